Background: an optimization exercise with open tools, aiming at small area. Do not read the settings as production practice. Where RTL was checked, it was by simulation tests only, not by an equivalence proof against the original. Runs are listed by start time; runs that overlapped did not see each other's results, and the first one shown may already differ from the original design. The series may have gaps, and a smaller design here may also do less where the tests do not look. No functional check of the RTL was part of runs 3, 4 and 17. The clock port is modelled as an ideal driver; clocking choices that lean on that would not hold on a real chip. No activity file was given, so power comes from the tool's default toggle rates.

==> flow/design.v <==
module module_top (
    input  logic        clk,
    input  logic [3:0]  fil,
    input  logic        rst_in,
    input  logic        rst,
    output logic        rst_1,
    output logic [3:0]  col,
    output logic [6:0]  seg,
    output logic        seg_dot,
    output logic [3:0]  cats
);
    assign rst_1   = 1'b1;
    assign seg_dot = 1'b0;
    logic [14:0] cnt;
    logic [1:0]  idx;        
    logic [1:0]  idx_prev;   
    wire term = cnt[14] & cnt[13] & cnt[11] & cnt[8] & cnt[6] & cnt[5] & cnt[4] & cnt[3];
    always_ff @(posedge clk) begin
        if (rst) begin
            cnt <= '0;
            idx <= 2'd0;
        end else if (term) begin
            cnt <= '0;
            idx <= idx + 2'd1;
        end else begin
            cnt <= cnt + 15'd1;
        end
        idx_prev <= idx;     
    end
    assign col = 4'b0001 << idx;
    logic [3:0] fil_reg;
    logic       rst_in_reg;
    always_ff @(posedge clk) begin
        if (rst) begin
            fil_reg    <= '0;
            rst_in_reg <= 1'b0;
        end else begin
            fil_reg    <= fil;
            rst_in_reg <= rst_in;
        end
    end
    logic press, reset;
    module_DeBounce DB     (.clk(clk), .rst(rst), .button_in(|fil_reg),  .DB_out(press));
    module_DeBounce DB_rst (.clk(clk), .rst(rst), .button_in(rst_in_reg), .DB_out(reset));
    logic [3:0] key;
    always_comb begin
        key = 4'h0;
        case (fil_reg)
            4'b0001: case (idx_prev) 2'd0: key = 4'h1; 2'd1: key = 4'h2; 2'd2: key = 4'h3; 2'd3: key = 4'hA; endcase
            4'b0010: case (idx_prev) 2'd0: key = 4'h4; 2'd1: key = 4'h5; 2'd2: key = 4'h6; 2'd3: key = 4'hB; endcase
            4'b0100: case (idx_prev) 2'd0: key = 4'h7; 2'd1: key = 4'h8; 2'd2: key = 4'h9; 2'd3: key = 4'hC; endcase
            4'b1000: case (idx_prev) 2'd0: key = 4'hE; 2'd1: key = 4'h0; 2'd2: key = 4'hF; 2'd3: key = 4'hD; endcase
            default: key = 4'h0;
        endcase
    end
    logic [3:0] numero;
    always_ff @(posedge clk)
        if (rst || reset) numero <= '0;
        else              numero <= key;
    localparam logic [2:0] INICIO = 3'b000, PRIMERO = 3'b001, SEGUNDO = 3'b010,
                           DIVIDIR = 3'b100, RESET = 3'b111;
    logic [2:0] state;
    always_ff @(posedge clk) begin
        if (rst || reset) state <= INICIO;
        else case (state)
            INICIO:  if (press) state <= PRIMERO;
            PRIMERO: if (press) state <= SEGUNDO;
            SEGUNDO: if (press) state <= DIVIDIR;
            DIVIDIR: if (press) state <= RESET;
            default: state <= INICIO;
        endcase
    end
    wire sel_disp = (state == DIVIDIR);
    wire clr_ab   = rst | reset | (state == RESET);
    logic [3:0] A, B;
    always_ff @(posedge clk) begin
        if (clr_ab) begin
            A <= '0;
            B <= '0;
        end else begin
            if (press && state == INICIO)  A <= numero;
            if (press && state == PRIMERO) B <= numero;
        end
    end
    logic       B_prev, start;
    logic [3:0] Rr, Q;
    logic [1:0] ind;
    logic       done;
    wire        bnz   = |B;
    wire  [4:0] Rn    = {Rr, A[~ind]};
    wire  [4:0] D     = Rn - {1'b0, B};
    wire        signo = D[4];
    always_ff @(posedge clk) begin
        if (rst) begin
            B_prev <= 1'b0;
            start  <= 1'b0;
            Rr     <= '0;
            ind    <= 2'd0;
            done   <= 1'b1;
            Q      <= '0;
        end else begin
            B_prev <= bnz;
            start  <= bnz & ~B_prev;
            if (!done) Q[~ind] <= ~signo;
            if (start) begin
                Rr   <= '0;
                ind  <= 2'd0;
                done <= 1'b0;
            end else if (!done) begin
                Rr <= signo ? Rn[3:0] : D[3:0];
                if (ind == 2'd3) done <= 1'b1;
                else             ind  <= ind + 2'd1;
            end
        end
    end
    wire       q_ten = Q[3] & (Q[2] | Q[1]);
    wire       r_ten = Rr[3] & (Rr[2] | Rr[1]);
    wire [3:0] q_one = q_ten ? Q - 4'd10 : Q;
    wire [3:0] r_one = r_ten ? Rr - 4'd10 : Rr;
    logic [3:0] num;
    always_comb begin
        if (sel_disp)
            case (idx)
                2'd0: num = r_one;
                2'd1: num = {3'b000, r_ten};
                2'd2: num = q_one;
                default: num = {3'b000, q_ten};
            endcase
        else
            case (idx)
                2'd1: num = B;
                2'd2: num = A;
                default: num = 4'h8;
            endcase
    end
    always_comb begin
        case (num)
            4'h0: seg = 7'b0111111;
            4'h1: seg = 7'b0000110;
            4'h2: seg = 7'b1011011;
            4'h3: seg = 7'b1001111;
            4'h4: seg = 7'b1100110;
            4'h5: seg = 7'b1101101;
            4'h6: seg = 7'b1111101;
            4'h7: seg = 7'b0000111;
            4'h8: seg = 7'b1111111;
            4'h9: seg = 7'b1101111;
            4'hA: seg = 7'b1110111;
            4'hB: seg = 7'b1111100;
            4'hC: seg = 7'b0111001;
            4'hD: seg = 7'b1011110;
            4'hE: seg = 7'b1111001;
            default: seg = 7'b1110001;
        endcase
    end
    assign cats = ~(sel_disp ? col : {1'b0, idx == 2'd2, idx == 2'd1, 1'b0});
endmodule
module module_DeBounce (
    input  logic clk,
    input  logic rst,
    input  logic button_in,
    output logic DB_out
);
    localparam logic [1:0] IDLE = 2'd0, PULSE = 2'd1, WAIT_LOW = 2'd2, INHIBITED = 2'd3;
    logic        DFF1, DFF2;
    logic [19:0] cnt;
    logic [1:0]  state;
    always_ff @(posedge clk) begin
        if (rst) begin
            DFF1   <= 1'b0;
            DFF2   <= 1'b0;
            cnt    <= '0;
            state  <= IDLE;
            DB_out <= 1'b0;
        end else begin
            DFF1   <= button_in;
            DFF2   <= DFF1;
            cnt    <= (DFF1 ^ DFF2) ? 20'd0 : cnt + 20'd1;
            DB_out <= (state == PULSE);
            case (state)
                IDLE:      if (cnt[9] && DFF2) state <= PULSE;
                PULSE:     state <= WAIT_LOW;
                WAIT_LOW:  if (!DFF2) state <= INHIBITED;
                INHIBITED: if (cnt[19] && !DFF2) state <= IDLE;
            endcase
        end
    end
endmodule
==> flow/run.sh <==
#!/bin/bash
# synth_recipe.tcl (not shown) runs the flow's synth.tcl, then flattens the netlist and writes it again
# the make line also repeats each setting of config.mk as NAME=value (left out here)
make -C /OpenROAD-flow-scripts/flow DESIGN_CONFIG=/design/flow/config.mk WORK_HOME=/design/flow/orfs CLKGATE_MAP_FILE= SYNTH_SCRIPT=/design/flow/synth_recipe.tcl finish
==> flow/config.mk <==
export PLATFORM = sky130hd
export DESIGN_NAME = module_top
export DESIGN_NICKNAME = module_top
export VERILOG_FILES = /design/flow/design.v
export SDC_FILE = /design/flow/constraint.sdc
export NUM_CORES = 4
export LEC_CHECK = 0
export CAP_MARGIN = 20
export CORE_MARGIN = 2
export CORE_UTILIZATION = 40
export SLEW_MARGIN = 20
==> flow/constraint.sdc <==
create_clock -name core_clock -period 10.0 [get_ports {clk}]
set_input_delay 2.0000 -clock core_clock [delete_from_list [all_inputs] [get_ports {clk}]]
set_output_delay 2.0000 -clock core_clock [all_outputs]
set_load 0.01 [all_outputs]
==> results of run 1 <==
-- metrics by stage --
stage                     area, um2  setup slack (ns)  total power [W]  hold slack (ns)  instances
after floorplan                5230              5.83         0.000512            0.373        597
after global placement         5550              5.20         0.000525            0.385        769
after detailed placement       5550              5.12         0.000530            0.387        769
after CTS                      5840              4.72         0.000874            0.397        785
after global routing           5840              4.45         0.000907            0.413        785
final                          5840              4.73         0.000862            0.393        785
-- metal layers --
metal  share of wire  global-route usage  vias to the layer above
met5               0                   0                        -
met4           0.016              0.0551                        0
met3           0.035              0.0410                       15
met2            0.44               0.225                       49
met1            0.51               0.199                     1847
li1                -                   -                     2047
-- how the worst max path moves through the flow --
stage               startpoint     end  slack (ns)  cells past startpoint
detailed placement       Rr[1]  seg[4]        5.12                     11
global route             Rr[1]  seg[4]        4.45                     11
finish                   Rr[1]  seg[4]        4.73                     11
floorplan                Rr[1]  seg[4]        5.83                     12
CTS                      Rr[1]  seg[4]        4.72                     11
global placement         Rr[1]  seg[4]        5.20                     11
-- power breakdown --
| part | switching, W | internal, W |
|---|---|---|
| Clock | 0.000147 | 0.000193 |
| Sequential | 0.0000143 | 0.000420 |
| Combinational | 0.0000505 | 0.0000368 |
| Total | 0.000212 | 0.000650 |
-- cells in the mapped netlist, drive strengths merged, types with 5 or more instances --
cell	instances
nand3	21
o21ai	18
dfxtp	102
a21oi	37
xnor2	16
inv	35
clkbuf	15
mux2i	12
buf	7
nand2b	5
nor3	9
nor2b	14
a211oi	6
ha	42
xor2	36
nand4	11
and3	10
nor2	97
nand2	29
or3	10
and4	8
-- layout make-up --
class,instances,area share
Inverter,35,0.0225
Clock buffer,12,0.0405
Tap cell,172,0.0369
Multi-Input combinational cell,438,0.505
Timing Repair Buffer,22,0.0373
Clock inverter,4,0.00815
Sequential cell,102,0.350
-- worst reg2reg max path, stage by stage, from the launching register on --
cell and delay [ns]:
dfxtp_1 0.45, mux4_2 0.58, inv_1 0.09, ha_1 0.13, inv_1 0.06, fa_1 0.40
a21o_1 0.19, a21oi_1 0.25, xor2_1 0.43, nor2_1 0.08, a211oi_1 0.24, nor3_1 0.07
-- logic make-up after synthesis --
family,after synthesis,synth area share
and+or+nand+nor,230,0.219
other,2,0.00143
DFF,102,0.390
adders and majority gates,43,0.104
buffers and inverters,57,0.0471
AOI/OAI and AO/OA,94,0.115
xor gates and xnor gates,52,0.0870
muxes,17,0.0359
==> flow_metrics.env, run 1 <==
export IMPL_status="no timing/DRC/antenna violations"
export IMPL_finClkSkew_ns=0.00656
export IMPL_nets=658
export IMPL_die_area_um2=14000
export IMPL_clk_latency_ns=0.35
export IMPL_most_common_layout_cells="dfxtp_1 (102), nor2_1 (97), ha_1 (42)"
export IMPL_ir_drop_mv=0.105
export IMPL_grt_overflow_total=0
export IMPL_postCtsHoldBufs=0
export IMPL_synth_area_leaders="dfxtp_1 (39%), ha_1 (10%), nor2_1 (7.0%), xor2_1 (6.0%), a21oi_1 (3.4%)"
export IMPL_wl_um=9710
export IMPL_slew_headroom=0.358
export IMPL_vias=3958
export IMPL_min_path_type="flop to flop"
export IMPL_cts_tree="done"
export IMPL_grt_use_total=0.148
export IMPL_power_leakage_nw=2.17
export IMPL_rr_endpoint="Rr[0]"
export IMPL_clkTransAtPathRegs_ns=0.07
export IMPL_synth_seq_cells=102
export IMPL_synth_edf_count=0
export IMPL_gp_congestion=0.827
export IMPL_core_area_um2=12700
export IMPL_min_to="start"
export IMPL_drt_pass1_iterations=4
export IMPL_grt_pass1_wl_um=17200
export IMPL_synth_top_flop_cell="dfxtp_1"
export IMPL_crit_reg2reg_launch="ind[1]"
export IMPL_syn2layout_area_growth_pct=11.5
export IMPL_syn_inst=597
export IMPL_postSynth_asyncResetShare=0
export IMPL_rr_worst_depth=11
export IMPL_drc=0
export IMPL_period_share=0.527
export IMPL_final_util=0.459
export IMPL_syn_nets=647
export IMPL_io_pins=24
export IMPL_reg2reg_setup_slack_ns=6.93
export IMPL_drt_vias_per_instance=5.04
export IMPL_drv_slew=0
export IMPL_max_freq_mhz=190
export IMPL_syn_avg_cell_area_um2=8.77
export IMPL_tightest_slew_ns=0.963
export IMPL_powerDensity_nw_per_um2=148
export IMPL_die_x_um=118
export IMPL_avgRoutedWirePerCell_um=12.4
export IMPL_maxCapViolations=0
export IMPL_cts_sinks=102
export IMPL_crit_path_max_incr_delay_ns=0.74
export IMPL_hold_violations=0
export IMPL_crit_buf_inv=3
export IMPL_hold_path_startpoint="B_prev"
export IMPL_numCtsBuffers=9
export IMPL_slowest_stage="a32oi_1"
export IMPL_layout_drive_gt1_share=0.0457
export IMPL_critPathMaxFanout=12
export IMPL_rsz0062_at_grt="no"
export IMPL_layout_commonest_cell="dfxtp_1"
export IMPL_dp_hpwl_um=6880
export IMPL_arrival_ns=3.27
export IMPL_grt_antenna_before_repair=0
export IMPL_reg_top3="DB.cnt (20), DB_rst.cnt (20), cnt (15)"
export IMPL_seq_area_um2=2040
export IMPL_ctsResizeCount=0
export IMPL_rows=41
export IMPL_grt_pass1_vias=3734
export IMPL_ys_warnings_count=2
export IMPL_synth_area_um2=5230
export IMPL_cp_required_ns=8.00
export IMPL_grt_max_degree=31
export IMPL_path_class="flop to output pin"
export IMPL_start_kind="flop"
export IMPL_drt_initial_drc_count=193
export IMPL_finalSetupViolCount=0
export IMPL_diodes=0
export IMPL_min_period_ns=5.27
export IMPL_start_util=0.411
export IMPL_cp_top_family="compound AO/OA/AOI/OAI gates"
export IMPL_multi_input_area_um2=2950
export IMPL_hold_depth=1
export IMPL_fillers=1258
export IMPL_port_buffers=21
export IMPL_cts_buffer_depth=2
export IMPL_crit_path_end_kind="output pin"
export IMPL_crit_chain="inv_1, ha_1, inv_1, ha_1, nand2_1, o211ai_1, o21ai_0, a32oi_1, nand2b_1, a2bb2oi_1, clkdlybuf4s50_1"
export IMPL_ctsHtreeMaxLevel=3
export IMPL_yosys_area_top_type="dfxtp_1"
export IMPL_ant_nets=0
export IMPL_cts_setup_buffers=0
export IMPL_ctsRootBufferMaster="clkbuf_16"
export IMPL_yosysSeqAreaShare=0.390
export IMPL_ys_types=55
export IMPL_die_h_um=118
export IMPL_synth_top_area_share=0.390
export IMPL_tns_ns=0
==> run 2, diff against run 1 <==
--- a/flow/config.mk
+++ b/flow/config.mk
@@ -7,2 +7,3 @@
 export LEC_CHECK = 0
+export ABC_AREA = 1
 export CAP_MARGIN = 20
==> flow_metrics.env, run 2 <==
export IMPL_power_leakage_nw=2.53
export IMPL_maxCapViolations=0
export IMPL_grt_max_degree=27
export IMPL_vias=4716
export IMPL_tns_ns=0
export IMPL_grt_use_total=0.155
export IMPL_layout_commonest_cell="nand2_1"
export IMPL_syn2layout_area_growth_pct=12.3
export IMPL_yosysMostFrequentCell="nand2_1"
export IMPL_synth_area_leaders="dfxtp_1 (37%), nand2_1 (11%), ha_1 (9.5%), inv_1 (8.2%), nor2_1 (7.3%)"
export IMPL_syn_nets=833
export IMPL_synth_area_um2=5530
export IMPL_ctsResizeCount=0
export IMPL_cp_required_ns=8.00
export IMPL_min_path_type="flop to flop"
export IMPL_synth_seq_cells=102
export IMPL_gp_congestion=0.818
export IMPL_reg2reg_setup_slack_ns=7.28
export IMPL_critPathMaxFanout=5
export IMPL_arrival_ns=2.90
export IMPL_whs_ns=0.393
export IMPL_drt_initial_drc_count=192
export IMPL_slew_headroom=0.651
export IMPL_dp_cells=972
export IMPL_grt_antenna_before_repair=0
export IMPL_final_cells=987
export IMPL_clk_latency_ns=0.35
export IMPL_rr_endpoint="Rr[3]"
export IMPL_hold_depth=1
export IMPL_cts_buffer_depth=2
export IMPL_wl_um=11000
export IMPL_ctsRootBufferMaster="clkbuf_16"
export IMPL_drt_vias_per_instance=4.78
export IMPL_rsz0062_at_grt="no"
export IMPL_layout_drive_gt1_share=0.0654
export IMPL_grt_overflow_total=0
export IMPL_cts_setup_buffers=0
export IMPL_die_area_um2=14800
export IMPL_synth_edf_count=0
export IMPL_yosysSeqAreaShare=0.369
export IMPL_synth_top_area_share=0.369
export IMPL_period_share=0.490
export IMPL_yosys_area_top_type="dfxtp_1"
export IMPL_synth_top_cells_by_count="nand2_1 (167), inv_1 (120), nor2_1 (107), dfxtp_1 (102), a21oi_1 (60)"
export IMPL_diodes=0
export IMPL_drt_pass1_iterations=6
export IMPL_drv_slew=0
export IMPL_crit_path_end_kind="output pin"
export IMPL_clkTransAtPathRegs_ns=0.07
export IMPL_cts_sinks=102
export IMPL_syn_inst=783
export IMPL_path_class="flop to output pin"
export IMPL_nets=857
export IMPL_placed_area_um2=5910
export IMPL_start_util=0.414
export IMPL_dp_hpwl_um=8330
export IMPL_final_area_um2=6200
export IMPL_synth_top_flop_cell="dfxtp_1"
export IMPL_port_buffers=21
export IMPL_core_area_um2=13300
export IMPL_syn_avg_cell_area_um2=7.06
export IMPL_postCtsHoldBufs=0
export IMPL_finalSetupViolCount=0
export IMPL_ant_nets=0
export IMPL_crit_reg2reg_launch="ind[0]"
export IMPL_cts_tree="done"
export IMPL_ys_warnings_count=2
export IMPL_reg_top3="DB.cnt (20), DB_rst.cnt (20), cnt (15)"
export IMPL_hold_violations=0
export IMPL_rows=42
export IMPL_drc=0
export IMPL_grt_pass1_vias=4327
export IMPL_max_freq_mhz=204
export IMPL_numCtsBuffers=9
export IMPL_most_common_layout_cells="nand2_1 (167), inv_1 (120), nor2_1 (107)"
export IMPL_hold_path_startpoint="B_prev"
export IMPL_postSynth_asyncResetShare=0
export IMPL_startpoint="Rr[1]"
export IMPL_die_x_um=122
export IMPL_finClkSkew_ns=0.00735
export IMPL_ys_types=42
export IMPL_min_period_ns=4.90
export IMPL_rr_worst_depth=15
export IMPL_status="no timing/DRC/antenna violations"
export IMPL_min_to="start"
export IMPL_grt_pass1_wl_um=18500
export IMPL_powerDensity_nw_per_um2=149
export IMPL_io_pins=24
export IMPL_tightest_slew_ns=0.522
export IMPL_start_kind="flop"
export IMPL_ctsHtreeMaxLevel=3
export IMPL_avgRoutedWirePerCell_um=11.1
export IMPL_die_h_um=122
export IMPL_ir_drop_mv=0.0931
[run 2: worst max-delay path by stage]
stage                     endpoint  slack [ns]
final                       seg[3]        5.10
after global routing        seg[3]        4.83
after CTS                   seg[3]        5.09
after detailed placement    seg[3]        5.48
after global placement      seg[1]        5.60
after floorplan             seg[3]        6.17
[run 2: cell families (layout without fill, tap and decap cells)]
logic type	Yosys count	in the layout	share of synthesized area
AO/OA/AOI/OAI	123	123	0.122
XOR/XNOR	7	7	0.0111
adder cells (fa/ha/maj)	43	43	0.0987
buffers and inverters	136	164	0.0969
flip-flops	102	102	0.369
other	2	2	0.00136
AND/OR/NAND/NOR	370	370	0.300
[run 2: metal layers]
metal	track usage	share of wire	vias up
met5	0	0	-
met4	0.0632	0.015	0
met3	0.0332	0.031	12
met2	0.256	0.46	66
met1	0.196	0.49	2113
li1	-	-	2525
[run 2: final cells by class]
| type | count | area (um2) |
|---|---|---|
| clock inverter | 3 | 45.0 |
| inverter | 127 | 484 |
| clock buffer | 12 | 246 |
| sequential | 102 | 2040 |
| multi-input combinational | 545 | 2950 |
| timing repair buffer | 22 | 218 |
| fill | 1360 | 7140 |
| tap | 176 | 220 |
[run 2: critical path, cell delays in order (launching register included)]
cell             delay [ns]
dfxtp_1                0.38
inv_1                  0.09
ha_1                   0.22
inv_1                  0.06
ha_1                   0.19
nand2_1                0.07
nand3_1                0.09
nand2_1                0.08
a21oi_1                0.35
ha_1                   0.28
nand3b_1               0.12
nand2_1                0.06
nand2_1                0.06
nand2_1                0.05
clkdlybuf4s50_1        0.46
[run 2: stage by stage]
step / setup slack [ns] / util / power, W
final: 5.10 / 0.465 / 0.000927
after global routing: 4.83 / 0.465 / 0.000978
after CTS: 5.09 / 0.465 / 0.000943
after detailed placement: 5.48 / 0.443 / 0.000589
after global placement: 5.60 / 0.443 / 0.000584
after floorplan: 6.17 / - / 0.000549
[run 2: power breakdown]
part / switching, W / internal, W
sequential: 0.0000158 / 0.000425
combinational: 0.0000843 / 0.0000554
clock: 0.000148 / 0.000200
==> run 3, diff against run 2 <==
==> flow/design.v (replaced) <==
module module_top (
    input  logic        clk,
    input  logic [3:0]  fil,
    input  logic        rst_in,
    input  logic        rst,
    output logic        rst_1,
    output logic [3:0]  col,
    output logic [6:0]  seg,
    output logic        seg_dot,
    output logic [3:0]  cats
);
    assign rst_1   = 1'b1;
    assign seg_dot = 1'b0;
    logic [14:0] sc;
    logic [1:0]  idx;        
    wire term = ~sc[14] & sc[13] & ~sc[12] & sc[11] & sc[9] & sc[7] & sc[6] & sc[5]
              & ~sc[4] & sc[3] & sc[1] & ~sc[0];
    always_ff @(posedge clk) begin
        if (rst || term) sc <= 15'd28769;
        else             sc <= {~sc[13:0], sc[14] ^ sc[0]};
        if (rst)       idx <= 2'd0;
        else if (term) idx <= idx + 2'd1;
    end
    assign col = 4'b0001 << idx;
    logic any_row, rst_in_reg;     
    always_ff @(posedge clk) begin
        if (rst) begin
            any_row    <= 1'b0;
            rst_in_reg <= 1'b0;
        end else begin
            any_row    <= |fil;
            rst_in_reg <= rst_in;
        end
    end
    logic press, reset, pulse, pulse_rst;
    module_DeBounce DB     (.clk(clk), .rst(rst), .button_in(any_row),    .DB_out(press), .pulse(pulse));
    module_DeBounce DB_rst (.clk(clk), .rst(rst), .button_in(rst_in_reg), .DB_out(reset), .pulse(pulse_rst));
    logic [3:0] key;
    always_comb begin
        key = 4'h0;
        case (fil)
            4'b0001: case (idx) 2'd0: key = 4'h1; 2'd1: key = 4'h2; 2'd2: key = 4'h3; 2'd3: key = 4'hA; endcase
            4'b0010: case (idx) 2'd0: key = 4'h4; 2'd1: key = 4'h5; 2'd2: key = 4'h6; 2'd3: key = 4'hB; endcase
            4'b0100: case (idx) 2'd0: key = 4'h7; 2'd1: key = 4'h8; 2'd2: key = 4'h9; 2'd3: key = 4'hC; endcase
            4'b1000: case (idx) 2'd0: key = 4'hE; 2'd1: key = 4'h0; 2'd2: key = 4'hF; 2'd3: key = 4'hD; endcase
            default: key = 4'h0;
        endcase
    end
    logic [3:0] numero;
    always_ff @(posedge clk)
        if (pulse) numero <= reset ? 4'h0 : numero;
        else       numero <= key;
    localparam logic [2:0] INICIO = 3'b000, PRIMERO = 3'b001, SEG1 = 3'b011, SEGUNDO = 3'b010,
                           DIVIDIR = 3'b110, RESET = 3'b100;
    logic [2:0] state;
    always_ff @(posedge clk) begin
        if (rst || reset) state <= INICIO;
        else case (state)
            INICIO:  if (press) state <= PRIMERO;
            PRIMERO: if (press) state <= SEG1;
            SEG1:    state <= press ? DIVIDIR : SEGUNDO;
            SEGUNDO: if (press) state <= DIVIDIR;
            DIVIDIR: if (press) state <= RESET;
            default: state <= INICIO;
        endcase
    end
    wire sel_disp = (state == DIVIDIR);
    wire clr_ab   = rst | reset | (state == RESET);
    logic [3:0] A, B;
    always_ff @(posedge clk) begin
        if (clr_ab) begin
            A <= '0;
            B <= '0;
        end else begin
            if (press && state == INICIO)  A <= numero;
            if (press && state == PRIMERO) B <= numero;
        end
    end
    localparam logic [2:0] D_IDLE = 3'b000, D_START = 3'b001;
    logic [2:0] dst;
    logic [3:0] Rr, Q;
    wire  [1:0] ind   = dst[1:0];
    wire        busy  = dst[2];
    wire  [4:0] Rn    = {Rr, A[~ind]};
    wire  [4:0] D     = Rn - {1'b0, B};
    wire        signo = D[4];
    always_ff @(posedge clk) begin
        if (rst) begin
            dst <= D_IDLE;
            Rr  <= '0;
            Q   <= '0;
        end else if (busy) begin
            Q[~ind] <= ~signo;
            Rr      <= signo ? Rn[3:0] : D[3:0];
            dst     <= (ind == 2'd3) ? D_IDLE : dst + 3'd1;
        end else if (dst == D_START) begin
            Rr  <= '0;
            dst <= 3'b100;
        end else if (state == SEG1 && B != 4'd0) begin
            dst <= D_START;
        end
    end
    wire       q_ten = Q[3] & (Q[2] | Q[1]);
    wire       r_ten = Rr[3] & (Rr[2] | Rr[1]);
    wire [3:0] q_one = q_ten ? Q - 4'd10 : Q;
    wire [3:0] r_one = r_ten ? Rr - 4'd10 : Rr;
    logic [3:0] num;
    always_comb begin
        if (sel_disp)
            case (idx)
                2'd0: num = r_one;
                2'd1: num = {3'b000, r_ten};
                2'd2: num = q_one;
                default: num = {3'b000, q_ten};
            endcase
        else
            case (idx)
                2'd1: num = B;
                2'd2: num = A;
                default: num = 4'h8;
            endcase
    end
    always_comb begin
        case (num)
            4'h0: seg = 7'b0111111;
            4'h1: seg = 7'b0000110;
            4'h2: seg = 7'b1011011;
            4'h3: seg = 7'b1001111;
            4'h4: seg = 7'b1100110;
            4'h5: seg = 7'b1101101;
            4'h6: seg = 7'b1111101;
            4'h7: seg = 7'b0000111;
            4'h8: seg = 7'b1111111;
            4'h9: seg = 7'b1101111;
            4'hA: seg = 7'b1110111;
            4'hB: seg = 7'b1111100;
            4'hC: seg = 7'b0111001;
            4'hD: seg = 7'b1011110;
            4'hE: seg = 7'b1111001;
            default: seg = 7'b1110001;
        endcase
    end
    assign cats = ~(sel_disp ? col : {1'b0, idx == 2'd2, idx == 2'd1, 1'b0});
endmodule
module module_DeBounce (
    input  logic clk,
    input  logic rst,
    input  logic button_in,
    output logic DB_out,
    output logic pulse        
);
    localparam logic [1:0] IDLE = 2'd0, PULSE = 2'd1, WAIT_LOW = 2'd2, INHIBITED = 2'd3;
    logic        DFF1, DFF2;
    logic [19:0] lf;
    logic [1:0]  state;
    wire t512  = ~lf[13] & ~lf[9] & lf[5] & ~lf[4] & lf[2] & ~lf[1];
    wire t2p19 = ~lf[18] & lf[17] & ~lf[16] & lf[15] & ~lf[14] & lf[13] & ~lf[12] & ~lf[10]
               & lf[9] & ~lf[8] & ~lf[7] & ~lf[6] & ~lf[5] & ~lf[3] & ~lf[2] & ~lf[1] & ~lf[0];
    assign pulse = (state == PULSE);
    always_ff @(posedge clk)
        if (DFF1 ^ DFF2) lf <= '0;
        else             lf <= {~lf[18:0], ~(lf[19] ^ lf[16])};
    always_ff @(posedge clk) begin
        if (rst) begin
            DFF1   <= 1'b0;
            DFF2   <= 1'b0;
            state  <= IDLE;
            DB_out <= 1'b0;
        end else begin
            DFF1   <= button_in;
            DFF2   <= DFF1;
            DB_out <= pulse;
            case (state)
                IDLE:      if (t512 && DFF2) state <= PULSE;
                PULSE:     state <= WAIT_LOW;
                WAIT_LOW:  if (!DFF2) state <= INHIBITED;
                INHIBITED: if (t2p19 && !DFF2) state <= IDLE;
            endcase
        end
    end
endmodule
--- a/flow/config.mk
+++ b/flow/config.mk
@@ -7,3 +7,2 @@
 export LEC_CHECK = 0
-export ABC_AREA = 1
 export CAP_MARGIN = 20
==> flow_metrics.env, run 3 <==
export IMPL_status="no timing/DRC/antenna violations"
export IMPL_ctsHtreeMaxLevel=3
export IMPL_layout_commonest_cell="dfxtp_1"
export IMPL_place_ws_ns=5.04
export IMPL_crit_path_end_kind="output pin"
export IMPL_switching_share=0.292
export IMPL_grt_use_total=0.156
export IMPL_gp_congestion=0.868
export IMPL_diodes=0
export IMPL_cp_top_family="compound AO/OA/AOI/OAI gates"
export IMPL_die_x_um=108
export IMPL_clkTransAtPathRegs_ns=0.11
export IMPL_crit_path_max_incr_delay_ns=0.55
export IMPL_grt_pass1_wl_um=14700
export IMPL_die_h_um=108
export IMPL_hold_violations=0
export IMPL_min_path_type="flop to flop"
export IMPL_cp_required_ns=8.00
export IMPL_tns_ns=0
export IMPL_drc=0
export IMPL_yosys_area_top_type="dfxtp_1"
export IMPL_start_util=0.415
export IMPL_syn_avg_cell_area_um2=9.18
export IMPL_slew_headroom=0.463
export IMPL_ctsResizeCount=0
export IMPL_drt_vias_per_instance=5.13
export IMPL_max_freq_mhz=186
export IMPL_dp_hpwl_um=6190
export IMPL_p_comb_frac=0.110
export IMPL_crit_buf_inv=2
export IMPL_nets=527
export IMPL_min_period_ns=5.39
export IMPL_synth_compound_area_frac=0.122
export IMPL_synth_seq_cells=95
export IMPL_syn_nets=514
export IMPL_clk_latency_ns=0.36
export IMPL_die_area_um2=11700
export IMPL_synth_area_um2=4320
export IMPL_ys_warnings_count=2
export IMPL_layout_drive_gt1_share=0.0593
export IMPL_synthSimpleGateAreaFrac=0.198
export IMPL_finalSetupViolCount=0
export IMPL_period_share=0.539
export IMPL_wl_um=8440
export IMPL_synth_edf_count=4
export IMPL_drt_pass1_iterations=4
export IMPL_synth_mux_area_frac=0.0475
export IMPL_reg_top3="DB.lf (20), DB_rst.lf (20), sc (15)"
export IMPL_reg2reg_setup_slack_ns=7.05
export IMPL_maxCapViolations=0
export IMPL_tightest_slew_ns=0.799
export IMPL_vias=3208
export IMPL_most_common_layout_cells="dfxtp_1 (91), nor2_1 (87), ha_1 (35)"
export IMPL_worst_slack_ns=4.61
export IMPL_finClkSkew_ns=0.0116
export IMPL_cts_buffer_depth=2
export IMPL_synth_top_family_by_area="simple AND/OR/NAND/NOR gates"
export IMPL_core_area_um2=10400
export IMPL_grt_overflow_total=0
export IMPL_postSynth_asyncResetShare=0
export IMPL_syn2layout_area_growth_pct=11.9
export IMPL_rsz0062_at_grt="no"
export IMPL_synth_top_area_share=0.422
export IMPL_synth_xor_area_share=0.0287
export IMPL_ys_types=59
export IMPL_io_pins=24
export IMPL_ctsRootBufferMaster="clkbuf_8"
export IMPL_synth_area_leaders="dfxtp_1 (42%), ha_1 (10%), nor2_1 (7.6%), mux2i_1 (3.7%), a21oi_1 (3.0%)"
export IMPL_p_int_w=0.000581
export IMPL_yosysMostFrequentCell="dfxtp_1"
export IMPL_numCtsBuffers=9
export IMPL_syn_inst=471
export IMPL_rows=37
export IMPL_arrival_ns=3.39
export IMPL_critPathMaxFanout=11
export IMPL_port_buffers=21
export IMPL_grt_pass1_vias=3108
export IMPL_grt_max_degree=37
export IMPL_clkPwrFrac=0.307
export IMPL_seq_power_share=0.583
export IMPL_cts_sinks=95
export IMPL_start_kind="flop"
export IMPL_synth_top_cells_by_count="dfxtp_1 (91), nor2_1 (87), ha_1 (35), nand2_1 (29), inv_1 (28)"
export IMPL_cts_setup_buffers=0
export IMPL_cts_tree="done"
export IMPL_power_leakage_nw=1.85
export IMPL_avgRoutedWirePerCell_um=13.5
export IMPL_drv_slew=0
export IMPL_path_class="flop to output pin"
export IMPL_slowest_stage="clkdlybuf4s50_1"
export IMPL_synth_fa_ha_area_frac=0.106
export IMPL_yosysSeqAreaShare=0.449
export IMPL_synth_top_flop_cell="dfxtp_1"
export IMPL_p_switching_w=0.000239
export IMPL_ant_nets=0
export IMPL_postCtsHoldBufs=0
export IMPL_crit_top_cell="a21oi_1"
export IMPL_fillers=1044
export IMPL_crit_chain="inv_1, ha_1, a222oi_1, nor2_1, a21oi_1, nor2_1, a31o_2, ha_1, a21oi_1, nor3_1, a21oi_1, clkdlybuf4s50_1"
export IMPL_ir_drop_mv=0.0804
export IMPL_drt_initial_drc_count=190
export IMPL_powerDensity_nw_per_um2=170
export IMPL_grt_antenna_before_repair=0
[run 3: cell count changes after synthesis, moves of 8 or more]
cell / previous run / this run
dfxtp_1: 102 / 91
mux2i_1: 0 / 16
a21oi_1: 60 / 26
nand4_1: 15 / 1
clkbuf_1: 3 / 16
nand3_1: 36 / 4
inv_1: 120 / 28
nor2b_1: 0 / 8
o21ai_0: 43 / 11
nor2_1: 107 / 87
nand2_1: 167 / 29
[run 3: path summary, 6_finish.rpt]
kind | cells past startpoint | endpoint | from
setup reg to reg | 10 | Q[0] | dst[1]
hold reg to reg | 1 | sc[9] | sc[8]
hold / removal | 1 | sc[9] | sc[8]
setup / recovery | 12 | seg[3] | idx[0]
[run 3: power by group through the flow]
stage	Clock (W)	Combinational [W]	Sequential, W
floorplan	0	0.0000765	0.000472
finish	0.000252	0.0000904	0.000478
CTS	0.000262	0.0000916	0.000478
detailed placement	0	0.0000912	0.000487
global placement	0	0.0000879	0.000485
global route	0.000281	0.000106	0.000485
[run 3: cells by family (layout without fill, tap and decap cells)]
family	Yosys count	in the layout
mux	19	19
simple gates	178	178
other cells	2	2
buf+inv	50	68
fa+ha+maj	36	36
flops	95	95
compound gates	79	79
xor+xnor	12	12
[run 3: through the flow]
| stage | power, W | instance area [um2] | cells | hold slack, ns | util |
|---|---|---|---|---|---|
| global route | 0.000872 | 4830 | 625 | 0.396 | 0.464 |
| CTS | 0.000832 | 4830 | 625 | 0.381 | 0.464 |
| detailed placement | 0.000578 | 4630 | 609 | 0.367 | 0.444 |
| global placement | 0.000573 | 4630 | 609 | 0.365 | 0.444 |
| finish | 0.000820 | 4830 | 625 | 0.381 | 0.464 |
| floorplan | 0.000549 | 4320 | 471 | 0.358 | - |
[run 3: area by class of cell]
type / instances / area (um2) / share of cell area
Sequential cell: 95 / 1940 / 0.402
Clock buffer: 9 / 124 / 0.0256
Inverter: 28 / 105 / 0.0217
Timing Repair Buffer: 24 / 233 / 0.0481
Clock inverter: 7 / 83.8 / 0.0173
Multi-Input combinational cell: 326 / 2180 / 0.450
Tap cell: 136 / 170 / 0.0352
[run 3: routing by layer]
layer  share of wire  vias to the layer above  GRT usage  wire, um
li1                -                     1643          -         -
met1            0.50                     1524      0.205      4190
met2            0.47                       39      0.257      3930
met3           0.033                        2     0.0392       278
met4          0.0043                        0     0.0385        36
met5               0                        -          0         0
[run 3: worst register-to-register path, cell delays in order, from the launching register on]
cell and delay (ns):
dfxtp_1 0.49, mux4_2 0.54, inv_1 0.09, ha_1 0.21, fa_1 0.22, and2b_1 0.19, o21ai_2 0.15, nand2b_4 0.10
xor2_4 0.27, or4b_1 0.47, a21oi_1 0.14
==> run 4, diff against run 3 <==
==> flow/flow/run.sh (new file) <==
#!/bin/bash
# Own layout flow: the standard flow (standard.sh) with
#  - synthesis through flow/own_synth.tcl: the standard synthesis script with
#    area-oriented ABC mapping and no half/full-adder cell extraction
#    (registers are mapped exactly as in the standard synthesis),
#  - port buffers of the smallest buffer cell,
#  - a small clock tree without dummy loads.
set -euo pipefail
W=$(pwd)
sed -e "s|SYNTH_SCRIPT=[^ ]*|SYNTH_SCRIPT=$W/flow/own_synth.tcl|" standard.sh > own_standard.sh
export BUFFER_PORTS_ARGS="-buffer_cell sky130_fd_sc_hd__buf_1"
export CTS_ARGS="-sink_clustering_enable -repair_clock_nets -dont_use_dummy_load -buf_list sky130_fd_sc_hd__clkbuf_4 -root_buf sky130_fd_sc_hd__clkbuf_8 -sink_clustering_size 25"
bash own_standard.sh finish > own_flow.log 2>&1
==> flow/flow/own_synth.tcl (new file) <==
proc synth {args} { yosys synth -nofsm -noshare {*}$args }
# area-oriented mapping: no half/full adder cells, plain ABC liberty mapping
proc extract_fa {args} { puts "own flow: extract_fa skipped" }
proc abc {args} {
  global lib_args lib_dont_use_args
  yosys abc {*}$lib_args {*}$lib_dont_use_args
}
source $::env(SCRIPTS_DIR)/synth.tcl
# left out here: clear keep_hierarchy, flatten, clean up, hide names made inside functions, write 1_2_yosys.v
==> flow/standard.sh (new file) <==
#!/bin/bash
# synth_recipe.tcl (not shown) runs the flow's synth.tcl, then flattens the netlist and writes it again
# the make line also repeats each setting of config.mk as NAME=value (left out here)
make -C /OpenROAD-flow-scripts/flow DESIGN_CONFIG=/design/flow/config.mk WORK_HOME=/design/flow/orfs CLKGATE_MAP_FILE= SYNTH_SCRIPT=/design/flow/synth_recipe.tcl "${@:-finish}"
--- a/flow/config.mk
+++ b/flow/config.mk
@@ -9,3 +9,3 @@
 export CORE_MARGIN = 2
-export CORE_UTILIZATION = 40
+export CORE_UTILIZATION = 55
 export SLEW_MARGIN = 20
removed: flow/run.sh
==> flow_metrics.env, run 4 <==
export IMPL_maxCapViolations=0
export IMPL_hold_violations=0
export IMPL_most_common_layout_cells="nor2_1 (93), dfxtp_1 (91), nand2_1 (31)"
export IMPL_die_x_um=85.0
export IMPL_yosysSeqAreaShare=0.538
export IMPL_reg_top3="DB.lf (20), DB_rst.lf (20), sc (15)"
export IMPL_cts_buffer_depth=2
export IMPL_grt_antenna_before_repair=0
export IMPL_grt_pass1_wl_um=12100
export IMPL_min_path_type="flop to flop"
export IMPL_finalSetupViolCount=0
export IMPL_crit_path_end_kind="output pin"
export IMPL_p_total_w=0.000698
export IMPL_ys_warnings_count=2
export IMPL_io_pins=24
export IMPL_ir_drop_mv=0.120
export IMPL_grt_overflow_total=0
export IMPL_syn_avg_cell_area_um2=8.93
export IMPL_status="no timing/DRC/antenna violations"
export IMPL_synth_top_area_share=0.505
export IMPL_numCtsBuffers=9
export IMPL_power_leakage_nw=1.43
export IMPL_drt_initial_drc_count=228
export IMPL_vias=2908
export IMPL_start_kind="flop"
export IMPL_tns_ns=0
export IMPL_slowest_stage="a21oi_1"
export IMPL_yosysMostFrequentCell="nor2_1"
export IMPL_period_share=0.508
export IMPL_start_util=0.568
export IMPL_syn_inst=404
export IMPL_dp_hpwl_um=5110
export IMPL_path_class="flop to output pin"
export IMPL_die_h_um=85.0
export IMPL_drt_vias_per_instance=5.68
export IMPL_placed_area_um2=3790
export IMPL_syn_nets=411
export IMPL_arrival_ns=3.08
export IMPL_wl_um=7130
export IMPL_ctsHtreeMaxLevel=3
export IMPL_ctsRootBufferMaster="clkbuf_8"
export IMPL_drv_slew=0
export IMPL_final_area_um2=3910
export IMPL_syn2layout_area_growth_pct=8.50
export IMPL_finClkSkew_ns=0.0214
export IMPL_cts_setup_buffers=0
export IMPL_clkPwrFrac=0.276
export IMPL_switching_share=0.239
export IMPL_slew_headroom=0.405
export IMPL_final_util=0.616
export IMPL_nets=444
export IMPL_die_area_um2=7220
export IMPL_max_freq_mhz=197
export IMPL_crit_path_max_incr_delay_ns=0.56
export IMPL_tightest_slew_ns=0.883
export IMPL_layout_drive_gt1_share=0.0299
export IMPL_clkTransAtPathRegs_ns=0.07
export IMPL_yosys_area_top_type="dfxtp_1"
export IMPL_synth_top_flop_cell="dfxtp_1"
export IMPL_reg2reg_setup_slack_ns=7.32
export IMPL_min_period_ns=5.08
export IMPL_grt_use_total=0.210
export IMPL_cts_sinks=95
export IMPL_core_area_um2=6350
export IMPL_postCtsHoldBufs=0
export IMPL_layout_commonest_cell="nor2_1"
export IMPL_diodes=0
export IMPL_grt_max_degree=33
export IMPL_postSynth_asyncResetShare=0
export IMPL_crit_chain="nor2b_1, clkinv_1, o22ai_1, o32ai_1, a21oi_1, nand2_1, nor2_1, a22oi_1, buf_1"
export IMPL_p_comb_frac=0.068
export IMPL_p_switching_w=0.000167
export IMPL_cp_required_ns=8.00
export IMPL_synth_area_um2=3610
export IMPL_drc=0
export IMPL_p_int_w=0.000531
export IMPL_ant_nets=0
export IMPL_clk_latency_ns=0.36
export IMPL_cts_tree="done"
export IMPL_avgRoutedWirePerCell_um=13.9
export IMPL_synth_edf_count=4
export IMPL_synth_area_leaders="dfxtp_1 (51%), nor2_1 (9.7%), edfxtp_1 (3.3%), nand2_1 (3.2%), a21oi_1 (3.1%)"
export IMPL_rows=29
export IMPL_drt_pass1_iterations=4
export IMPL_synth_seq_cells=95
export IMPL_rsz0062_at_grt="no"
export IMPL_gp_congestion=0.877
export IMPL_seq_power_share=0.656
export IMPL_port_buffers=21
export IMPL_ys_types=46
export IMPL_powerDensity_nw_per_um2=178
export IMPL_synth_top_cells_by_count="nor2_1 (93), dfxtp_1 (91), nand2_1 (31), a21oi_1 (22), nor3_1 (17)"
export IMPL_critPathMaxFanout=11
export IMPL_ctsResizeCount=0
export IMPL_grt_pass1_vias=2618
-- run 4: area by class of cell --
cell class / count / area, um2
timing repair buffer: 24 / 101
clock buffer: 9 / 124
multi-input combinational: 299 / 1620
sequential: 95 / 1940
tap: 77 / 96.3
inverter: 8 / 30.0
fill: 582 / 2440
-- run 4: power by group through the flow --
stage | sequential (W) | combinational (W) | clock (W)
floorplan | 0.000458 | 0.0000369 | 0
global placement | 0.000466 | 0.0000463 | 0
detailed placement | 0.000466 | 0.0000481 | 0
CTS | 0.000458 | 0.0000483 | 0.000198
global route | 0.000464 | 0.0000557 | 0.000214
finish | 0.000458 | 0.0000476 | 0.000192
-- run 4: kinds of logic after synthesis --
family / count (synthesis) / synth area share
other cells: 2 / 0.00208
xor+xnor: 11 / 0.0267
simple gates: 209 / 0.278
compound gates: 76 / 0.136
buf+inv: 10 / 0.0125
flops: 95 / 0.538
mux: 1 / 0.00624
-- run 4: layer usage --
layer,wire [um],GRT usage
met1,3520,0.294
met2,3140,0.315
met3,346,0.0545
met4,118,0.0750
met5,0,0
-- run 4: stage by stage --
step	hold slack, ns	worst slack (ns)	std cells
floorplan	0.353	5.67	404
global placement	0.360	5.52	503
detailed placement	0.366	5.36	503
CTS	0.384	4.97	512
global route	0.400	4.60	512
finish	0.383	4.92	512
-- run 4: worst paths after layout --
kind	startpoint	cells after the start	endpoint
setup / recovery	idx[1]	9	seg[0]
hold reg to reg	sc[2]	1	sc[3]
setup reg to reg	dst[1]	7	Rr[1]
hold / removal	sc[2]	1	sc[3]
-- run 4: worst max-delay path: cells and delay by family (launching register included) --
family | cells | cell delay, ns
buf+inv | 2 | 0.41
simple gates | 3 | 0.85
flops | 1 | 0.51
compound gates | 4 | 0.98
==> run 5, diff against run 4 <==
--- a/flow/design.v
+++ b/flow/design.v
@@ -50,4 +50,3 @@
     always_ff @(posedge clk)
-        if (pulse) numero <= reset ? 4'h0 : numero;
-        else       numero <= key;
+        numero <= pulse ? (numero & {4{~reset}}) : key;
     localparam logic [2:0] INICIO = 3'b000, PRIMERO = 3'b001, SEG1 = 3'b011, SEGUNDO = 3'b010,
@@ -60,3 +59,3 @@
             PRIMERO: if (press) state <= SEG1;
-            SEG1:    state <= press ? DIVIDIR : SEGUNDO;
+            SEG1:    state <= SEGUNDO;    
             SEGUNDO: if (press) state <= DIVIDIR;
@@ -78,24 +77,34 @@
     end
-    localparam logic [2:0] D_IDLE = 3'b000, D_START = 3'b001;
     logic [2:0] dst;
     logic [3:0] Rr, Q;
-    wire  [1:0] ind   = dst[1:0];
-    wire        busy  = dst[2];
-    wire  [4:0] Rn    = {Rr, A[~ind]};
-    wire  [4:0] D     = Rn - {1'b0, B};
-    wire        signo = D[4];
+    wire        busy = dst[1];
+    wire        a = dst[2] ? (dst[0] ? A[0] : A[1]) : (dst[0] ? A[3] : A[2]);
+    wire  [3:0] x = {Rr[2:0], a};
+    wire  [4:0] bw;
+    wire  [3:0] d;
+    assign bw[0] = 1'b0;
+    for (genvar i = 0; i < 4; i++) begin : fsub
+        assign d[i]    = x[i] ^ B[i] ^ bw[i];
+        assign bw[i+1] = (~x[i] & B[i]) | (~x[i] & bw[i]) | (B[i] & bw[i]);
+    end
+    wire signo = Rr[3] ^ bw[4];      
     always_ff @(posedge clk) begin
         if (rst) begin
-            dst <= D_IDLE;
+            dst <= 3'b000;
             Rr  <= '0;
             Q   <= '0;
-        end else if (busy) begin
-            Q[~ind] <= ~signo;
-            Rr      <= signo ? Rn[3:0] : D[3:0];
-            dst     <= (ind == 2'd3) ? D_IDLE : dst + 3'd1;
-        end else if (dst == D_START) begin
-            Rr  <= '0;
-            dst <= 3'b100;
-        end else if (state == SEG1 && B != 4'd0) begin
-            dst <= D_START;
+        end else begin
+            if (dst == 3'b001) Rr <= '0;
+            if (busy) begin
+                Q  <= {Q[2:0], ~signo};
+                Rr <= signo ? x : d;
+            end
+            case (dst)
+                3'b000:  if (state == SEG1 && B != 4'd0) dst <= 3'b001;
+                3'b001:  dst <= 3'b011;
+                3'b011:  dst <= 3'b010;
+                3'b010:  dst <= 3'b110;
+                3'b110:  dst <= 3'b111;
+                default: dst <= 3'b000;
+            endcase
         end
@@ -147,10 +156,11 @@
     input  logic rst,
-    input  logic button_in,
-    output logic DB_out,
+    input  logic button_in,   
+    output logic DB_out,      
     output logic pulse        
 );
-    localparam logic [1:0] IDLE = 2'd0, PULSE = 2'd1, WAIT_LOW = 2'd2, INHIBITED = 2'd3;
-    logic        DFF1, DFF2;
+    localparam logic [2:0] IDLE = 3'b000, PULSE = 3'b001, WL1 = 3'b011, WLF = 3'b111,
+                           INHF = 3'b110, WAIT_LOW = 3'b010, INHIBITED = 3'b100;
+    logic        DFF1;
     logic [19:0] lf;
-    logic [1:0]  state;
+    logic [2:0]  state;
     wire t512  = ~lf[13] & ~lf[9] & lf[5] & ~lf[4] & lf[2] & ~lf[1];
@@ -158,21 +168,22 @@
                & lf[9] & ~lf[8] & ~lf[7] & ~lf[6] & ~lf[5] & ~lf[3] & ~lf[2] & ~lf[1] & ~lf[0];
-    assign pulse = (state == PULSE);
+    assign DB_out = state[2] & state[1];
+    assign pulse  = (state == WL1);
     always_ff @(posedge clk)
-        if (DFF1 ^ DFF2) lf <= '0;
-        else             lf <= {~lf[18:0], ~(lf[19] ^ lf[16])};
+        if (button_in ^ DFF1) lf <= '0;
+        else                  lf <= {~lf[18:0], ~(lf[19] ^ lf[16])};
     always_ff @(posedge clk) begin
         if (rst) begin
-            DFF1   <= 1'b0;
-            DFF2   <= 1'b0;
-            state  <= IDLE;
-            DB_out <= 1'b0;
+            DFF1  <= 1'b0;
+            state <= IDLE;
         end else begin
-            DFF1   <= button_in;
-            DFF2   <= DFF1;
-            DB_out <= pulse;
+            DFF1 <= button_in;
             case (state)
-                IDLE:      if (t512 && DFF2) state <= PULSE;
-                PULSE:     state <= WAIT_LOW;
-                WAIT_LOW:  if (!DFF2) state <= INHIBITED;
-                INHIBITED: if (t2p19 && !DFF2) state <= IDLE;
+                IDLE:      if (t512 && DFF1) state <= PULSE;
+                PULSE:     state <= WL1;
+                WL1:       state <= DFF1 ? WLF : INHF;
+                WLF:       state <= DFF1 ? WAIT_LOW : INHIBITED;
+                INHF:      state <= INHIBITED;    
+                WAIT_LOW:  if (!DFF1) state <= INHIBITED;
+                INHIBITED: if (t2p19 && !DFF1) state <= IDLE;
+                default:   state <= INHIBITED;
             endcase
--- a/flow/flow/run.sh
+++ b/flow/flow/run.sh
@@ -11,3 +11,3 @@
 export BUFFER_PORTS_ARGS="-buffer_cell sky130_fd_sc_hd__buf_1"
-export CTS_ARGS="-sink_clustering_enable -repair_clock_nets -dont_use_dummy_load -buf_list sky130_fd_sc_hd__clkbuf_4 -root_buf sky130_fd_sc_hd__clkbuf_8 -sink_clustering_size 25"
+export CTS_ARGS="-sink_clustering_enable -repair_clock_nets -dont_use_dummy_load -buf_list sky130_fd_sc_hd__clkbuf_2 -root_buf sky130_fd_sc_hd__clkbuf_16 -tree_buf sky130_fd_sc_hd__clkbuf_2"
 bash own_standard.sh finish > own_flow.log 2>&1
--- a/flow/flow/own_synth.tcl
+++ b/flow/flow/own_synth.tcl
@@ -2,3 +2,3 @@
 # area-oriented mapping: no half/full adder cells, plain ABC liberty mapping
-proc extract_fa {args} { puts "own flow: extract_fa skipped" }
+proc extract_fa {args} { yosys extract_fa -fa }
 proc abc {args} {
--- a/flow/config.mk
+++ b/flow/config.mk
@@ -10,2 +10,3 @@
 export CORE_UTILIZATION = 55
+export GPL_TIMING_DRIVEN = 0
 export SLEW_MARGIN = 20
==> flow_metrics.env, run 5 <==
export IMPL_rr_endpoint="Rr[0]"
export IMPL_placed_area_um2=3730
export IMPL_yosys_area_top_type="dfxtp_1"
export IMPL_synth_seq_cells=93
export IMPL_ir_drop_mv=0.128
export IMPL_port_buffers=21
export IMPL_arrival_ns=2.87
export IMPL_fillers=559
export IMPL_grt_pass1_vias=2739
export IMPL_crit_buf_inv=2
export IMPL_crit_chain="nand2b_1, clkinv_1, a221oi_1, a31o_1, nand2_1, a21boi_0, o21bai_1, buf_1"
export IMPL_worst_slack_ns=5.13
export IMPL_path_class="flop to output pin"
export IMPL_power_leakage_nw=1.43
export IMPL_syn_avg_cell_area_um2=9.12
export IMPL_gp_congestion=0.842
export IMPL_tns_ns=0
export IMPL_dp_hpwl_um=5040
export IMPL_seq_area_um2=1860
export IMPL_powerDensity_nw_per_um2=189
export IMPL_synth_top_cells_by_count="nor2_1 (94), dfxtp_1 (93), a21oi_1 (24), nand2_1 (22), clkinv_1 (12)"
export IMPL_crit_reg2reg_launch="dst[2]"
export IMPL_grt_overflow_total=0
export IMPL_ctsHtreeMaxLevel=3
export IMPL_synth_top_area_share=0.526
export IMPL_start_kind="flop"
export IMPL_rsz0062_at_grt="no"
export IMPL_final_area_um2=3950
export IMPL_ant_nets=0
export IMPL_grt_use_total=0.212
export IMPL_status="no timing/DRC/antenna violations"
export IMPL_drt_pass1_iterations=4
export IMPL_maxCapViolations=0
export IMPL_ys_warnings_count=2
export IMPL_die_h_um=84.2
export IMPL_multi_input_area_um2=1630
export IMPL_yosysSeqAreaShare=0.526
export IMPL_rows=29
export IMPL_reg_top3="DB.lf (20), DB_rst.lf (20), sc (15)"
export IMPL_core_area_um2=6280
export IMPL_ctsResizeCount=0
export IMPL_reg2reg_setup_slack_ns=6.85
export IMPL_clk_latency_ns=0.33
export IMPL_p_total_w=0.000747
export IMPL_p_comb_frac=0.051
export IMPL_p_switching_w=0.000164
export IMPL_critPathMaxFanout=14
export IMPL_crit_path_max_incr_delay_ns=0.56
export IMPL_postSynth_asyncResetShare=0
export IMPL_place_ws_ns=5.50
export IMPL_tightest_slew_ns=0.829
export IMPL_wl_um=7100
export IMPL_grt_antenna_before_repair=0
export IMPL_drc=0
export IMPL_drv_slew=0
export IMPL_whs_ns=0.374
export IMPL_synth_edf_count=0
export IMPL_synth_area_um2=3540
export IMPL_drt_vias_per_instance=5.71
export IMPL_syn2layout_area_growth_pct=11.8
export IMPL_clkTransAtPathRegs_ns=0.05
export IMPL_max_freq_mhz=206
export IMPL_hold_path_startpoint="sc[11]"
export IMPL_die_x_um=84.2
export IMPL_syn_inst=388
export IMPL_vias=2826
export IMPL_period_share=0.487
export IMPL_p_int_w=0.000583
export IMPL_postCtsHoldBufs=0
export IMPL_cts_sinks=93
export IMPL_grt_pass1_wl_um=12300
export IMPL_slowest_stage="dfxtp_1"
export IMPL_min_to="sc[12]"
export IMPL_ys_types=50
export IMPL_syn_nets=398
export IMPL_clkPwrFrac=0.374
export IMPL_crit_path_end_kind="output pin"
export IMPL_most_common_layout_cells="nor2_1 (94), dfxtp_1 (93), a21oi_1 (24)"
export IMPL_min_period_ns=4.87
export IMPL_finClkSkew_ns=0.0146
export IMPL_switching_share=0.220
export IMPL_die_area_um2=7090
export IMPL_hold_violations=0
export IMPL_rr_worst_depth=10
export IMPL_cts_buffer_depth=2
export IMPL_yosysMostFrequentCell="nor2_1"
export IMPL_layout_drive_gt1_share=0.0359
export IMPL_numCtsBuffers=9
export IMPL_cts_tree="done"
export IMPL_hold_depth=1
export IMPL_io_pins=24
export IMPL_cts_setup_buffers=0
export IMPL_layout_commonest_cell="nor2_1"
export IMPL_grt_max_degree=31
export IMPL_ctsRootBufferMaster="clkbuf_16"
export IMPL_synth_area_leaders="dfxtp_1 (53%), nor2_1 (10%), a21oi_1 (3.4%), nand2_1 (2.3%), mux2i_1 (2.0%)"
export IMPL_slew_headroom=0.444
export IMPL_finalSetupViolCount=0
export IMPL_nets=430
export IMPL_min_path_type="flop to flop"
export IMPL_start_util=0.563
export IMPL_cp_required_ns=8.00
export IMPL_synth_top_flop_cell="dfxtp_1"
export IMPL_seq_power_share=0.575
export IMPL_drt_initial_drc_count=165
export IMPL_cp_top_family="compound AO/OA/AOI/OAI gates"
export IMPL_diodes=0
export IMPL_avgRoutedWirePerCell_um=14.4
==> run 5: cell count changes in the layout (fill, tap and decap cells not counted), moves of 6 or more <==
cell	before	now
a311oi_1	6	0
nor3_1	17	5
nand2b_1	16	8
clkbuf_16	0	9
a31oi_1	11	4
clkbuf_8	9	0
nand3_1	5	11
nor2b_1	14	5
nand2_1	31	22
mux2i_1	0	7
==> run 5: kinds of logic (layout without fill, tap and decap cells) <==
family          Yosys count  count (layout)  share of synthesized area
mux                       8               8                     0.0262
flops                    93              93                      0.526
simple gates            181             181                      0.243
other cells               2               2                    0.00212
fa+ha+maj                 3               3                     0.0170
compound gates           81              81                      0.153
buf+inv                  14              44                     0.0170
xor+xnor                  6               6                     0.0149
==> run 5: per-stage QoR <==
stage,instances,util
after floorplan,388,-
after global placement,486,0.591
after detailed placement,486,0.594
after CTS,495,0.630
after global routing,495,0.630
final,495,0.630
==> run 5: routing by layer <==
| layer | global-route usage | up-vias | share of wire | wire [um] |
|---|---|---|---|---|
| met5 | 0 | - | 0 | 0 |
| met4 | 0.0894 | 0 | 0.024 | 167 |
| met2 | 0.347 | 43 | 0.46 | 3260 |
| met3 | 0.0423 | 17 | 0.033 | 233 |
| met1 | 0.275 | 1340 | 0.48 | 3440 |
| li1 | - | 1426 | - | - |
==> run 5: cell type report <==
type,instances,share of cell area
Buffer,2,0.00380
Sequential cell,93,0.471
Clock buffer,9,0.0570
Multi-Input combinational cell,281,0.412
Tap cell,77,0.0244
Timing Repair Buffer,21,0.0203
Inverter,12,0.0114
==> run 5: how the worst max path moves through the flow <==
stage,startpoint,end,cells past startpoint,slack (ns)
6_report,idx[0],seg[2],8,5.13
5_1_grt,idx[1],seg[3],8,4.82
4_1_cts,idx[1],seg[3],8,5.13
3_5_place_dp,idx[0],seg[3],8,5.50
3_3_place_gp,idx[0],seg[3],8,5.51
2_1_floorplan,idx[0],seg[3],7,5.86
==> run 5: power groups by stage <==
stage                      logic, W  registers, W  clock network [W]
final                     0.0000378      0.000429           0.000280
after global routing      0.0000443      0.000434           0.000298
after CTS                 0.0000384      0.000430           0.000286
after detailed placement  0.0000382      0.000437                  0
after global placement    0.0000370      0.000436                  0
after floorplan           0.0000293      0.000430                  0
==> run 6, diff against run 5 <==
--- a/flow/flow/run.sh
+++ b/flow/flow/run.sh
@@ -11,3 +11,3 @@
 export BUFFER_PORTS_ARGS="-buffer_cell sky130_fd_sc_hd__buf_1"
-export CTS_ARGS="-sink_clustering_enable -repair_clock_nets -dont_use_dummy_load -buf_list sky130_fd_sc_hd__clkbuf_2 -root_buf sky130_fd_sc_hd__clkbuf_16 -tree_buf sky130_fd_sc_hd__clkbuf_2"
+export CTS_ARGS="-sink_clustering_enable -repair_clock_nets -dont_use_dummy_load -buf_list sky130_fd_sc_hd__clkbuf_4 -root_buf sky130_fd_sc_hd__clkbuf_8 -tree_buf sky130_fd_sc_hd__clkbuf_4"
 bash own_standard.sh finish > own_flow.log 2>&1
==> flow_metrics.env, run 6 <==
export IMPL_grt_pass1_wl_um=12300
export IMPL_cts_tree="done"
export IMPL_core_area_um2=6280
export IMPL_syn_inst=388
export IMPL_drt_pass1_iterations=4
export IMPL_p_total_w=0.000659
export IMPL_crit_chain="nand2b_1, clkinv_1, a221oi_1, a31o_1, nand2_1, a21boi_0, o21bai_1, buf_1"
export IMPL_status="no timing/DRC/antenna violations"
export IMPL_postSynth_asyncResetShare=0
export IMPL_dp_hpwl_um=5040
export IMPL_synth_area_um2=3540
export IMPL_crit_buf_inv=2
export IMPL_diodes=0
export IMPL_ctsHtreeMaxLevel=3
export IMPL_finalSetupViolCount=0
export IMPL_seq_power_share=0.650
export IMPL_finClkSkew_ns=0.0216
export IMPL_clk_latency_ns=0.36
export IMPL_critPathMaxFanout=14
export IMPL_ys_types=50
export IMPL_path_class="flop to output pin"
export IMPL_die_area_um2=7090
export IMPL_avgRoutedWirePerCell_um=14.3
export IMPL_drc=0
export IMPL_drv_slew=0
export IMPL_synth_top_flop_cell="dfxtp_1"
export IMPL_rows=29
export IMPL_layout_commonest_cell="nor2_1"
export IMPL_synth_area_leaders="dfxtp_1 (53%), nor2_1 (10%), a21oi_1 (3.4%), nand2_1 (2.3%), mux2i_1 (2.0%)"
export IMPL_final_util=0.614
export IMPL_layout_drive_gt1_share=0.0359
export IMPL_synth_seq_cells=93
export IMPL_yosysSeqAreaShare=0.526
export IMPL_gp_congestion=0.842
export IMPL_place_ws_ns=5.50
export IMPL_wl_um=7090
export IMPL_min_period_ns=4.88
export IMPL_numCtsBuffers=9
export IMPL_nets=430
export IMPL_ys_warnings_count=2
export IMPL_placed_area_um2=3730
export IMPL_yosys_area_top_type="dfxtp_1"
export IMPL_cp_required_ns=8.00
export IMPL_period_share=0.488
export IMPL_top_layer="met4"
export IMPL_arrival_ns=2.88
export IMPL_ctsRootBufferMaster="clkbuf_8"
export IMPL_ctsResizeCount=0
export IMPL_drt_initial_drc_count=149
export IMPL_port_buffers=21
export IMPL_p_switching_w=0.000155
export IMPL_powerDensity_nw_per_um2=171
export IMPL_most_common_layout_cells="nor2_1 (94), dfxtp_1 (93), a21oi_1 (24)"
export IMPL_route_met2_wl_um=3240
export IMPL_wl_met3_um=231
export IMPL_vias=2790
export IMPL_synth_top_cells_by_count="nor2_1 (94), dfxtp_1 (93), a21oi_1 (24), nand2_1 (22), clkinv_1 (12)"
export IMPL_cts_sinks=93
export IMPL_start_util=0.563
export IMPL_cts_setup_buffers=0
export IMPL_clkPwrFrac=0.292
export IMPL_reg_top3="DB.lf (20), DB_rst.lf (20), sc (15)"
export IMPL_syn_avg_cell_area_um2=9.12
export IMPL_cp_top_family="compound AO/OA/AOI/OAI gates"
export IMPL_power_leakage_nw=1.38
export IMPL_synth_edf_count=0
export IMPL_die_h_um=84.2
export IMPL_postCtsHoldBufs=0
export IMPL_syn2layout_area_growth_pct=8.91
export IMPL_io_pins=24
export IMPL_final_area_um2=3850
export IMPL_grt_use_total=0.211
export IMPL_yosysMostFrequentCell="nor2_1"
export IMPL_synth_top_area_share=0.526
export IMPL_maxCapViolations=0
export IMPL_ant_nets=0
export IMPL_grt_overflow_total=0
export IMPL_switching_share=0.235
export IMPL_slew_headroom=0.446
export IMPL_worst_slack_ns=5.12
export IMPL_wl_met1_um=3450
export IMPL_crit_path_end_kind="output pin"
export IMPL_ir_drop_mv=0.123
export IMPL_clkTransAtPathRegs_ns=0.07
export IMPL_start_kind="flop"
export IMPL_grt_max_degree=31
export IMPL_p_comb_frac=0.057
export IMPL_drt_vias_per_instance=5.64
export IMPL_cts_buffer_depth=2
export IMPL_tns_ns=0
export IMPL_hold_violations=0
export IMPL_slowest_stage="dfxtp_1"
export IMPL_tightest_slew_ns=0.826
export IMPL_syn_nets=398
export IMPL_rsz0062_at_grt="no"
export IMPL_grt_antenna_before_repair=0
export IMPL_min_path_type="flop to flop"
export IMPL_crit_path_max_incr_delay_ns=0.57
export IMPL_grt_pass1_vias=2746
export IMPL_p_int_w=0.000505
export IMPL_max_freq_mhz=205
export IMPL_die_x_um=84.2
-- run 6: through the flow --
stage          cells  hold WS, ns
2_1_floorplan    388        0.353
3_3_place_gp     486        0.359
3_5_place_dp     486        0.363
4_1_cts          495        0.380
5_1_grt          495        0.399
6_report         495        0.378
-- run 6: power groups by stage --
| stage | Combinational (W) | Sequential (W) | Clock (W) |
|---|---|---|---|
| 2_1_floorplan | 0.0000293 | 0.000430 | 0 |
| 3_3_place_gp | 0.0000370 | 0.000436 | 0 |
| 3_5_place_dp | 0.0000382 | 0.000437 | 0 |
| 4_1_cts | 0.0000384 | 0.000429 | 0.000198 |
| 5_1_grt | 0.0000443 | 0.000434 | 0.000209 |
| 6_report | 0.0000377 | 0.000429 | 0.000193 |
-- run 6: worst register-to-register path, delay by kind of cell, from the launching register on --
kind / cells / cell delay, ns
DFF: 1 / 0.39
and+or+nand+nor: 3 / 0.34
xor gates and xnor gates: 1 / 0.49
muxes: 1 / 0.55
AOI/OAI and AO/OA: 1 / 0.21
buffers and inverters: 1 / 0.07
adders and majority gates: 3 / 0.97
-- run 6: final cells by class --
class,instances,area (um2)
fillers,570,2420
flip-flops and latches,93,1860
multi-input cells,281,1630
clock buffers,9,124
well taps,77,96.3
repair buffers,21,80.1
inverters,12,45.0
plain buffers,2,15.0
-- run 6: worst paths after layout --
| check | start | endpoint | slack [ns] | cells after the start |
|---|---|---|---|---|
| setup reg to reg | dst[2] | Rr[0] | 6.84 | 10 |
| hold reg to reg | sc[11] | sc[12] | 0.38 | 1 |
| hold / removal | sc[11] | sc[12] | 0.38 | 1 |
| setup / recovery | idx[0] | seg[2] | 5.12 | 8 |
-- run 6: cell families (layout without fill, tap and decap cells) --
| kind of cell | Yosys count | after routing | share of synthesized area |
|---|---|---|---|
| AO/OA/AOI/OAI | 81 | 81 | 0.153 |
| XOR/XNOR | 6 | 6 | 0.0149 |
| adder cells (fa/ha/maj) | 3 | 3 | 0.0170 |
| buffers and inverters | 14 | 44 | 0.0170 |
| flip-flops | 93 | 93 | 0.526 |
| multiplexers | 8 | 8 | 0.0262 |
| other | 2 | 2 | 0.00212 |
| AND/OR/NAND/NOR | 181 | 181 | 0.243 |
-- run 6: layer usage --
layer,up-vias,global-route usage
met5,-,0
met4,0,0.0938
met3,20,0.0423
li1,1424,-
met2,43,0.343
met1,1303,0.275
==> run 7, diff against run 6 <==
--- a/flow/flow/run.sh
+++ b/flow/flow/run.sh
@@ -11,3 +11,7 @@
 export BUFFER_PORTS_ARGS="-buffer_cell sky130_fd_sc_hd__buf_1"
-export CTS_ARGS="-sink_clustering_enable -repair_clock_nets -dont_use_dummy_load -buf_list sky130_fd_sc_hd__clkbuf_4 -root_buf sky130_fd_sc_hd__clkbuf_8 -tree_buf sky130_fd_sc_hd__clkbuf_4"
+export CTS_ARGS="-sink_clustering_enable -repair_clock_nets -dont_use_dummy_load -buf_list sky130_fd_sc_hd__clkbuf_1 -root_buf sky130_fd_sc_hd__clkbuf_1"
+export PRE_CTS_TCL=$W/flow/pre_cts.tcl
+export CLK_GROUPS=6
+export CLK_ROOT_CELL=sky130_fd_sc_hd__clkbuf_4
+export CLK_BUF_CELL=sky130_fd_sc_hd__clkbuf_8
 bash own_standard.sh finish > own_flow.log 2>&1
==> flow/flow/pre_cts.tcl (new file) <==
# Clock buffering done here instead of by CTS: the registers are split into
# CLK_GROUPS groups by position (k-means), and each group gets one clock
# buffer at its centre, driven straight from the clock port. CTS then finds
# no net left to buffer.
set ngroups $::env(CLK_GROUPS)
set bufcell $::env(CLK_BUF_CELL)
set block [ord::get_db_block]
set dbu [$block getDbUnitsPerMicron]
set net [$block findNet clk]
set sinks {}
foreach it [$net getITerms] {
  set bb [[$it getInst] getBBox]
  lappend sinks [list $it [expr {([$bb xMin] + [$bb xMax]) / 2.0}] [expr {([$bb yMin] + [$bb yMax]) / 2.0}]]
}
set n [llength $sinks]
# initial centres: spread along a diagonal sweep of sinks sorted by x+y
set sorted [lsort -real -index 0 [lmap s $sinks {list [expr {[lindex $s 1] + [lindex $s 2]}] {*}$s}]]
set cx {}
set cy {}
for {set g 0} {$g < $ngroups} {incr g} {
  set s [lindex $sorted [expr {int(($g + 0.5) * $n / $ngroups)}]]
  lappend cx [lindex $s 2]
  lappend cy [lindex $s 3]
}
for {set iter 0} {$iter < 30} {incr iter} {
  set members [lrepeat $ngroups {}]
  foreach s $sinks {
    set best 0
    set bestd 1e30
    for {set g 0} {$g < $ngroups} {incr g} {
      set d [expr {abs([lindex $s 1] - [lindex $cx $g]) + abs([lindex $s 2] - [lindex $cy $g])}]
      if {$d < $bestd} { set bestd $d; set best $g }
    }
    lset members $best [concat [lindex $members $best] [list $s]]
  }
  for {set g 0} {$g < $ngroups} {incr g} {
    set m [lindex $members $g]
    if {[llength $m] == 0} continue
    set sx 0.0
    set sy 0.0
    foreach s $m { set sx [expr {$sx + [lindex $s 1]}]; set sy [expr {$sy + [lindex $s 2]}] }
    lset cx $g [expr {$sx / [llength $m]}]
    lset cy $g [expr {$sy / [llength $m]}]
  }
}
set skip {}
for {set g 0} {$g < $ngroups} {incr g} {
  set m [lindex $members $g]
  if {[llength $m] == 0} continue
  set pins [lmap s $m {
    set it [lindex $s 0]
    get_pins "[[$it getInst] getName]/[[$it getMTerm] getName]"
  }]
  set before [llength [$net getITerms]]
  insert_buffer -buffer_cell $bufcell -net clk -load_pins $pins \
    -location [list [expr {[lindex $cx $g] / $dbu}] [expr {[lindex $cy $g] / $dbu}]] \
    -buffer_name clkbuf_g$g -net_name clknet_g$g
  puts "pre_cts: group $g: [llength $m] registers, centre [expr {[lindex $cx $g] / $dbu}] [expr {[lindex $cy $g] / $dbu}]"
}
if {[info exists ::env(CLK_ROOT_CELL)] && $::env(CLK_ROOT_CELL) ne ""} {
  # a root buffer between the port and the group buffers, at their centre
  set sx 0.0
  set sy 0.0
  set k 0
  foreach it [$net getITerms] {
    set bb [[$it getInst] getBBox]
    set sx [expr {$sx + ([$bb xMin] + [$bb xMax]) / 2.0}]
    set sy [expr {$sy + ([$bb yMin] + [$bb yMax]) / 2.0}]
    incr k
  }
  insert_buffer -buffer_cell $::env(CLK_ROOT_CELL) -net clk \
    -location [list [expr {$sx / $k / $dbu}] [expr {$sy / $k / $dbu}]] \
    -buffer_name clkbuf_root -net_name clknet_root
}
foreach it [$net getITerms] {
  set inst [$it getInst]
  set out [$inst findITerm X]
  if {$out ne "NULL" && [$out getNet] ne "NULL"} {
    lappend skip [[$out getNet] getName]
    foreach it2 [[$out getNet] getITerms] {
      set o2 [[$it2 getInst] findITerm X]
      if {$o2 ne "NULL" && [$o2 getNet] ne "NULL"} { lappend skip [[$o2 getNet] getName] }
    }
  }
}
lappend skip clk
puts "pre_cts: clock port drives [llength [$net getITerms]] pins; CTS skips $skip"
set_cts_config -skip_nets $skip
==> flow_metrics.env, run 7 <==
export IMPL_port_buffers=21
export IMPL_reg_top3="DB.lf (20), DB_rst.lf (20), sc (15)"
export IMPL_finalSetupViolCount=0
export IMPL_drv_slew=0
export IMPL_met1_usage=0.271
export IMPL_final_util=0.608
export IMPL_die_area_um2=7090
export IMPL_syn_nets=398
export IMPL_syn2layout_area_growth_pct=7.96
export IMPL_synth_top_cells_by_count="nor2_1 (94), dfxtp_1 (93), a21oi_1 (24), nand2_1 (22), clkinv_1 (12)"
export IMPL_slew_headroom=0.446
export IMPL_rows=29
export IMPL_grt_use_total=0.196
export IMPL_min_period_ns=4.93
export IMPL_grt_pass1_wl_um=12100
export IMPL_drt_vias_per_instance=5.69
export IMPL_crit_reg2reg_launch="dst[2]"
export IMPL_placed_area_um2=3730
export IMPL_postSynth_asyncResetShare=0
export IMPL_die_h_um=84.2
export IMPL_vias=2804
export IMPL_nets=428
export IMPL_syn_inst=388
export IMPL_drc=0
export IMPL_wl_um=6960
export IMPL_die_x_um=84.2
export IMPL_layout_drive_gt1_share=0.0313
export IMPL_cts_setup_buffers=0
export IMPL_use_met3=0.0216
export IMPL_hold_depth=1
export IMPL_powerDensity_nw_per_um2=165
export IMPL_ctsResizeCount=0
export IMPL_dp_hpwl_um=5040
export IMPL_min_to="sc[12]"
export IMPL_tightest_slew_ns=0.830
export IMPL_grt_pass1_vias=2703
export IMPL_postCtsHoldBufs=0
export IMPL_grt_max_degree=31
export IMPL_yosysMostFrequentCell="nor2_1"
export IMPL_grt_overflow_total=0
export IMPL_synth_area_um2=3540
export IMPL_finClkSkew_ns=0.0329
export IMPL_syn_avg_cell_area_um2=9.12
export IMPL_max_freq_mhz=203
export IMPL_core_area_um2=6280
export IMPL_maxCapViolations=0
export IMPL_layout_commonest_cell="nor2_1"
export IMPL_ant_nets=0
export IMPL_tns_ns=0
export IMPL_period_share=0.493
export IMPL_synth_edf_count=0
export IMPL_gp_congestion=0.842
export IMPL_crit_path_end_kind="output pin"
export IMPL_status="no timing/DRC/antenna violations"
export IMPL_rsz0062_at_grt="no"
export IMPL_ir_drop_mv=0.152
export IMPL_synth_area_leaders="dfxtp_1 (53%), nor2_1 (10%), a21oi_1 (3.4%), nand2_1 (2.3%), mux2i_1 (2.0%)"
export IMPL_power_leakage_nw=1.37
export IMPL_arrival_ns=2.93
export IMPL_place_ws_ns=5.50
export IMPL_final_area_um2=3820
export IMPL_avgRoutedWirePerCell_um=14.1
export IMPL_ys_warnings_count=2
export IMPL_hold_path_startpoint="sc[11]"
export IMPL_worst_slack_ns=5.07
export IMPL_start_util=0.563
export IMPL_clk_latency_ns=0.42
export IMPL_synth_seq_cells=93
export IMPL_fillers=564
export IMPL_cp_required_ns=8.00
export IMPL_start_kind="flop"
export IMPL_diodes=0
export IMPL_clkTransAtPathRegs_ns=0.12
export IMPL_min_path_type="flop to flop"
export IMPL_met2_usage=0.339
export IMPL_synth_top_flop_cell="dfxtp_1"
export IMPL_io_pins=24
export IMPL_grt_antenna_before_repair=0
export IMPL_path_class="flop to output pin"
export IMPL_rr_worst_depth=10
export IMPL_reg2reg_setup_slack_ns=6.84
export IMPL_hold_violations=0
export IMPL_grt_busiest_layer="met2"
export IMPL_rr_endpoint="Rr[0]"
export IMPL_most_common_layout_cells="nor2_1 (94), dfxtp_1 (93), a21oi_1 (24)"
export IMPL_yosys_area_top_type="dfxtp_1"
export IMPL_ys_types=50
export IMPL_yosysSeqAreaShare=0.526
export IMPL_critPathMaxFanout=14
export IMPL_drt_pass1_iterations=4
export IMPL_whs_ns=0.359
export IMPL_drt_initial_drc_count=147
export IMPL_synth_top_area_share=0.526
[run 7: cell types whose count changed in the layout (fill, tap and decap cells not counted), sizes merged]
| cell | delta |
|---|---|
| clkbuf | -2 |
[run 7: worst max-delay path by stage]
stage	start	to	slack (ns)	depth (start not counted)
6_report	idx[0]	seg[2]	5.07	8
5_1_grt	state[2]	seg[3]	4.71	7
4_1_cts	idx[0]	seg[3]	5.48	8
3_5_place_dp	idx[0]	seg[3]	5.50	8
3_3_place_gp	idx[0]	seg[3]	5.51	8
2_1_floorplan	idx[0]	seg[3]	5.86	7
[run 7: critical path, cell delays in order (launching register included)]
cell      delay (ns)
dfxtp_1         0.57
nand2b_1        0.32
clkinv_1        0.24
a221oi_1        0.50
a31o_1          0.26
nand2_1         0.09
a21boi_0        0.25
o21bai_1        0.14
buf_1           0.16
[run 7: layout make-up, without the clock buffers]
type	instances	area [um2]	area share
Buffer	2	15.0	0.00393
Tap cell	77	96.3	0.0252
Inverter	12	45.0	0.0118
Sequential cell	93	1860	0.488
Multi-Input combinational cell	281	1630	0.427
Timing Repair Buffer	21	80.1	0.0210
[run 7: kinds of logic after synthesis]
family,after synthesis,share of synthesized area
buffers and inverters,14,0.0170
muxes,8,0.0262
other,2,0.00212
xor gates and xnor gates,6,0.0149
and+or+nand+nor,181,0.243
DFF,93,0.526
adders and majority gates,3,0.0170
AOI/OAI and AO/OA,81,0.153
[run 7: where the power goes]
part           leakage (nW)  switching [W]  internal, W
combinational         0.549      0.0000205    0.0000173
sequential            0.769      0.0000222     0.000406
clock                0.0477       0.000106    0.0000587
total                  1.37       0.000149     0.000482
[run 7: layer usage]
metal | part of all wire | wire length (um)
met5 | 0 | 0
met4 | 0.017 | 117
met3 | 0.037 | 258
met2 | 0.45 | 3140
met1 | 0.49 | 3440
[run 7: stage by stage]
stage	cells	power [W]
floorplan	388	0.000460
global placement	486	0.000473
detailed placement	486	0.000476
CTS	493	0.000600
global route	493	0.000658
finish	493	0.000631
==> run 8, diff against run 7 <==
--- a/flow/flow/pre_cts.tcl
+++ b/flow/flow/pre_cts.tcl
@@ -1,3 +1,3 @@
 # Clock buffering done here instead of by CTS: the registers are split into
-# CLK_GROUPS groups by position (k-means), and each group gets one clock
+# CLK_GROUPS groups of near-equal size by position (k-means with a size cap), and each group gets one clock
 # buffer at its centre, driven straight from the clock port. CTS then finds
@@ -24,12 +24,23 @@
 }
+set cap [expr {($n + $ngroups - 1) / $ngroups}]
 for {set iter 0} {$iter < 30} {incr iter} {
+  # assign each register to the nearest centre that still has room
+  set pairs {}
+  set i 0
+  foreach s $sinks {
+    for {set g 0} {$g < $ngroups} {incr g} {
+      lappend pairs [list [expr {abs([lindex $s 1] - [lindex $cx $g]) + abs([lindex $s 2] - [lindex $cy $g])}] $i $g]
+    }
+    incr i
+  }
+  set pairs [lsort -real -index 0 $pairs]
+  set taken [lrepeat $n 0]
+  set count [lrepeat $ngroups 0]
   set members [lrepeat $ngroups {}]
-  foreach s $sinks {
-    set best 0
-    set bestd 1e30
-    for {set g 0} {$g < $ngroups} {incr g} {
-      set d [expr {abs([lindex $s 1] - [lindex $cx $g]) + abs([lindex $s 2] - [lindex $cy $g])}]
-      if {$d < $bestd} { set bestd $d; set best $g }
-    }
-    lset members $best [concat [lindex $members $best] [list $s]]
+  foreach pr $pairs {
+    lassign $pr d i g
+    if {[lindex $taken $i] || [lindex $count $g] >= $cap} continue
+    lset taken $i 1
+    lset count $g [expr {[lindex $count $g] + 1}]
+    lset members $g [concat [lindex $members $g] [list [lindex $sinks $i]]]
   }
==> flow_metrics.env, run 8 <==
export IMPL_arrival_ns=2.99
export IMPL_min_path_type="flop to flop"
export IMPL_io_pins=24
export IMPL_path_class="flop to output pin"
export IMPL_finClkSkew_ns=0.0143
export IMPL_drc=0
export IMPL_drt_pass1_iterations=6
export IMPL_port_buffers=21
export IMPL_fillers=567
export IMPL_grt_pass1_vias=2708
export IMPL_yosys_area_top_type="dfxtp_1"
export IMPL_synth_edf_count=0
export IMPL_maxCapViolations=0
export IMPL_min_period_ns=4.99
export IMPL_wl_um=6960
export IMPL_synth_top_family_by_area="simple AND/OR/NAND/NOR gates"
export IMPL_synth_seq_cells=93
export IMPL_rsz0062_at_grt="no"
export IMPL_grt_pass1_wl_um=12100
export IMPL_min_to="sc[12]"
export IMPL_synthSimpleGateAreaFrac=0.243
export IMPL_ir_drop_mv=0.150
export IMPL_die_h_um=84.2
export IMPL_drv_slew=0
export IMPL_yosysMostFrequentCell="nor2_1"
export IMPL_tns_ns=0
export IMPL_clkTransAtPathRegs_ns=0.10
export IMPL_status="no timing/DRC/antenna violations"
export IMPL_syn2layout_area_growth_pct=7.96
export IMPL_die_area_um2=7090
export IMPL_synth_area_leaders="dfxtp_1 (53%), nor2_1 (10%), a21oi_1 (3.4%), nand2_1 (2.3%), mux2i_1 (2.0%)"
export IMPL_power_leakage_nw=1.37
export IMPL_finalSetupViolCount=0
export IMPL_final_util=0.608
export IMPL_drt_initial_drc_count=155
export IMPL_most_common_layout_cells="nor2_1 (94), dfxtp_1 (93), a21oi_1 (24)"
export IMPL_tightest_slew_ns=0.832
export IMPL_powerDensity_nw_per_um2=165
export IMPL_final_cells=493
export IMPL_dp_cells=486
export IMPL_period_share=0.499
export IMPL_reg2reg_setup_slack_ns=6.85
export IMPL_postCtsHoldBufs=0
export IMPL_core_area_um2=6280
export IMPL_synth_compound_area_frac=0.153
export IMPL_drt_vias_per_instance=5.70
export IMPL_yosysSeqAreaShare=0.526
export IMPL_slew_headroom=0.442
export IMPL_p_total_w=0.000630
export IMPL_diodes=0
export IMPL_synth_top_cells_by_count="nor2_1 (94), dfxtp_1 (93), a21oi_1 (24), nand2_1 (22), clkinv_1 (12)"
export IMPL_vias=2812
export IMPL_synth_top_flop_cell="dfxtp_1"
export IMPL_rr_endpoint="Rr[0]"
export IMPL_syn_inst=388
export IMPL_synth_mux_area_frac=0.0262
export IMPL_reg_top3="DB.lf (20), DB_rst.lf (20), sc (15)"
export IMPL_crit_path_end_kind="output pin"
export IMPL_ys_warnings_count=2
export IMPL_nets=428
export IMPL_clk_latency_ns=0.40
export IMPL_rows=29
export IMPL_cp_required_ns=8.00
export IMPL_ant_nets=0
export IMPL_critPathMaxFanout=14
export IMPL_synth_fa_ha_area_frac=0.0170
export IMPL_synth_top_area_share=0.526
export IMPL_synth_area_um2=3540
export IMPL_cts_setup_buffers=0
export IMPL_hold_depth=1
export IMPL_layout_commonest_cell="nor2_1"
export IMPL_hold_violations=0
export IMPL_grt_antenna_before_repair=0
export IMPL_ctsResizeCount=0
export IMPL_rr_worst_depth=10
export IMPL_seq_area_um2=1860
export IMPL_crit_reg2reg_launch="dst[2]"
export IMPL_start_util=0.563
export IMPL_multi_input_area_um2=1630
export IMPL_ys_types=50
export IMPL_dp_hpwl_um=5040
export IMPL_die_x_um=84.2
export IMPL_grt_overflow_total=0
export IMPL_syn_avg_cell_area_um2=9.12
export IMPL_avgRoutedWirePerCell_um=14.1
export IMPL_grt_use_total=0.195
export IMPL_gp_congestion=0.842
export IMPL_synth_xor_area_share=0.0149
export IMPL_hold_path_startpoint="sc[11]"
export IMPL_postSynth_asyncResetShare=0
export IMPL_layout_drive_gt1_share=0.0313
export IMPL_start_kind="flop"
export IMPL_syn_nets=398
export IMPL_grt_max_degree=31
export IMPL_max_freq_mhz=201
[run 8: worst max-delay path by stage]
| stage | cells past startpoint | slack (ns) | to | from |
|---|---|---|---|---|
| after floorplan | 7 | 5.86 | seg[3] | idx[0] |
| after global placement | 8 | 5.51 | seg[3] | idx[0] |
| after detailed placement | 8 | 5.50 | seg[3] | idx[0] |
| after CTS | 8 | 5.48 | seg[3] | idx[0] |
| after global routing | 8 | 4.71 | seg[3] | idx[0] |
| final | 8 | 5.01 | seg[3] | idx[0] |
[run 8: cell families (layout without fill, tap and decap cells)]
kind of cell,Yosys count,after routing
muxes,8,8
and+or+nand+nor,181,181
DFF,93,93
adders and majority gates,3,3
AOI/OAI and AO/OA,81,81
xor gates and xnor gates,6,6
other,2,2
buffers and inverters,14,42
[run 8: cell type report, without the clock buffers]
type,count,area share
Inverter,12,0.0118
Buffer,2,0.00393
Multi-Input combinational cell,281,0.427
Sequential cell,93,0.488
Tap cell,77,0.0252
Timing Repair Buffer,21,0.0210
[run 8: power by group]
part | leakage, nW | internal [W] | switching, W | total, W
clock | 0.0477 | 0.0000587 | 0.000105 | 0.000163
sequential | 0.769 | 0.000406 | 0.0000222 | 0.000429
combinational | 0.549 | 0.0000173 | 0.0000206 | 0.0000379
[run 8: worst max-delay path, cell delays in order (launching register included)]
cell and delay (ns):
dfxtp_1 0.58, nand2b_1 0.24, clkinv_1 0.16, nand3b_1 0.13, a211oi_1 0.71, nor2_1 0.18, or2_0 0.27, o211ai_1 0.16
buf_1 0.17
[run 8: per-layer routing]
metal  wire length, um  GRT usage  part of all wire  up-vias
met5                 0          0                 0        -
met4               137     0.0323             0.020        0
met3               297     0.0226             0.043       15
li1                  -          -                 -     1424
met1              3300      0.268              0.47     1314
met2              3220      0.340              0.46       59
[run 8: through the flow]
step	worst slack, ns	instance area, um2	hold WS (ns)
3_3_place_gp	5.51	3710	0.359
3_5_place_dp	5.50	3730	0.363
5_1_grt	4.71	3820	0.398
4_1_cts	5.48	3820	0.363
2_1_floorplan	5.86	3540	0.353
6_report	5.01	3820	0.382
==> run 9, diff against run 8 <==
--- a/flow/flow/run.sh
+++ b/flow/flow/run.sh
@@ -3,6 +3,11 @@
 #  - synthesis through flow/own_synth.tcl: the standard synthesis script with
-#    area-oriented ABC mapping and no half/full-adder cell extraction
-#    (registers are mapped exactly as in the standard synthesis),
+#    area-oriented ABC mapping and only full-adder cell extraction (no
+#    half-adder cells); registers are mapped exactly as in the standard
+#    synthesis,
 #  - port buffers of the smallest buffer cell,
-#  - a small clock tree without dummy loads.
+#  - a small clock tree built by flow/pre_cts.tcl before CTS (CTS then has
+#    nothing left to buffer): the registers in CLK_GROUPS groups of
+#    near-equal size by position, one CLK_BUF_CELL per group, one
+#    CLK_ROOT_CELL from the clock port to the group buffers.
+# Each tool's output is in orfs/logs/; make's output is in own_flow.log.
 set -euo pipefail
--- a/flow/flow/own_synth.tcl
+++ b/flow/flow/own_synth.tcl
@@ -1,3 +1,3 @@
 proc synth {args} { yosys synth -nofsm -noshare {*}$args }
-# area-oriented mapping: no half/full adder cells, plain ABC liberty mapping
+# area-oriented mapping: full adder cells only, plain ABC liberty mapping
 proc extract_fa {args} { yosys extract_fa -fa }
==> flow_metrics.env, run 9 <==
export IMPL_maxCapViolations=0
export IMPL_clkTransAtPathRegs_ns=0.10
export IMPL_die_h_um=84.2
export IMPL_hold_violations=0
export IMPL_tightest_slew_ns=0.832
export IMPL_min_period_ns=4.99
export IMPL_ys_types=50
export IMPL_synth_area_leaders="dfxtp_1 (53%), nor2_1 (10%), a21oi_1 (3.4%), nand2_1 (2.3%), mux2i_1 (2.0%)"
export IMPL_placed_area_um2=3730
export IMPL_vias=2812
export IMPL_avgRoutedWirePerCell_um=14.1
export IMPL_drt_initial_drc_count=155
export IMPL_io_pins=24
export IMPL_syn_inst=388
export IMPL_arrival_ns=2.99
export IMPL_fillers=567
export IMPL_synth_area_um2=3540
export IMPL_period_share=0.499
export IMPL_reg_top3="DB.lf (20), DB_rst.lf (20), sc (15)"
export IMPL_synth_top_flop_cell="dfxtp_1"
export IMPL_tns_ns=0
export IMPL_rr_worst_depth=10
export IMPL_synth_top_area_share=0.526
export IMPL_postSynth_asyncResetShare=0
export IMPL_syn2layout_area_growth_pct=7.96
export IMPL_drv_slew=0
export IMPL_finClkSkew_ns=0.0143
export IMPL_most_common_layout_cells="nor2_1 (94), dfxtp_1 (93), a21oi_1 (24)"
export IMPL_max_freq_mhz=201
export IMPL_rr_endpoint="Rr[0]"
export IMPL_finalSetupViolCount=0
export IMPL_grt_use_total=0.195
export IMPL_grt_overflow_total=0
export IMPL_diodes=0
export IMPL_min_path_type="flop to flop"
export IMPL_start_kind="flop"
export IMPL_drt_vias_per_instance=5.70
export IMPL_crit_reg2reg_launch="dst[2]"
export IMPL_rsz0062_at_grt="no"
export IMPL_drc=0
export IMPL_synth_top_cells_by_count="nor2_1 (94), dfxtp_1 (93), a21oi_1 (24), nand2_1 (22), clkinv_1 (12)"
export IMPL_grt_pass1_vias=2708
export IMPL_port_buffers=21
export IMPL_clk_latency_ns=0.40
export IMPL_syn_nets=398
export IMPL_die_x_um=84.2
export IMPL_synth_edf_count=0
export IMPL_ant_nets=0
export IMPL_path_class="flop to output pin"
export IMPL_status="no timing/DRC/antenna violations"
export IMPL_cts_setup_buffers=0
export IMPL_layout_drive_gt1_share=0.0313
export IMPL_nets=428
export IMPL_slew_headroom=0.442
export IMPL_synth_seq_cells=93
export IMPL_start_util=0.563
export IMPL_crit_chain="nand2b_1, clkinv_1, nand3b_1, a211oi_1, nor2_1, or2_0, o211ai_1, buf_1"
export IMPL_endpoint="seg[3]"
export IMPL_ctsResizeCount=0
export IMPL_syn_avg_cell_area_um2=9.12
export IMPL_wl_um=6960
export IMPL_crit_path_end_kind="output pin"
export IMPL_startpoint="idx[0]"
export IMPL_dp_hpwl_um=5040
export IMPL_grt_antenna_before_repair=0
export IMPL_dp_cells=486
export IMPL_slowest_stage="a211oi_1"
export IMPL_core_area_um2=6280
export IMPL_final_area_um2=3820
export IMPL_p_total_w=0.000630
export IMPL_gp_congestion=0.842
export IMPL_yosys_area_top_type="dfxtp_1"
export IMPL_postCtsHoldBufs=0
export IMPL_powerDensity_nw_per_um2=165
export IMPL_cp_required_ns=8.00
export IMPL_final_cells=493
export IMPL_power_leakage_nw=1.37
export IMPL_ys_warnings_count=2
export IMPL_yosysMostFrequentCell="nor2_1"
export IMPL_reg2reg_setup_slack_ns=6.85
export IMPL_yosysSeqAreaShare=0.526
export IMPL_critPathMaxFanout=14
export IMPL_rows=29
export IMPL_crit_path_max_incr_delay_ns=0.71
export IMPL_grt_pass1_wl_um=12100
export IMPL_layout_commonest_cell="nor2_1"
export IMPL_ir_drop_mv=0.150
export IMPL_grt_max_degree=31
export IMPL_drt_pass1_iterations=6
export IMPL_die_area_um2=7090
[run 9: cell counts in the layout (fill, tap and decap cells not counted)]
No cell type changed its count.
[run 9: area by class of cell, without the clock buffers]
class	instances	area [um2]	share of cell area
sequential	93	1860	0.488
multi-input combinational	281	1630	0.427
tap	77	96.3	0.0252
timing repair buffer	21	80.1	0.0210
inverter	12	45.0	0.0118
buffer	2	15.0	0.00393
[run 9: worst min path at each step]
stage / startpoint / to / slack (ns) / cells past startpoint
floorplan: sc[4] / sc[5] / 0.35 / 1
global placement: sc[12] / sc[13] / 0.36 / 1
detailed placement: sc[11] / sc[12] / 0.36 / 1
CTS: sc[11] / sc[12] / 0.36 / 1
global route: sc[8] / sc[9] / 0.40 / 1
finish: sc[11] / sc[12] / 0.38 / 1
[run 9: kinds of logic after synthesis]
group / count (synthesis) / share of synthesized area
adder cells (fa/ha/maj): 3 / 0.0170
AND/OR/NAND/NOR: 181 / 0.243
buffers and inverters: 14 / 0.0170
multiplexers: 8 / 0.0262
AO/OA/AOI/OAI: 81 / 0.153
other: 2 / 0.00212
XOR/XNOR: 6 / 0.0149
flip-flops: 93 / 0.526
[run 9: power breakdown]
part,switching (W),total (W),leakage [nW],internal [W]
sequential,0.0000222,0.000429,0.769,0.000406
clock,0.000105,0.000163,0.0477,0.0000587
combinational,0.0000206,0.0000379,0.549,0.0000173
[run 9: routing by layer]
layer / track usage / part of all wire / up-vias
li1: - / - / 1424
met1: 0.268 / 0.47 / 1314
met2: 0.340 / 0.46 / 59
met3: 0.0226 / 0.043 / 15
met4: 0.0323 / 0.020 / 0
met5: 0 / 0 / -
[run 9: metrics by stage]
step	hold WS [ns]	setup WS [ns]	util
after detailed placement	0.363	5.50	0.594
after global placement	0.359	5.51	0.591
after CTS	0.363	5.48	0.608
after global routing	0.398	4.71	0.608
after floorplan	0.353	5.86	-
final	0.382	5.01	0.608
[run 9: critical path: cells and delay by family (launching register included)]
kind                   cells  cell delay (ns)
AND/OR/NAND/NOR            4             0.82
buffers and inverters      2             0.33
AO/OA/AOI/OAI              2             0.87
flip-flops                 1             0.58
==> run 10, diff against run 9 <==
==> flow/flow/area.abc (new file) <==
strash; dch -f; amap; topo; dnsize
==> flow/flow/own_synth.tcl (replaced) <==
set ::own_flow_dir [file dirname [file normalize [info script]]]
proc synth {args} { yosys synth -nofsm -noshare {*}$args }
# area-oriented mapping: full adder cells only, ABC area mapping (area.abc)
proc extract_fa {args} { yosys extract_fa -fa }
proc abc {args} {
  global lib_args lib_dont_use_args
  yosys abc {*}$lib_args {*}$lib_dont_use_args -script $::own_flow_dir/area.abc
}
# constant outputs get the smallest buffer
proc insbuf {args} { yosys insbuf -buf sky130_fd_sc_hd__buf_1 A X }
source $::env(SCRIPTS_DIR)/synth.tcl
# left out here: clear keep_hierarchy, flatten, clean up, hide names made inside functions, write 1_2_yosys.v
==> flow_metrics.env, run 10 <==
export IMPL_syn_inst=419
export IMPL_arrival_ns=3.37
export IMPL_dp_cells=517
export IMPL_dp_hpwl_um=5170
export IMPL_wl_met3_um=218
export IMPL_top_layer="met4"
export IMPL_grt_pass1_wl_um=11700
export IMPL_max_freq_mhz=186
export IMPL_drc=0
export IMPL_synth_top_cells_by_count="nor2_1 (111), dfxtp_1 (93), clkinv_1 (53), o21ai_0 (23), a21oi_1 (21)"
export IMPL_powerDensity_nw_per_um2=173
export IMPL_p_switching_w=0.000164
export IMPL_min_path_type="flop to flop"
export IMPL_syn_avg_cell_area_um2=8.40
export IMPL_wl_met1_um=3400
export IMPL_slew_headroom=0.346
export IMPL_clk_latency_ns=0.42
export IMPL_nets=459
export IMPL_seq_power_share=0.654
export IMPL_synth_area_leaders="dfxtp_1 (53%), nor2_1 (12%), clkinv_1 (5.7%), o21ai_0 (3.3%), a21oi_1 (3.0%)"
export IMPL_tightest_slew_ns=0.980
export IMPL_start_util=0.561
export IMPL_gp_congestion=0.859
export IMPL_cp_required_ns=8.00
export IMPL_critPathMaxFanout=7
export IMPL_most_common_layout_cells="nor2_1 (111), dfxtp_1 (93), clkinv_1 (53)"
export IMPL_core_area_um2=6280
export IMPL_layout_drive_gt1_share=0.0201
export IMPL_drt_vias_per_instance=5.52
export IMPL_route_met2_wl_um=2990
export IMPL_reg_top3="DB.lf (20), DB_rst.lf (20), sc (15)"
export IMPL_grt_pass1_vias=2599
export IMPL_ir_drop_mv=0.137
export IMPL_hold_violations=0
export IMPL_status="no timing/DRC/antenna violations"
export IMPL_cts_setup_buffers=0
export IMPL_min_period_ns=5.37
export IMPL_port_buffers=21
export IMPL_seq_area_um2=1860
export IMPL_avgRoutedWirePerCell_um=12.9
export IMPL_wl_um=6750
export IMPL_io_pins=24
export IMPL_drt_pass1_iterations=4
export IMPL_synth_edf_count=0
export IMPL_final_cells=524
export IMPL_finClkSkew_ns=0.0115
export IMPL_synth_area_um2=3520
export IMPL_rsz0062_at_grt="no"
export IMPL_yosysSeqAreaShare=0.529
export IMPL_synth_seq_cells=93
export IMPL_synth_top_area_share=0.529
export IMPL_p_comb_frac=0.097
export IMPL_grt_use_total=0.191
export IMPL_ys_types=36
export IMPL_period_share=0.537
export IMPL_crit_path_end_kind="output pin"
export IMPL_multi_input_area_um2=1470
export IMPL_clkTransAtPathRegs_ns=0.09
export IMPL_die_area_um2=7060
export IMPL_yosysMostFrequentCell="nor2_1"
export IMPL_rows=29
export IMPL_start_kind="flop"
export IMPL_diodes=0
export IMPL_tns_ns=0
export IMPL_clkPwrFrac=0.249
export IMPL_die_h_um=84.0
export IMPL_syn_nets=429
export IMPL_synth_top_flop_cell="dfxtp_1"
export IMPL_ctsResizeCount=0
export IMPL_ant_nets=0
export IMPL_grt_overflow_total=0
export IMPL_fillers=590
export IMPL_power_leakage_nw=1.34
export IMPL_postCtsHoldBufs=0
export IMPL_finalSetupViolCount=0
export IMPL_path_class="flop to output pin"
export IMPL_grt_antenna_before_repair=0
export IMPL_p_int_w=0.000492
export IMPL_switching_share=0.250
export IMPL_layout_commonest_cell="nor2_1"
export IMPL_grt_max_degree=22
export IMPL_vias=2890
export IMPL_drv_slew=0
export IMPL_postSynth_asyncResetShare=0
export IMPL_yosys_area_top_type="dfxtp_1"
export IMPL_ys_warnings_count=2
export IMPL_drt_initial_drc_count=149
export IMPL_die_x_um=84.0
export IMPL_maxCapViolations=0
export IMPL_syn2layout_area_growth_pct=7.89
[run 10: cell type report, without the clock buffers]
| class | instances | share of cell area |
|---|---|---|
| multi-input combinational | 271 | 0.386 |
| timing repair buffer | 21 | 0.0208 |
| inverter | 53 | 0.0524 |
| tap | 77 | 0.0254 |
| buffer | 2 | 0.00198 |
| sequential | 93 | 0.490 |
[run 10: per-layer routing]
metal,up-vias,global-route usage
li1,1525,-
met1,1291,0.278
met2,60,0.316
met3,14,0.0129
met4,0,0.0411
met5,-,0
[run 10: critical path, stage by stage, from the launching register on]
cell      delay, ns
dfxtp_1        0.46
clkinv_1       0.16
nor2_1         0.40
clkinv_1       0.31
o21ai_0        0.21
o21ai_0        0.10
o221ai_1       0.37
clkinv_1       0.16
nor2_1         0.19
clkinv_1       0.13
a22oi_1        0.19
o32ai_1        0.10
buf_1          0.17
[run 10: worst paths after layout]
| path | cells after the start | endpoint | from | slack [ns] |
|---|---|---|---|---|
| worst max-delay path | 12 | seg[3] | idx[1] | 4.63 |
| worst min-delay path | 1 | sc[11] | sc[10] | 0.38 |
| worst max register to register | 14 | Rr[2] | dst[0] | 6.73 |
| worst min register to register | 1 | sc[11] | sc[10] | 0.38 |
[run 10: cell families (layout without fill, tap and decap cells)]
family / after synthesis / after routing / synth area share
simple gates: 168 / 168 / 0.211
compound gates: 98 / 98 / 0.183
flops: 93 / 93 / 0.529
buf+inv: 55 / 83 / 0.0586
fa+ha+maj: 3 / 3 / 0.0171
other cells: 2 / 2 / 0.00213
[run 10: power by group through the flow]
stage	registers, W	logic (W)	clock network, W
CTS	0.000438	0.0000647	0.000124
global placement	0.000437	0.0000630	0
floorplan	0.000431	0.0000518	0
finish	0.000428	0.0000639	0.000163
detailed placement	0.000437	0.0000649	0
global route	0.000434	0.0000750	0.000184
[run 10: stage by stage]
step	utilization	area [um2]	hold WS [ns]	setup slack (ns)	power [W]
finish	0.605	3800	0.384	4.63	0.000656
global route	0.605	3800	0.397	4.36	0.000692
CTS	0.605	3800	0.375	5.17	0.000627
detailed placement	0.591	3710	0.374	5.17	0.000502
global placement	0.589	3700	0.371	5.23	0.000500
floorplan	-	3520	0.368	5.60	0.000483
==> run 11, diff against run 10 <==
--- a/flow/flow/run.sh
+++ b/flow/flow/run.sh
@@ -18,5 +18,6 @@
 export PRE_CTS_TCL=$W/flow/pre_cts.tcl
+export POST_CTS_TCL=$W/flow/post_cts.tcl
 export CLK_GROUPS=6
-export CLK_ROOT_CELL=sky130_fd_sc_hd__clkbuf_4
-export CLK_BUF_CELL=sky130_fd_sc_hd__clkbuf_8
+export CLK_ROOT_INV=sky130_fd_sc_hd__inv_4
+export CLK_LEAF_INV=sky130_fd_sc_hd__inv_8
 bash own_standard.sh finish > own_flow.log 2>&1
==> flow/flow/post_cts.tcl (new file) <==
# Clock tree of inverters, built after CTS (which is left nothing to do):
# the registers in CLK_GROUPS groups of near-equal size by position (k-means
# with a size cap); each group is driven by one CLK_LEAF_INV at its centre,
# and one CLK_ROOT_INV between the clock port and the leaf inverters, so every
# register sees the clock through two inversions.
set ngroups $::env(CLK_GROUPS)
set db [ord::get_db]
set block [ord::get_db_block]
set leafm [$db findMaster $::env(CLK_LEAF_INV)]
set rootm [$db findMaster $::env(CLK_ROOT_INV)]
set net [$block findNet clk]
set sinks {}
foreach it [$net getITerms] {
  set bb [[$it getInst] getBBox]
  lappend sinks [list $it [expr {([$bb xMin] + [$bb xMax]) / 2.0}] [expr {([$bb yMin] + [$bb yMax]) / 2.0}]]
}
set n [llength $sinks]
set sorted [lsort -real -index 0 [lmap s $sinks {list [expr {[lindex $s 1] + [lindex $s 2]}] {*}$s}]]
set cx {}
set cy {}
for {set g 0} {$g < $ngroups} {incr g} {
  set s [lindex $sorted [expr {int(($g + 0.5) * $n / $ngroups)}]]
  lappend cx [lindex $s 2]
  lappend cy [lindex $s 3]
}
set cap [expr {($n + $ngroups - 1) / $ngroups}]
for {set iter 0} {$iter < 30} {incr iter} {
  set pairs {}
  set i 0
  foreach s $sinks {
    for {set g 0} {$g < $ngroups} {incr g} {
      lappend pairs [list [expr {abs([lindex $s 1] - [lindex $cx $g]) + abs([lindex $s 2] - [lindex $cy $g])}] $i $g]
    }
    incr i
  }
  set pairs [lsort -real -index 0 $pairs]
  set taken [lrepeat $n 0]
  set count [lrepeat $ngroups 0]
  set members [lrepeat $ngroups {}]
  foreach pr $pairs {
    lassign $pr d i g
    if {[lindex $taken $i] || [lindex $count $g] >= $cap} continue
    lset taken $i 1
    lset count $g [expr {[lindex $count $g] + 1}]
    lset members $g [concat [lindex $members $g] [list [lindex $sinks $i]]]
  }
  for {set g 0} {$g < $ngroups} {incr g} {
    set m [lindex $members $g]
    if {[llength $m] == 0} continue
    set sx 0.0
    set sy 0.0
    foreach s $m { set sx [expr {$sx + [lindex $s 1]}]; set sy [expr {$sy + [lindex $s 2]}] }
    lset cx $g [expr {$sx / [llength $m]}]
    lset cy $g [expr {$sy / [llength $m]}]
  }
}
proc place_at {inst x y} {
  $inst setLocation [expr {int($x)}] [expr {int($y)}]
  $inst setPlacementStatus PLACED
}
# root inverter at the centre of the groups
set rx 0.0
set ry 0.0
for {set g 0} {$g < $ngroups} {incr g} { set rx [expr {$rx + [lindex $cx $g]}]; set ry [expr {$ry + [lindex $cy $g]}] }
set root [odb::dbInst_create $block $rootm clkinv_root]
place_at $root [expr {$rx / $ngroups}] [expr {$ry / $ngroups}]
set rnet [odb::dbNet_create $block clknet_root]
$rnet setSigType CLOCK
[$root findITerm A] connect $net
[$root findITerm Y] connect $rnet
for {set g 0} {$g < $ngroups} {incr g} {
  set m [lindex $members $g]
  if {[llength $m] == 0} continue
  set leaf [odb::dbInst_create $block $leafm clkinv_g$g]
  place_at $leaf [lindex $cx $g] [lindex $cy $g]
  set gnet [odb::dbNet_create $block clknet_g$g]
  $gnet setSigType CLOCK
  [$leaf findITerm A] connect $rnet
  [$leaf findITerm Y] connect $gnet
  foreach s $m {
    set it [lindex $s 0]
    $it disconnect
    $it connect $gnet
  }
  puts "post_cts: group $g: [llength $m] registers"
}
puts "post_cts: clock port drives [llength [$net getITerms]] pins"
detailed_placement
check_placement -verbose
estimate_parasitics -placement
report_clock_skew
==> flow/flow/pre_cts.tcl (replaced) <==
set_cts_config -skip_nets clk
==> flow_metrics.env, run 11 <==
export IMPL_layout_commonest_cell="nor2_1"
export IMPL_syn_nets=429
export IMPL_grt_pass1_vias=2582
export IMPL_die_h_um=84.0
export IMPL_crit_top_cell="clkinv_1"
export IMPL_tightest_slew_ns=0.981
export IMPL_grt_pass1_wl_um=11700
export IMPL_diodes=0
export IMPL_wl_um=6760
export IMPL_dp_hpwl_um=5170
export IMPL_gp_congestion=0.859
export IMPL_synth_edf_count=0
export IMPL_ir_drop_mv=0.119
export IMPL_cp_required_ns=8.00
export IMPL_synth_area_um2=3520
export IMPL_vias=2886
export IMPL_drt_initial_drc_count=134
export IMPL_rows=29
export IMPL_met2_usage=0.313
export IMPL_die_area_um2=7060
export IMPL_crit_chain="clkinv_1, nor2_1, clkinv_1, o21ai_0, o21ai_0, o221ai_1, clkinv_1, nor2_1, clkinv_1, a22oi_1, o32ai_1, buf_1"
export IMPL_most_common_layout_cells="nor2_1 (111), dfxtp_1 (93), clkinv_1 (53)"
export IMPL_yosysSeqAreaShare=0.529
export IMPL_syn_inst=419
export IMPL_crit_path_max_incr_delay_ns=0.45
export IMPL_arrival_ns=3.14
export IMPL_synth_top_area_share=0.529
export IMPL_grt_overflow_total=0
export IMPL_avgRoutedWirePerCell_um=12.9
export IMPL_crit_path_end_kind="output pin"
export IMPL_hold_violations=0
export IMPL_clkTransAtPathRegs_ns=0.09
export IMPL_drt_vias_per_instance=5.51
export IMPL_io_pins=24
export IMPL_nets=459
export IMPL_start_util=0.561
export IMPL_maxCapViolations=0
export IMPL_finalSetupViolCount=0
export IMPL_tns_ns=0
export IMPL_synth_top_cells_by_count="nor2_1 (111), dfxtp_1 (93), clkinv_1 (53), o21ai_0 (23), a21oi_1 (21)"
export IMPL_use_met3=0.0119
export IMPL_postSynth_asyncResetShare=0
export IMPL_yosys_area_top_type="dfxtp_1"
export IMPL_start_kind="flop"
export IMPL_drt_pass1_iterations=4
export IMPL_power_leakage_nw=1.33
export IMPL_ys_warnings_count=2
export IMPL_grt_busiest_layer="met2"
export IMPL_drv_slew=0
export IMPL_synth_top_flop_cell="dfxtp_1"
export IMPL_drc=0
export IMPL_startpoint="idx[1]"
export IMPL_reg_top3="DB.lf (20), DB_rst.lf (20), sc (15)"
export IMPL_rsz0062_at_grt="no"
export IMPL_syn_avg_cell_area_um2=8.40
export IMPL_hold_path_startpoint="sc[10]"
export IMPL_syn2layout_area_growth_pct=7.43
export IMPL_critPathMaxFanout=7
export IMPL_synth_seq_cells=93
export IMPL_core_area_um2=6280
export IMPL_yosysMostFrequentCell="nor2_1"
export IMPL_clk_latency_ns=0.25
export IMPL_grt_use_total=0.192
export IMPL_min_period_ns=5.14
export IMPL_layout_drive_gt1_share=0.0201
export IMPL_cp_top_family="compound AO/OA/AOI/OAI gates"
export IMPL_slew_headroom=0.346
export IMPL_status="no timing/DRC/antenna violations"
export IMPL_powerDensity_nw_per_um2=171
export IMPL_p_total_w=0.000647
export IMPL_fillers=598
export IMPL_slowest_stage="dfxtp_1"
export IMPL_met1_usage=0.281
export IMPL_grt_max_degree=22
export IMPL_port_buffers=21
export IMPL_ys_types=36
export IMPL_max_freq_mhz=194
export IMPL_period_share=0.514
export IMPL_crit_reg2reg_launch="dst[0]"
export IMPL_grt_antenna_before_repair=0
export IMPL_die_x_um=84.0
export IMPL_ant_nets=0
export IMPL_path_class="flop to output pin"
export IMPL_min_path_type="flop to flop"
export IMPL_finClkSkew_ns=0.00913
export IMPL_synth_area_leaders="dfxtp_1 (53%), nor2_1 (12%), clkinv_1 (5.7%), o21ai_0 (3.3%), a21oi_1 (3.0%)"
export IMPL_crit_buf_inv=5
run 11: changes by cell type in the layout (fill, tap and decap cells not counted), sizes merged:
cell,delta
inv,+7
clkbuf,-7
run 11: per-stage QoR:
| stage | hold WS [ns] | worst slack, ns | instance area (um2) | utilization | cells |
|---|---|---|---|---|---|
| finish | 0.383 | 4.86 | 3780 | 0.603 | 524 |
| global route | 0.396 | 4.52 | 3780 | 0.603 | 524 |
| detailed placement | 0.374 | 5.17 | 3710 | 0.591 | 517 |
| global placement | 0.371 | 5.23 | 3700 | 0.589 | 517 |
| floorplan | 0.368 | 5.60 | 3520 | - | 419 |
run 11: logic make-up (layout without fill, tap and decap cells):
family | after synthesis | count (layout) | share of synthesized area
flops | 93 | 93 | 0.529
compound gates | 98 | 98 | 0.183
simple gates | 168 | 168 | 0.211
other cells | 2 | 2 | 0.00213
fa+ha+maj | 3 | 3 | 0.0171
buf+inv | 55 | 83 | 0.0586
run 11: final cells by class:
class | instances | area (um2) | area share
sequential | 93 | 1860 | 0.492
timing repair buffer | 21 | 78.8 | 0.0208
inverter | 60 | 273 | 0.0721
tap | 77 | 96.3 | 0.0255
multi-input combinational | 271 | 1470 | 0.387
buffer | 2 | 7.51 | 0.00198
run 11: report_power, final:
part	switching, W	leakage [nW]	internal, W
registers	0.0000216	0.770	0.000407
clock network	0.000132	0.0408	0.0000225
logic	0.0000373	0.518	0.0000265
run 11: final timing paths:
| path | endpoint | slack (ns) | cells past startpoint |
|---|---|---|---|
| setup reg to reg | Rr[2] | 6.73 | 14 |
| setup / recovery | seg[3] | 4.86 | 12 |
| hold reg to reg | sc[11] | 0.38 | 1 |
| hold / removal | sc[11] | 0.38 | 1 |
run 11: per-layer routing:
layer	wire, um	up-vias
met5	0	-
met4	148	0
met3	198	16
met2	3000	45
met1	3410	1287
li1	-	1538
==> run 12, diff against run 11 <==
--- a/flow/flow/run.sh
+++ b/flow/flow/run.sh
@@ -21,3 +21,3 @@
 export CLK_ROOT_INV=sky130_fd_sc_hd__inv_4
-export CLK_LEAF_INV=sky130_fd_sc_hd__inv_8
+export CLK_LEAF_INV=sky130_fd_sc_hd__inv_6
 bash own_standard.sh finish > own_flow.log 2>&1
==> flow_metrics.env, run 12 <==
export IMPL_status="no timing/DRC/antenna violations"
export IMPL_grt_pass1_wl_um=11700
export IMPL_slowest_stage="dfxtp_1"
export IMPL_slew_headroom=0.335
export IMPL_reg2reg_setup_slack_ns=6.73
export IMPL_crit_path_max_incr_delay_ns=0.46
export IMPL_clk_latency_ns=0.24
export IMPL_most_common_layout_cells="nor2_1 (111), dfxtp_1 (93), clkinv_1 (53)"
export IMPL_crit_reg2reg_launch="dst[0]"
export IMPL_min_to="sc[11]"
export IMPL_ant_nets=0
export IMPL_cp_required_ns=8.00
export IMPL_yosysSeqAreaShare=0.529
export IMPL_crit_buf_inv=5
export IMPL_powerDensity_nw_per_um2=168
export IMPL_grt_pass1_vias=2592
export IMPL_die_x_um=84.0
export IMPL_syn2layout_area_growth_pct=7.00
export IMPL_ys_types=36
export IMPL_finClkSkew_ns=0.0125
export IMPL_final_util=0.600
export IMPL_yosys_area_top_type="dfxtp_1"
export IMPL_synth_area_um2=3520
export IMPL_reg_top3="DB.lf (20), DB_rst.lf (20), sc (15)"
export IMPL_drc=0
export IMPL_finalSetupViolCount=0
export IMPL_gp_congestion=0.859
export IMPL_path_class="flop to output pin"
export IMPL_drv_slew=0
export IMPL_grt_use_total=0.192
export IMPL_rr_worst_depth=14
export IMPL_synth_seq_cells=93
export IMPL_crit_path_end_kind="output pin"
export IMPL_synth_edf_count=0
export IMPL_grt_antenna_before_repair=0
export IMPL_cp_num_cells=12
export IMPL_min_path_type="flop to flop"
export IMPL_synth_top_cells_by_count="nor2_1 (111), dfxtp_1 (93), clkinv_1 (53), o21ai_0 (23), a21oi_1 (21)"
export IMPL_rr_endpoint="Rr[2]"
export IMPL_synth_area_leaders="dfxtp_1 (53%), nor2_1 (12%), clkinv_1 (5.7%), o21ai_0 (3.3%), a21oi_1 (3.0%)"
export IMPL_syn_avg_cell_area_um2=8.40
export IMPL_die_h_um=84.0
export IMPL_tns_ns=0
export IMPL_layout_drive_gt1_share=0.0201
export IMPL_hold_violations=0
export IMPL_whs_ns=0.385
export IMPL_power_leakage_nw=1.32
export IMPL_synth_top_area_share=0.529
export IMPL_drt_vias_per_instance=5.54
export IMPL_die_area_um2=7060
export IMPL_rows=29
export IMPL_tightest_slew_ns=0.997
export IMPL_hold_path_startpoint="sc[10]"
export IMPL_layout_commonest_cell="nor2_1"
export IMPL_diodes=0
export IMPL_rsz0062_at_grt="no"
export IMPL_vias=2904
export IMPL_yosysMostFrequentCell="nor2_1"
export IMPL_period_share=0.517
export IMPL_maxCapViolations=0
export IMPL_postSynth_asyncResetShare=0
export IMPL_fillers=596
export IMPL_drt_pass1_iterations=4
export IMPL_wl_um=6760
export IMPL_crit_top_cell="clkinv_1"
export IMPL_avgRoutedWirePerCell_um=12.9
export IMPL_max_freq_mhz=194
export IMPL_syn_inst=419
export IMPL_core_area_um2=6280
export IMPL_crit_chain="clkinv_1, nor2_1, clkinv_1, o21ai_0, o21ai_0, o221ai_1, clkinv_1, nor2_1, clkinv_1, a22oi_1, o32ai_1, buf_1"
export IMPL_arrival_ns=3.17
export IMPL_start_kind="flop"
export IMPL_dp_hpwl_um=5170
export IMPL_ys_warnings_count=2
export IMPL_worst_slack_ns=4.83
export IMPL_hold_depth=1
export IMPL_min_period_ns=5.17
export IMPL_synth_top_flop_cell="dfxtp_1"
export IMPL_syn_nets=429
export IMPL_clkTransAtPathRegs_ns=0.10
export IMPL_nets=459
export IMPL_cp_top_family="compound AO/OA/AOI/OAI gates"
export IMPL_ir_drop_mv=0.116
export IMPL_start_util=0.561
export IMPL_io_pins=24
export IMPL_grt_overflow_total=0
export IMPL_grt_max_degree=22
export IMPL_place_ws_ns=5.17
export IMPL_critPathMaxFanout=7
export IMPL_port_buffers=21
export IMPL_drt_initial_drc_count=153
[run 12: area by class of cell]
cell class              count  area [um2]  share of cell area
well taps                  77        96.3              0.0256
inverters                  60         258              0.0684
repair buffers             21        78.8              0.0209
plain buffers               2        7.51             0.00199
flip-flops and latches     93        1860               0.494
multi-input cells         271        1470               0.389
[run 12: cells by family after synthesis]
logic type	count (synthesis)	synth area share
AO/OA/AOI/OAI	98	0.183
buffers and inverters	55	0.0586
adder cells (fa/ha/maj)	3	0.0171
flip-flops	93	0.529
other	2	0.00213
AND/OR/NAND/NOR	168	0.211
[run 12: through the flow]
step                      power (W)  cell area (um2)  instances
final                      0.000633             3770        524
after global routing       0.000670             3770        524
after detailed placement   0.000502             3710        517
after global placement     0.000500             3700        517
after floorplan            0.000483             3520        419
[run 12: worst reg2reg max path, stage by stage, from the launching register on]
cell	delay (ns)
dfxtp_1	0.49
clkinv_1	0.13
o22ai_1	0.18
o22ai_1	0.13
nor2_1	0.18
fa_1	0.21
clkinv_1	0.07
fa_1	0.39
fa_1	0.39
a21oi_1	0.29
clkinv_1	0.23
o22ai_1	0.21
nor2_1	0.06
a21oi_1	0.11
nor2_1	0.05
[run 12: report_power, final]
group / switching, W / total [W] / internal (W) / leakage (nW)
Sequential: 0.0000216 / 0.000429 / 0.000407 / 0.770
Clock: 0.000123 / 0.000140 / 0.0000168 / 0.0316
Combinational: 0.0000374 / 0.0000639 / 0.0000265 / 0.518
[run 12: metal layers]
layer / track usage / part of all wire
met1: 0.278 / 0.50
met2: 0.316 / 0.44
met3: 0.0119 / 0.038
met4: 0.0440 / 0.022
met5: 0 / 0
[run 12: worst max-delay path by stage]
stage | from | to | slack [ns]
floorplan | idx[1] | seg[3] | 5.60
global placement | idx[1] | seg[3] | 5.23
detailed placement | idx[1] | seg[3] | 5.17
global route | idx[1] | seg[3] | 4.53
finish | idx[1] | seg[3] | 4.83
==> run 13, diff against run 12 <==
--- a/flow/flow/run.sh
+++ b/flow/flow/run.sh
@@ -19,5 +19,5 @@
 export POST_CTS_TCL=$W/flow/post_cts.tcl
-export CLK_GROUPS=6
-export CLK_ROOT_INV=sky130_fd_sc_hd__inv_4
-export CLK_LEAF_INV=sky130_fd_sc_hd__inv_6
+export CLK_GROUPS=8
+export CLK_ROOT_INV=sky130_fd_sc_hd__inv_8
+export CLK_LEAF_INV=sky130_fd_sc_hd__inv_4
 bash own_standard.sh finish > own_flow.log 2>&1
==> flow_metrics.env, run 13 <==
export IMPL_status="no timing/DRC/antenna violations"
export IMPL_diodes=0
export IMPL_rows=29
export IMPL_critPathMaxFanout=7
export IMPL_ys_types=36
export IMPL_rsz0062_at_grt="no"
export IMPL_hold_path_startpoint="sc[10]"
export IMPL_ir_drop_mv=0.132
export IMPL_powerDensity_nw_per_um2=169
export IMPL_drt_vias_per_instance=5.52
export IMPL_dp_hpwl_um=5170
export IMPL_period_share=0.511
export IMPL_start_kind="flop"
export IMPL_crit_reg2reg_launch="dst[0]"
export IMPL_synth_edf_count=0
export IMPL_grt_pass1_vias=2624
export IMPL_grt_pass1_wl_um=11700
export IMPL_grt_overflow_total=0
export IMPL_path_class="flop to output pin"
export IMPL_grt_antenna_before_repair=0
export IMPL_min_period_ns=5.11
export IMPL_min_path_type="flop to flop"
export IMPL_max_freq_mhz=196
export IMPL_finalSetupViolCount=0
export IMPL_clk_latency_ns=0.17
export IMPL_crit_path_end_kind="output pin"
export IMPL_synth_top_flop_cell="dfxtp_1"
export IMPL_wl_um=6880
export IMPL_syn_inst=419
export IMPL_syn_avg_cell_area_um2=8.40
export IMPL_io_pins=24
export IMPL_most_common_layout_cells="nor2_1 (111), dfxtp_1 (93), clkinv_1 (53)"
export IMPL_ant_nets=0
export IMPL_hold_violations=0
export IMPL_place_ws_ns=5.17
export IMPL_yosysSeqAreaShare=0.529
export IMPL_layout_commonest_cell="nor2_1"
export IMPL_drt_pass1_iterations=4
export IMPL_port_buffers=21
export IMPL_synth_area_um2=3520
export IMPL_tns_ns=0
export IMPL_avgRoutedWirePerCell_um=13.1
export IMPL_postSynth_asyncResetShare=0
export IMPL_clkTransAtPathRegs_ns=0.11
export IMPL_yosysMostFrequentCell="nor2_1"
export IMPL_grt_use_total=0.193
export IMPL_layout_drive_gt1_share=0.0245
export IMPL_synth_top_cells_by_count="nor2_1 (111), dfxtp_1 (93), clkinv_1 (53), o21ai_0 (23), a21oi_1 (21)"
export IMPL_p_total_w=0.000635
export IMPL_die_x_um=84.0
export IMPL_syn2layout_area_growth_pct=7.07
export IMPL_ys_warnings_count=2
export IMPL_whs_ns=0.385
export IMPL_grt_max_degree=22
export IMPL_drt_initial_drc_count=142
export IMPL_die_h_um=84.0
export IMPL_tightest_slew_ns=0.983
export IMPL_slew_headroom=0.345
export IMPL_start_util=0.561
export IMPL_drv_slew=0
export IMPL_core_area_um2=6280
export IMPL_cp_required_ns=8.00
export IMPL_worst_slack_ns=4.89
export IMPL_nets=461
export IMPL_maxCapViolations=0
export IMPL_startpoint="idx[1]"
export IMPL_yosys_area_top_type="dfxtp_1"
export IMPL_reg_top3="DB.lf (20), DB_rst.lf (20), sc (15)"
export IMPL_power_leakage_nw=1.33
export IMPL_arrival_ns=3.11
export IMPL_synth_seq_cells=93
export IMPL_vias=2903
export IMPL_syn_nets=429
export IMPL_gp_congestion=0.859
export IMPL_synth_top_area_share=0.529
export IMPL_finClkSkew_ns=0.0133
export IMPL_synth_area_leaders="dfxtp_1 (53%), nor2_1 (12%), clkinv_1 (5.7%), o21ai_0 (3.3%), a21oi_1 (3.0%)"
export IMPL_die_area_um2=7060
export IMPL_drc=0
==> run 13: logic make-up after synthesis <==
family	share of synthesized area
DFF	0.529
other	0.00213
adders and majority gates	0.0171
and+or+nand+nor	0.211
AOI/OAI and AO/OA	0.183
buffers and inverters	0.0586
==> run 13: cell type report <==
class | instances | area [um2]
multi-input combinational | 271 | 1470
inverter | 62 | 260
tap | 77 | 96.3
timing repair buffer | 21 | 78.8
sequential | 93 | 1860
fill | 600 | 2510
buffer | 2 | 7.51
==> run 13: power by group <==
| group | internal (W) | switching [W] | total, W | leakage, nW |
|---|---|---|---|---|
| clock | 0.0000184 | 0.000125 | 0.000143 | 0.0418 |
| combinational | 0.0000265 | 0.0000374 | 0.0000639 | 0.518 |
| sequential | 0.000407 | 0.0000215 | 0.000428 | 0.770 |
==> run 13: worst max-delay path: stages (launching register included) <==
cell and delay (ns):
dfxtp_1 0.46, clkinv_1 0.16, nor2_1 0.38, clkinv_1 0.29, o21ai_0 0.20, o21ai_0 0.10, o221ai_1 0.37, clkinv_1 0.16
nor2_1 0.19, clkinv_1 0.14, a22oi_1 0.21, o32ai_1 0.10, buf_1 0.17
==> run 13: per-stage QoR <==
| stage | instance area [um2] | instances | utilization |
|---|---|---|---|
| 6_report | 3770 | 526 | 0.601 |
| 5_1_grt | 3770 | 526 | 0.601 |
| 3_5_place_dp | 3710 | 517 | 0.591 |
| 3_3_place_gp | 3700 | 517 | 0.589 |
| 2_1_floorplan | 3520 | 419 | - |
==> run 13: path summary, 6_finish.rpt <==
kind	endpoint	slack (ns)	cells past startpoint
worst max-delay path	seg[3]	4.89	12
worst max register to register	Rr[2]	6.75	14
worst min-delay path	sc[11]	0.39	1
worst min register to register	sc[11]	0.39	1
==> run 13: metal layers <==
layer | vias up | routed length [um] | share of wire | GRT usage
met2 | 62 | 3060 | 0.44 | 0.321
met3 | 14 | 249 | 0.036 | 0.0158
met1 | 1290 | 3450 | 0.50 | 0.275
met4 | 0 | 121 | 0.018 | 0.0440
met5 | - | 0 | 0 | 0
li1 | 1537 | - | - | -
==> run 14, diff against run 13 <==
--- a/flow/flow/run.sh
+++ b/flow/flow/run.sh
@@ -19,5 +19,5 @@
 export POST_CTS_TCL=$W/flow/post_cts.tcl
-export CLK_GROUPS=8
-export CLK_ROOT_INV=sky130_fd_sc_hd__inv_8
-export CLK_LEAF_INV=sky130_fd_sc_hd__inv_4
+export CLK_GROUPS=5
+export CLK_ROOT_INV=sky130_fd_sc_hd__inv_4
+export CLK_LEAF_INV=sky130_fd_sc_hd__inv_8
 bash own_standard.sh finish > own_flow.log 2>&1
==> flow_metrics.env, run 14 <==
export IMPL_avgRoutedWirePerCell_um=13.0
export IMPL_arrival_ns=3.18
export IMPL_crit_reg2reg_launch="dst[0]"
export IMPL_synth_area_um2=3520
export IMPL_crit_path_end_kind="output pin"
export IMPL_postSynth_asyncResetShare=0
export IMPL_maxCapViolations=0
export IMPL_die_x_um=84.0
export IMPL_die_area_um2=7060
export IMPL_yosysSeqAreaShare=0.529
export IMPL_crit_chain="clkinv_1, nor2_1, clkinv_1, o21ai_0, o21ai_0, o221ai_1, clkinv_1, nor2_1, clkinv_1, a22oi_1, o32ai_1, buf_1"
export IMPL_place_ws_ns=5.17
export IMPL_vias=2905
export IMPL_drt_initial_drc_count=132
export IMPL_clk_latency_ns=0.23
export IMPL_syn2layout_area_growth_pct=7.11
export IMPL_diodes=0
export IMPL_most_common_layout_cells="nor2_1 (111), dfxtp_1 (93), clkinv_1 (53)"
export IMPL_syn_nets=429
export IMPL_min_to="sc[11]"
export IMPL_yosys_area_top_type="dfxtp_1"
export IMPL_rr_worst_depth=14
export IMPL_wl_um=6810
export IMPL_die_h_um=84.0
export IMPL_start_kind="flop"
export IMPL_hold_depth=1
export IMPL_core_area_um2=6280
export IMPL_grt_antenna_before_repair=0
export IMPL_cp_required_ns=8.00
export IMPL_power_leakage_nw=1.32
export IMPL_synth_edf_count=0
export IMPL_drv_slew=0
export IMPL_synth_area_leaders="dfxtp_1 (53%), nor2_1 (12%), clkinv_1 (5.7%), o21ai_0 (3.3%), a21oi_1 (3.0%)"
export IMPL_min_period_ns=5.18
export IMPL_synth_top_flop_cell="dfxtp_1"
export IMPL_critPathMaxFanout=7
export IMPL_status="no timing/DRC/antenna violations"
export IMPL_dp_hpwl_um=5170
export IMPL_layout_drive_gt1_share=0.0179
export IMPL_syn_avg_cell_area_um2=8.40
export IMPL_port_buffers=21
export IMPL_rr_endpoint="Rr[2]"
export IMPL_reg2reg_setup_slack_ns=6.75
export IMPL_finClkSkew_ns=0.00867
export IMPL_finalSetupViolCount=0
export IMPL_hold_path_startpoint="sc[10]"
export IMPL_syn_inst=419
export IMPL_grt_overflow_total=0
export IMPL_nets=458
export IMPL_reg_top3="DB.lf (20), DB_rst.lf (20), sc (15)"
export IMPL_path_class="flop to output pin"
export IMPL_synth_top_area_share=0.529
export IMPL_grt_use_total=0.191
export IMPL_min_path_type="flop to flop"
export IMPL_io_pins=24
export IMPL_final_cells=523
export IMPL_worst_slack_ns=4.82
export IMPL_crit_top_cell="clkinv_1"
export IMPL_rsz0062_at_grt="no"
export IMPL_grt_max_degree=22
export IMPL_clkTransAtPathRegs_ns=0.10
export IMPL_period_share=0.518
export IMPL_drc=0
export IMPL_crit_path_max_incr_delay_ns=0.46
export IMPL_gp_congestion=0.859
export IMPL_final_area_um2=3770
export IMPL_synth_seq_cells=93
export IMPL_grt_pass1_wl_um=11600
export IMPL_ys_warnings_count=2
export IMPL_slowest_stage="dfxtp_1"
export IMPL_start_util=0.561
export IMPL_tightest_slew_ns=1.01
export IMPL_yosysMostFrequentCell="nor2_1"
export IMPL_drt_pass1_iterations=7
export IMPL_hold_violations=0
export IMPL_dp_cells=517
export IMPL_ys_types=36
export IMPL_rows=29
export IMPL_max_freq_mhz=193
export IMPL_ant_nets=0
export IMPL_powerDensity_nw_per_um2=169
export IMPL_placed_area_um2=3710
export IMPL_slew_headroom=0.329
export IMPL_grt_pass1_vias=2587
export IMPL_synth_top_cells_by_count="nor2_1 (111), dfxtp_1 (93), clkinv_1 (53), o21ai_0 (23), a21oi_1 (21)"
export IMPL_ir_drop_mv=0.133
export IMPL_drt_vias_per_instance=5.55
export IMPL_tns_ns=0
export IMPL_layout_commonest_cell="nor2_1"
==> run 14: area by class of cell <==
cell class / instances / area [um2]
fill: 596 / 2510
sequential: 93 / 1860
multi-input combinational: 271 / 1470
inverter: 59 / 262
tap: 77 / 96.3
timing repair buffer: 21 / 78.8
buffer: 2 / 7.51
==> run 14: worst max-delay path by stage <==
| stage | startpoint | end | slack [ns] | cells after the start |
|---|---|---|---|---|
| global route | idx[1] | seg[3] | 4.53 | 12 |
| finish | idx[1] | seg[3] | 4.82 | 12 |
| floorplan | idx[1] | seg[3] | 5.60 | 11 |
| detailed placement | idx[1] | seg[3] | 5.17 | 12 |
| global placement | idx[1] | seg[3] | 5.23 | 12 |
==> run 14: critical path, delay by kind of cell, from the launching register on <==
family	cells	cell delay, ns
simple gates	2	0.57
compound gates	5	1.00
buf+inv	5	0.93
flops	1	0.46
==> run 14: cells by family after synthesis <==
kind of cell	count (synthesis)	synth area share
AO/OA/AOI/OAI	98	0.183
buffers and inverters	55	0.0586
flip-flops	93	0.529
adder cells (fa/ha/maj)	3	0.0171
other	2	0.00213
AND/OR/NAND/NOR	168	0.211
==> run 14: per-layer routing <==
metal | share of wire | track usage | vias up | wire [um]
met5 | 0 | 0 | - | 0
met4 | 0.014 | 0.0337 | 0 | 97
met3 | 0.035 | 0.0158 | 9 | 235
met2 | 0.45 | 0.325 | 63 | 3070
met1 | 0.50 | 0.269 | 1305 | 3400
li1 | - | - | 1528 | -
==> run 14: stage by stage <==
step                      utilization  hold WS, ns  total power [W]
after detailed placement        0.591        0.374         0.000502
final                           0.601        0.384         0.000637
after global routing            0.601        0.397         0.000672
after floorplan                     -        0.368         0.000483
after global placement          0.589        0.371         0.000500
==> run 14: power breakdown <==
part	total, W	switching (W)	internal, W	leakage (nW)
clock network	0.000145	0.000126	0.0000191	0.0347
logic	0.0000639	0.0000374	0.0000265	0.518
registers	0.000429	0.0000217	0.000407	0.770
==> run 15, diff against run 14 <==
--- a/flow/design.v
+++ b/flow/design.v
@@ -111,22 +111,7 @@
     end
-    wire       q_ten = Q[3] & (Q[2] | Q[1]);
-    wire       r_ten = Rr[3] & (Rr[2] | Rr[1]);
-    wire [3:0] q_one = q_ten ? Q - 4'd10 : Q;
-    wire [3:0] r_one = r_ten ? Rr - 4'd10 : Rr;
-    logic [3:0] num;
-    always_comb begin
-        if (sel_disp)
-            case (idx)
-                2'd0: num = r_one;
-                2'd1: num = {3'b000, r_ten};
-                2'd2: num = q_one;
-                default: num = {3'b000, q_ten};
-            endcase
-        else
-            case (idx)
-                2'd1: num = B;
-                2'd2: num = A;
-                default: num = 4'h8;
-            endcase
-    end
+    wire [3:0] v   = idx[1] ? Q : Rr;
+    wire       ten = v[3] & (v[2] | v[1]);
+    wire [3:0] one = ten ? {1'b0, v[2] & v[1], v[2] & ~v[1], v[0]} : v;
+    wire [3:0] num = sel_disp ? (idx[0] ? {3'b000, ten} : one)
+                              : (idx == 2'd1 ? B : idx == 2'd2 ? A : 4'h8);
     always_comb begin
@@ -160,4 +145,4 @@
 );
-    localparam logic [2:0] IDLE = 3'b000, PULSE = 3'b001, WL1 = 3'b011, WLF = 3'b111,
-                           INHF = 3'b110, WAIT_LOW = 3'b010, INHIBITED = 3'b100;
+    localparam logic [2:0] IDLE = 3'd6, PULSE = 3'd7, WL1 = 3'd5, WLF = 3'd3,
+                           INHF = 3'd1, WAIT_LOW = 3'd0, INHIBITED = 3'd2;
     logic        DFF1;
@@ -168,3 +153,3 @@
                & lf[9] & ~lf[8] & ~lf[7] & ~lf[6] & ~lf[5] & ~lf[3] & ~lf[2] & ~lf[1] & ~lf[0];
-    assign DB_out = state[2] & state[1];
+    assign DB_out = (state == WLF) || (state == INHF);
     assign pulse  = (state == WL1);
--- a/flow/flow/run.sh
+++ b/flow/flow/run.sh
@@ -7,6 +7,7 @@
 #  - port buffers of the smallest buffer cell,
-#  - a small clock tree built by flow/pre_cts.tcl before CTS (CTS then has
-#    nothing left to buffer): the registers in CLK_GROUPS groups of
-#    near-equal size by position, one CLK_BUF_CELL per group, one
-#    CLK_ROOT_CELL from the clock port to the group buffers.
+#  - a small clock tree of inverters built by flow/post_cts.tcl after CTS
+#    (flow/pre_cts.tcl tells CTS to leave the clock net alone): the
+#    registers in CLK_GROUPS groups of near-equal size by position, one
+#    CLK_LEAF_INV per group, one CLK_ROOT_INV from the clock port to the
+#    group inverters.
 # Each tool's output is in orfs/logs/; make's output is in own_flow.log.
@@ -16,3 +17,2 @@
 export BUFFER_PORTS_ARGS="-buffer_cell sky130_fd_sc_hd__buf_1"
-export CTS_ARGS="-sink_clustering_enable -repair_clock_nets -dont_use_dummy_load -buf_list sky130_fd_sc_hd__clkbuf_1 -root_buf sky130_fd_sc_hd__clkbuf_1"
 export PRE_CTS_TCL=$W/flow/pre_cts.tcl
==> flow/flow/pre_cts.tcl (replaced) <==
# CTS builds no tree: flow/post_cts.tcl builds it after CTS
set_cts_config -skip_nets clk
==> flow_metrics.env, run 15 <==
export IMPL_grt_use_total=0.190
export IMPL_die_area_um2=6920
export IMPL_finalSetupViolCount=0
export IMPL_start_kind="flop"
export IMPL_avgRoutedWirePerCell_um=13.1
export IMPL_grt_max_degree=21
export IMPL_dp_hpwl_um=4940
export IMPL_die_x_um=83.2
export IMPL_final_area_um2=3700
export IMPL_nets=444
export IMPL_yosysSeqAreaShare=0.540
export IMPL_most_common_layout_cells="nor2_1 (98), dfxtp_1 (93), clkinv_1 (48)"
export IMPL_crit_reg2reg_launch="dst[0]"
export IMPL_rr_endpoint="Rr[3]"
export IMPL_diodes=0
export IMPL_yosysMostFrequentCell="nor2_1"
export IMPL_syn2layout_area_growth_pct=7.18
export IMPL_fillers=531
export IMPL_arrival_ns=3.21
export IMPL_vias=2862
export IMPL_powerDensity_nw_per_um2=174
export IMPL_rr_worst_depth=14
export IMPL_ant_nets=0
export IMPL_rows=28
export IMPL_drv_slew=0
export IMPL_grt_overflow_total=0
export IMPL_start_util=0.576
export IMPL_port_buffers=21
export IMPL_synth_area_um2=3450
export IMPL_ys_types=34
export IMPL_synth_top_area_share=0.540
export IMPL_maxCapViolations=0
export IMPL_drt_vias_per_instance=5.64
export IMPL_die_h_um=83.2
export IMPL_grt_antenna_before_repair=0
export IMPL_hold_path_startpoint="DB.lf[11]"
export IMPL_hold_violations=0
export IMPL_synth_area_leaders="dfxtp_1 (54%), nor2_1 (11%), clkinv_1 (5.2%), o22ai_1 (3.4%), o21ai_0 (3.3%)"
export IMPL_cp_required_ns=8.00
export IMPL_core_area_um2=5990
export IMPL_reg2reg_setup_slack_ns=6.76
export IMPL_tightest_slew_ns=0.906
export IMPL_postSynth_asyncResetShare=0
export IMPL_gp_congestion=0.826
export IMPL_min_period_ns=5.21
export IMPL_syn_avg_cell_area_um2=8.51
export IMPL_layout_drive_gt1_share=0.0185
export IMPL_clkTransAtPathRegs_ns=0.10
export IMPL_synth_top_flop_cell="dfxtp_1"
export IMPL_ys_warnings_count=2
export IMPL_drt_pass1_iterations=5
export IMPL_slew_headroom=0.396
export IMPL_yosys_area_top_type="dfxtp_1"
export IMPL_place_ws_ns=5.18
export IMPL_worst_slack_ns=4.79
export IMPL_grt_pass1_vias=2598
export IMPL_grt_pass1_wl_um=11400
export IMPL_multi_input_area_um2=1410
export IMPL_syn_inst=405
export IMPL_rsz0062_at_grt="no"
export IMPL_min_path_type="flop to flop"
export IMPL_crit_path_end_kind="output pin"
export IMPL_path_class="flop to output pin"
export IMPL_hold_depth=1
export IMPL_ir_drop_mv=0.116
export IMPL_status="no timing/DRC/antenna violations"
export IMPL_power_leakage_nw=1.29
export IMPL_reg_top3="DB.lf (20), DB_rst.lf (20), sc (15)"
export IMPL_drt_initial_drc_count=138
export IMPL_final_util=0.617
export IMPL_critPathMaxFanout=8
export IMPL_period_share=0.521
export IMPL_syn_nets=415
export IMPL_layout_commonest_cell="nor2_1"
export IMPL_min_to="DB.lf[12]"
export IMPL_tns_ns=0
export IMPL_seq_area_um2=1860
export IMPL_wl_um=6650
export IMPL_synth_edf_count=0
export IMPL_max_freq_mhz=192
export IMPL_clk_latency_ns=0.24
export IMPL_finClkSkew_ns=0.0121
export IMPL_drc=0
export IMPL_placed_area_um2=3630
export IMPL_synth_seq_cells=93
export IMPL_synth_top_cells_by_count="nor2_1 (98), dfxtp_1 (93), clkinv_1 (48), o21ai_0 (23), a21oi_1 (21)"
export IMPL_io_pins=24
run 15: changes by cell type after synthesis, sizes merged, moves of 4 or more:
cell and change:
nor2 -13, nor4 +10, clkinv -5, nor3 -4, o22ai +4, or4 -4
run 15: worst max path at each step:
stage	startpoint	to	depth (start not counted)
2_1_floorplan	idx[1]	seg[3]	8
3_3_place_gp	state[2]	seg[3]	9
3_5_place_dp	state[2]	seg[3]	9
5_1_grt	state[2]	seg[3]	9
6_report	state[2]	seg[3]	9
run 15: per-layer routing:
layer / vias to the layer above / global-route usage / part of all wire
met1: 1319 / 0.270 / 0.50
met4: 0 / 0.0328 / 0.017
met2: 67 / 0.320 / 0.44
li1: 1465 / - / -
met3: 11 / 0.0199 / 0.049
met5: - / 0 / 0
run 15: cells by family (layout without fill, tap and decap cells):
kind of cell    after synthesis  after routing  share of synthesized area
buf+inv                      50             77                     0.0544
flops                        93             93                      0.540
simple gates                167            167                      0.221
other cells                   2              2                    0.00218
fa+ha+maj                     3              3                     0.0174
compound gates               90             90                      0.165
run 15: where the power goes:
group	switching, W	leakage [nW]	internal, W	total (W)
combinational	0.0000384	0.485	0.0000263	0.0000648
sequential	0.0000257	0.771	0.000409	0.000435
clock	0.000124	0.0347	0.0000191	0.000143
total	0.000188	1.29	0.000454	0.000643
run 15: critical path, stage by stage (launching register included):
cell      delay (ns)
dfxtp_1         0.42
clkinv_1        0.13
nor2_1          0.49
nand2_1         0.18
o32ai_1         0.68
clkinv_1        0.34
nor2_1          0.28
o21ai_0         0.12
o311ai_0        0.13
buf_1           0.19
run 15: cell type report:
type / count / area share
sequential: 93 / 0.504
multi-input combinational: 262 / 0.382
inverter: 54 / 0.0657
tap: 75 / 0.0254
timing repair buffer: 21 / 0.0213
buffer: 2 / 0.00203
run 15: through the flow:
step | power, W | instances | hold WS, ns
global route | 0.000677 | 507 | 0.394
global placement | 0.000504 | 501 | 0.370
finish | 0.000643 | 507 | 0.386
detailed placement | 0.000508 | 501 | 0.374
floorplan | 0.000488 | 405 | 0.368
==> run 16, diff against run 15 <==
--- a/flow/config.mk
+++ b/flow/config.mk
@@ -9,3 +9,3 @@
 export CORE_MARGIN = 2
-export CORE_UTILIZATION = 55
+export CORE_UTILIZATION = 70
 export GPL_TIMING_DRIVEN = 0
==> flow_metrics.env, run 16 <==
export IMPL_yosysMostFrequentCell="nor2_1"
export IMPL_powerDensity_nw_per_um2=173
export IMPL_yosys_area_top_type="dfxtp_1"
export IMPL_tightest_slew_ns=0.892
export IMPL_drt_pass1_iterations=4
export IMPL_vias=2844
export IMPL_die_h_um=74.2
export IMPL_whs_ns=0.388
export IMPL_drt_vias_per_instance=5.70
export IMPL_finalSetupViolCount=0
export IMPL_synth_top_flop_cell="dfxtp_1"
export IMPL_crit_path_end_kind="output pin"
export IMPL_place_ws_ns=5.14
export IMPL_dp_hpwl_um=5040
export IMPL_p_total_w=0.000639
export IMPL_ant_nets=0
export IMPL_port_buffers=21
export IMPL_slowest_stage="o32ai_1"
export IMPL_wl_um=6590
export IMPL_crit_path_max_incr_delay_ns=0.61
export IMPL_worst_slack_ns=4.80
export IMPL_nets=444
export IMPL_grt_pass1_vias=2577
export IMPL_fillers=340
export IMPL_diodes=0
export IMPL_ys_warnings_count=2
export IMPL_seq_area_um2=1860
export IMPL_most_common_layout_cells="nor2_1 (98), dfxtp_1 (93), clkinv_1 (48)"
export IMPL_cp_required_ns=8.00
export IMPL_rsz0062_at_grt="no"
export IMPL_crit_chain="clkinv_1, o22ai_1, nor2_1, o32ai_1, clkinv_1, nor2_1, nand3_1, o311ai_0, buf_1"
export IMPL_final_area_um2=3690
export IMPL_reg_top3="DB.lf (20), DB_rst.lf (20), sc (15)"
export IMPL_synth_top_area_share=0.540
export IMPL_arrival_ns=3.20
export IMPL_grt_use_total=0.249
export IMPL_grt_max_degree=21
export IMPL_top_layer="met4"
export IMPL_slew_headroom=0.406
export IMPL_min_period_ns=5.20
export IMPL_io_pins=24
export IMPL_syn_nets=415
export IMPL_syn2layout_area_growth_pct=6.89
export IMPL_start_kind="flop"
export IMPL_reg2reg_setup_slack_ns=6.67
export IMPL_avgRoutedWirePerCell_um=13.2
export IMPL_path_class="flop to output pin"
export IMPL_hold_violations=0
export IMPL_route_met2_wl_um=3120
export IMPL_core_area_um2=4720
export IMPL_rr_endpoint="Rr[2]"
export IMPL_postSynth_asyncResetShare=0
export IMPL_grt_antenna_before_repair=0
export IMPL_rr_worst_depth=14
export IMPL_gp_congestion=0.873
export IMPL_crit_reg2reg_launch="dst[0]"
export IMPL_ys_types=34
export IMPL_clk_latency_ns=0.23
export IMPL_tns_ns=0
export IMPL_grt_pass1_wl_um=11200
export IMPL_synth_area_um2=3450
export IMPL_layout_commonest_cell="nor2_1"
export IMPL_max_freq_mhz=192
export IMPL_drt_initial_drc_count=206
export IMPL_min_path_type="flop to flop"
export IMPL_yosysSeqAreaShare=0.540
export IMPL_synth_edf_count=0
export IMPL_multi_input_area_um2=1410
export IMPL_clkTransAtPathRegs_ns=0.09
export IMPL_syn_avg_cell_area_um2=8.51
export IMPL_period_share=0.520
export IMPL_grt_overflow_total=0
export IMPL_status="no timing/DRC/antenna violations"
export IMPL_maxCapViolations=0
export IMPL_synth_seq_cells=93
export IMPL_syn_inst=405
export IMPL_finClkSkew_ns=0.00733
export IMPL_die_x_um=74.2
export IMPL_layout_drive_gt1_share=0.0185
export IMPL_endpoint="seg[3]"
export IMPL_placed_area_um2=3620
export IMPL_ir_drop_mv=0.156
export IMPL_power_leakage_nw=1.29
export IMPL_wl_met3_um=331
export IMPL_startpoint="idx[1]"
export IMPL_synth_top_cells_by_count="nor2_1 (98), dfxtp_1 (93), clkinv_1 (48), o21ai_0 (23), a21oi_1 (21)"
export IMPL_synth_area_leaders="dfxtp_1 (54%), nor2_1 (11%), clkinv_1 (5.2%), o22ai_1 (3.4%), o21ai_0 (3.3%)"
export IMPL_wl_met1_um=3010
export IMPL_drv_slew=0
export IMPL_start_util=0.730
export IMPL_rows=25
export IMPL_critPathMaxFanout=10
export IMPL_die_area_um2=5500
export IMPL_drc=0
## run 16: area by class of cell
type                    instances  share of cell area
multi-input cells             262               0.383
repair buffers                 21              0.0214
inverters                      54              0.0659
plain buffers                   2             0.00204
well taps                      67              0.0227
flip-flops and latches         93               0.505
## run 16: kinds of logic (layout without fill, tap and decap cells)
group | count (synthesis) | count (layout) | share of synthesized area
AND/OR/NAND/NOR | 167 | 167 | 0.221
flip-flops | 93 | 93 | 0.540
other | 2 | 2 | 0.00218
adder cells (fa/ha/maj) | 3 | 3 | 0.0174
AO/OA/AOI/OAI | 90 | 90 | 0.165
buffers and inverters | 50 | 77 | 0.0544
## run 16: layer usage
| metal | track usage | up-vias |
|---|---|---|
| li1 | - | 1469 |
| met5 | 0 | - |
| met1 | 0.347 | 1279 |
| met2 | 0.429 | 84 |
| met4 | 0.0525 | 0 |
| met3 | 0.0176 | 12 |
## run 16: critical path: cells and delay by family, from the launching register on
kind                   cells  cell delay (ns)
AO/OA/AOI/OAI              3             1.09
buffers and inverters      3             0.81
flip-flops                 1             0.57
AND/OR/NAND/NOR            3             0.50
## run 16: worst min path at each step
stage,from,endpoint,slack [ns],cells after the start
global placement,DB_rst.lf[11],DB_rst.lf[12],0.37,1
global route,DB_rst.lf[11],DB_rst.lf[12],0.40,1
finish,DB_rst.lf[11],DB_rst.lf[12],0.39,1
floorplan,DB.lf[11],DB.lf[12],0.37,1
detailed placement,DB_rst.lf[11],DB_rst.lf[12],0.37,1
## run 16: through the flow
stage / utilization / cells
floorplan: - / 405
global placement: 0.765 / 493
global route: 0.780 / 499
detailed placement: 0.767 / 493
finish: 0.780 / 499
## run 16: report_power, final
part           switching (W)  internal, W  leakage (nW)
Clock               0.000121    0.0000190        0.0347
Sequential         0.0000257     0.000409         0.771
Combinational      0.0000386    0.0000263         0.485
==> run 17, diff against run 16 <==
--- a/flow/design.v
+++ b/flow/design.v
@@ -78,3 +78,4 @@
     logic [2:0] dst;
-    logic [3:0] Rr, Q;
+    logic [3:0] Rr, Qn;
+    wire  [3:0] Q = ~Qn;
     wire        busy = dst[1];
@@ -94,3 +95,3 @@
             Rr  <= '0;
-            Q   <= '0;
+            Qn  <= '1;
         end else begin
@@ -98,3 +99,3 @@
             if (busy) begin
-                Q  <= {Q[2:0], ~signo};
+                Qn <= {Qn[2:0], signo};
                 Rr <= signo ? x : d;
--- a/flow/flow/run.sh
+++ b/flow/flow/run.sh
@@ -19,5 +19,5 @@
 export POST_CTS_TCL=$W/flow/post_cts.tcl
-export CLK_GROUPS=5
+export CLK_GROUPS=6
 export CLK_ROOT_INV=sky130_fd_sc_hd__inv_4
-export CLK_LEAF_INV=sky130_fd_sc_hd__inv_8
+export CLK_LEAF_INV=sky130_fd_sc_hd__inv_6
 bash own_standard.sh finish > own_flow.log 2>&1
--- a/flow/config.mk
+++ b/flow/config.mk
@@ -9,3 +9,3 @@
 export CORE_MARGIN = 2
-export CORE_UTILIZATION = 70
+export CORE_UTILIZATION = 55
 export GPL_TIMING_DRIVEN = 0
==> flow_metrics.env, run 17 <==
export IMPL_maxCapViolations=0
export IMPL_power_leakage_nw=1.28
export IMPL_slew_headroom=0.486
export IMPL_wl_met3_um=260
export IMPL_arrival_ns=3.03
export IMPL_reg_top3="DB.lf (20), DB_rst.lf (20), sc (15)"
export IMPL_drc=0
export IMPL_io_pins=24
export IMPL_finalSetupViolCount=0
export IMPL_min_period_ns=5.03
export IMPL_nets=447
export IMPL_die_area_um2=6910
export IMPL_hold_violations=0
export IMPL_route_met2_wl_um=2990
export IMPL_final_util=0.615
export IMPL_final_area_um2=3690
export IMPL_synth_top_flop_cell="dfxtp_1"
export IMPL_synth_edf_count=0
export IMPL_synth_area_um2=3440
export IMPL_tns_ns=0
export IMPL_ys_warnings_count=2
export IMPL_tightest_slew_ns=0.770
export IMPL_vias=2827
export IMPL_drt_initial_drc_count=122
export IMPL_critPathMaxFanout=10
export IMPL_grt_use_total=0.184
export IMPL_period_share=0.503
export IMPL_syn2layout_area_growth_pct=7.09
export IMPL_crit_buf_inv=4
export IMPL_diodes=0
export IMPL_cp_top_family="compound AO/OA/AOI/OAI gates"
export IMPL_avgRoutedWirePerCell_um=12.9
export IMPL_die_h_um=83.1
export IMPL_min_path_type="flop to flop"
export IMPL_synth_top_cells_by_count="nor2_1 (95), dfxtp_1 (93), clkinv_1 (50), o21ai_0 (25)"
export IMPL_syn_nets=417
export IMPL_status="no timing/DRC/antenna violations"
export IMPL_grt_pass1_vias=2463
export IMPL_ys_types=37
export IMPL_wl_um=6590
export IMPL_clk_latency_ns=0.22
export IMPL_syn_avg_cell_area_um2=8.46
export IMPL_syn_inst=407
export IMPL_start_util=0.575
export IMPL_finClkSkew_ns=0.0109
export IMPL_layout_commonest_cell="nor2_1"
export IMPL_ant_nets=0
export IMPL_synth_area_leaders="dfxtp_1 (54%), nor2_1 (10%), clkinv_1 (5.5%), o22ai_1 (4.0%), o21ai_0 (3.6%)"
export IMPL_powerDensity_nw_per_um2=174
export IMPL_grt_pass1_wl_um=11200
export IMPL_synth_seq_cells=93
export IMPL_die_x_um=83.1
export IMPL_drt_vias_per_instance=5.54
export IMPL_top_layer="met4"
export IMPL_gp_congestion=0.792
export IMPL_grt_max_degree=21
export IMPL_synth_top_area_share=0.541
export IMPL_postSynth_asyncResetShare=0
export IMPL_drt_pass1_iterations=4
export IMPL_slowest_stage="o32ai_1"
export IMPL_crit_path_max_incr_delay_ns=0.51
export IMPL_crit_path_end_kind="output pin"
export IMPL_yosysMostFrequentCell="nor2_1"
export IMPL_core_area_um2=5990
export IMPL_max_freq_mhz=199
export IMPL_rows=28
export IMPL_yosys_area_top_type="dfxtp_1"
export IMPL_grt_antenna_before_repair=0
export IMPL_wl_met1_um=3270
export IMPL_path_class="flop to output pin"
export IMPL_cp_required_ns=8.00
export IMPL_grt_overflow_total=0
export IMPL_start_kind="flop"
export IMPL_drv_slew=0
export IMPL_port_buffers=21
export IMPL_whs_ns=0.387
export IMPL_rsz0062_at_grt="no"
export IMPL_most_common_layout_cells="nor2_1 (95), dfxtp_1 (93), clkinv_1 (50)"
export IMPL_clkTransAtPathRegs_ns=0.09
export IMPL_fillers=568
export IMPL_ir_drop_mv=0.129
export IMPL_yosysSeqAreaShare=0.541
export IMPL_crit_chain="clkinv_1, o22ai_1, clkinv_1, nor2_1, a21oi_1, o32ai_1, clkinv_1, nor2_1, nor2_1, o21ai_0, o311ai_0, buf_1"
export IMPL_placed_area_um2=3630
export IMPL_dp_hpwl_um=5060
export IMPL_layout_drive_gt1_share=0.0207
==> run 17: cell count changes in the layout (fill, tap and decap cells not counted), moves of 3 or more <==
cell     delta
inv_6       +6
o221a_1     -4
a22oi_1     -4
inv_8       -5
or4_1       +3
o22ai_1     +3
nor2_1      -3
nor3_1      -3
o22a_1      +3
nor4_1      -4
==> run 17: final cells by class <==
cell class | instances | area (um2) | area share
Buffer | 2 | 7.51 | 0.00204
Inverter | 57 | 246 | 0.0668
Multi-Input combinational cell | 262 | 1400 | 0.379
Sequential cell | 93 | 1860 | 0.505
Tap cell | 75 | 93.8 | 0.0254
Timing Repair Buffer | 21 | 78.8 | 0.0214
==> run 17: through the flow <==
stage	worst slack [ns]	total power [W]	instances
2_1_floorplan	5.78	0.000493	407
3_3_place_gp	5.33	0.000510	503
3_5_place_dp	5.28	0.000514	503
6_report	4.97	0.000640	510
5_1_grt	4.60	0.000679	510
==> run 17: metal layers <==
layer | up-vias | track usage
met5 | - | 0
met4 | 0 | 0.0224
met3 | 9 | 0.0189
met2 | 47 | 0.301
met1 | 1295 | 0.272
li1 | 1476 | -
==> run 17: kinds of logic (layout without fill, tap and decap cells) <==
| kind of cell | after synthesis | in the layout | share of synthesized area |
|---|---|---|---|
| AND/OR/NAND/NOR | 162 | 162 | 0.213 |
| buffers and inverters | 52 | 80 | 0.0567 |
| other | 2 | 2 | 0.00218 |
| flip-flops | 93 | 93 | 0.541 |
| adder cells (fa/ha/maj) | 3 | 3 | 0.0174 |
| AO/OA/AOI/OAI | 95 | 95 | 0.170 |
==> run 17: final timing paths <==
path,startpoint,endpoint,slack [ns],depth (start not counted)
setup / recovery,idx[1],seg[3],4.97,12
hold reg to reg,sc[10],sc[11],0.39,1
hold / removal,sc[10],sc[11],0.39,1
setup reg to reg,dst[0],Rr[2],6.77,13
==> run 17: worst register-to-register path: stages (launching register included) <==
cell and delay [ns]:
dfxtp_1 0.45, clkinv_1 0.15, o22ai_1 0.18, o22ai_1 0.13
nor2_1 0.18, fa_1 0.20, clkinv_1 0.07, fa_1 0.37
fa_1 0.39, a21oi_1 0.45, clkinv_1 0.21, o22ai_1 0.15
o22a_1 0.14, nor2_1 0.04
==> run 17: power by group <==
group          internal (W)   total, W  switching [W]
clock network     0.0000168   0.000135       0.000118
registers          0.000410   0.000436      0.0000257
logic             0.0000290  0.0000693      0.0000403
total              0.000456   0.000640       0.000184
==> run 18, diff against run 17 <==
--- a/flow/design.v
+++ b/flow/design.v
@@ -48,31 +48,28 @@
     end
-    logic [3:0] numero;
-    always_ff @(posedge clk)
-        numero <= pulse ? (numero & {4{~reset}}) : key;
     localparam logic [2:0] INICIO = 3'b000, PRIMERO = 3'b001, SEG1 = 3'b011, SEGUNDO = 3'b010,
                            DIVIDIR = 3'b110, RESET = 3'b100;
-    logic [2:0] state;
-    always_ff @(posedge clk) begin
-        if (rst || reset) state <= INICIO;
+    logic [2:0] state, state_n;
+    always_comb begin
+        if (rst || reset) state_n = INICIO;
         else case (state)
-            INICIO:  if (press) state <= PRIMERO;
-            PRIMERO: if (press) state <= SEG1;
-            SEG1:    state <= SEGUNDO;    
-            SEGUNDO: if (press) state <= DIVIDIR;
-            DIVIDIR: if (press) state <= RESET;
-            default: state <= INICIO;
+            INICIO:  state_n = press ? PRIMERO : INICIO;
+            PRIMERO: state_n = press ? SEG1 : PRIMERO;
+            SEG1:    state_n = SEGUNDO;    
+            SEGUNDO: state_n = press ? DIVIDIR : SEGUNDO;
+            DIVIDIR: state_n = press ? RESET : DIVIDIR;
+            default: state_n = INICIO;
         endcase
     end
+    always_ff @(posedge clk) state <= state_n;
     wire sel_disp = (state == DIVIDIR);
-    wire clr_ab   = rst | reset | (state == RESET);
     logic [3:0] A, B;
+    wire  [3:0] numero_next_A = pulse ? (A & {4{~reset}}) : key;
+    wire  [3:0] numero_next_B = pulse ? (B & {4{~reset}}) : key;
     always_ff @(posedge clk) begin
-        if (clr_ab) begin
-            A <= '0;
-            B <= '0;
-        end else begin
-            if (press && state == INICIO)  A <= numero;
-            if (press && state == PRIMERO) B <= numero;
-        end
+        if (state_n == INICIO)  A <= numero_next_A;
+        if (state_n == INICIO)  B <= 4'h0;
+        else if (state_n == PRIMERO) B <= numero_next_B;
     end
+    wire        a_zero = (state == INICIO);                       
+    wire        b_zero = (state == INICIO) | (state == PRIMERO);   
     logic [2:0] dst;
@@ -81,3 +78,3 @@
     wire        busy = dst[1];
-    wire        a = dst[2] ? (dst[0] ? A[0] : A[1]) : (dst[0] ? A[3] : A[2]);
+    wire        a = ~a_zero & (dst[2] ? (dst[0] ? A[0] : A[1]) : (dst[0] ? A[3] : A[2]));
     wire  [3:0] x = {Rr[2:0], a};
@@ -116,3 +113,3 @@
     wire [3:0] num = sel_disp ? (idx[0] ? {3'b000, ten} : one)
-                              : (idx == 2'd1 ? B : idx == 2'd2 ? A : 4'h8);
+                              : (idx == 2'd1 ? (B & {4{~b_zero}}) : idx == 2'd2 ? (A & {4{~a_zero}}) : 4'h8);
     always_comb begin
==> flow_metrics.env, run 18 <==
export IMPL_avgRoutedWirePerCell_um=13.6
export IMPL_ir_drop_mv=0.107
export IMPL_rr_worst_depth=13
export IMPL_vias=2851
export IMPL_crit_path_end_kind="output pin"
export IMPL_die_x_um=82.8
export IMPL_grt_max_degree=21
export IMPL_syn_avg_cell_area_um2=8.56
export IMPL_worst_slack_ns=4.67
export IMPL_grt_pass1_wl_um=11500
export IMPL_whs_ns=0.390
export IMPL_synth_fa_ha_area_frac=0.0176
export IMPL_layout_drive_gt1_share=0.0211
export IMPL_yosysSeqAreaShare=0.533
export IMPL_dp_hpwl_um=4980
export IMPL_reg2reg_setup_slack_ns=6.29
export IMPL_tns_ns=0
export IMPL_synth_top_flop_cell="dfxtp_1"
export IMPL_synth_top_cells_by_count="nor2_1 (101), dfxtp_1 (85), clkinv_1 (47), o21ai_0 (19), nor3_1 (18)"
export IMPL_postSynth_asyncResetShare=0
export IMPL_synth_top_family_by_area="simple AND/OR/NAND/NOR gates"
export IMPL_maxCapViolations=0
export IMPL_synth_mux_area_frac=0
export IMPL_yosys_area_top_type="dfxtp_1"
export IMPL_port_buffers=21
export IMPL_syn2layout_area_growth_pct=7.14
export IMPL_die_area_um2=6860
export IMPL_arrival_ns=3.33
export IMPL_power_leakage_nw=1.26
export IMPL_max_freq_mhz=188
export IMPL_hold_violations=0
export IMPL_p_total_w=0.000625
export IMPL_syn_nets=409
export IMPL_period_share=0.533
export IMPL_most_common_layout_cells="nor2_1 (101), dfxtp_1 (85), clkinv_1 (47)"
export IMPL_finClkSkew_ns=0.0262
export IMPL_drt_pass1_iterations=4
export IMPL_tightest_slew_ns=0.923
export IMPL_drt_initial_drc_count=124
export IMPL_syn_inst=399
export IMPL_rsz0062_at_grt="no"
export IMPL_start_kind="flop"
export IMPL_io_pins=24
export IMPL_min_path_type="flop to flop"
export IMPL_finalSetupViolCount=0
export IMPL_status="no timing/DRC/antenna violations"
export IMPL_diodes=0
export IMPL_powerDensity_nw_per_um2=171
export IMPL_slew_headroom=0.383
export IMPL_grt_antenna_before_repair=0
export IMPL_min_to="sc[3]"
export IMPL_drt_vias_per_instance=5.68
export IMPL_die_h_um=82.8
export IMPL_drv_slew=0
export IMPL_rows=28
export IMPL_gp_congestion=0.880
export IMPL_synth_seq_cells=89
export IMPL_critPathMaxFanout=10
export IMPL_nets=439
export IMPL_path_class="flop to output pin"
export IMPL_grt_overflow_total=0
export IMPL_place_ws_ns=5.05
export IMPL_drc=0
export IMPL_grt_pass1_vias=2579
export IMPL_synth_area_um2=3420
export IMPL_layout_commonest_cell="nor2_1"
export IMPL_min_period_ns=5.33
export IMPL_synth_xor_area_share=0
export IMPL_yosysMostFrequentCell="nor2_1"
export IMPL_cp_required_ns=8.00
export IMPL_fillers=561
export IMPL_ant_nets=0
export IMPL_start_util=0.574
export IMPL_grt_use_total=0.191
export IMPL_core_area_um2=5960
export IMPL_ys_warnings_count=2
export IMPL_hold_depth=1
export IMPL_wl_um=6840
export IMPL_crit_reg2reg_launch="state[1]"
export IMPL_ys_types=37
export IMPL_clk_latency_ns=0.25
export IMPL_synth_top_area_share=0.498
export IMPL_multi_input_area_um2=1420
export IMPL_hold_path_startpoint="sc[2]"
export IMPL_seq_area_um2=1820
export IMPL_synth_edf_count=4
export IMPL_synthSimpleGateAreaFrac=0.228
export IMPL_synth_compound_area_frac=0.166
export IMPL_clkTransAtPathRegs_ns=0.09
export IMPL_reg_top3="DB.lf (20), DB_rst.lf (20), sc (15)"
export IMPL_synth_area_leaders="dfxtp_1 (50%), nor2_1 (11%), clkinv_1 (5.2%), edfxtp_1 (3.5%), o21ai_0 (2.8%)"
export IMPL_rr_endpoint="Rr[2]"
==> run 18: cell types whose count changed in the layout (fill, tap and decap cells not counted), moves of 4 or more <==
cell and change:
nor2_1 +6, o22ai_1 -8, edfxtp_1 +4, o22a_1 +5
a21oi_1 -9, nor3_1 +8, o21ai_0 -6, dfxtp_1 -8
nor4_1 -4
==> run 18: cells by family (layout without fill, tap and decap cells) <==
logic type	Yosys count	after routing
adders and majority gates	3	3
and+or+nand+nor	172	172
other	2	2
AOI/OAI and AO/OA	84	84
DFF	89	89
buffers and inverters	49	77
==> run 18: final cells by class <==
cell class / count / share of cell area
flip-flops and latches: 89 / 0.498
multi-input cells: 261 / 0.389
inverters: 54 / 0.0643
well taps: 75 / 0.0256
repair buffers: 21 / 0.0215
plain buffers: 2 / 0.00205
==> run 18: power by group <==
group / internal (W) / switching, W / total [W]
Sequential: 0.000395 / 0.0000224 / 0.000418
Clock: 0.0000168 / 0.000125 / 0.000142
Combinational: 0.0000261 / 0.0000390 / 0.0000651
==> run 18: how the worst max path moves through the flow <==
stage                 from  endpoint  slack, ns
finish              idx[1]    seg[0]       4.67
global route        idx[1]    seg[0]       4.37
detailed placement  idx[1]    seg[0]       5.05
global placement    idx[1]    seg[3]       5.10
floorplan           idx[1]    seg[3]       5.56
==> run 18: per-layer routing <==
| metal | wire, um | track usage | up-vias |
|---|---|---|---|
| li1 | - | - | 1459 |
| met1 | 3360 | 0.266 | 1331 |
| met2 | 3040 | 0.326 | 54 |
| met3 | 325 | 0.0229 | 7 |
| met4 | 113 | 0.0343 | 0 |
| met5 | 0 | 0 | - |
==> run 18: metrics by stage <==
step	cells	util	cell area [um2]
after floorplan	399	-	3420
final	502	0.615	3660
after detailed placement	495	0.605	3600
after global routing	502	0.615	3660
after global placement	495	0.603	3590
==> run 18: worst max-delay path, cell delays in order, from the launching register on <==
cell and delay [ns]:
dfxtp_1 0.52, clkinv_1 0.25, o22ai_1 0.31, clkinv_1 0.17, nor2_1 0.13, o21ai_0 0.09
o32ai_1 0.57, clkinv_1 0.26, nor2_1 0.27, o21ai_0 0.16, o22a_1 0.26, buf_1 0.12
==> run 19, diff against run 18 <==
--- a/flow/flow/run.sh
+++ b/flow/flow/run.sh
@@ -19,5 +19,5 @@
 export POST_CTS_TCL=$W/flow/post_cts.tcl
-export CLK_GROUPS=6
+export CLK_GROUPS=5
 export CLK_ROOT_INV=sky130_fd_sc_hd__inv_4
-export CLK_LEAF_INV=sky130_fd_sc_hd__inv_6
+export CLK_LEAF_INV=sky130_fd_sc_hd__inv_8
 bash own_standard.sh finish > own_flow.log 2>&1
==> flow_metrics.env, run 19 <==
export IMPL_status="no timing/DRC/antenna violations"
export IMPL_synth_top_flop_cell="dfxtp_1"
export IMPL_grt_pass1_vias=2563
export IMPL_rows=28
export IMPL_dp_cells=495
export IMPL_avgRoutedWirePerCell_um=13.3
export IMPL_die_h_um=82.8
export IMPL_finalSetupViolCount=0
export IMPL_port_buffers=21
export IMPL_drt_initial_drc_count=135
export IMPL_slew_headroom=0.398
export IMPL_rr_worst_depth=13
export IMPL_p_switching_w=0.000185
export IMPL_path_class="flop to output pin"
export IMPL_tns_ns=0
export IMPL_p_int_w=0.000440
export IMPL_nets=438
export IMPL_gp_congestion=0.880
export IMPL_start_util=0.574
export IMPL_seq_power_share=0.668
export IMPL_maxCapViolations=0
export IMPL_yosysSeqAreaShare=0.533
export IMPL_grt_overflow_total=0
export IMPL_dp_hpwl_um=4980
export IMPL_clkPwrFrac=0.229
export IMPL_critPathMaxFanout=10
export IMPL_yosys_area_top_type="dfxtp_1"
export IMPL_grt_antenna_before_repair=0
export IMPL_switching_share=0.295
export IMPL_finClkSkew_ns=0.0128
export IMPL_vias=2849
export IMPL_cp_num_cells=11
export IMPL_diodes=0
export IMPL_grt_use_total=0.190
export IMPL_rsz0062_at_grt="no"
export IMPL_endpoint="seg[0]"
export IMPL_crit_top_cell="clkinv_1"
export IMPL_tightest_slew_ns=0.900
export IMPL_grt_max_degree=21
export IMPL_layout_commonest_cell="nor2_1"
export IMPL_startpoint="idx[1]"
export IMPL_slowest_stage="o32ai_1"
export IMPL_ys_types=37
export IMPL_postSynth_asyncResetShare=0
export IMPL_ys_warnings_count=2
export IMPL_synth_top_cells_by_count="nor2_1 (101), dfxtp_1 (85), clkinv_1 (47), o21ai_0 (19), nor3_1 (18)"
export IMPL_crit_path_max_incr_delay_ns=0.57
export IMPL_drc=0
export IMPL_crit_path_end_kind="output pin"
export IMPL_min_period_ns=5.32
export IMPL_final_cells=501
export IMPL_powerDensity_nw_per_um2=171
export IMPL_syn_avg_cell_area_um2=8.56
export IMPL_crit_chain="clkinv_1, o22ai_1, clkinv_1, nor2_1, o21ai_0, o32ai_1, clkinv_1, nor2_1, o21ai_0, o22a_1, buf_1"
export IMPL_power_leakage_nw=1.26
export IMPL_synth_top_area_share=0.498
export IMPL_crit_buf_inv=4
export IMPL_rr_endpoint="Rr[1]"
export IMPL_synth_area_leaders="dfxtp_1 (50%), nor2_1 (11%), clkinv_1 (5.2%), edfxtp_1 (3.5%), o21ai_0 (2.8%)"
export IMPL_ant_nets=0
export IMPL_layout_drive_gt1_share=0.0188
export IMPL_period_share=0.532
export IMPL_synth_edf_count=4
export IMPL_arrival_ns=3.32
export IMPL_yosysMostFrequentCell="nor2_1"
export IMPL_syn_nets=409
export IMPL_clkTransAtPathRegs_ns=0.08
export IMPL_final_util=0.615
export IMPL_grt_pass1_wl_um=11400
export IMPL_drt_pass1_iterations=4
export IMPL_min_path_type="flop to flop"
export IMPL_drt_vias_per_instance=5.69
export IMPL_wl_um=6670
export IMPL_cp_required_ns=8.00
export IMPL_syn_inst=399
export IMPL_max_freq_mhz=188
export IMPL_syn2layout_area_growth_pct=7.25
export IMPL_hold_violations=0
export IMPL_reg_top3="DB.lf (20), DB_rst.lf (20), sc (15)"
export IMPL_start_kind="flop"
export IMPL_die_area_um2=6860
export IMPL_reg2reg_setup_slack_ns=6.29
export IMPL_synth_area_um2=3420
export IMPL_crit_reg2reg_launch="state[1]"
export IMPL_p_comb_frac=0.103
export IMPL_drv_slew=0
export IMPL_core_area_um2=5960
export IMPL_io_pins=24
export IMPL_die_x_um=82.8
export IMPL_cp_top_family="compound AO/OA/AOI/OAI gates"
export IMPL_clk_latency_ns=0.23
export IMPL_ir_drop_mv=0.131
export IMPL_most_common_layout_cells="nor2_1 (101), dfxtp_1 (85), clkinv_1 (47)"
export IMPL_synth_seq_cells=89
==> run 19: cell counts after synthesis <==
No cell type changed its count.
==> run 19: worst min path at each step <==
stage	start	cells past startpoint	slack, ns	to
5_1_grt	sc[10]	1	0.41	sc[11]
3_5_place_dp	sc[2]	1	0.38	sc[3]
3_3_place_gp	DB_rst.lf[11]	1	0.37	DB_rst.lf[12]
2_1_floorplan	DB.lf[11]	1	0.37	DB.lf[12]
6_report	sc[2]	1	0.39	sc[3]
==> run 19: area by class of cell <==
class | instances | area (um2)
Fill cell | 545 | 2290
Sequential cell | 89 | 1820
Multi-Input combinational cell | 261 | 1420
Inverter | 53 | 239
Tap cell | 75 | 93.8
Timing Repair Buffer | 21 | 78.8
Buffer | 2 | 7.51
==> run 19: kinds of logic after synthesis <==
group | count (synthesis) | share of synthesized area
adder cells (fa/ha/maj) | 3 | 0.0176
flip-flops | 89 | 0.533
buffers and inverters | 49 | 0.0538
other | 2 | 0.00220
AND/OR/NAND/NOR | 172 | 0.228
AO/OA/AOI/OAI | 84 | 0.166
==> run 19: metrics by stage <==
step	hold WS [ns]	total power, W	cell area, um2	setup slack [ns]
finish	0.388	0.000625	3660	4.68
global route	0.406	0.000660	3660	4.38
detailed placement	0.380	0.000490	3600	5.05
global placement	0.371	0.000487	3590	5.10
floorplan	0.368	0.000470	3420	5.56
==> run 19: per-layer routing <==
metal	vias up	track usage	part of all wire
li1	1456	-	-
met1	1297	0.270	0.48
met2	86	0.319	0.45
met3	10	0.0239	0.058
met4	0	0.0253	0.013
met5	-	0	0
==> run 19: power groups by stage <==
stage / clock network, W / logic [W] / registers [W]
detailed placement: 0 / 0.0000642 / 0.000426
global placement: 0 / 0.0000611 / 0.000426
floorplan: 0 / 0.0000504 / 0.000420
global route: 0.000162 / 0.0000752 / 0.000423
finish: 0.000143 / 0.0000645 / 0.000417
==> run 20, diff against run 19 <==
==> flow/flow/area.abc (replaced) <==
strash; dch -f; amap; strash; dch -f; amap; strash; dch -f; amap; strash; dch -f; amap; strash; dch -f; amap; strash; dch -f; amap; topo; dnsize
--- a/flow/flow/own_synth.tcl
+++ b/flow/flow/own_synth.tcl
@@ -2,3 +2,4 @@
 proc synth {args} { yosys synth -nofsm -noshare {*}$args }
-# area-oriented mapping: full adder cells only, ABC area mapping (area.abc)
+# area-oriented mapping: full adder cells only, ABC area mapping (area.abc:
+# six rounds of choice computation and area mapping)
 proc extract_fa {args} { yosys extract_fa -fa }
==> flow_metrics.env, run 20 <==
export IMPL_diodes=0
export IMPL_status="no timing/DRC/antenna violations"
export IMPL_tightest_slew_ns=0.794
export IMPL_drt_vias_per_instance=5.54
export IMPL_synth_edf_count=4
export IMPL_syn_avg_cell_area_um2=8.39
export IMPL_worst_slack_ns=4.64
export IMPL_p_total_w=0.000582
export IMPL_slew_headroom=0.469
export IMPL_yosys_area_top_type="dfxtp_1"
export IMPL_grt_pass1_vias=2439
export IMPL_ys_types=34
export IMPL_grt_overflow_total=0
export IMPL_route_met2_wl_um=2950
export IMPL_grt_pass1_wl_um=11400
export IMPL_grt_antenna_before_repair=0
export IMPL_synth_area_leaders="dfxtp_1 (51%), nor2_1 (12%), clkinv_1 (5.4%), edfxtp_1 (3.6%), nor3_1 (2.8%)"
export IMPL_clkTransAtPathRegs_ns=0.09
export IMPL_dp_hpwl_um=4990
export IMPL_start_kind="flop"
export IMPL_min_path_type="flop to flop"
export IMPL_p_comb_frac=0.059
export IMPL_reg2reg_setup_slack_ns=6.19
export IMPL_port_buffers=21
export IMPL_powerDensity_nw_per_um2=161
export IMPL_place_ws_ns=4.92
export IMPL_crit_path_end_kind="output pin"
export IMPL_postSynth_asyncResetShare=0
export IMPL_drv_slew=0
export IMPL_synth_top_area_share=0.506
export IMPL_ir_drop_mv=0.150
export IMPL_synth_area_um2=3360
export IMPL_clkPwrFrac=0.245
export IMPL_yosysSeqAreaShare=0.541
export IMPL_hold_violations=0
export IMPL_gp_congestion=0.912
export IMPL_top_layer="met4"
export IMPL_power_leakage_nw=1.30
export IMPL_synth_seq_cells=89
export IMPL_die_x_um=82.2
export IMPL_cp_required_ns=8.00
export IMPL_synth_top_cells_by_count="nor2_1 (104), dfxtp_1 (85), clkinv_1 (48), nand2_1 (24), nor3_1 (19)"
export IMPL_p_int_w=0.000422
export IMPL_die_area_um2=6760
export IMPL_layout_commonest_cell="nor2_1"
export IMPL_die_h_um=82.2
export IMPL_rsz0062_at_grt="no"
export IMPL_critPathMaxFanout=7
export IMPL_seq_power_share=0.696
export IMPL_wl_met3_um=353
export IMPL_avgRoutedWirePerCell_um=13.3
export IMPL_grt_use_total=0.207
export IMPL_syn_nets=411
export IMPL_p_switching_w=0.000161
export IMPL_yosysMostFrequentCell="nor2_1"
export IMPL_fillers=553
export IMPL_wl_um=6670
export IMPL_io_pins=24
export IMPL_drt_pass1_iterations=4
export IMPL_period_share=0.536
export IMPL_layout_drive_gt1_share=0.0187
export IMPL_wl_met1_um=3230
export IMPL_tns_ns=0
export IMPL_nets=440
export IMPL_clk_latency_ns=0.24
export IMPL_min_period_ns=5.36
export IMPL_synth_top_flop_cell="dfxtp_1"
export IMPL_final_cells=503
export IMPL_syn2layout_area_growth_pct=7.36
export IMPL_switching_share=0.276
export IMPL_maxCapViolations=0
export IMPL_most_common_layout_cells="nor2_1 (104), dfxtp_1 (85), clkinv_1 (48)"
export IMPL_whs_ns=0.391
export IMPL_ys_warnings_count=2
export IMPL_finClkSkew_ns=0.0118
export IMPL_arrival_ns=3.36
export IMPL_reg_top3="DB.lf (20), DB_rst.lf (20), sc (15)"
export IMPL_ant_nets=0
export IMPL_max_freq_mhz=186
export IMPL_path_class="flop to output pin"
export IMPL_vias=2785
export IMPL_syn_inst=401
export IMPL_grt_max_degree=21
export IMPL_rows=28
export IMPL_drc=0
export IMPL_core_area_um2=5920
export IMPL_start_util=0.568
export IMPL_dp_cells=497
export IMPL_finalSetupViolCount=0
export IMPL_drt_initial_drc_count=228
run 20: cell types whose count changed in the layout (fill, tap and decap cells not counted), moves of 4 or more:
cell	change
nand2_1	+9
a21oi_1	+5
o22ai_1	-6
o221ai_1	+7
a2111oi_0	-4
a221oi_1	-4
run 20: worst paths after layout:
path | cells after the start | from | endpoint
setup / recovery | 10 | state[2] | seg[3]
hold / removal | 1 | sc[10] | sc[11]
setup reg to reg | 14 | dst[0] | Rr[0]
hold reg to reg | 1 | sc[10] | sc[11]
run 20: per-stage QoR:
step                instance area [um2]   util
finish                             3610  0.610
global route                       3610  0.610
detailed placement                 3550  0.600
global placement                   3540  0.597
floorplan                          3360      -
run 20: cells by family (layout without fill, tap and decap cells):
logic type                 Yosys count  count (layout)  share of synthesized area
other                                2               2                    0.00223
buffers and inverters               50              77                     0.0558
adders and majority gates            3               3                     0.0179
and+or+nand+nor                    179             179                      0.230
AOI/OAI and AO/OA                   78              78                      0.153
DFF                                 89              89                      0.541
run 20: area by class of cell:
class / count / area, um2 / area share
Timing Repair Buffer: 21 / 78.8 / 0.0218
Multi-Input combinational cell: 262 / 1370 / 0.379
Sequential cell: 89 / 1820 / 0.504
Buffer: 2 / 7.51 / 0.00208
Inverter: 54 / 243 / 0.0672
Tap cell: 75 / 93.8 / 0.0260
run 20: worst max-delay path: stages, from the launching register on:
cell      delay [ns]
dfxtp_1         0.35
clkinv_1        0.14
nor2_1          0.40
clkinv_1        0.18
nor2_1          0.26
clkinv_1        0.13
o32ai_1         0.73
clkinv_1        0.32
nor3_1          0.33
a311o_1         0.16
buf_1           0.15
run 20: per-layer routing:
metal / vias up / GRT usage
met3: 12 / 0.0174
met5: - / 0
met1: 1278 / 0.312
li1: 1422 / -
met4: 0 / 0.0483
met2: 73 / 0.322
run 20: power by group through the flow:
stage / clock (W) / combinational, W / sequential, W
2_1_floorplan: 0 / 0.0000265 / 0.000408
3_3_place_gp: 0 / 0.0000332 / 0.000413
3_5_place_dp: 0 / 0.0000348 / 0.000414
5_1_grt: 0.000160 / 0.0000403 / 0.000410
6_report: 0.000142 / 0.0000344 / 0.000406
==> run 21, diff against run 20 <==
==> flow/flow/area.abc (replaced) <==
strash; &get -n; &deepsyn -T 120; &put; strash; dch -f; amap; strash; dch -f; amap; strash; dch -f; amap; strash; dch -f; amap; strash; dch -f; amap; strash; dch -f; amap; topo; dnsize
--- a/flow/flow/own_synth.tcl
+++ b/flow/flow/own_synth.tcl
@@ -3,3 +3,4 @@
 # area-oriented mapping: full adder cells only, ABC area mapping (area.abc:
-# six rounds of choice computation and area mapping)
+# SAT-based AIG resynthesis for up to 120 s, then six rounds of choice
+# computation and area mapping)
 proc extract_fa {args} { yosys extract_fa -fa }
==> flow_metrics.env, run 21 <==
export IMPL_status="no timing/DRC/antenna violations"
export IMPL_grt_pass1_vias=2347
export IMPL_reg2reg_setup_slack_ns=6.73
export IMPL_clkPwrFrac=0.244
export IMPL_drt_vias_per_instance=5.55
export IMPL_ir_drop_mv=0.117
export IMPL_seq_power_share=0.696
export IMPL_clk_latency_ns=0.24
export IMPL_crit_path_end_kind="output pin"
export IMPL_p_switching_w=0.000161
export IMPL_synth_top_cells_by_count="nor2_1 (89), dfxtp_1 (85), clkinv_1 (42), nand2_1 (19), nor3_1 (19)"
export IMPL_p_int_w=0.000422
export IMPL_slew_headroom=0.467
export IMPL_rows=28
export IMPL_start_kind="flop"
export IMPL_grt_overflow_total=0
export IMPL_synthSimpleGateAreaFrac=0.233
export IMPL_whs_ns=0.383
export IMPL_rsz0062_at_grt="no"
export IMPL_yosysSeqAreaShare=0.553
export IMPL_drt_pass1_iterations=6
export IMPL_crit_reg2reg_launch="state[1]"
export IMPL_vias=2640
export IMPL_powerDensity_nw_per_um2=165
export IMPL_synth_seq_cells=89
export IMPL_layout_drive_gt1_share=0.0200
export IMPL_maxCapViolations=0
export IMPL_met1_usage=0.283
export IMPL_die_x_um=81.4
export IMPL_synth_area_um2=3290
export IMPL_core_area_um2=5850
export IMPL_ant_nets=0
export IMPL_cp_top_family="simple AND/OR/NAND/NOR gates"
export IMPL_switching_share=0.276
export IMPL_synth_edf_count=4
export IMPL_ys_types=35
export IMPL_hold_path_startpoint="sc[10]"
export IMPL_hold_violations=0
export IMPL_drv_slew=0
export IMPL_yosysMostFrequentCell="nor2_1"
export IMPL_period_share=0.530
export IMPL_most_common_layout_cells="nor2_1 (89), dfxtp_1 (85), clkinv_1 (42)"
export IMPL_syn_nets=384
export IMPL_use_met3=0.0211
export IMPL_port_buffers=21
export IMPL_grt_max_degree=21
export IMPL_cp_required_ns=8.00
export IMPL_min_period_ns=5.30
export IMPL_syn_inst=374
export IMPL_drc=0
export IMPL_yosys_area_top_type="dfxtp_1"
export IMPL_met2_usage=0.338
export IMPL_gp_congestion=0.857
export IMPL_critPathMaxFanout=7
export IMPL_avgRoutedWirePerCell_um=13.7
export IMPL_synth_mux_area_frac=0
export IMPL_wl_um=6530
export IMPL_finClkSkew_ns=0.0103
export IMPL_final_area_um2=3540
export IMPL_placed_area_um2=3480
export IMPL_synth_top_area_share=0.517
export IMPL_crit_chain="clkinv_1, nor2_1, nand2_1, o22ai_1, nor2_1, a41oi_1, nor2_1, o21a_1, nor3_1, o22a_1, buf_1"
export IMPL_syn_avg_cell_area_um2=8.80
export IMPL_grt_antenna_before_repair=0
export IMPL_slowest_stage="dfxtp_1"
export IMPL_synth_top_family_by_area="simple AND/OR/NAND/NOR gates"
export IMPL_synth_top_flop_cell="dfxtp_1"
export IMPL_clkTransAtPathRegs_ns=0.10
export IMPL_nets=413
export IMPL_postSynth_asyncResetShare=0
export IMPL_min_to="sc[11]"
export IMPL_startpoint="idx[0]"
export IMPL_synth_area_leaders="dfxtp_1 (52%), nor2_1 (10%), clkinv_1 (4.8%), edfxtp_1 (3.6%), o22ai_1 (3.0%)"
export IMPL_dp_hpwl_um=4830
export IMPL_dp_cells=470
export IMPL_max_freq_mhz=189
export IMPL_crit_top_cell="nor2_1"
export IMPL_crit_path_max_incr_delay_ns=0.48
export IMPL_tightest_slew_ns=0.799
export IMPL_synth_fa_ha_area_frac=0.0182
export IMPL_io_pins=24
export IMPL_place_ws_ns=5.03
export IMPL_p_comb_frac=0.060
export IMPL_hold_depth=1
export IMPL_final_cells=476
export IMPL_layout_commonest_cell="nor2_1"
export IMPL_grt_use_total=0.201
export IMPL_grt_busiest_layer="met2"
export IMPL_ys_warnings_count=2
export IMPL_rr_worst_depth=10
export IMPL_synth_compound_area_frac=0.143
export IMPL_finalSetupViolCount=0
export IMPL_syn2layout_area_growth_pct=7.53
export IMPL_start_util=0.563
export IMPL_drt_initial_drc_count=87
export IMPL_synth_xor_area_share=0
export IMPL_arrival_ns=3.30
export IMPL_die_h_um=81.4
export IMPL_crit_buf_inv=2
export IMPL_path_class="flop to output pin"
export IMPL_reg_top3="DB.lf (20), DB_rst.lf (20), sc (15)"
export IMPL_rr_endpoint="Rr[0]"
export IMPL_diodes=0
export IMPL_tns_ns=0
export IMPL_worst_slack_ns=4.70
export IMPL_power_leakage_nw=1.22
export IMPL_die_area_um2=6620
export IMPL_grt_pass1_wl_um=10800
export IMPL_min_path_type="flop to flop"
## run 21: cell families after synthesis
logic type / after synthesis
adders and majority gates: 3
buffers and inverters: 44
DFF: 89
and+or+nand+nor: 169
other: 2
AOI/OAI and AO/OA: 67
## run 21: worst register-to-register path: stages, from the launching register on
cell and delay [ns]:
dfxtp_1 0.35, or3_1 0.43, o21ai_0 0.16, nand2_1 0.12, fa_1 0.40, fa_1 0.39
fa_1 0.40, a21oi_1 0.30, clkinv_1 0.21, o21a_1 0.21, o32ai_1 0.21
## run 21: how the worst max path moves through the flow
stage                     depth (start not counted)  endpoint
final                                            11    seg[2]
after global routing                             11    seg[2]
after global placement                           11    seg[2]
after detailed placement                         11    seg[2]
after floorplan                                  10    seg[2]
## run 21: area by class of cell
cell class / instances / area [um2]
plain buffers: 2 / 7.51
fillers: 530 / 2310
inverters: 48 / 220
multi-input cells: 241 / 1320
flip-flops and latches: 89 / 1820
well taps: 75 / 93.8
repair buffers: 21 / 78.8
## run 21: metrics by stage
step                total power (W)   util
floorplan                  0.000435      -
global placement           0.000448  0.592
global route               0.000615  0.605
detailed placement         0.000449  0.594
finish                     0.000583  0.605
## run 21: power by group through the flow
| stage | registers (W) | logic [W] | clock network, W |
|---|---|---|---|
| after floorplan | 0.000409 | 0.0000268 | 0 |
| after global placement | 0.000414 | 0.0000340 | 0 |
| after detailed placement | 0.000414 | 0.0000354 | 0 |
| after global routing | 0.000410 | 0.0000412 | 0.000163 |
| final | 0.000406 | 0.0000352 | 0.000142 |
## run 21: layer usage
layer	vias to the layer above	part of all wire
li1	1359	-
met1	1219	0.50
met2	51	0.45
met3	11	0.036
met4	0	0.021
met5	-	0

==> afterwards: timing with drivers on the ports <==
In the flow no input, the clock included, has a driving cell. The finished layouts below were timed again as built, in two steps. Step 1 (the two cells are an assumption about what drives the block):
set clk [get_ports {clk}]
set_driving_cell -lib_cell sky130_fd_sc_hd__clkbuf_16 $clk
set_driving_cell -lib_cell sky130_fd_sc_hd__buf_2 [delete_from_list [all_inputs] $clk]
Step 2, shift: input delay + t, output delay - t, t = (earliest + latest rising clock arrival at the registers) / 2. This alone moves slack from input paths to output paths. Slacks: ideal ports / drivers / drivers and shift; pairs: ideal ports / drivers.
| run | shift t [ns] | slack for setup (ns) | worst setup path at the end | slew at the worst register clock pin (ns) | worst data-port slew with drivers (ns) |
|---|---|---|---|---|---|
| run 1 | 0.382 | 4.733 / 4.695 / 5.076 | register to output | 0.07 / 0.07 | 0.04 |
| run 2 | 0.385 | 5.100 / 5.062 / 5.446 | register to output | 0.07 / 0.07 | 0.03 |
| run 3 | 0.391 | 4.612 / 4.580 / 4.971 | register to output | 0.11 / 0.11 | 0.04 |
| run 4 | 0.373 | 4.917 / 4.890 / 5.263 | register to output | 0.09 / 0.09 | 0.03 |
| run 5 | 0.357 | 5.134 / 5.103 / 5.460 | register to output | 0.07 / 0.07 | 0.05 |
| run 6 | 0.376 | 5.117 / 5.087 / 5.463 | register to output | 0.09 / 0.09 | 0.05 |
| run 7 | 0.427 | 5.065 / 5.039 / 5.466 | register to output | 0.12 / 0.12 | 0.05 |
| run 8 | 0.421 | 5.014 / 4.987 / 5.408 | register to output | 0.10 / 0.10 | 0.05 |
| run 9 | 0.421 | 5.014 / 4.987 / 5.408 | register to output | 0.10 / 0.10 | 0.05 |
| run 10 | 0.436 | 4.633 / 4.607 / 5.043 | register to output | 0.10 / 0.10 | 0.03 |
| run 11 | 0.281 | 4.855 / 4.824 / 5.105 | register to output | 0.09 / 0.09 | 0.03 |
| run 12 | 0.264 | 4.834 / 4.802 / 5.066 | register to output | 0.11 / 0.11 | 0.03 |
| run 13 | 0.211 | 4.886 / 4.841 / 5.052 | register to output | 0.11 / 0.11 | 0.03 |
| run 14 | 0.262 | 4.825 / 4.793 / 5.055 | register to output | 0.10 / 0.10 | 0.03 |
| run 15 | 0.268 | 4.789 / 4.754 / 5.022 | register to output | 0.10 / 0.10 | 0.04 |
| run 16 | 0.256 | 4.802 / 4.771 / 5.026 | register to output | 0.09 / 0.09 | 0.04 |
| run 17 | 0.254 | 4.966 / 4.932 / 5.185 | register to output | 0.10 / 0.10 | 0.03 |
| run 18 | 0.267 | 4.674 / 4.642 / 4.908 | register to output | 0.12 / 0.12 | 0.03 |
| run 19 | 0.262 | 4.685 / 4.649 / 4.911 | register to output | 0.10 / 0.10 | 0.03 |
| run 20 | 0.266 | 4.636 / 4.601 / 4.867 | register to output | 0.10 / 0.10 | 0.03 |
| run 21 | 0.267 | 4.699 / 4.663 / 4.930 | register to output | 0.10 / 0.10 | 0.03 |
After both steps setup and hold are still met in every run listed.
